Background: an optimization exercise with open tools, aiming at small area, a short achievable clock period and few clock cycles. Do not read the settings as production practice. Where RTL was checked, it was by simulation tests only, not by an equivalence proof against the original. Runs are listed by start time; runs that overlapped did not see each other's results, and the first one shown may already differ from the original design. Some runs may be left out. An edit can pass the tests and still lose a function that they never use. Only the layout flow was run in run 1; the RTL was not checked for function there.

===== design.v =====
`timescale 1ns / 1ps
module RegisterFile(
	input 					clk,
	input 					rst,
	input 		[4:0] 	read_index_1,
	input 		[4:0] 	read_index_2,
	input 		[4:0] 	write_index,
	input 		[23:0] 	write_data,
	input 					write_enable,
	input						data_ready,
	input						left_click,
	input						right_click,
	input			[15:0]	mouse_x,
	input			[15:0]	mouse_y,
	input						x_overflow,
	input						y_overflow,
	output reg 	[23:0] 	read_data_1,
	output reg 	[23:0] 	read_data_2
   );
	reg [15:0] r0;
	reg [15:0] r1;
	reg [15:0] r2;
	reg [15:0] r3;
	reg [15:0] r4;
	reg [15:0] r5;
	reg [15:0] r6;
	reg [15:0] r7;
	reg [15:0] r8;
	reg [15:0] r9;
	reg [15:0] r10;
	reg [15:0] r11;
	reg [15:0] r12;
	reg [15:0] r13;
	reg [15:0] r14;
	reg [15:0] r15;
	reg [15:0] r16;
	reg [15:0] r17;
	reg [15:0] r18;
	reg r_x_overflow;
	reg r_y_overflow;
	reg [15:0] r_read_data;
	reg [15:0] r_mouse_x;
	reg [15:0] r_mouse_y;
	reg r_data_ready;
	reg r_left_click;
	reg r_right_click;
	reg [23:0] lr0;
	reg [23:0] lr1;
	reg [23:0] lr2;
	reg [23:0] lr3;
	reg [23:0] lr4;
	always@*
	begin
	  case(read_index_1)
		 0 :	 read_data_1 = {{8{r0[15]}}, r0};
		 1 :	 read_data_1 = {{8{r1[15]}}, r1};
		 2 :	 read_data_1 = {{8{r2[15]}}, r2};
		 3 :	 read_data_1 = {{8{r3[15]}}, r3};
		 4 :	 read_data_1 = {{8{r4[15]}}, r4};
		 5 :	 read_data_1 = {{8{r5[15]}}, r5};
		 6 :	 read_data_1 = {{8{r6[15]}}, r6};
		 7 :	 read_data_1 = {{8{r7[15]}}, r7};
		 8 :	 read_data_1 = {{8{r8[15]}}, r8};
		 9 :	 read_data_1 = {{8{r9[15]}}, r9};
		 10 :  read_data_1 = {{8{r10[15]}}, r10};
		 11 :  read_data_1 = {{8{r11[15]}}, r11};
		 12 :  read_data_1 = {{8{r12[15]}}, r12};
		 13 :  read_data_1 = {{8{r13[15]}}, r13};
		 14 :  read_data_1 = {{8{r14[15]}}, r14};
		 15 :  read_data_1 = {{8{r15[15]}}, r15};
		 16 :  read_data_1 = {{8{r16[15]}}, r16};
		 17 :  read_data_1 = {{8{r17[15]}}, r17};
		 18 :  read_data_1 = {{8{r18[15]}}, r18};
		 19 :  read_data_1 = {15'b0, r_x_overflow};
		 20 :  read_data_1 = {15'b0, r_y_overflow};
		 21 :  read_data_1 = {8'b0, r_read_data};
		 22 :  read_data_1 = r_mouse_x;
		 23 :  read_data_1 = r_mouse_y;
		 24 :  read_data_1 = {15'b0, r_data_ready};
		 25 :  read_data_1 = {15'b0, r_left_click};
		 26 :  read_data_1 = {15'b0, r_right_click};
		 27 :  read_data_1 = lr0;
		 28 :  read_data_1 = lr1;
		 29 :  read_data_1 = lr2;
		 30 :  read_data_1 = lr3;
		 31 :  read_data_1 = lr4;
	  endcase
	  case(read_index_2)
		 0 :	 read_data_2 = {{8{r0[15]}}, r0};
		 1 :	 read_data_2 = {{8{r1[15]}}, r1};
		 2 :	 read_data_2 = {{8{r2[15]}}, r2};
		 3 :	 read_data_2 = {{8{r3[15]}}, r3};
		 4 :	 read_data_2 = {{8{r4[15]}}, r4};
		 5 :	 read_data_2 = {{8{r5[15]}}, r5};
		 6 :	 read_data_2 = {{8{r6[15]}}, r6};
		 7 :	 read_data_2 = {{8{r7[15]}}, r7};
		 8 :	 read_data_2 = {{8{r8[15]}}, r8};
		 9 :	 read_data_2 = {{8{r9[15]}}, r9};
		 10 :  read_data_2 = {{8{r10[15]}}, r10};
		 11 :  read_data_2 = {{8{r11[15]}}, r11};
		 12 :  read_data_2 = {{8{r12[15]}}, r12};
		 13 :  read_data_2 = {{8{r13[15]}}, r13};
		 14 :  read_data_2 = {{8{r14[15]}}, r14};
		 15 :  read_data_2 = {{8{r15[15]}}, r15};
		 16 :  read_data_2 = {{8{r16[15]}}, r16};
		 17 :  read_data_2 = {{8{r17[15]}}, r17};
		 18 :  read_data_2 = {{8{r18[15]}}, r18};
		 19 :  read_data_2 = {15'b0, r_x_overflow};
		 20 :  read_data_2 = {15'b0, r_y_overflow};
		 21 :  read_data_2 = {8'b0, r_read_data};
		 22 :  read_data_2 = r_mouse_x;
		 23 :  read_data_2 = r_mouse_y;
		 24 :  read_data_2 = {15'b0, r_data_ready};
		 25 :  read_data_2 = {15'b0, r_left_click};
		 26 :  read_data_2 = {15'b0, r_right_click};
		 27 :  read_data_2 = lr0;
		 28 :  read_data_2 = lr1;
		 29 :  read_data_2 = lr2;
		 30 :  read_data_2 = lr3;
		 31 :  read_data_2 = lr4;
	  endcase
	end
	always@(posedge clk)
	begin
		r_data_ready <= data_ready;
		if (data_ready) begin
			r_read_data <= 16'd1;
			r_mouse_x 	<= mouse_x;
			r_mouse_y	<= mouse_y;
			r_left_click	<= left_click;
			r_right_click  <= right_click;
			r_x_overflow	<= x_overflow;
			r_y_overflow	<= y_overflow;
		end
	  if(rst)
	  begin
		 r0 <= 16'h0000; r1 <= 16'h0000; r2 <= 16'h0000; r3 <= 16'h0000;
		 r4 <= 16'h0000; r5 <= 16'h0000; r6 <= 16'h0000; r7 <= 16'h0000;
		 r8 <= 16'h0000; r9 <= 16'h0000; r10 <= 16'h0000; r11 <= 16'h0000;
		 r12 <= 16'h0000; r13 <= 16'h0000; r14 <= 16'h0000; r15 <= 16'h0000;
		 r16 <= 16'h0000; r17 <= 16'h0000; r18 <= 16'h0000;
		 r_read_data <= 16'h0000;
		 lr0 <= 24'h000000; lr1 <= 24'h000000; lr2 <= 24'h000000; lr3 <= 24'h000000; lr4 <= 24'h000000;
	  end
	  else if(write_enable)
	  begin
		 case(write_index)
			0 : 	r0 <= write_data[15:0];
			1 : 	r1 <= write_data[15:0];
			2 : 	r2 <= write_data[15:0];
			3 : 	r3 <= write_data[15:0];
			4 : 	r4 <= write_data[15:0];
			5 : 	r5 <= write_data[15:0];
			6 : 	r6 <= write_data[15:0];
			7 : 	r7 <= write_data[15:0];
			8 : 	r8 <= write_data[15:0];
			9 : 	r9 <= write_data[15:0];
			10 :  r10 <= write_data[15:0];
			11 :  r11 <= write_data[15:0];
			12 :  r12 <= write_data[15:0];
			13 :  r13 <= write_data[15:0];
			14 :  r14 <= write_data[15:0];
			15 :  r15 <= write_data[15:0];
			16 :  r16 <= write_data[15:0];
			17 :  r17 <= write_data[15:0];
			18 :  r18 <= write_data[15:0];
			21	:	r_read_data <= write_data[15:0];
			27 :  lr0 <= write_data;
			28 :  lr1 <= write_data;
			29 :  lr2 <= write_data;
			30 :  lr3 <= write_data;
			31	:	lr4 <= write_data;
			default: begin
			end
		 endcase
	  end
	end
endmodule
`timescale 1ns / 1ps
module Core(
	input						clk,
	input						rst,
	input						debug_core,
	input						debug_next_inst,
	input			[15:0]	data_from_ram,
	input			[15:0]	mouse_x,
	input			[15:0]	mouse_y,
	input						x_overflow,
	input						y_overflow,
	input						data_ready,
	input						left_click,
	input						right_click,
	output reg	[14:0]	ram_address,
	output reg	[15:0]	data_to_ram,
	output reg				web
	);
	parameter ADD 		= 5'b00000;
	parameter SUB 		= 5'b00001;
	parameter ADDI 	= 5'b00010;
	parameter SHLLI 	= 5'b00011;
	parameter SHRLI 	= 5'b00100;
	parameter JUMP 	= 5'b00101;
	parameter ADDR 	= 5'b00110;
	parameter JUMPL 	= 5'b00111;
	parameter JUMPG 	= 5'b01000;
	parameter JUMPE 	= 5'b01001;
	parameter JUMPNE 	= 5'b01010;
	parameter CMP 		= 5'b01011;
	parameter RET 		= 5'b01100;
	parameter LOAD 	= 5'b01101;
	parameter LOADI 	= 5'b01110;
	parameter STORE 	= 5'b01111;
	parameter MOV 		= 5'b10000;
	parameter INCRSR 	= 5'b10001;
	parameter INDRAW	= 5'b10010;
	parameter INERSR	= 5'b10011;
	parameter SETCOLR	= 5'b10100;
	parameter FETCH 	= 3'b000;
	parameter DECODE  = 3'b001;
	parameter EXECUTE = 3'b010;
	parameter LOAD1 	= 3'b011;
	parameter LOAD2 	= 3'b100;
	parameter STORE1  = 3'b101;
	wire [23:0] read_data_1;
	wire [23:0] read_data_2;
	reg [4:0] 	read_index_1; 	 
	reg [4:0] 	read_index_2; 	 
	reg [4:0] 	write_index; 	 
	reg 			write_enable; 	 
	reg [23:0] 	write_data; 	 
	RegisterFile _RegisterFile(.clk				(clk), 
										.rst				(rst), 
										.read_data_1	(read_data_1), 
										.read_data_2	(read_data_2), 
										.read_index_1	(read_index_1), 
										.read_index_2	(read_index_2), 
										.write_index	(write_index), 
										.write_enable	(write_enable), 
										.write_data		(write_data),
										.mouse_x			(mouse_x),
										.mouse_y			(mouse_y),
										.x_overflow		(x_overflow),
										.y_overflow		(y_overflow),
										.left_click		(left_click),
										.right_click	(right_click),
										.data_ready		(data_ready));
	reg [14:0] program_counter;
	reg [14:0] next_program_counter;
	reg [23:0] program_return_link;
	reg status_ZF;
	reg status_GF;
	reg status_LF;
	reg [3:0] core_state;
	reg [4:0] 	dest_reg_index;
	reg [10:0] 	immediateL;
	reg [5:0] 	immediateS;
	reg [23:0] 	data_from_reg_1;
	reg [23:0] 	data_from_reg_2;
	reg [3:0]	selected_color;
	reg [4:0] opcode;	 
	reg next_status_ZF;
	reg next_status_GF;
	reg next_status_LF;
	reg [3:0] next_selected_color;
	reg [3:0]	next_state;		 
	always@(*) begin
		web = 1'b0;
		ram_address = 16'b0;
		next_state = 4'b0;
		write_data = 24'b0;
		write_enable = 0;		
		next_program_counter = program_counter + 1'b1;		
		read_index_1 = 5'b0;
		read_index_2 = 5'b0;
		write_index = dest_reg_index;
		data_to_ram = 16'b0;
		next_status_ZF = 0;
		next_status_LF = 0;
		next_status_GF = 0;
		next_selected_color = 4'b0111;
		case(core_state)
			FETCH:	begin
							ram_address = program_counter;
						end
			DECODE:	begin
							read_index_1 = data_from_ram[4:0];
							read_index_2 = data_from_ram[9:5];
							if (data_from_ram[15:11] == LOAD)
								next_state = LOAD1;
							else if (data_from_ram[15:11] == STORE)
								next_state = STORE1;
							else
								next_state = EXECUTE;
						end
			EXECUTE:	begin
							case(opcode)
								ADD:		begin
												write_data = data_from_reg_1 + data_from_reg_2;
												write_enable = 1;
											end
								SUB:		begin
												write_data = data_from_reg_1 - data_from_reg_2;
												write_enable = 1;
											end
								ADDI:		begin
												write_data = data_from_reg_1 + {{10{immediateS[5]}},immediateS};
												write_enable = 1;
											end
								SHLLI:	begin
												write_data = data_from_reg_1 << immediateS;
												write_enable = 1;
											end
								SHRLI:	begin
												write_data = data_from_reg_1 >>> immediateS;
												write_enable = 1;
											end
								JUMP:		begin
												next_program_counter = (program_counter + 1'b1) + {{4{immediateL[10]}},immediateL};
											end
								ADDR:	begin
												write_data = (data_from_reg_1<<6)+(data_from_reg_1<<4) + (data_from_reg_2>>2);
												write_index = 5'd31;
												write_enable = 1;
											end
								JUMPL:	begin
												if(status_LF) begin													
													next_program_counter = (program_counter + 1'b1) + {{4{immediateL[10]}}, immediateL};
												end
											end
								JUMPG:	begin
												if(status_GF) begin
													next_program_counter = (program_counter + 1'b1) + {{4{immediateL[10]}}, immediateL};
												end
											end
								JUMPE:	begin
												if(status_ZF == 1) begin
													next_program_counter = (program_counter + 1'b1) + {{4{immediateL[10]}},immediateL};
												end
											end
								JUMPNE:	begin
												if(status_ZF == 0) begin
													next_program_counter = (program_counter + 1'b1) + {{4{immediateL[10]}},immediateL};
												end
											end
								CMP:		begin
												next_status_ZF = !(|(data_from_reg_1 - data_from_reg_2));	 
												if ($signed(data_from_reg_1) < $signed(data_from_reg_2)) begin
													next_status_LF = 1'b1;
												end
												if ($signed(data_from_reg_1) > $signed(data_from_reg_2)) begin
													next_status_GF = 1'b1;
												end
											end
								RET:		begin
											end
								MOV:		begin
												write_data = data_from_reg_2;
												write_index = dest_reg_index;
												write_enable = 1;
											end
								LOADI:	begin
												write_index = dest_reg_index;
												write_data = immediateS;
												write_enable = 1;
											end
								INCRSR: begin
												write_index = 5'd16;
												write_enable = 1'b1;
												case(data_from_reg_1[1:0])
													0 : write_data = {(4'b1111),(data_from_reg_2[11:0])};
													1 : write_data = {(data_from_reg_2[15:12]),(4'b1111),(data_from_reg_2[7:0])};
													2 : write_data = {(data_from_reg_2[15:8]),(4'b1111),(data_from_reg_2[3:0])};
													3 : write_data = {(data_from_reg_2[15:4]),(4'b1111)};
												endcase
											end
								INDRAW: begin
												write_index = 5'd16;
												write_enable =1'b1;
												case(data_from_reg_1[1:0])
													0 : write_data = {selected_color,(data_from_reg_2[11:0])};
													1 : write_data = {(data_from_reg_2[15:12]),selected_color,(data_from_reg_2[7:0])};
													2 : write_data = {(data_from_reg_2[15:8]),selected_color,(data_from_reg_2[3:0])};
													3 : write_data = {(data_from_reg_2[15:4]),selected_color};
												endcase
											end
								INERSR: begin
												write_index = 5'd16;
												write_enable = 1'b1;
												case(data_from_reg_1[1:0])
													0 : write_data = {(4'b0000),(data_from_reg_2[11:0])};
													1 : write_data = {(data_from_reg_2[15:12]),(4'b0000),(data_from_reg_2[7:0])};
													2 : write_data = {(data_from_reg_2[15:8]),(4'b0000),(data_from_reg_2[3:0])};
													3 : write_data = {(data_from_reg_2[15:4]),(4'b0000)};
												endcase
											end
								SETCOLR:	begin
												case(data_from_reg_1[1:0])
													0: next_selected_color = data_from_reg_2[15:12];
													1:	next_selected_color = data_from_reg_2[11:8];
													2:	next_selected_color = data_from_reg_2[7:4];
													3:	next_selected_color = data_from_reg_2[3:0];
												endcase
											end
							endcase
						end
			LOAD1:	begin
							ram_address = data_from_reg_2[14:0];  
						end
			LOAD2:	begin
							write_data = data_from_ram;
							write_index = dest_reg_index;
							write_enable = 1;
						end
			STORE1:	begin
							ram_address = data_from_reg_1[14:0];
							data_to_ram = data_from_reg_2[15:0];
							web = 1'b1;
						end
			default:	begin
						end
		endcase
	end
	always@(posedge clk)	begin
		if (rst) begin
			program_counter <= 15'd19216;	 
			core_state <= FETCH;
			status_ZF <= 1'b0;
			status_GF <= 1'b0;
			status_LF <= 1'b0;
			selected_color <= 4'b0100;
			opcode <= 5'b0;
		end
		else
		case(core_state)
			FETCH:	begin
							if (!debug_core) begin
								core_state <= DECODE;
							end
							else begin
								core_state <= FETCH;
								if (debug_next_inst) begin
									core_state <= DECODE;
								end
							end
						end
			DECODE:	begin
							opcode <= data_from_ram[15:11];
							core_state <= next_state;
							dest_reg_index <= data_from_ram[4:0];
							immediateL <= data_from_ram[10:0];
							immediateS <= data_from_ram[10:5];
							data_from_reg_1 <= read_data_1;
							data_from_reg_2 <= read_data_2;
						end
			EXECUTE:	begin
							core_state <= FETCH;
							program_counter <= next_program_counter;
							status_ZF <= next_status_ZF;
							status_LF <= next_status_LF;
							status_GF <= next_status_GF;
							if(opcode == SETCOLR) begin
								selected_color <= next_selected_color;
							end
						end
			LOAD1:	begin
							core_state <= LOAD2;
						end
			LOAD2:	begin							
							core_state <= FETCH;
							program_counter <= next_program_counter;
						end
			STORE1:	begin
							core_state <= FETCH;
							program_counter <= next_program_counter;
						end
			endcase
	end
endmodule

===== constraint.sdc =====
create_clock -name core_clock -period 7.0 [get_ports {clk}]
set_input_delay 1.4000 -clock core_clock [delete_from_list [all_inputs] [get_ports {clk}]]
set_output_delay 1.4000 -clock core_clock [all_outputs]
set_load 0.01 [all_outputs]

===== run.sh =====
#!/bin/bash
# synth_recipe.tcl (not shown) runs the flow's synth.tcl, then flattens the netlist and writes it again
# the make line also repeats each setting of config.mk as NAME=value (left out here)
make -C /OpenROAD-flow-scripts/flow DESIGN_CONFIG=/design/flow/config.mk WORK_HOME=/design/flow/orfs CLKGATE_MAP_FILE= SYNTH_SCRIPT=/design/flow/synth_recipe.tcl finish

===== config.mk =====
export PLATFORM = sky130hd
export DESIGN_NAME = Core
export DESIGN_NICKNAME = Core
export VERILOG_FILES = /design/flow/design.v
export SDC_FILE = /design/flow/constraint.sdc
export NUM_CORES = 4
export LEC_CHECK = 0
export CAP_MARGIN = 20
export CORE_MARGIN = 2
export CORE_UTILIZATION = 30
export PLACE_DENSITY = 0.5
export SLEW_MARGIN = 20

==> impl_metrics.json, run 1 <==
{
  "status": "timing/DRC/antenna clean",
  "drt-pass1-iter-count": 7,
  "synth_top_area_share_pct": 27.29,
  "clk_pin_slew_ns": 0.06,
  "cts_tree": "yes",
  "drive_gt1_share_pct": 9.601,
  "syn-mean-instance-area_um2": 8.668,
  "cts.sinks": 566,
  "synth_top_area_cell": "dfxtp_1",
  "ys_ff_latch": 566,
  "setup_tns_ns": 0,
  "fin_crit_sh_pct": 75.43,
  "layout_commonest_cell": "dfxtp_1",
  "start_util_pct": 30.22,
  "r2r_end": "_RegisterFile.r14[15]$_SDFFE_PP0P_",
  "io_pins": 89,
  "synth_ff_type": "dfxtp_1",
  "drtIter0Drc": 5354,
  "syn_inst": 3986,
  "slew_headroom_pct": 15.75,
  "wire_per_inst_um": 29.57,
  "final_nets": 4114,
  "hold_path_depth": 2,
  "vias_per_cell": 6.287,
  "met2_usage_pct": 40.15,
  "ctsHtreeMaxLevel": 3,
  "crit_required_ns": 5.60,
  "place_hpwl_um": 113100,
  "synth-edff-count": 95,
  "synth_area_leaders": "dfxtp_1 (27%), edfxtp_1 (8.3%), a22oi_1 (5.1%)",
  "busiest_layer": "met2",
  "cap_violations": 0,
  "worstPathMaxFanout": 27,
  "place_congestion": 1.001,
  "die_w_um": 343.4,
  "grt_max_degree": 173,
  "finalWirelength_um": 163300,
  "timing.fmax_mhz": 189.4,
  "finalCriticalPeriod_ns": 5.280,
  "grt_usage_pct": 26.77,
  "antenna_found_initial": 6,
  "n_fill_cell": 11820,
  "syn_nets": 4147,
  "critPathArrivalTime_ns": 3.88,
  "die_height_um": 343.4,
  "grt_pass1_vias": 31910,
  "drc": 0,
  "critical_path.startpoint_type": "register",
  "grt_pass1_wl_um": 233300,
  "drv_slew": 0,
  "crit_type": "reg -> out",
  "dieArea_mm2": 0.1179,
  "synth.distinct_cells": 96,
  "mappedNetlistArea_mm2": 0.03455,
  "holdCritPathClass": "reg -> reg",
  "reg2reg_from": "opcode[0]$_SDFFE_PP0P_",
  "use_met3_pct": 6.057,
  "critPathCaptureType": "output pin",
  "yosysWarnings": 2,
  "critical_path.startpoint": "core_state[1]$_SDFFE_PP0P_",
  "numPortBuffers": 88,
  "tightest_slew_ns": 1.263,
  "clk_latency_ns": 0.65,
  "rows": 124,
  "hold_buffers": 0,
  "ys_seq_area_share_pct": 35.55,
  "cts_resized": 0,
  "clock_path_buffers": 3,
  "r2r_slack_ns": 1.83,
  "diodes": 0,
  "rsz0062_at_grt": "false",
  "async_reset_ff_share_pct": 0,
  "endpoint": "ram_address[1]",
  "ctsRootBufferMaster": "clkbuf_16",
  "vias": 34720,
  "reg2reg_depth": 14,
  "cts_buffers": 69,
  "postCtsSetupRepairBufs": 0,
  "use_met1_pct": 36.93,
  "coreArea_mm2": 0.1143,
  "setup_violations": 0,
  "final_cell_mix": "dfxtp_1 (471), nor2_1 (405), nand2_1 (324)",
  "overflow": 0,
  "synthToLayoutAreaGrowth_pct": 13.68,
  "skew_ns": 0.03113,
  "hold_viol": 0,
  "ant_nets": 0
}
==> worst min path at each step <==
stage / startpoint / end / slack (ns)
3_5_place_dp: _RegisterFile.r16[1]$_SDFFE_PP0P_ / _RegisterFile.r16[1]$_SDFFE_PP0P_ / 0.46
4_1_cts: _RegisterFile.r16[1]$_SDFFE_PP0P_ / _RegisterFile.r16[1]$_SDFFE_PP0P_ / 0.47
3_3_place_gp: status_LF$_SDFFE_PP0N_ / status_LF$_SDFFE_PP0N_ / 0.46
2_1_floorplan: status_LF$_SDFFE_PP0N_ / status_LF$_SDFFE_PP0N_ / 0.42
5_1_grt: _RegisterFile.r7[6]$_SDFFE_PP0P_ / _RegisterFile.r7[6]$_SDFFE_PP0P_ / 0.49
6_report: _RegisterFile.r6[5]$_SDFFE_PP0P_ / _RegisterFile.r6[5]$_SDFFE_PP0P_ / 0.47
==> metal layers <==
metal,wire (µm),up-vias
li1,-,15170
met1,68560,16900
met2,69470,2222
met3,17630,432
met4,7649,0
met5,0,-
==> cells in the mapped netlist, types with 15 or more instances <==
cell type	count
buf_4	18
inv_1	82
a31oi_1	22
and2_1	21
buf_2	56
mux2_2	19
a21o_1	36
and3_1	18
dfxtp_1	471
nand4b_1	18
clkbuf_1	227
a211oi_2	22
ha_1	84
xnor2_1	37
edfxtp_1	95
o21ai_1	21
o21a_1	16
mux4_1	20
fa_1	20
nand3b_1	202
xor2_1	30
nand2_1	325
a21oi_1	204
nor2_1	423
o211ai_1	20
a22o_1	95
mux2i_1	44
nor2b_1	22
nor3_1	58
a22oi_1	236
nand4_1	69
a211oi_1	156
o31ai_1	35
nand3_1	80
or3_1	15
a222oi_1	48
mux4_2	30
a221oi_1	112
o22ai_1	15
o21ai_0	276
==> state kept, by name (all words and copies together) (netlist names), 24 cells and up <==
signal / flops
_RegisterFile.lr3: 24
_RegisterFile.lr1: 24
_RegisterFile.lr2: 24
data_from_reg_1: 24
_RegisterFile.lr4: 24
_RegisterFile.lr0: 24
data_from_reg_2: 24
==> through the flow <==
step / setup WS, ns / utilization (%) / cells / instance area, µm² / hold WS [ns]
2_1_floorplan: 2.092 / - / 3986 / 34550 / 0.4199
3_3_place_gp: 1.949 / 32.34 / 5394 / 36980 / 0.4554
3_5_place_dp: 1.907 / 32.36 / 5394 / 37000 / 0.4634
4_1_cts: 1.642 / 34.34 / 5522 / 39270 / 0.4719
5_1_grt: 1.467 / 34.35 / 5522 / 39280 / 0.4940
6_report: 1.720 / 34.35 / 5522 / 39280 / 0.4739
==> logic make-up (layout without fill, tap and decap cells) <==
kind of cell,after synthesis,count (layout),share of synthesized area (%)
flip-flops,566,566,35.55
AO/OA/AOI/OAI,1405,1405,28.82
buffers and inverters,418,442,5.425
XOR/XNOR,67,67,1.698
multiplexers,113,113,5.370
adder cells (fa/ha/maj),104,104,4.201
AND/OR/NAND/NOR,1313,1313,18.94
==> layout make-up <==
cell class                      instances  area [µm²]  share of cell area [%]
Clock buffer                           92        1947                   4.957
Clock inverter                         36       324.1                  0.8251
Inverter                               85       319.1                  0.8123
Multi-Input combinational cell       3002       20550                   52.32
Sequential cell                       566       12280                   31.27
Tap cell                             1512        1892                   4.816
Timing Repair Buffer                  229        1964                   5.001
==> worst max-delay path, stage by stage, from the launching register on <==
cell and delay, ns:
dfxtp_1 1.00, and2_1 0.86, a22oi_1 0.35, o21ai_0 0.39, clkdlybuf4s50_1 0.62
Power of run 1 is not shown: the default activity estimate is doubtful for this run.
==> run 2, diff against run 1 <==
==> design.v (replaced) <==
`timescale 1ns / 1ps
module RegisterFile(
	input 					clk,
	input 					rst,
	input 		[4:0] 	read_index_1,
	input 		[4:0] 	read_index_2,
	input 		[4:0] 	write_index,
	input 		[23:0] 	write_data,
	input 					write_enable,
	input						data_ready,
	input						left_click,
	input						right_click,
	input			[15:0]	mouse_x,
	input			[15:0]	mouse_y,
	input						x_overflow,
	input						y_overflow,
	output 		[23:0] 	read_data_1,
	output 		[23:0] 	read_data_2
   );
	reg [18:0] r_valid;
	reg [4:0]  lr_valid;
	reg r_x_overflow;
	reg r_y_overflow;
	reg [15:0] r_read_data;
	reg [15:0] r_mouse_x;
	reg [15:0] r_mouse_y;
	reg r_data_ready;
	reg r_left_click;
	reg r_right_click;
	wire [23:0] rv [0:31];
	wire [31:0] valid;
	genvar gi;
	generate
		for (gi = 0; gi < 19; gi = gi + 1) begin : g_r
			reg [15:0] r;
			always @(posedge clk)
				if (write_enable && write_index == gi)
					r <= write_data[15:0];
			assign rv[gi] = {{8{r[15]}}, r};
			assign valid[gi] = r_valid[gi];
		end
		for (gi = 0; gi < 5; gi = gi + 1) begin : g_lr
			reg [23:0] lr;
			always @(posedge clk)
				if (write_enable && write_index == 27 + gi)
					lr <= write_data;
			assign rv[27 + gi] = lr;
			assign valid[27 + gi] = lr_valid[gi];
		end
	endgenerate
	assign rv[19] = {23'b0, r_x_overflow};
	assign rv[20] = {23'b0, r_y_overflow};
	assign rv[21] = {8'b0, r_read_data};
	assign rv[22] = {8'b0, r_mouse_x};
	assign rv[23] = {8'b0, r_mouse_y};
	assign rv[24] = {23'b0, r_data_ready};
	assign rv[25] = {23'b0, r_left_click};
	assign rv[26] = {23'b0, r_right_click};
	assign valid[26:19] = 8'hFF;
	assign read_data_1 = valid[read_index_1] ? rv[read_index_1] : 24'b0;
	assign read_data_2 = valid[read_index_2] ? rv[read_index_2] : 24'b0;
	integer i;
	always @(posedge clk) begin
		r_data_ready <= data_ready;
		if (data_ready) begin
			r_mouse_x     <= mouse_x;
			r_mouse_y     <= mouse_y;
			r_left_click  <= left_click;
			r_right_click <= right_click;
			r_x_overflow  <= x_overflow;
			r_y_overflow  <= y_overflow;
		end
		if (rst)
			r_read_data <= 16'h0000;
		else if (write_enable && write_index == 5'd21)
			r_read_data <= write_data[15:0];
		else if (data_ready)
			r_read_data <= 16'd1;
	end
	always @(posedge clk) begin
		if (rst) begin
			r_valid  <= 19'b0;
			lr_valid <= 5'b0;
		end else begin
			for (i = 0; i < 19; i = i + 1)
				if (write_enable && write_index == i)
					r_valid[i] <= 1'b1;
			for (i = 0; i < 5; i = i + 1)
				if (write_enable && write_index == 27 + i)
					lr_valid[i] <= 1'b1;
		end
	end
endmodule
`timescale 1ns / 1ps
module Core(
	input						clk,
	input						rst,
	input						debug_core,
	input						debug_next_inst,
	input			[15:0]	data_from_ram,
	input			[15:0]	mouse_x,
	input			[15:0]	mouse_y,
	input						x_overflow,
	input						y_overflow,
	input						data_ready,
	input						left_click,
	input						right_click,
	output reg	[14:0]	ram_address,
	output		[15:0]	data_to_ram,
	output					web
	);
	localparam ADD 		= 5'b00000;
	localparam SUB 		= 5'b00001;
	localparam ADDI 		= 5'b00010;
	localparam SHLLI 		= 5'b00011;
	localparam SHRLI 		= 5'b00100;
	localparam JUMP 		= 5'b00101;
	localparam ADDR 		= 5'b00110;
	localparam JUMPL 		= 5'b00111;
	localparam JUMPG 		= 5'b01000;
	localparam JUMPE 		= 5'b01001;
	localparam JUMPNE 	= 5'b01010;
	localparam CMP 		= 5'b01011;
	localparam RET 		= 5'b01100;
	localparam LOAD 		= 5'b01101;
	localparam LOADI 		= 5'b01110;
	localparam STORE 		= 5'b01111;
	localparam MOV 		= 5'b10000;
	localparam INCRSR 	= 5'b10001;
	localparam INDRAW		= 5'b10010;
	localparam INERSR		= 5'b10011;
	localparam SETCOLR	= 5'b10100;
	reg [14:0] fpc;			 
	reg        fv;				 
	reg [15:0] q0, q1;
	reg        q0v, q1v;
	reg [14:0] pc;				 
	reg        e_lda;			 
	reg        e_ldb;			 
	reg        e_st;			 
	reg        e_ex;			 
	reg        e_we;			 
	reg        e_ldwe;		 
	reg [4:0]  e_rd;
	reg        e_wsx;			 
	reg        e_wzx;			 
	reg [23:0] ea, eb;
	reg [5:0]  e_sh;
	reg        e_add, e_sub, e_shl, e_shr, e_addr, e_passb, e_nib, e_cmp, e_setc;
	reg [1:0]  e_nibk;		 
	reg status_ZF, status_GF, status_LF;
	reg [3:0] selected_color;
	wire [23:0] rd_a, rd_b;
	wire [23:0] w_data;
	wire        w_en;
	RegisterFile _RegisterFile(.clk				(clk),
										.rst				(rst),
										.read_data_1	(rd_a),
										.read_data_2	(rd_b),
										.read_index_1	(q0[4:0]),
										.read_index_2	(q0[9:5]),
										.write_index	(e_rd),
										.write_enable	(w_en),
										.write_data		(w_data),
										.mouse_x			(mouse_x),
										.mouse_y			(mouse_y),
										.x_overflow		(x_overflow),
										.y_overflow		(y_overflow),
										.left_click		(left_click),
										.right_click	(right_click),
										.data_ready		(data_ready));
	wire [23:0] sum  = ea + eb;
	wire [23:0] diff = ea - eb;
	wire [23:0] shl  = ea << e_sh;
	wire [23:0] shr  = ea >> e_sh;
	wire [23:0] addr = (ea << 6) + (ea << 4) + (eb >> 2);
	wire [3:0]  nib  = (e_nibk == 2'd0) ? 4'b1111 : (e_nibk == 2'd1) ? selected_color : 4'b0000;
	reg  [15:0] nibw;
	always @* begin
		case (ea[1:0])
			2'd0: nibw = {nib, eb[11:0]};
			2'd1: nibw = {eb[15:12], nib, eb[7:0]};
			2'd2: nibw = {eb[15:8], nib, eb[3:0]};
			default: nibw = {eb[15:4], nib};
		endcase
	end
	reg [3:0] colw;
	always @* begin
		case (ea[1:0])
			2'd0: colw = eb[15:12];
			2'd1: colw = eb[11:8];
			2'd2: colw = eb[7:4];
			default: colw = eb[3:0];
		endcase
	end
	wire [23:0] alu = ({24{e_add}}   & sum)
	                | ({24{e_sub}}   & diff)
	                | ({24{e_shl}}   & shl)
	                | ({24{e_shr}}   & shr)
	                | ({24{e_addr}}  & addr)
	                | ({24{e_passb}} & eb)
	                | ({24{e_nib}}   & {8'b0, nibw});
	assign w_data = e_ldb ? {8'b0, data_from_ram} : alu;
	assign w_en   = (e_ldb & e_ldwe) | e_we;
	wire [23:0] w_fwd = e_wsx ? {{8{w_data[15]}}, w_data[15:0]}
	                  : e_wzx ? {8'b0, w_data[15:0]}
	                  : w_data;
	wire c_zf = (ea == eb);
	wire c_lf = $signed(ea) < $signed(eb);
	wire c_gf = $signed(ea) > $signed(eb);
	wire f_zf = e_ex ? (e_cmp & c_zf) : status_ZF;
	wire f_lf = e_ex ? (e_cmp & c_lf) : status_LF;
	wire f_gf = e_ex ? (e_cmp & c_gf) : status_GF;
	wire port_busy = e_lda | e_st;
	always @* begin
		if (e_lda)     ram_address = eb[14:0];
		else if (e_st) ram_address = ea[14:0];
		else           ram_address = fpc;
	end
	assign web = e_st;
	assign data_to_ram = eb[15:0];
	wire [4:0] d_op = q0[15:11];
	wire [4:0] d_ra = q0[4:0];
	wire [4:0] d_rb = q0[9:5];
	wire [5:0] d_imm = q0[10:5];
	wire fwd_a = w_en & (e_rd == d_ra);
	wire fwd_b = w_en & (e_rd == d_rb);
	wire [23:0] va = fwd_a ? w_fwd : rd_a;
	wire [23:0] vb = fwd_b ? w_fwd : rd_b;
	wire d_is_ld  = (d_op == LOAD);
	wire d_is_st  = (d_op == STORE);
	wire d_jmp    = (d_op == JUMP);
	wire d_jl     = (d_op == JUMPL);
	wire d_jg     = (d_op == JUMPG);
	wire d_je     = (d_op == JUMPE);
	wire d_jne    = (d_op == JUMPNE);
	wire d_addi   = (d_op == ADDI);
	wire d_loadi  = (d_op == LOADI);
	wire d_nib    = (d_op == INCRSR) | (d_op == INDRAW) | (d_op == INERSR);
	wire d_writes = (d_op == ADD) | (d_op == SUB) | d_addi | (d_op == SHLLI) | (d_op == SHRLI)
	              | (d_op == ADDR) | (d_op == MOV) | d_loadi | d_nib;
	wire [4:0] d_wr = (d_op == ADDR) ? 5'd31 : d_nib ? 5'd16 : d_ra;
	wire d_wr_sx = (d_wr <= 5'd18);
	wire d_wr_zx = (d_wr == 5'd21);
	wire d_wr_ok = d_wr_sx | d_wr_zx | (d_wr >= 5'd27);
	wire d_taken = d_jmp | (d_jl & f_lf) | (d_jg & f_gf) | (d_je & f_zf) | (d_jne & ~f_zf);
	wire [14:0] pc1 = pc + 15'd1;
	wire [14:0] target = pc1 + {{4{q0[10]}}, q0[10:0]};
	wire dbg_ok = ~debug_core | debug_next_inst;
	wire issue = q0v & ~e_lda & dbg_ok;
	wire redirect = issue & d_taken;
	wire [1:0] q_after = q0v + q1v + fv - issue;
	wire fetch = ~port_busy & (q_after <= 2'd1);
	always @(posedge clk) begin
		if (rst) begin
			fpc <= 15'd19216;
			pc  <= 15'd19216;
			fv  <= 1'b0;
			q0v <= 1'b0;
			q1v <= 1'b0;
		end else begin
			if (redirect) fpc <= target;
			else if (fetch) fpc <= fpc + 15'd1;
			fv <= fetch & ~redirect;
			if (issue) pc <= redirect ? target : pc1;
			if (redirect) begin
				q0v <= 1'b0;
				q1v <= 1'b0;
			end else if (issue) begin
				q0  <= q1v ? q1 : data_from_ram;
				q0v <= q1v | fv;
				q1  <= data_from_ram;
				q1v <= q1v & fv;
			end else if (q0v) begin
				if (!q1v) q1 <= data_from_ram;
				q1v <= q1v | fv;
			end else begin
				q0  <= data_from_ram;
				q0v <= fv;
			end
		end
	end
	always @(posedge clk) begin
		if (rst) begin
			e_lda <= 1'b0;
			e_ldb <= 1'b0;
			e_st  <= 1'b0;
			e_ex  <= 1'b0;
			e_we  <= 1'b0;
		end else if (issue) begin
			e_lda <= d_is_ld;
			e_ldb <= 1'b0;
			e_st  <= d_is_st;
			e_ex  <= ~d_is_ld & ~d_is_st;
			e_we  <= d_writes & d_wr_ok;
		end else begin
			e_lda <= 1'b0;
			e_ldb <= e_lda;
			e_st  <= 1'b0;
			e_ex  <= 1'b0;
			e_we  <= 1'b0;
		end
	end
	always @(posedge clk) begin
		if (issue) begin
			e_rd   <= d_is_ld ? d_ra : d_wr;
			e_wsx  <= d_is_ld ? (d_ra <= 5'd18) : d_wr_sx;
			e_wzx  <= d_is_ld ? (d_ra == 5'd21) : d_wr_zx;
			e_ldwe <= (d_ra <= 5'd18) | (d_ra == 5'd21) | (d_ra >= 5'd27);
			ea     <= va;
			eb     <= d_addi  ? {8'b0, {10{d_imm[5]}}, d_imm}
			        : d_loadi ? {18'b0, d_imm}
			        : vb;
			e_sh   <= d_imm;
			e_add  <= (d_op == ADD) | d_addi;
			e_sub  <= (d_op == SUB);
			e_shl  <= (d_op == SHLLI);
			e_shr  <= (d_op == SHRLI);
			e_addr <= (d_op == ADDR);
			e_passb <= (d_op == MOV) | d_loadi;
			e_nib  <= d_nib;
			e_nibk <= (d_op == INCRSR) ? 2'd0 : (d_op == INDRAW) ? 2'd1 : 2'd2;
			e_cmp  <= (d_op == CMP);
			e_setc <= (d_op == SETCOLR);
		end
	end
	always @(posedge clk) begin
		if (rst) begin
			status_ZF <= 1'b0;
			status_GF <= 1'b0;
			status_LF <= 1'b0;
			selected_color <= 4'b0100;
		end else begin
			if (e_ex) begin
				status_ZF <= e_cmp & c_zf;
				status_GF <= e_cmp & c_gf;
				status_LF <= e_cmp & c_lf;
				if (e_setc) selected_color <= colw;
			end
		end
	end
endmodule
==> impl_metrics.json, run 2 <==
{
  "critPathCaptureType": "register",
  "hold_buffers": 0,
  "timing.fmax_mhz": 193.6,
  "hold_viol": 0,
  "die_w_um": 356.3,
  "status": "timing/DRC/antenna clean",
  "grt_usage_pct": 25.68,
  "synth_top_area_share_pct": 45.56,
  "ys_ff_latch": 651,
  "io_pins": 89,
  "coreArea_mm2": 0.1235,
  "cp_slowest_stage_delay_ns": 0.87,
  "crit_required_ns": 7.35,
  "rows": 129,
  "drive_gt1_share_pct": 13.51,
  "syn_inst": 3347,
  "critPathArrivalTime_ns": 5.52,
  "synth_common_cells": "edfxtp_1 (565), nor2_1 (287), a22oi_1 (280)",
  "overflow": 0,
  "slew_headroom_pct": 9.706,
  "finalCriticalPeriod_ns": 5.166,
  "ys_seq_area_share_pct": 50.18,
  "clk_pin_slew_ns": 0.06,
  "setup_violations": 0,
  "drt-pass1-iter-count": 9,
  "syn_nets": 3512,
  "holdCritPathClass": "reg -> reg",
  "cap_violations": 0,
  "synth_top_area_cell": "edfxtp_1",
  "grt_pass1_wl_um": 233600,
  "synth_area_leaders": "edfxtp_1 (46%), a22oi_1 (5.6%), dfxtp_1 (4.6%)",
  "crit_type": "reg -> reg",
  "rsz0062_at_grt": "false",
  "numPortBuffers": 88,
  "synth_ff_type": "edfxtp_1",
  "synthToLayoutAreaGrowth_pct": 15.43,
  "crit_buf_inv": 1,
  "cts.sinks": 651,
  "regArea_mm2": 0.01869,
  "multi_input_area_mm2": 0.01744,
  "ctsRootBufferMaster": "clkbuf_16",
  "critical_path.top_delay_family": "compound AO/OA/AOI/OAI gates",
  "largest-register": "_RegisterFile.g_r.r",
  "drtIter0Drc": 4861,
  "drc": 0,
  "finalWirelength_um": 168300,
  "layout_commonest_cell": "edfxtp_1",
  "cp_slowest_cell": "o211ai_1",
  "drv_slew": 0,
  "place_congestion": 0.9495,
  "crit_chain": "inv_1 -> ha_1 -> fa_1 -> nand2b_1 -> a211oi_1 -> or3_1 -> a21oi_1 -> o21ai_1 -> a21oi_1 -> xnor2_1 -> o211ai_1 -> and2_1",
  "synth.distinct_cells": 88,
  "ant_nets": 0,
  "crit_path_frequent_cell": "a21oi_1",
  "cts_buffers": 74,
  "die_height_um": 356.3,
  "ctsHtreeMaxLevel": 3,
  "fin_crit_sh_pct": 73.80,
  "vias_per_cell": 6.300,
  "final_nets": 3577,
  "yosysWarnings": 2,
  "diodes": 0,
  "worstPathMaxFanout": 24,
  "cts_resized": 0,
  "antenna_found_initial": 8,
  "start_util_pct": 30.16,
  "skew_ns": 0.06599,
  "place_hpwl_um": 107700,
  "async_reset_ff_share_pct": 0,
  "grt_pass1_vias": 30760,
  "reg2reg_from": "ea[0]$_DFFE_PP_",
  "critical_path.startpoint": "ea[0]$_DFFE_PP_",
  "vias": 32180,
  "wire_per_inst_um": 32.95,
  "setup_tns_ns": 0,
  "clock_path_buffers": 3,
  "dieArea_mm2": 0.1270,
  "cts_tree": "yes",
  "synth-edff-count": 565,
  "synth_most_common_cell": "edfxtp_1",
  "largest_register_ffs": 304,
  "final_cell_mix": "edfxtp_1 (565), a22oi_1 (280), nor2_1 (250)",
  "critical_path.startpoint_type": "register",
  "postCtsSetupRepairBufs": 0,
  "n_fill_cell": 12270,
  "syn-mean-instance-area_um2": 11.13,
  "mappedNetlistArea_mm2": 0.03724,
  "grt_max_degree": 81,
  "top_regs": "_RegisterFile.g_r.r x304, _RegisterFile.g_lr.lr x120",
  "tightest_slew_ns": 1.353,
  "hold_path_startpoint": "selected_color[3]$_SDFFE_PP0P_",
  "clk_latency_ns": 0.67
}
-- run 2: changes by cell type in the layout (fill, tap and decap cells not counted), moves of 44 or more --
cell / change
nand2_1: -115
o21ai_0: -142
mux2_2: +52
a21oi_1: -64
a211oi_1: -134
nand3b_1: -183
dfxtp_1: -385
edfxtp_1: +470
a22oi_1: +44
nor2_1: -155
-- run 2: final cells by class --
cell class	instances	share of cell area (%)
Clock inverter	43	1.289
Multi-Input combinational cell	2360	40.58
Sequential cell	651	43.47
Timing Repair Buffer	218	4.336
Clock buffer	92	4.627
Inverter	107	0.9371
Tap cell	1637	4.764
-- run 2: cells by family after synthesis --
kind of cell,count (synthesis),synth area share [%]
adder cells (fa/ha/maj),108,4.031
AO/OA/AOI/OAI,1042,20.36
XOR/XNOR,80,1.881
flip-flops,651,50.18
AND/OR/NAND/NOR,926,12.26
buffers and inverters,336,3.786
multiplexers,204,7.502
-- run 2: final timing paths --
| path | cells after the start | endpoint | slack [ns] |
|---|---|---|---|
| max | 12 | _RegisterFile.g_r[11].r[14]$_DFFE_PP_ | 1.83 |
| min | 2 | selected_color[3]$_SDFFE_PP0P_ | 0.46 |
| max reg2reg | 12 | _RegisterFile.g_r[11].r[14]$_DFFE_PP_ | 1.83 |
| min reg2reg | 2 | selected_color[3]$_SDFFE_PP0P_ | 0.46 |
-- run 2: worst reg2reg max path, cell delays in order, from the launching register on --
cell	delay (ns)
edfxtp_1	0.81
inv_1	0.30
ha_1	0.29
fa_1	0.38
nand2b_1	0.18
a211oi_1	0.32
or3_1	0.17
a21oi_1	0.11
o21ai_1	0.38
a21oi_1	0.16
xnor2_1	0.16
o211ai_1	0.87
and2_1	0.76
-- run 2: routing by layer --
layer	GRT usage, %	up-vias	share of wire [%]	wire length (µm)
li1	-	13370	-	-
met3	7.064	597	12	20970
met4	11.46	4	5.5	9226
met5	0	-	0.014	23
met1	33.73	15770	39	65270
met2	39.40	2444	43	72800
-- run 2: stage by stage --
stage | cell area, µm² | util [%] | instances | setup slack (ns) | hold slack, ns
2_1_floorplan | 37240 | - | 3347 | 1.346 | 0.4354
3_3_place_gp | 40430 | 32.74 | 4972 | 2.026 | 0.4447
3_5_place_dp | 40430 | 32.74 | 4972 | 1.988 | 0.4511
4_1_cts | 42980 | 34.80 | 5107 | 1.974 | 0.4625
5_1_grt | 42990 | 34.82 | 5108 | 1.662 | 0.4860
6_report | 42990 | 34.82 | 5108 | 1.834 | 0.4570
Testbench counts for the RTL of run 2, summed over its fixed seeds: cycles 58,330.
Power of run 2 is not shown: the default activity estimate is doubtful for this run.
==> run 3, diff against run 2 <==
--- a/design.v
+++ b/design.v
@@ -243,7 +243,7 @@
 	wire d_wr_sx = (d_wr <= 5'd18);
 	wire d_wr_zx = (d_wr == 5'd21);
 	wire d_wr_ok = d_wr_sx | d_wr_zx | (d_wr >= 5'd27);
-	wire d_taken = d_jmp | (d_jl & f_lf) | (d_jg & f_gf) | (d_je & f_zf) | (d_jne & ~f_zf);
+	wire d_taken = (q0[10:0] != 11'd0) & (d_jmp | (d_jl & f_lf) | (d_jg & f_gf) | (d_je & f_zf) | (d_jne & ~f_zf));
 	wire [14:0] pc1 = pc + 15'd1;
 	wire [14:0] target = pc1 + {{4{q0[10]}}, q0[10:0]};
 	wire dbg_ok = ~debug_core | debug_next_inst;
--- a/config.mk
+++ b/config.mk
@@ -7,6 +7,7 @@
 export LEC_CHECK = 0
 export CAP_MARGIN = 20
 export CORE_MARGIN = 2
-export CORE_UTILIZATION = 30
-export PLACE_DENSITY = 0.5
+export CORE_UTILIZATION = 40
+export PLACE_DENSITY = 0.6
+export SETUP_SLACK_MARGIN = 4.2
 export SLEW_MARGIN = 20
==> impl_metrics.json, run 3 <==
{
  "status": "timing/DRC/antenna clean",
  "place_hpwl_um": 98990,
  "critPathCaptureType": "register",
  "cp_slowest_cell": "fa_1",
  "hold_end": "selected_color[3]$_SDFFE_PP0P_",
  "synth-simple-area-share_pct": 12.27,
  "synth_compound_area_share_pct": 20.74,
  "drv_slew": 0,
  "cts_buffers": 71,
  "cts_tree": "yes",
  "critical_path.top_delay_family": "compound AO/OA/AOI/OAI gates",
  "synth_area_leaders": "edfxtp_1 (46%), dfxtp_1 (4.6%), a22oi_1 (4.2%)",
  "crit_chain": "inv_2 -> fa_1 -> inv_2 -> buf_6 -> ha_4 -> a21o_1 -> and4_4 -> o211ai_1 -> buf_4 -> a31oi_4 -> a31oi_4 -> nor3b_2 -> o21ai_2 -> o2111ai_4 -> a221o_1",
  "worstPathMaxFanout": 3,
  "mappedNetlistArea_mm2": 0.03712,
  "cp_slowest_stage_delay_ns": 0.56,
  "reg2reg_from": "eb[8]$_DFFE_PP_",
  "hold_path_depth": 2,
  "start_util_pct": 40.43,
  "crit_buf_inv": 4,
  "setup_tns_ns": 0,
  "io_pins": 89,
  "die_height_um": 308.6,
  "antenna_found_initial": 3,
  "hold_viol": 0,
  "crit_required_ns": 7.40,
  "cap_violations": 0,
  "ys_seq_area_share_pct": 50.35,
  "hold_buffers": 0,
  "r2r_slack_ns": 3.03,
  "busiest_layer": "met2",
  "die_w_um": 308.6,
  "layout_commonest_cell": "edfxtp_1",
  "wire_per_inst_um": 35.01,
  "largest_register_ffs": 304,
  "crit_type": "reg -> reg",
  "synth_common_cells": "edfxtp_1 (565), nor2_1 (269), a22oi_1 (208), nand2_1 (208), clkbuf_1 (182)",
  "synth_top_area_share_pct": 45.71,
  "rows": 111,
  "finalCriticalPeriod_ns": 3.969,
  "syn_inst": 3330,
  "fin_crit_sh_pct": 56.70,
  "critical_path.startpoint_type": "register",
  "grt_pass1_wl_um": 244800,
  "synthToLayoutAreaGrowth_pct": 34.07,
  "synthAdderAreaFrac_pct": 4.045,
  "critPathArrivalTime_ns": 4.37,
  "holdCritPathClass": "reg -> reg",
  "async_reset_ff_share_pct": 0,
  "final_cell_mix": "edfxtp_1 (565), buf_4 (265), nor2_1 (210)",
  "vias": 35800,
  "syn_nets": 3495,
  "dieArea_mm2": 0.09524,
  "hold_path_startpoint": "selected_color[3]$_SDFFE_PP0P_",
  "finalWirelength_um": 178000,
  "clk_pin_slew_ns": 0.07,
  "synth_most_common_cell": "edfxtp_1",
  "ant_nets": 0,
  "ctsHtreeMaxLevel": 3,
  "r2r_end": "ea[20]$_DFFE_PP_",
  "tightest_slew_ns": 1.168,
  "use_met3_pct": 14.16,
  "vias_per_cell": 7.041,
  "place_inst": 4535,
  "synth-edff-count": 565,
  "grt_pass1_vias": 33350,
  "synth.distinct_cells": 94,
  "coreArea_mm2": 0.09180,
  "skew_ns": 0.03650,
  "synth_xor_area_share_pct": 1.911,
  "met2_usage_pct": 52.18,
  "drive_gt1_share_pct": 32.36,
  "ys_ff_latch": 651,
  "grt_max_degree": 54,
  "cts.sinks": 651,
  "top_regs": "_RegisterFile.g_r.r x304, _RegisterFile.g_lr.lr x120",
  "final_nets": 3947,
  "clock_path_buffers": 3,
  "timing.fmax_mhz": 252.0,
  "synth_top_area_cell": "edfxtp_1",
  "synth_top_family_by_area": "compound AO/OA/AOI/OAI gates",
  "setup_violations": 0,
  "place_congestion": 0.9782,
  "synth_mux_area_share_pct": 6.843,
  "clk_latency_ns": 0.66,
  "use_met1_pct": 45.64,
  "syn-mean-instance-area_um2": 11.15,
  "reg2reg_depth": 15,
  "rsz0062_at_grt": "true",
  "drc": 0,
  "largest-register": "_RegisterFile.g_r.r",
  "drt-pass1-iter-count": 12,
  "final_cells": 5085,
  "slew_headroom_pct": 22.16,
  "drtIter0Drc": 6648,
  "final_util_pct": 54.20,
  "grt_usage_pct": 35.93,
  "synth_ff_type": "edfxtp_1",
  "overflow": 0,
  "ctsRootBufferMaster": "clkbuf_16",
  "numPortBuffers": 88,
  "yosysWarnings": 2
}
## run 3: cell count changes in the layout (fill, tap and decap cells not counted), sizes merged, moves of 20 or more
| cell | change |
|---|---|
| a21o | -20 |
| a21oi | +22 |
| a221oi | +26 |
| a22o | +31 |
| a22oi | -72 |
| buf | +398 |
| clkdlybuf4s50 | -32 |
| mux2 | -21 |
## run 3: worst reg2reg max path, cell delays in order (launching register included)
cell,delay [ns]
edfxtp_1,0.49
inv_2,0.09
fa_1,0.56
inv_2,0.05
buf_6,0.11
ha_4,0.24
a21o_1,0.15
and4_4,0.24
o211ai_1,0.18
buf_4,0.21
a31oi_4,0.29
a31oi_4,0.14
nor3b_2,0.18
o21ai_2,0.21
o2111ai_4,0.19
a221o_1,0.40
## run 3: logic make-up after synthesis
logic type,count (synthesis)
multiplexers,175
flip-flops,651
XOR/XNOR,81
AO/OA/AOI/OAI,1047
adder cells (fa/ha/maj),108
buffers and inverters,344
AND/OR/NAND/NOR,924
## run 3: layout make-up
type / instances / area (µm²)
well taps: 1243 / 1555
diodes: 4 / 10.01
clock buffers: 91 / 1962
multi-input cells: 2351 / 20140
repair buffers: 596 / 6442
clock inverters: 38 / 437.9
repair inverters: 10 / 70.07
fillers: 7561 / 42040
flip-flops and latches: 651 / 18690
inverters: 101 / 451.7
## run 3: how the worst max path moves through the flow
stage                     from                   end  depth (start not counted)
2_1_floorplan  debug_next_inst   fpc[1]$_SDFFE_PP0P_                         12
3_3_place_gp   debug_next_inst  fpc[14]$_SDFFE_PP1P_                         11
3_5_place_dp   debug_next_inst  fpc[13]$_SDFFE_PP0P_                         11
4_1_cts        ea[0]$_DFFE_PP_  eb[21]$_SDFFCE_PP0P_                         13
5_1_grt        eb[8]$_DFFE_PP_  eb[21]$_SDFFCE_PP0P_                         12
6_report       eb[8]$_DFFE_PP_      ea[20]$_DFFE_PP_                         15
## run 3: what timing repair did
item / CTS / global route
endpoints found under the setup margin: 763 / 614
pin swaps: 116 / 141
buffers inserted: 270 / 95
cloned: 43 / 9
endpoints found under the hold margin: 0 / 0
resized for setup: 655 / 289
## run 3: through the flow
stage	setup slack [ns]	hold slack, ns	instance area (µm²)
3_5_place_dp	1.792	0.4520	39950
6_report	3.031	0.4583	49760
2_1_floorplan	3.250	0.4363	37570
3_3_place_gp	1.849	0.4462	39940
4_1_cts	3.127	0.4603	47430
5_1_grt	2.937	0.4796	49750
## run 3: routing by layer
layer	wire (µm)	part of all wire, %
met1	62030	35
met2	73340	41
met3	28170	16
met4	14050	7.9
met5	462	0.26
Testbench counts for the RTL of run 3, summed over its fixed seeds: cycles 56,511.
Power of run 3 is not shown: the default activity estimate is doubtful for this run.
==> run 4, diff against run 3 <==
--- a/design.v
+++ b/design.v
@@ -107,7 +107,7 @@
 	input						right_click,
 	output reg	[14:0]	ram_address,
 	output		[15:0]	data_to_ram,
-	output					web
+	output reg				web
 	);
 	localparam ADD 		= 5'b00000;
 	localparam SUB 		= 5'b00001;
@@ -148,20 +148,23 @@
 	reg [5:0]  e_sh;
 	reg        e_add, e_sub, e_shl, e_shr, e_addr, e_passb, e_nib, e_cmp, e_setc;
 	reg [1:0]  e_nibk;		 
+	reg [23:0] wres;			 
+	reg [4:0]  w_rd;
+	reg        w_we;
+	reg        w_sx;			 
+	reg        w_zx;			 
 	reg status_ZF, status_GF, status_LF;
 	reg [3:0] selected_color;
 	wire [23:0] rd_a, rd_b;
-	wire [23:0] w_data;
-	wire        w_en;
 	RegisterFile _RegisterFile(.clk				(clk),
 										.rst				(rst),
 										.read_data_1	(rd_a),
 										.read_data_2	(rd_b),
 										.read_index_1	(q0[4:0]),
 										.read_index_2	(q0[9:5]),
-										.write_index	(e_rd),
-										.write_enable	(w_en),
-										.write_data		(w_data),
+										.write_index	(w_rd),
+										.write_enable	(w_we),
+										.write_data		(wres),
 										.mouse_x			(mouse_x),
 										.mouse_y			(mouse_y),
 										.x_overflow		(x_overflow),
@@ -169,71 +172,61 @@
 										.left_click		(left_click),
 										.right_click	(right_click),
 										.data_ready		(data_ready));
-	wire [23:0] sum  = ea + eb;
-	wire [23:0] diff = ea - eb;
-	wire [23:0] shl  = ea << e_sh;
-	wire [23:0] shr  = ea >> e_sh;
-	wire [23:0] addr = (ea << 6) + (ea << 4) + (eb >> 2);
+	wire [23:0] wt = w_sx ? {{8{wres[15]}}, wres[15:0]} : w_zx ? {8'b0, wres[15:0]} : wres;
+	wire [23:0] A = ea;
+	wire [23:0] B = eb;
+	wire [23:0] sum;
+	Add24 _add(.a(A), .b(B ^ {24{e_sub}}), .cin(e_sub), .s(sum));
+	wire [23:0] shl  = A << e_sh;
+	wire [23:0] shr  = A >> e_sh;
+	wire [23:0] ax = {A[17:0], 6'b0};
+	wire [23:0] ay = {A[19:0], 4'b0};
+	wire [23:0] az = {2'b0, B[23:2]};
+	wire [23:0] acs = ax ^ ay ^ az;
+	wire [23:0] acc = (ax & ay) | (ax & az) | (ay & az);
+	wire [23:0] addr;
+	Add24 _addr(.a(acs), .b({acc[22:0], 1'b0}), .cin(1'b0), .s(addr));
 	wire [3:0]  nib  = (e_nibk == 2'd0) ? 4'b1111 : (e_nibk == 2'd1) ? selected_color : 4'b0000;
 	reg  [15:0] nibw;
 	always @* begin
-		case (ea[1:0])
-			2'd0: nibw = {nib, eb[11:0]};
-			2'd1: nibw = {eb[15:12], nib, eb[7:0]};
-			2'd2: nibw = {eb[15:8], nib, eb[3:0]};
-			default: nibw = {eb[15:4], nib};
+		case (A[1:0])
+			2'd0: nibw = {nib, B[11:0]};
+			2'd1: nibw = {B[15:12], nib, B[7:0]};
+			2'd2: nibw = {B[15:8], nib, B[3:0]};
+			default: nibw = {B[15:4], nib};
 		endcase
 	end
 	reg [3:0] colw;
 	always @* begin
-		case (ea[1:0])
-			2'd0: colw = eb[15:12];
-			2'd1: colw = eb[11:8];
-			2'd2: colw = eb[7:4];
-			default: colw = eb[3:0];
+		case (A[1:0])
+			2'd0: colw = B[15:12];
+			2'd1: colw = B[11:8];
+			2'd2: colw = B[7:4];
+			default: colw = B[3:0];
 		endcase
 	end
-	wire [23:0] alu = ({24{e_add}}   & sum)
-	                | ({24{e_sub}}   & diff)
+	wire [23:0] alu = ({24{e_add | e_sub}} & sum)
 	                | ({24{e_shl}}   & shl)
 	                | ({24{e_shr}}   & shr)
 	                | ({24{e_addr}}  & addr)
-	                | ({24{e_passb}} & eb)
+	                | ({24{e_passb}} & B)
 	                | ({24{e_nib}}   & {8'b0, nibw});
-	assign w_data = e_ldb ? {8'b0, data_from_ram} : alu;
-	assign w_en   = (e_ldb & e_ldwe) | e_we;
-	wire [23:0] w_fwd = e_wsx ? {{8{w_data[15]}}, w_data[15:0]}
-	                  : e_wzx ? {8'b0, w_data[15:0]}
-	                  : w_data;
-	wire c_zf = (ea == eb);
-	wire c_lf = $signed(ea) < $signed(eb);
-	wire c_gf = $signed(ea) > $signed(eb);
-	wire f_zf = e_ex ? (e_cmp & c_zf) : status_ZF;
-	wire f_lf = e_ex ? (e_cmp & c_lf) : status_LF;
-	wire f_gf = e_ex ? (e_cmp & c_gf) : status_GF;
-	wire port_busy = e_lda | e_st;
-	always @* begin
-		if (e_lda)     ram_address = eb[14:0];
-		else if (e_st) ram_address = ea[14:0];
-		else           ram_address = fpc;
-	end
-	assign web = e_st;
-	assign data_to_ram = eb[15:0];
+	wire [23:0] e_res = alu | {8'b0, {16{e_ldb}} & data_from_ram};
+	wire e_wr = e_we | (e_ldb & e_ldwe);
+	wire [23:0] e_rt = e_wsx ? {{8{e_res[15]}}, e_res[15:0]} : e_wzx ? {8'b0, e_res[15:0]} : e_res;
+	wire c_zf = (A == B);
+	wire c_lf = $signed(A) < $signed(B);
+	wire c_gf = $signed(B) < $signed(A);
+	wire f_zf = e_cmp ? c_zf : (~e_ex & status_ZF);
+	wire f_lf = e_cmp ? c_lf : (~e_ex & status_LF);
+	wire f_gf = e_cmp ? c_gf : (~e_ex & status_GF);
 	wire [4:0] d_op = q0[15:11];
 	wire [4:0] d_ra = q0[4:0];
 	wire [4:0] d_rb = q0[9:5];
 	wire [5:0] d_imm = q0[10:5];
-	wire fwd_a = w_en & (e_rd == d_ra);
-	wire fwd_b = w_en & (e_rd == d_rb);
-	wire [23:0] va = fwd_a ? w_fwd : rd_a;
-	wire [23:0] vb = fwd_b ? w_fwd : rd_b;
 	wire d_is_ld  = (d_op == LOAD);
 	wire d_is_st  = (d_op == STORE);
-	wire d_jmp    = (d_op == JUMP);
-	wire d_jl     = (d_op == JUMPL);
-	wire d_jg     = (d_op == JUMPG);
-	wire d_je     = (d_op == JUMPE);
-	wire d_jne    = (d_op == JUMPNE);
+	wire d_sub    = (d_op == SUB);
 	wire d_addi   = (d_op == ADDI);
 	wire d_loadi  = (d_op == LOADI);
 	wire d_nib    = (d_op == INCRSR) | (d_op == INDRAW) | (d_op == INERSR);
@@ -243,14 +236,32 @@
 	wire d_wr_sx = (d_wr <= 5'd18);
 	wire d_wr_zx = (d_wr == 5'd21);
 	wire d_wr_ok = d_wr_sx | d_wr_zx | (d_wr >= 5'd27);
-	wire d_taken = (q0[10:0] != 11'd0) & (d_jmp | (d_jl & f_lf) | (d_jg & f_gf) | (d_je & f_zf) | (d_jne & ~f_zf));
+	wire d_ra_ok = (d_ra <= 5'd18) | (d_ra == 5'd21) | (d_ra >= 5'd27);
+	wire w_a = w_we & (w_rd == d_ra);
+	wire w_b = w_we & (w_rd == d_rb);
+	wire [23:0] va = w_a ? wt : rd_a;
+	wire d_bimm = d_addi | d_loadi;
+	wire [23:0] b_imm = d_addi ? {8'b0, {10{d_imm[5]}}, d_imm} : {18'b0, d_imm};
+	wire [23:0] vb = d_bimm ? b_imm : w_b ? wt : rd_b;
+	wire e_a = e_wr & (e_rd == d_ra);
+	wire e_b = e_wr & (e_rd == d_rb) & ~d_bimm;
+	wire [23:0] xa = e_a ? e_rt : va;
+	wire [23:0] xb = e_b ? e_rt : vb;
+	wire d_jmp = (d_op == JUMP);
+	wire d_jl  = (d_op == JUMPL);
+	wire d_jg  = (d_op == JUMPG);
+	wire d_je  = (d_op == JUMPE);
+	wire d_jne = (d_op == JUMPNE);
+	wire d_taken = (q0[10:0] != 11'd0) &
+	               (d_jmp | (d_jl & f_lf) | (d_jg & f_gf) | (d_je & f_zf) | (d_jne & ~f_zf));
 	wire [14:0] pc1 = pc + 15'd1;
 	wire [14:0] target = pc1 + {{4{q0[10]}}, q0[10:0]};
 	wire dbg_ok = ~debug_core | debug_next_inst;
 	wire issue = q0v & ~e_lda & dbg_ok;
 	wire redirect = issue & d_taken;
-	wire [1:0] q_after = q0v + q1v + fv - issue;
-	wire fetch = ~port_busy & (q_after <= 2'd1);
+	wire port_busy = e_lda | e_st;
+	wire fetch = ~port_busy & (issue | ~((q0v & q1v) | (q0v & fv) | (q1v & fv)));
+	wire [14:0] fpc_next = redirect ? target : fetch ? fpc + 15'd1 : fpc;
 	always @(posedge clk) begin
 		if (rst) begin
 			fpc <= 15'd19216;
@@ -259,46 +270,59 @@
 			q0v <= 1'b0;
 			q1v <= 1'b0;
 		end else begin
-			if (redirect) fpc <= target;
-			else if (fetch) fpc <= fpc + 15'd1;
-			fv <= fetch & ~redirect;
+			fpc <= fpc_next;
+			fv  <= fetch & ~redirect;
 			if (issue) pc <= redirect ? target : pc1;
 			if (redirect) begin
 				q0v <= 1'b0;
 				q1v <= 1'b0;
 			end else if (issue) begin
-				q0  <= q1v ? q1 : data_from_ram;
 				q0v <= q1v | fv;
-				q1  <= data_from_ram;
 				q1v <= q1v & fv;
 			end else if (q0v) begin
-				if (!q1v) q1 <= data_from_ram;
 				q1v <= q1v | fv;
 			end else begin
-				q0  <= data_from_ram;
 				q0v <= fv;
 			end
 		end
 	end
 	always @(posedge clk) begin
+		if (issue) begin
+			q0 <= q1v ? q1 : data_from_ram;
+			q1 <= data_from_ram;
+		end else if (q0v) begin
+			if (!q1v) q1 <= data_from_ram;
+		end else begin
+			q0 <= data_from_ram;
+		end
+	end
+	always @(posedge clk) begin
+		if (rst) begin
+			ram_address <= 15'd19216;
+			web <= 1'b0;
+		end else begin
+			if (issue & d_is_ld)      ram_address <= xb[14:0];
+			else if (issue & d_is_st) ram_address <= xa[14:0];
+			else                      ram_address <= fpc_next;
+			web <= issue & d_is_st;
+		end
+	end
+	assign data_to_ram = eb[15:0];
+	always @(posedge clk) begin
 		if (rst) begin
 			e_lda <= 1'b0;
 			e_ldb <= 1'b0;
 			e_st  <= 1'b0;
 			e_ex  <= 1'b0;
 			e_we  <= 1'b0;
-		end else if (issue) begin
-			e_lda <= d_is_ld;
-			e_ldb <= 1'b0;
-			e_st  <= d_is_st;
-			e_ex  <= ~d_is_ld & ~d_is_st;
-			e_we  <= d_writes & d_wr_ok;
+			e_cmp <= 1'b0;
 		end else begin
-			e_lda <= 1'b0;
+			e_lda <= issue & d_is_ld;
 			e_ldb <= e_lda;
-			e_st  <= 1'b0;
-			e_ex  <= 1'b0;
-			e_we  <= 1'b0;
+			e_st  <= issue & d_is_st;
+			e_ex  <= issue & ~d_is_ld & ~d_is_st;
+			e_we  <= issue & d_writes & d_wr_ok;
+			e_cmp <= issue & (d_op == CMP);
 		end
 	end
 	always @(posedge clk) begin
@@ -306,37 +330,72 @@
 			e_rd   <= d_is_ld ? d_ra : d_wr;
 			e_wsx  <= d_is_ld ? (d_ra <= 5'd18) : d_wr_sx;
 			e_wzx  <= d_is_ld ? (d_ra == 5'd21) : d_wr_zx;
-			e_ldwe <= (d_ra <= 5'd18) | (d_ra == 5'd21) | (d_ra >= 5'd27);
-			ea     <= va;
-			eb     <= d_addi  ? {8'b0, {10{d_imm[5]}}, d_imm}
-			        : d_loadi ? {18'b0, d_imm}
-			        : vb;
-			e_sh   <= d_imm;
-			e_add  <= (d_op == ADD) | d_addi;
-			e_sub  <= (d_op == SUB);
-			e_shl  <= (d_op == SHLLI);
-			e_shr  <= (d_op == SHRLI);
-			e_addr <= (d_op == ADDR);
-			e_passb <= (d_op == MOV) | d_loadi;
-			e_nib  <= d_nib;
-			e_nibk <= (d_op == INCRSR) ? 2'd0 : (d_op == INDRAW) ? 2'd1 : 2'd2;
-			e_cmp  <= (d_op == CMP);
-			e_setc <= (d_op == SETCOLR);
+			e_ldwe <= d_ra_ok;
 		end
 	end
 	always @(posedge clk) begin
+		ea      <= xa;
+		eb      <= xb;
+		e_sh    <= d_imm;
+		e_add   <= issue & ((d_op == ADD) | d_addi);
+		e_sub   <= issue & d_sub;
+		e_shl   <= issue & (d_op == SHLLI);
+		e_shr   <= issue & (d_op == SHRLI);
+		e_addr  <= issue & (d_op == ADDR);
+		e_passb <= issue & ((d_op == MOV) | d_loadi);
+		e_nib   <= issue & d_nib;
+		e_nibk  <= (d_op == INCRSR) ? 2'd0 : (d_op == INDRAW) ? 2'd1 : 2'd2;
+		e_setc  <= (d_op == SETCOLR);
+	end
+	always @(posedge clk) begin
+		if (rst)
+			w_we <= 1'b0;
+		else
+			w_we <= e_wr;
+		w_rd <= e_rd;
+		w_sx <= e_wsx;
+		w_zx <= e_wzx;
+		wres <= e_res;
+	end
+	always @(posedge clk) begin
 		if (rst) begin
 			status_ZF <= 1'b0;
 			status_GF <= 1'b0;
 			status_LF <= 1'b0;
 			selected_color <= 4'b0100;
 		end else begin
-			if (e_ex) begin
-				status_ZF <= e_cmp & c_zf;
-				status_GF <= e_cmp & c_gf;
-				status_LF <= e_cmp & c_lf;
-				if (e_setc) selected_color <= colw;
-			end
+			status_ZF <= f_zf;
+			status_GF <= f_gf;
+			status_LF <= f_lf;
+			if (e_ex & e_setc) selected_color <= colw;
 		end
 	end
 endmodule
+module Add24(
+	input  [23:0] a,
+	input  [23:0] b,
+	input         cin,
+	output [23:0] s
+	);
+	wire [23:0] p = a ^ b;
+	wire [23:0] g0 = a & b;
+	wire [23:0] G [0:5];
+	wire [23:0] P [0:5];
+	assign G[0] = {g0[23:1], g0[0] | (p[0] & cin)};
+	assign P[0] = p;
+	genvar l, i;
+	generate
+		for (l = 0; l < 5; l = l + 1) begin : lv
+			for (i = 0; i < 24; i = i + 1) begin : bt
+				if (i >= (1 << l)) begin : m
+					assign G[l+1][i] = G[l][i] | (P[l][i] & G[l][i - (1 << l)]);
+					assign P[l+1][i] = P[l][i] & P[l][i - (1 << l)];
+				end else begin : k
+					assign G[l+1][i] = G[l][i];
+					assign P[l+1][i] = P[l][i];
+				end
+			end
+		end
+	endgenerate
+	assign s = p ^ {G[5][22:0], cin};
+endmodule
--- a/config.mk
+++ b/config.mk
@@ -5,9 +5,10 @@
 export SDC_FILE = /design/flow/constraint.sdc
 export NUM_CORES = 4
 export LEC_CHECK = 0
+export ABC_AREA = 1
 export CAP_MARGIN = 20
 export CORE_MARGIN = 2
 export CORE_UTILIZATION = 40
 export PLACE_DENSITY = 0.6
-export SETUP_SLACK_MARGIN = 4.2
+export SETUP_SLACK_MARGIN = 3
 export SLEW_MARGIN = 20
==> impl_metrics.json, run 4 <==
{
  "cts_tree": "yes",
  "start_util_pct": 40.39,
  "fin_crit_sh_pct": 58.28,
  "ys_ff_latch": 698,
  "finalWirelength_um": 176100,
  "skew_ns": 0.04604,
  "cp_slowest_stage_delay_ns": 0.61,
  "antenna_found_initial": 8,
  "synth_most_common_cell": "nand2_1",
  "hold_viol": 0,
  "grt_pass1_vias": 33910,
  "holdCritPathClass": "reg -> reg",
  "die_height_um": 316.5,
  "mappedNetlistArea_mm2": 0.03906,
  "worstPathMaxFanout": 11,
  "synth.distinct_cells": 63,
  "wl_met2_um": 70320,
  "syn_inst": 4706,
  "cap_violations": 0,
  "syn_nets": 4865,
  "async_reset_ff_share_pct": 0,
  "io_pins": 89,
  "vias": 37540,
  "grt_pass1_wl_um": 245400,
  "critical_path.startpoint_type": "register",
  "cp_slowest_cell": "edfxtp_1",
  "clock_path_buffers": 3,
  "dieArea_mm2": 0.1002,
  "coreArea_mm2": 0.09671,
  "vias_per_cell": 6.156,
  "drive_gt1_share_pct": 6.914,
  "synth_common_cells": "nand2_1 (1006), inv_1 (628), edfxtp_1 (500)",
  "final_nets": 4911,
  "cts_buffers": 79,
  "setup_tns_ns": 0,
  "wl_met3_um": 25290,
  "finalCriticalPeriod_ns": 4.080,
  "overflow": 0,
  "rsz0062_at_grt": "false",
  "numPortBuffers": 88,
  "yosysWarnings": 3,
  "place_hpwl_um": 118400,
  "die_w_um": 316.5,
  "synthToLayoutAreaGrowth_pct": 12.12,
  "ant_nets": 0,
  "crit_type": "reg -> reg",
  "drv_slew": 0,
  "dr.max_layer_used": "met5",
  "synth_ff_type": "edfxtp_1",
  "final_cells": 6098,
  "critPathCaptureType": "register",
  "grt_max_degree": 67,
  "crit_required_ns": 7.59,
  "synth_top_area_cell": "edfxtp_1",
  "crit_path_frequent_cell": "nand2_1",
  "slew_headroom_pct": 14.93,
  "largest-register": "_RegisterFile.g_r.r",
  "ctsHtreeMaxLevel": 3,
  "ys_seq_area_share_pct": 48.59,
  "post-place-ws_ns": 2.512,
  "worst_slack_ns": 2.920,
  "drt-pass1-iter-count": 9,
  "status": "timing/DRC/antenna clean",
  "rows": 114,
  "critPathArrivalTime_ns": 4.67,
  "setup_violations": 0,
  "synth-edff-count": 500,
  "syn-mean-instance-area_um2": 8.300,
  "layout_commonest_cell": "nand2_1",
  "synth_top_area_share_pct": 38.44,
  "ctsRootBufferMaster": "clkbuf_16",
  "timing.fmax_mhz": 245.1,
  "final_cell_mix": "nand2_1 (1004), inv_1 (627), edfxtp_1 (500)",
  "top_regs": "_RegisterFile.g_r.r x304, _RegisterFile.g_lr.lr x120",
  "clk_latency_ns": 0.69,
  "cts.sinks": 698,
  "crit_chain": "nand2_1 -> nor2_2 -> nand2_2 -> inv_1 -> nand2_1 -> o21ai_0 -> a21oi_1 -> nand3b_1 -> nand3_1 -> nand2_1 -> nand2_1 -> a21oi_1 -> nand2_1 -> nand2_1",
  "wire_per_inst_um": 28.88,
  "met1_length_um": 69760,
  "drc": 0,
  "synth_area_leaders": "edfxtp_1 (38%), dfxtp_1 (10%), nand2_1 (9.7%)",
  "place_congestion": 1.004,
  "r2r_slack_ns": 2.92,
  "fin_area_mm2": 0.04379,
  "place_inst": 5943,
  "tightest_slew_ns": 1.275,
  "clk_pin_slew_ns": 0.07,
  "largest_register_ffs": 304,
  "grt_usage_pct": 34.40,
  "place_area_mm2": 0.04122,
  "drtIter0Drc": 6450
}
==> run 4: cell types whose count changed in the layout (fill, tap and decap cells not counted), sizes merged, moves of 65 or more <==
| cell | previous run | this run |
|---|---|---|
| inv | 97 | 669 |
| dfxtp | 86 | 198 |
| nand3 | 69 | 261 |
| edfxtp | 565 | 500 |
| buf | 529 | 69 |
| nand2 | 208 | 1034 |
| a22o | 93 | 8 |
| a21oi | 162 | 254 |
| o21ai | 138 | 351 |
| a221oi | 114 | 29 |
| o22ai | 19 | 280 |
| nor2 | 274 | 418 |
| a22oi | 208 | 11 |
==> run 4: cell type report <==
| class | instances | area (µm²) |
|---|---|---|
| antenna | 6 | 15.01 |
| fill | 9575 | 52910 |
| clock buffer | 102 | 2145 |
| sequential | 698 | 18990 |
| timing repair buffer | 155 | 1374 |
| inverter | 670 | 2521 |
| clock inverter | 43 | 357.8 |
| multi-input combinational | 3148 | 16800 |
| tap | 1276 | 1597 |
==> run 4: what timing repair did <==
| action | 4_1_cts | 5_1_grt |
|---|---|---|
| resized for setup | 1 | 7 |
| endpoints found under the setup margin | 43 | 40 |
| hold buffers | 0 | 0 |
| buffers inserted | 0 | 4 |
==> run 4: metrics by stage <==
stage	hold slack, ns	util [%]
global route	0.4569	45.27
finish	0.4438	45.28
detailed placement	0.4256	42.62
floorplan	0.3487	-
CTS	0.4438	45.21
global placement	0.4250	42.62
==> run 4: cell families after synthesis <==
logic type      after synthesis  share of synthesized area [%]
simple gates               1861                          20.38
compound gates             1105                          16.71
buf+inv                     860                          8.873
flops                       698                          48.59
fa+ha+maj                   102                          3.633
xor+xnor                     73                          1.637
mux                           7                         0.1794
==> run 4: per-layer routing <==
layer,GRT usage [%],vias to the layer above
li1,-,16250
met1,47.27,17640
met4,16.85,12
met5,0.4735,-
met3,12.28,704
met2,47.67,2935
==> run 4: worst paths after layout <==
path / start / to / cells past startpoint
max: q0[1]$_DFFE_PP_ / ram_address[11]$_SDFF_PP1_ / 14
min: e_rd[0]$_DFFE_PP_ / w_rd[0]$_DFF_P_ / 0
max reg2reg: q0[1]$_DFFE_PP_ / ram_address[11]$_SDFF_PP1_ / 14
min reg2reg: e_rd[0]$_DFFE_PP_ / w_rd[0]$_DFF_P_ / 0
==> run 4: worst max-delay path, delay by kind of cell, from the launching register on <==
kind | cells | cell delay, ns
simple gates | 10 | 2.44
buf+inv | 1 | 0.61
flops | 1 | 0.61
compound gates | 3 | 0.32
Testbench counts for the RTL of run 4, summed over its fixed seeds: cycles 56,511.
Power of run 4 is not shown: the default activity estimate is doubtful for this run.
==> run 5, diff against run 4 <==
--- a/design.v
+++ b/design.v
@@ -133,6 +133,7 @@
 	reg [14:0] fpc;			 
 	reg        fv;				 
 	reg [15:0] q0, q1;
+	reg        p_jmp, p_jl, p_jg, p_je, p_jne, p_ld, p_st;
 	reg        q0v, q1v;
 	reg [14:0] pc;				 
 	reg        e_lda;			 
@@ -148,11 +149,6 @@
 	reg [5:0]  e_sh;
 	reg        e_add, e_sub, e_shl, e_shr, e_addr, e_passb, e_nib, e_cmp, e_setc;
 	reg [1:0]  e_nibk;		 
-	reg [23:0] wres;			 
-	reg [4:0]  w_rd;
-	reg        w_we;
-	reg        w_sx;			 
-	reg        w_zx;			 
 	reg status_ZF, status_GF, status_LF;
 	reg [3:0] selected_color;
 	wire [23:0] rd_a, rd_b;
@@ -162,9 +158,9 @@
 										.read_data_2	(rd_b),
 										.read_index_1	(q0[4:0]),
 										.read_index_2	(q0[9:5]),
-										.write_index	(w_rd),
-										.write_enable	(w_we),
-										.write_data		(wres),
+										.write_index	(e_rd),
+										.write_enable	(e_wr),
+										.write_data		(e_res),
 										.mouse_x			(mouse_x),
 										.mouse_y			(mouse_y),
 										.x_overflow		(x_overflow),
@@ -172,7 +168,6 @@
 										.left_click		(left_click),
 										.right_click	(right_click),
 										.data_ready		(data_ready));
-	wire [23:0] wt = w_sx ? {{8{wres[15]}}, wres[15:0]} : w_zx ? {8'b0, wres[15:0]} : wres;
 	wire [23:0] A = ea;
 	wire [23:0] B = eb;
 	wire [23:0] sum;
@@ -224,8 +219,8 @@
 	wire [4:0] d_ra = q0[4:0];
 	wire [4:0] d_rb = q0[9:5];
 	wire [5:0] d_imm = q0[10:5];
-	wire d_is_ld  = (d_op == LOAD);
-	wire d_is_st  = (d_op == STORE);
+	wire d_is_ld  = p_ld;
+	wire d_is_st  = p_st;
 	wire d_sub    = (d_op == SUB);
 	wire d_addi   = (d_op == ADDI);
 	wire d_loadi  = (d_op == LOADI);
@@ -237,23 +232,15 @@
 	wire d_wr_zx = (d_wr == 5'd21);
 	wire d_wr_ok = d_wr_sx | d_wr_zx | (d_wr >= 5'd27);
 	wire d_ra_ok = (d_ra <= 5'd18) | (d_ra == 5'd21) | (d_ra >= 5'd27);
-	wire w_a = w_we & (w_rd == d_ra);
-	wire w_b = w_we & (w_rd == d_rb);
-	wire [23:0] va = w_a ? wt : rd_a;
+	wire [23:0] va = rd_a;
 	wire d_bimm = d_addi | d_loadi;
 	wire [23:0] b_imm = d_addi ? {8'b0, {10{d_imm[5]}}, d_imm} : {18'b0, d_imm};
-	wire [23:0] vb = d_bimm ? b_imm : w_b ? wt : rd_b;
+	wire [23:0] vb = d_bimm ? b_imm : rd_b;
 	wire e_a = e_wr & (e_rd == d_ra);
 	wire e_b = e_wr & (e_rd == d_rb) & ~d_bimm;
 	wire [23:0] xa = e_a ? e_rt : va;
 	wire [23:0] xb = e_b ? e_rt : vb;
-	wire d_jmp = (d_op == JUMP);
-	wire d_jl  = (d_op == JUMPL);
-	wire d_jg  = (d_op == JUMPG);
-	wire d_je  = (d_op == JUMPE);
-	wire d_jne = (d_op == JUMPNE);
-	wire d_taken = (q0[10:0] != 11'd0) &
-	               (d_jmp | (d_jl & f_lf) | (d_jg & f_gf) | (d_je & f_zf) | (d_jne & ~f_zf));
+	wire d_taken = p_jmp | (p_jl & f_lf) | (p_jg & f_gf) | (p_je & f_zf) | (p_jne & ~f_zf);
 	wire [14:0] pc1 = pc + 15'd1;
 	wire [14:0] target = pc1 + {{4{q0[10]}}, q0[10:0]};
 	wire dbg_ok = ~debug_core | debug_next_inst;
@@ -286,15 +273,21 @@
 			end
 		end
 	end
+	wire [15:0] q0_in = q1v ? q1 : data_from_ram;
+	wire        q0_nz = (q0_in[10:0] != 11'd0);
 	always @(posedge clk) begin
-		if (issue) begin
-			q0 <= q1v ? q1 : data_from_ram;
-			q1 <= data_from_ram;
-		end else if (q0v) begin
-			if (!q1v) q1 <= data_from_ram;
-		end else begin
-			q0 <= data_from_ram;
+		if (issue | ~q0v) begin
+			q0    <= q0_in;
+			p_jmp <= q0_nz & (q0_in[15:11] == JUMP);
+			p_jl  <= q0_nz & (q0_in[15:11] == JUMPL);
+			p_jg  <= q0_nz & (q0_in[15:11] == JUMPG);
+			p_je  <= q0_nz & (q0_in[15:11] == JUMPE);
+			p_jne <= q0_nz & (q0_in[15:11] == JUMPNE);
+			p_ld  <= (q0_in[15:11] == LOAD);
+			p_st  <= (q0_in[15:11] == STORE);
 		end
+		if (issue | ~q0v | ~q1v)
+			q1 <= data_from_ram;
 	end
 	always @(posedge clk) begin
 		if (rst) begin
@@ -348,16 +341,6 @@
 		e_setc  <= (d_op == SETCOLR);
 	end
 	always @(posedge clk) begin
-		if (rst)
-			w_we <= 1'b0;
-		else
-			w_we <= e_wr;
-		w_rd <= e_rd;
-		w_sx <= e_wsx;
-		w_zx <= e_wzx;
-		wres <= e_res;
-	end
-	always @(posedge clk) begin
 		if (rst) begin
 			status_ZF <= 1'b0;
 			status_GF <= 1'b0;
--- a/config.mk
+++ b/config.mk
@@ -10,5 +10,5 @@
 export CORE_MARGIN = 2
 export CORE_UTILIZATION = 40
 export PLACE_DENSITY = 0.6
-export SETUP_SLACK_MARGIN = 3
+export SETUP_SLACK_MARGIN = 4.2
 export SLEW_MARGIN = 20
==> impl_metrics.json, run 5 <==
{
  "setup_violations": 0,
  "critPathArrivalTime_ns": 3.78,
  "dieArea_mm2": 0.09548,
  "critical_path.startpoint": "q0[1]$_DFFE_PP_",
  "coreArea_mm2": 0.09194,
  "hold_buffers": 0,
  "antenna_found_initial": 8,
  "worstPathMaxFanout": 6,
  "path_depth": 17,
  "clk_pin_slew_ns": 0.06,
  "synth-edff-count": 507,
  "endpoint": "ram_address[10]$_SDFF_PP0_",
  "vias_per_cell": 6.379,
  "synthToLayoutAreaGrowth_pct": 36.61,
  "syn_nets": 4514,
  "crit_chain": "buf_6 -> inv_8 -> nor2_4 -> nand2_2 -> clkinvlp_4 -> nand2_2 -> nand2_2 -> a21oi_2 -> nand2_2 -> nor2_4 -> nand4_1 -> nand3_2 -> nand3_2 -> nand2_1 -> inv_1 -> nand2_1 -> nand2_1",
  "drc": 0,
  "drt-pass1-iter-count": 13,
  "cap_violations": 0,
  "synth_top_area_share_pct": 40.92,
  "die_w_um": 309.0,
  "layout_commonest_cell": "nand2_1",
  "fin_crit_sh_pct": 46.50,
  "grt_max_degree": 52,
  "mappedNetlistArea_mm2": 0.03721,
  "r2r_slack_ns": 3.74,
  "grt_pass1_vias": 35330,
  "wire_per_inst_um": 31.38,
  "synth_common_cells": "nand2_1 (1025), inv_1 (547), edfxtp_1 (507)",
  "r2r_end": "ram_address[10]$_SDFF_PP0_",
  "hold_path_startpoint": "_RegisterFile.r_valid[1]$_SDFFE_PP0P_",
  "cp_slowest_stage_delay_ns": 0.61,
  "ctsRootBufferMaster": "clkbuf_16",
  "clock_path_buffers": 3,
  "place_hpwl_um": 119700,
  "slew_headroom_pct": 28.45,
  "cts_tree": "yes",
  "grt_pass1_wl_um": 255900,
  "syn_inst": 4355,
  "ant_nets": 0,
  "numPortBuffers": 88,
  "critPathCaptureType": "register",
  "crit_buf_inv": 4,
  "final_cell_mix": "nand2_1 (871), edfxtp_1 (507), inv_1 (492)",
  "start_util_pct": 40.47,
  "crit_type": "reg -> reg",
  "die_height_um": 309.0,
  "setup_tns_ns": 0,
  "critical_path.startpoint_type": "register",
  "synth_ff_type": "edfxtp_1",
  "final_util_pct": 55.29,
  "synth_most_common_cell": "nand2_1",
  "status": "timing/DRC/antenna clean",
  "reg2reg_from": "q0[1]$_DFFE_PP_",
  "async_reset_ff_share_pct": 0,
  "io_pins": 89,
  "ctsHtreeMaxLevel": 3,
  "cts.sinks": 673,
  "drive_gt1_share_pct": 27.37,
  "place_congestion": 1.069,
  "reg2reg_depth": 17,
  "drtIter0Drc": 7144,
  "clk_latency_ns": 0.66,
  "rows": 111,
  "crit_required_ns": 7.53,
  "synth_top_area_cell": "edfxtp_1",
  "hold_viol": 0,
  "finalCriticalPeriod_ns": 3.255,
  "largest-register": "_RegisterFile.g_r.r",
  "grt_usage_pct": 38.01,
  "vias": 39470,
  "drv_slew": 0,
  "crit_path_frequent_cell": "nand2_2",
  "yosysWarnings": 3,
  "holdCritPathClass": "reg -> reg",
  "cts_buffers": 74,
  "timing.fmax_mhz": 307.2,
  "rsz0062_at_grt": "true",
  "overflow": 0,
  "ys_seq_area_share_pct": 49.85,
  "syn-mean-instance-area_um2": 8.544,
  "cp_slowest_cell": "nand4_1",
  "largest_register_ffs": 304,
  "final_nets": 5041,
  "finalWirelength_um": 194200,
  "critical_path.top_delay_family": "simple AND/OR/NAND/NOR gates",
  "synth.distinct_cells": 64,
  "top_regs": "_RegisterFile.g_r.r x304, _RegisterFile.g_lr.lr x120",
  "tightest_slew_ns": 1.071,
  "skew_ns": 0.04212,
  "ys_ff_latch": 673,
  "synth_area_leaders": "edfxtp_1 (41%), nand2_1 (10%), dfxtp_1 (8.9%)"
}
-- run 5: cell types whose count changed after synthesis, moves of 26 or more --
cell,change
o22ai_1,-111
inv_1,-81
nor2_1,-60
nand3_1,-33
dfxtp_1,-32
a21oi_1,-30
o21ai_1,-29
a221oi_1,+26
o21ai_0,-26
-- run 5: worst min path at each step --
| stage | endpoint | slack (ns) | cells after the start |
|---|---|---|---|
| detailed placement | e_ex$_SDFF_PP0_ | 0.44 | 1 |
| global route | _RegisterFile.r_valid[10]$_SDFFE_PP0P_ | 0.49 | 2 |
| CTS | _RegisterFile.r_read_data[9]$_SDFFE_PP0P_ | 0.47 | 2 |
| global placement | selected_color[2]$_SDFFE_PP1P_ | 0.45 | 2 |
| finish | _RegisterFile.r_valid[1]$_SDFFE_PP0P_ | 0.46 | 2 |
| floorplan | e_sh[3]$_DFF_P_ | 0.37 | 0 |
-- run 5: logic make-up after synthesis --
group	count (synthesis)	synth area share [%]
buffers and inverters	733	8.026
AND/OR/NAND/NOR	1816	20.81
multiplexers	16	0.4304
AO/OA/AOI/OAI	940	15.31
adder cells (fa/ha/maj)	102	3.813
flip-flops	673	49.85
XOR/XNOR	75	1.765
-- run 5: repair_timing --
item | in CTS | in global routing
resized for setup | 680 | 527
setup endpoints to repair | 639 | 496
pin swaps | 137 | 211
cloned | 18 | 18
buffers inserted | 224 | 177
-- run 5: worst register-to-register path, delay by kind of cell, from the launching register on --
| family | cells | cell delay, ns |
|---|---|---|
| simple gates | 12 | 1.92 |
| buf+inv | 4 | 0.60 |
| flops | 1 | 0.52 |
| compound gates | 1 | 0.12 |
-- run 5: layout make-up --
| class | count | area, µm² |
|---|---|---|
| Fill cell | 8047 | 41110 |
| Tap cell | 1243 | 1555 |
| Antenna cell | 5 | 12.51 |
| Sequential cell | 673 | 18710 |
| Timing Repair inverter | 4 | 42.54 |
| Clock inverter | 35 | 476.7 |
| Clock buffer | 99 | 2081 |
| Inverter | 584 | 2457 |
| Multi-Input combinational cell | 2965 | 19570 |
| Timing Repair Buffer | 580 | 5926 |
-- run 5: metal layers --
layer  vias up  global-route usage [%]  share of wire, %
met3      1118                   17.96                17
li1      16180                       -                 -
met5         -                       0             0.098
met1     18530                   45.27                34
met4        12                   25.94               9.3
met2      3630                   54.18                40
-- run 5: per-stage QoR --
stage	instance area (µm²)	instances	setup WS (ns)	hold WS, ns
after floorplan	37370	4355	4.085	0.3711
after global placement	39670	5612	2.683	0.4489
after detailed placement	39670	5612	2.741	0.4379
after CTS	46870	5988	3.944	0.4676
after global routing	50820	6183	3.754	0.4902
final	50830	6188	3.745	0.4649
Testbench counts for the RTL of run 5, summed over its fixed seeds: cycles 56,511.
Power of run 5 is not shown: the default activity estimate is doubtful for this run.
==> run 6, diff against run 5 <==
--- a/config.mk
+++ b/config.mk
@@ -8,7 +8,8 @@
 export ABC_AREA = 1
 export CAP_MARGIN = 20
 export CORE_MARGIN = 2
-export CORE_UTILIZATION = 40
-export PLACE_DENSITY = 0.6
+export CORE_UTILIZATION = 55
+export PLACE_DENSITY = 0.7
 export SETUP_SLACK_MARGIN = 4.2
 export SLEW_MARGIN = 20
+export TNS_END_PERCENT = 0
==> impl_metrics.json, run 6 <==
{
  "status": "timing/DRC/antenna clean",
  "final_cell_mix": "nand2_1 (978), inv_1 (522), edfxtp_1 (507)",
  "drt-pass1-iter-count": 13,
  "rsz0062_at_grt": "true",
  "grt_usage_pct": 50.16,
  "start_util_pct": 55.50,
  "clk_latency_ns": 0.66,
  "synth-edff-count": 507,
  "critPathArrivalTime_ns": 3.96,
  "top_regs": "_RegisterFile.g_r.r x304, _RegisterFile.g_lr.lr x120",
  "yosysWarnings": 3,
  "mappedNetlistArea_mm2": 0.03721,
  "place_area_mm2": 0.03923,
  "async_reset_ff_share_pct": 0,
  "reg2reg_from": "q0[3]$_DFFE_PP_",
  "ant_nets": 0,
  "place_hpwl_um": 120000,
  "crit_type": "reg -> reg",
  "slew_headroom_pct": 17.28,
  "setup_tns_ns": 0,
  "critical_path.startpoint": "q0[3]$_DFFE_PP_",
  "endpoint": "ram_address[3]$_SDFF_PP0_",
  "critPathCaptureType": "register",
  "synth_top_area_share_pct": 40.92,
  "setup_violations": 0,
  "holdCritPathClass": "reg -> reg",
  "grt_max_degree": 64,
  "regArea_mm2": 0.01868,
  "synth_area_leaders": "edfxtp_1 (41%), nand2_1 (10%), dfxtp_1 (8.9%)",
  "final_nets": 4759,
  "timing.fmax_mhz": 292.5,
  "largest_register_ffs": 304,
  "numPortBuffers": 88,
  "antenna_found_initial": 10,
  "place_congestion": 1.123,
  "synth_most_common_cell": "nand2_1",
  "wire_per_inst_um": 32.92,
  "drc": 0,
  "ctsRootBufferMaster": "clkbuf_16",
  "grt_pass1_wl_um": 247400,
  "grt_pass1_vias": 34320,
  "vias_per_cell": 6.874,
  "coreArea_mm2": 0.06704,
  "crit_chain": "nand2_1 -> inv_1 -> buf_4 -> nand2_2 -> inv_1 -> nand2_1 -> o21ai_0 -> nor4_1 -> nand4_1 -> nand3_1 -> nand3_1 -> nand3_1 -> nand2_1",
  "drive_gt1_share_pct": 15.75,
  "tightest_slew_ns": 1.238,
  "clk_pin_slew_ns": 0.06,
  "clock_path_buffers": 3,
  "ctsHtreeMaxLevel": 3,
  "die_height_um": 264.1,
  "r2r_end": "ram_address[3]$_SDFF_PP0_",
  "r2r_slack_ns": 3.58,
  "reg2reg_depth": 13,
  "ys_seq_area_share_pct": 49.85,
  "worstPathMaxFanout": 12,
  "drv_slew": 0,
  "critical_path.startpoint_type": "register",
  "cts_buffers": 75,
  "synth_top_area_cell": "edfxtp_1",
  "n_fill_cell": 5532,
  "multi_input_area_mm2": 0.01721,
  "cts.sinks": 673,
  "layout_commonest_cell": "nand2_1",
  "cp_slowest_stage_delay_ns": 0.71,
  "syn_inst": 4355,
  "synthToLayoutAreaGrowth_pct": 20.33,
  "die_w_um": 264.1,
  "dieArea_mm2": 0.06975,
  "vias": 38090,
  "synth.distinct_cells": 64,
  "synth_ff_type": "edfxtp_1",
  "overflow": 0,
  "fin_crit_sh_pct": 48.84,
  "cts_tree": "yes",
  "syn_nets": 4514,
  "skew_ns": 0.04274,
  "rows": 95,
  "hold_viol": 0,
  "synth_common_cells": "nand2_1 (1025), inv_1 (547), edfxtp_1 (507)",
  "finalWirelength_um": 182400,
  "crit_required_ns": 7.54,
  "syn-mean-instance-area_um2": 8.544,
  "ys_ff_latch": 673,
  "cap_violations": 0,
  "fin_area_mm2": 0.04478,
  "finalCriticalPeriod_ns": 3.419,
  "io_pins": 89,
  "drtIter0Drc": 7148,
  "largest-register": "_RegisterFile.g_r.r",
  "cp_slowest_cell": "nor4_1",
  "worst_hold_slack_ns": 0.4750
}
-- run 6: worst min path at each step --
stage / start / end / slack, ns / cells after the start
3_3_place_gp: p_st$_DFFE_PP_ / e_ex$_SDFF_PP0_ / 0.43 / 1
3_5_place_dp: p_st$_DFFE_PP_ / e_ex$_SDFF_PP0_ / 0.46 / 1
5_1_grt: _RegisterFile.r_read_data[4]$_SDFFE_PP0P_ / _RegisterFile.r_read_data[4]$_SDFFE_PP0P_ / 0.49 / 2
4_1_cts: _RegisterFile.r_read_data[9]$_SDFFE_PP0P_ / _RegisterFile.r_read_data[9]$_SDFFE_PP0P_ / 0.47 / 2
2_1_floorplan: q0[8]$_DFFE_PP_ / e_sh[3]$_DFF_P_ / 0.37 / 0
6_report: _RegisterFile.lr_valid[0]$_SDFFE_PP0P_ / _RegisterFile.lr_valid[0]$_SDFFE_PP0P_ / 0.47 / 2
-- run 6: through the flow --
| step | cells | util, % | worst slack [ns] |
|---|---|---|---|
| floorplan | 4355 | - | 4.067 |
| global placement | 5253 | 58.52 | 2.755 |
| detailed placement | 5253 | 58.52 | 2.672 |
| CTS | 5470 | 64.69 | 3.939 |
| global route | 5534 | 66.76 | 3.717 |
| finish | 5541 | 66.79 | 3.581 |
-- run 6: cell families (layout without fill, tap and decap cells) --
kind of cell             Yosys count  after routing  share of synthesized area (%)
XOR/XNOR                          75             75                          1.765
AO/OA/AOI/OAI                    940            940                          15.31
multiplexers                      16             16                         0.4304
adder cells (fa/ha/maj)          102            102                          3.813
flip-flops                       673            673                          49.85
AND/OR/NAND/NOR                 1816           1823                          20.81
other                              0              7                              0
buffers and inverters            733           1032                          8.026
-- run 6: timing repair --
| item | 4_1_cts | 5_1_grt |
|---|---|---|
| pin swaps | 48 | 67 |
| endpoints found under the setup margin | 613 | 612 |
| hold endpoints to repair | 0 | 0 |
| gates resized for setup | 272 | 199 |
| setup buffers | 72 | 58 |
| hold buffers | 0 | 0 |
| gates cloned | 7 | 6 |
-- run 6: per-layer routing --
metal	vias up	GRT usage (%)	share of wire, %
met4	24	30.70	8.7
met1	17790	63.11	35
met2	3663	68.04	38
met5	-	1.040	0.33
li1	15610	-	-
met3	1006	25.54	18
-- run 6: area by class of cell --
class                      instances  area share (%)
tap                              873           2.440
timing repair inverter             3         0.05309
clock buffer                     102           4.692
clock inverter                    36          0.8299
sequential                       673           41.72
inverter                         584           5.156
antenna                            7         0.03912
multi-input combinational       2956           38.44
timing repair buffer             307           6.634
-- run 6: worst max-delay path: cells and delay by family (launching register included) --
family,cells,cell delay [ns]
simple gates,9,2.19
compound gates,1,0.08
buf+inv,3,0.51
flops,1,0.52
Power of run 6 is not shown: the default activity estimate is doubtful for this run.
==> run 7, diff against run 6 <==
--- a/config.mk
+++ b/config.mk
@@ -9,6 +9,8 @@
 export CAP_MARGIN = 20
 export CORE_MARGIN = 2
 export CORE_UTILIZATION = 55
+export CTS_CLUSTER_DIAMETER = 100
+export CTS_CLUSTER_SIZE = 25
 export PLACE_DENSITY = 0.7
 export SETUP_SLACK_MARGIN = 4.2
 export SLEW_MARGIN = 20
==> impl_metrics.json, run 7 <==
{
  "ys_ff_latch": 673,
  "synthToLayoutAreaGrowth_pct": 15.20,
  "yosysWarnings": 3,
  "ctsHtreeMaxLevel": 2,
  "drc": 0,
  "cts_buffers": 34,
  "numPortBuffers": 88,
  "die_w_um": 264.1,
  "coreArea_mm2": 0.06704,
  "synth_top_area_cell": "edfxtp_1",
  "top_regs": "_RegisterFile.g_r.r x304, _RegisterFile.g_lr.lr x120",
  "largest_register_ffs": 304,
  "worst_slack_ns": 3.630,
  "place_congestion": 1.123,
  "critical_path.top_delay_family": "simple AND/OR/NAND/NOR gates",
  "ys_seq_area_share_pct": 49.85,
  "ant_nets": 0,
  "cp_slowest_cell": "a211oi_2",
  "rows": 95,
  "cts_tree": "yes",
  "critPathCaptureType": "register",
  "tightest_slew_ns": 1.211,
  "synth_ff_type": "edfxtp_1",
  "final_nets": 4690,
  "crit_buf_inv": 4,
  "rsz0062_at_grt": "true",
  "clk_pin_slew_ns": 0.10,
  "timing.fmax_mhz": 296.7,
  "status": "timing/DRC/antenna clean",
  "path_depth": 14,
  "mappedNetlistArea_mm2": 0.03721,
  "hold_viol": 0,
  "finalWirelength_um": 178200,
  "vias": 37340,
  "syn_nets": 4514,
  "final_cell_mix": "nand2_1 (988), inv_1 (528), edfxtp_1 (507)",
  "synth_area_leaders": "edfxtp_1 (41%), nand2_1 (10%), dfxtp_1 (8.9%)",
  "place_hpwl_um": 120000,
  "cts.sinks": 673,
  "critPathArrivalTime_ns": 3.90,
  "wl_met3_um": 31770,
  "ctsRootBufferMaster": "clkbuf_16",
  "syn_inst": 4355,
  "post-place-ws_ns": 2.672,
  "layout_commonest_cell": "nand2_1",
  "synth-edff-count": 507,
  "critical_path.startpoint_type": "register",
  "dr.max_layer_used": "met5",
  "skew_ns": 0.05818,
  "drive_gt1_share_pct": 13.44,
  "grt_max_degree": 64,
  "synth_common_cells": "nand2_1 (1025), inv_1 (547), edfxtp_1 (507)",
  "setup_violations": 0,
  "drt-pass1-iter-count": 13,
  "grt_pass1_wl_um": 242900,
  "wl_met2_um": 68690,
  "async_reset_ff_share_pct": 0,
  "finalCriticalPeriod_ns": 3.370,
  "grt_pass1_vias": 33580,
  "hold_buffers": 0,
  "hold_path_depth": 2,
  "met1_length_um": 62720,
  "io_pins": 89,
  "crit_type": "reg -> reg",
  "synth_most_common_cell": "nand2_1",
  "cp_slowest_stage_delay_ns": 0.56,
  "drv_slew": 0,
  "cap_violations": 0,
  "start_util_pct": 55.50,
  "largest-register": "_RegisterFile.g_r.r",
  "vias_per_cell": 6.870,
  "worstPathMaxFanout": 12,
  "synth_top_area_share_pct": 40.92,
  "reg2reg_depth": 14,
  "crit_required_ns": 7.53,
  "antenna_found_initial": 18,
  "clk_latency_ns": 0.65,
  "wire_per_inst_um": 32.78,
  "slew_headroom_pct": 19.06,
  "crit_chain": "buf_4 -> nor2_4 -> nand2_1 -> buf_4 -> clkinvlp_4 -> buf_4 -> nand2_1 -> o211ai_1 -> a211oi_2 -> nand4_1 -> nand3_1 -> nand3_1 -> nand3_1 -> nand2_1",
  "holdCritPathClass": "reg -> reg",
  "syn-mean-instance-area_um2": 8.544,
  "die_height_um": 264.1,
  "clock_path_buffers": 3,
  "dieArea_mm2": 0.06975,
  "setup_tns_ns": 0,
  "synth.distinct_cells": 64,
  "grt_usage_pct": 49.22,
  "fin_crit_sh_pct": 48.14,
  "overflow": 0,
  "drtIter0Drc": 7278
}
run 7: worst paths after layout:
| path | startpoint | end | slack, ns |
|---|---|---|---|
| setup reg to reg | q0[1]$_DFFE_PP_ | ram_address[3]$_SDFF_PP0_ | 3.63 |
| hold reg to reg | _RegisterFile.r_read_data[9]$_SDFFE_PP0P_ | _RegisterFile.r_read_data[9]$_SDFFE_PP0P_ | 0.48 |
| hold / removal | _RegisterFile.r_read_data[9]$_SDFFE_PP0P_ | _RegisterFile.r_read_data[9]$_SDFFE_PP0P_ | 0.48 |
| setup / recovery | q0[1]$_DFFE_PP_ | ram_address[3]$_SDFF_PP0_ | 3.63 |
run 7: kinds of logic (layout without fill, tap and decap cells):
group                      after synthesis  count (layout)  synth area share [%]
AOI/OAI and AO/OA                      940             940                 15.31
xor gates and xnor gates                75              75                 1.765
adders and majority gates              102             102                 3.813
buffers and inverters                  733             928                 8.026
DFF                                    673             673                 49.85
muxes                                   16              16                0.4304
other                                    0               8                     0
and+or+nand+nor                       1816            1820                 20.81
run 7: cell type report:
cell class | instances | area, µm²
clock buffers | 49 | 928.4
clock inverters | 10 | 140.1
repair buffers | 282 | 2616
fillers | 5797 | 24180
inverters | 584 | 2283
repair inverters | 3 | 23.77
flip-flops and latches | 673 | 18670
multi-input cells | 2953 | 17090
diodes | 8 | 20.02
well taps | 873 | 1092
run 7: routing by layer:
metal  vias to the layer above  track usage, %
met2                      3660           66.88
met1                     17360           62.63
li1                      15410               -
met4                        18           29.02
met5                         -           2.841
met3                       887           24.32
run 7: worst reg2reg max path: stages (launching register included):
cell and delay, ns:
edfxtp_1 0.51, buf_4 0.19, nor2_4 0.07, nand2_1 0.07, buf_4 0.31, clkinvlp_4 0.25
buf_4 0.25, nand2_1 0.11, o211ai_1 0.12, a211oi_2 0.56, nand4_1 0.41, nand3_1 0.21
nand3_1 0.09, nand3_1 0.09, nand2_1 0.05
run 7: through the flow:
step           instances  utilization [%]  hold WS, ns  area, µm²
6_report            5435            63.94       0.4770      42860
3_5_place_dp        5253            58.52       0.4562      39230
4_1_cts             5393            62.40       0.4744      41830
3_3_place_gp        5253            58.52       0.4338      39230
5_1_grt             5429            63.92       0.4938      42850
2_1_floorplan       4355                -       0.3711      37320
run 7: repair_timing:
action                     in CTS  in global routing
gates cloned                    7                  3
setup endpoints to repair     610                613
gates resized for setup       247                158
pin swaps                      45                 51
setup buffers                  74                 31
Power of run 7 is not shown: the default activity estimate is doubtful for this run.
==> run 8, diff against run 7 <==
--- a/design.v
+++ b/design.v
@@ -136,6 +136,7 @@
 	reg        p_jmp, p_jl, p_jg, p_je, p_jne, p_ld, p_st;
 	reg        q0v, q1v;
 	reg [14:0] pc;				 
+	reg        pred;			 
 	reg        e_lda;			 
 	reg        e_ldb;			 
 	reg        e_st;			 
@@ -245,22 +246,36 @@
 	wire [14:0] target = pc1 + {{4{q0[10]}}, q0[10:0]};
 	wire dbg_ok = ~debug_core | debug_next_inst;
 	wire issue = q0v & ~e_lda & dbg_ok;
-	wire redirect = issue & d_taken;
+	wire redirect = issue & d_taken & ~pred;
+	wire ptaken   = issue & d_taken & pred;
+	wire pmiss    = pred & ~(issue & d_taken);
 	wire port_busy = e_lda | e_st;
 	wire fetch = ~port_busy & (issue | ~((q0v & q1v) | (q0v & fv) | (q1v & fv)));
-	wire [14:0] fpc_next = redirect ? target : fetch ? fpc + 15'd1 : fpc;
+	wire [4:0]  f_op = data_from_ram[15:11];
+	wire        f_likely = (data_from_ram[10:0] != 11'd0) &
+	                       ((f_op == JUMP) | (f_op == JUMPNE) |
+	                        (data_from_ram[10] & ((f_op == JUMPL) | (f_op == JUMPG) | (f_op == JUMPE))));
+	wire predict = fv & f_likely & fetch & ~pred & ~redirect & ~q1v & (~q0v | issue)
+	             & ~(issue & (d_is_ld | d_is_st));
+	wire [14:0] f_target = fpc + {{4{data_from_ram[10]}}, data_from_ram[10:0]};
+	wire [14:0] fpc_next = redirect ? target
+	                     : pmiss    ? pc1 + 15'd1
+	                     : predict  ? f_target
+	                     : fetch    ? fpc + 15'd1 : fpc;
 	always @(posedge clk) begin
 		if (rst) begin
 			fpc <= 15'd19216;
 			pc  <= 15'd19216;
 			fv  <= 1'b0;
+			pred <= 1'b0;
 			q0v <= 1'b0;
 			q1v <= 1'b0;
 		end else begin
 			fpc <= fpc_next;
-			fv  <= fetch & ~redirect;
-			if (issue) pc <= redirect ? target : pc1;
-			if (redirect) begin
+			fv  <= fetch & ~redirect & ~pmiss;
+			pred <= predict;
+			if (issue) pc <= (redirect | ptaken) ? target : pc1;
+			if (redirect | ptaken) begin
 				q0v <= 1'b0;
 				q1v <= 1'b0;
 			end else if (issue) begin
==> impl_metrics.json, run 8 <==
{
  "critPathArrivalTime_ns": 3.99,
  "final_nets": 4791,
  "vias_per_cell": 6.651,
  "timing.fmax_mhz": 288.2,
  "place_congestion": 1.158,
  "synth_top_area_cell": "edfxtp_1",
  "hold_path_depth": 2,
  "n_fill_cell": 5535,
  "post-place-ws_ns": 2.376,
  "r2r_slack_ns": 3.53,
  "cts_buffers": 35,
  "grt_usage_pct": 43.01,
  "clk_pin_slew_ns": 0.10,
  "rows": 96,
  "setup_tns_ns": 0,
  "reg2reg_depth": 13,
  "fin_crit_sh_pct": 49.57,
  "overflow": 0,
  "critical_path.top_delay_family": "compound AO/OA/AOI/OAI gates",
  "clock_path_buffers": 3,
  "final_cell_mix": "nand2_1 (871), inv_1 (515), edfxtp_1 (507)",
  "ctsRootBufferMaster": "clkbuf_16",
  "vias": 36790,
  "largest-register": "_RegisterFile.g_r.r",
  "crit_type": "reg -> reg",
  "worst_slack_ns": 3.530,
  "worst_hold_slack_ns": 0.4805,
  "synth_xor_area_share_pct": 2.307,
  "synthToLayoutAreaGrowth_pct": 19.81,
  "syn_inst": 4327,
  "r2r_end": "ram_address[6]$_SDFF_PP0_",
  "cts_tree": "yes",
  "worstPathMaxFanout": 16,
  "layout_commonest_cell": "nand2_1",
  "critPathCaptureType": "register",
  "finalCriticalPeriod_ns": 3.470,
  "start_util_pct": 55.32,
  "synth_ff_type": "edfxtp_1",
  "dieArea_mm2": 0.07086,
  "synth_common_cells": "nand2_1 (944), inv_1 (550), edfxtp_1 (507)",
  "drv_slew": 0,
  "grt_pass1_vias": 32850,
  "crit_chain": "nand2_1 -> nor2_1 -> nand2_1 -> buf_4 -> inv_2 -> nand2_1 -> o21ai_0 -> a221oi_1 -> o2111ai_2 -> o311ai_1 -> a21oi_1 -> nand2_1 -> nand2_1",
  "synth-simple-area-share_pct": 18.34,
  "reg2reg_from": "q0[5]$_DFFE_PN_",
  "hold_end": "_RegisterFile.r_valid[15]$_SDFFE_PP0P_",
  "cp_slowest_cell": "edfxtp_1",
  "rsz0062_at_grt": "true",
  "drt-pass1-iter-count": 8,
  "finalWirelength_um": 159500,
  "synth_most_common_cell": "nand2_1",
  "die_height_um": 266.2,
  "grt_max_degree": 71,
  "async_reset_ff_share_pct": 0,
  "ctsHtreeMaxLevel": 2,
  "cts.sinks": 674,
  "numPortBuffers": 88,
  "ys_seq_area_share_pct": 49.11,
  "status": "timing/DRC/antenna clean",
  "synth-edff-count": 507,
  "synth_top_area_share_pct": 40.27,
  "drc": 0,
  "cap_violations": 0,
  "drtIter0Drc": 7128,
  "die_w_um": 266.2,
  "io_pins": 89,
  "drive_gt1_share_pct": 18.42,
  "ys_ff_latch": 674,
  "crit_required_ns": 7.52,
  "fin_area_mm2": 0.04530,
  "syn_nets": 4503,
  "hold_path_startpoint": "_RegisterFile.r_valid[15]$_SDFFE_PP0P_",
  "synth_mux_area_share_pct": 0.1588,
  "mappedNetlistArea_mm2": 0.03781,
  "largest_register_ffs": 304,
  "coreArea_mm2": 0.06835,
  "holdCritPathClass": "reg -> reg",
  "tightest_slew_ns": 1.113,
  "place_hpwl_um": 109800,
  "wire_per_inst_um": 28.84,
  "grt_pass1_wl_um": 222100,
  "slew_headroom_pct": 25.68,
  "critical_path.startpoint_type": "register",
  "skew_ns": 0.04886,
  "hold_viol": 0,
  "crit_path_frequent_cell": "nand2_1",
  "clk_latency_ns": 0.65,
  "top_regs": "_RegisterFile.g_r.r x304, _RegisterFile.g_lr.lr x120",
  "synth_top_family_by_area": "simple AND/OR/NAND/NOR gates",
  "synth.distinct_cells": 73,
  "crit_buf_inv": 2,
  "synth_compound_area_share_pct": 17.62,
  "antenna_found_initial": 13,
  "yosysWarnings": 3,
  "place_area_mm2": 0.03965,
  "synthAdderAreaFrac_pct": 4.335,
  "cp_slowest_stage_delay_ns": 0.56,
  "synth_area_leaders": "edfxtp_1 (40%), nand2_1 (9.4%), dfxtp_1 (8.8%)",
  "setup_violations": 0,
  "syn-mean-instance-area_um2": 8.738,
  "ant_nets": 0
}
## run 8: per-stage QoR
step           utilization [%]  std cells
2_1_floorplan                -       4327
3_3_place_gp             58.01       5213
3_5_place_dp             58.01       5213
4_1_cts                  62.84       5387
5_1_grt                  66.26       5526
6_report                 66.28       5531
## run 8: cell type report
class / count / area [µm²] / share of cell area, %
flip-flops and latches: 674 / 18700 / 41.28
diodes: 8 / 20.02 / 0.04419
well taps: 882 / 1104 / 2.436
repair inverters: 2 / 12.51 / 0.02762
clock inverters: 12 / 161.4 / 0.3563
multi-input cells: 2898 / 18230 / 40.25
repair buffers: 406 / 3731 / 8.237
clock buffers: 51 / 935.9 / 2.066
inverters: 598 / 2401 / 5.301
## run 8: worst max-delay path by stage
stage	cells past startpoint	endpoint	slack, ns	startpoint
global placement	16	ram_address[14]$_SDFF_PP1_	2.38	debug_core
global route	13	ram_address[6]$_SDFF_PP0_	3.58	q0[5]$_DFFE_PN_
CTS	18	ea[16]$_DFF_P_	3.71	eb[8]$_DFF_P_
finish	13	ram_address[6]$_SDFF_PP0_	3.53	q0[5]$_DFFE_PN_
detailed placement	16	ram_address[14]$_SDFF_PP1_	2.38	debug_core
floorplan	19	ram_address[12]$_SDFF_PP0_	3.63	data_from_ram[0]
## run 8: layer usage
layer	up-vias	part of all wire, %	track usage (%)
met5	-	0.067	0.7623
met4	12	6.6	22.08
li1	15750	-	-
met1	17270	36	57.25
met3	665	16	15.20
met2	3083	41	61.73
## run 8: tightest hold or removal path, cell delays in order, from the launching register on
cell	delay [ns]
dfxtp_1	0.34
nor2_1	0.05
nor2_1	0.07
## run 8: repair_timing
action / CTS / global route
cloned: 9 / 4
resized for setup: 299 / 319
endpoints found under the setup margin: 614 / 616
pin swaps: 37 / 101
hold buffers: 0 / 0
buffers inserted: 102 / 132
## run 8: cells by family (layout without fill, tap and decap cells)
family	after synthesis	after routing
multiplexers	6	6
adder cells (fa/ha/maj)	119	119
flip-flops	674	674
XOR/XNOR	97	97
AO/OA/AOI/OAI	1055	1055
other	0	8
AND/OR/NAND/NOR	1618	1621
buffers and inverters	758	1069
Testbench counts for the RTL of run 8, summed over its fixed seeds: cycles 55,308.
Power of run 8 is not shown: the default activity estimate is doubtful for this run.
==> run 9, diff against run 8 <==
--- a/config.mk
+++ b/config.mk
@@ -9,7 +9,7 @@
 export CAP_MARGIN = 20
 export CORE_MARGIN = 2
 export CORE_UTILIZATION = 55
-export CTS_CLUSTER_DIAMETER = 100
+export CTS_CLUSTER_DIAMETER = 60
 export CTS_CLUSTER_SIZE = 25
 export PLACE_DENSITY = 0.7
 export SETUP_SLACK_MARGIN = 4.2
==> impl_metrics.json, run 9 <==
{
  "clock_path_buffers": 3,
  "synth_area_leaders": "edfxtp_1 (40%), nand2_1 (9.4%), dfxtp_1 (8.8%)",
  "overflow": 0,
  "setup_violations": 0,
  "crit_type": "reg -> reg",
  "hold_buffers": 0,
  "yosysWarnings": 3,
  "synth_compound_area_share_pct": 17.62,
  "setup_tns_ns": 0,
  "hold_viol": 0,
  "r2r_slack_ns": 3.61,
  "ctsRootBufferMaster": "clkbuf_16",
  "die_w_um": 266.2,
  "ctsHtreeMaxLevel": 2,
  "largest-register": "_RegisterFile.g_r.r",
  "critical_path.startpoint_type": "register",
  "dieArea_mm2": 0.07086,
  "rows": 96,
  "syn_nets": 4503,
  "crit_chain": "nand2_1 -> inv_1 -> nand3_4 -> clkinv_2 -> a221oi_1 -> nand4_1 -> o221ai_1 -> nand2_1 -> a21oi_1 -> a21oi_1",
  "synth_xor_area_share_pct": 2.307,
  "syn-mean-instance-area_um2": 8.738,
  "synth.distinct_cells": 73,
  "ys_seq_area_share_pct": 49.11,
  "ant_nets": 0,
  "timing.fmax_mhz": 295.0,
  "clk_latency_ns": 0.67,
  "status": "timing/DRC/antenna clean",
  "die_height_um": 266.2,
  "largest_register_ffs": 304,
  "synth_mux_area_share_pct": 0.1588,
  "slew_headroom_pct": 24.83,
  "cp_slowest_stage_delay_ns": 0.52,
  "grt_usage_pct": 43.23,
  "drt-pass1-iter-count": 10,
  "critPathArrivalTime_ns": 3.94,
  "n_fill_cell": 5351,
  "cts_buffers": 51,
  "reg2reg_depth": 10,
  "finalCriticalPeriod_ns": 3.390,
  "drv_slew": 0,
  "antenna_found_initial": 9,
  "cp_slowest_cell": "a221oi_1",
  "holdCritPathClass": "reg -> reg",
  "vias": 37260,
  "start_util_pct": 55.32,
  "async_reset_ff_share_pct": 0,
  "io_pins": 89,
  "crit_required_ns": 7.55,
  "critPathCaptureType": "register",
  "reg2reg_from": "q0[2]$_DFFE_PN_",
  "top_regs": "_RegisterFile.g_r.r x304, _RegisterFile.g_lr.lr x120",
  "coreArea_mm2": 0.06835,
  "syn_inst": 4327,
  "place_congestion": 1.158,
  "cts_tree": "yes",
  "drc": 0,
  "path_depth": 10,
  "synth_ff_type": "edfxtp_1",
  "layout_commonest_cell": "nand2_1",
  "critical_path.startpoint": "q0[2]$_DFFE_PN_",
  "cts.sinks": 674,
  "final_cell_mix": "nand2_1 (859), inv_1 (514), edfxtp_1 (507)",
  "finalWirelength_um": 160800,
  "rsz0062_at_grt": "true",
  "final_nets": 4814,
  "hold_path_depth": 2,
  "skew_ns": 0.05460,
  "synth-edff-count": 507,
  "clk_pin_slew_ns": 0.09,
  "ys_ff_latch": 674,
  "tightest_slew_ns": 1.126,
  "grt_pass1_vias": 33120,
  "grt_pass1_wl_um": 223500,
  "worstPathMaxFanout": 15,
  "endpoint": "ram_address[2]$_SDFF_PP0_",
  "synth_top_area_share_pct": 40.27,
  "critical_path.top_delay_family": "compound AO/OA/AOI/OAI gates",
  "crit_buf_inv": 2,
  "grt_max_degree": 71,
  "fin_crit_sh_pct": 48.43,
  "r2r_end": "ram_address[2]$_SDFF_PP0_",
  "synth-simple-area-share_pct": 18.34,
  "mappedNetlistArea_mm2": 0.03781,
  "vias_per_cell": 6.692,
  "synth_top_area_cell": "edfxtp_1",
  "synth_common_cells": "nand2_1 (944), inv_1 (550), edfxtp_1 (507)",
  "synth_top_family_by_area": "simple AND/OR/NAND/NOR gates",
  "drtIter0Drc": 6742,
  "numPortBuffers": 88,
  "synthAdderAreaFrac_pct": 4.335,
  "place_hpwl_um": 109800,
  "wire_per_inst_um": 28.87,
  "synth_most_common_cell": "nand2_1",
  "cap_violations": 0,
  "drive_gt1_share_pct": 19.70,
  "synthToLayoutAreaGrowth_pct": 22.30
}
## run 9: cell counts after synthesis
No cell type changed its count.
## run 9: final cells by class
| class | instances | area (µm²) | share of cell area (%) |
|---|---|---|---|
| diodes | 5 | 12.51 | 0.02706 |
| clock buffers | 57 | 1361 | 2.944 |
| clock inverters | 39 | 548.0 | 1.185 |
| inverters | 598 | 2400 | 5.190 |
| multi-input cells | 2898 | 18360 | 39.70 |
| flip-flops and latches | 674 | 18690 | 40.42 |
| well taps | 882 | 1104 | 2.387 |
| repair buffers | 414 | 3757 | 8.126 |
| repair inverters | 1 | 7.507 | 0.01624 |
## run 9: worst register-to-register path, cell delays in order (launching register included)
cell and delay [ns]:
edfxtp_1 0.50, nand2_1 0.22, inv_1 0.25, nand3_4 0.29, clkinv_2 0.32, a221oi_1 0.52, nand4_1 0.30, o221ai_1 0.42
nand2_1 0.20, a21oi_1 0.18, a21oi_1 0.08
## run 9: worst min path at each step
stage / from / to / slack [ns]
floorplan: q0[5]$_DFFE_PN_ / e_sh[0]$_DFF_P_ / 0.37
global placement: _RegisterFile.r_valid[2]$_SDFFE_PP0P_ / _RegisterFile.r_valid[2]$_SDFFE_PP0P_ / 0.45
detailed placement: _RegisterFile.r_valid[3]$_SDFFE_PP0P_ / _RegisterFile.r_valid[3]$_SDFFE_PP0P_ / 0.46
CTS: _RegisterFile.r_valid[3]$_SDFFE_PP0P_ / _RegisterFile.r_valid[3]$_SDFFE_PP0P_ / 0.48
global route: _RegisterFile.r_read_data[9]$_SDFFE_PP0P_ / _RegisterFile.r_read_data[9]$_SDFFE_PP0P_ / 0.50
finish: pc[12]$_SDFFE_PP0P_ / pc[12]$_SDFFE_PP0P_ / 0.48
## run 9: kinds of logic (layout without fill, tap and decap cells)
family | after synthesis | after routing
buffers and inverters | 758 | 1109
flip-flops | 674 | 674
XOR/XNOR | 97 | 97
AND/OR/NAND/NOR | 1618 | 1621
adder cells (fa/ha/maj) | 119 | 119
multiplexers | 6 | 6
AO/OA/AOI/OAI | 1055 | 1055
other | 0 | 5
## run 9: metrics by stage
step           area (µm²)  instances  util [%]  setup WS (ns)  hold slack (ns)
2_1_floorplan       37830       4327         -          3.626           0.3711
3_3_place_gp        39640       5213     58.01          2.382           0.4508
3_5_place_dp        39650       5213     58.01          2.376           0.4559
4_1_cts             43590       5413     63.78          3.691           0.4781
5_1_grt             46230       5564     67.64          3.602           0.5031
6_report            46240       5568     67.66          3.610           0.4775
## run 9: metal layers
metal | global-route usage [%] | share of wire, % | vias up
met1 | 57.53 | 36 | 17380
li1 | - | - | 15840
met2 | 61.62 | 41 | 3245
met5 | 0.6237 | 0.15 | -
met3 | 15.26 | 16 | 781
met4 | 23.20 | 7.2 | 14
## run 9: timing repair
| action | in CTS | in global routing |
|---|---|---|
| setup buffers | 95 | 147 |
| gates cloned | 9 | 3 |
| endpoints found under the setup margin | 614 | 598 |
| resized for setup | 283 | 369 |
| pin swaps | 34 | 115 |
Power of run 9 is not shown: the default activity estimate is doubtful for this run.
==> run 10, diff against run 9 <==
--- a/design.v
+++ b/design.v
@@ -136,7 +136,6 @@
 	reg        p_jmp, p_jl, p_jg, p_je, p_jne, p_ld, p_st;
 	reg        q0v, q1v;
 	reg [14:0] pc;				 
-	reg        pred;			 
 	reg        e_lda;			 
 	reg        e_ldb;			 
 	reg        e_st;			 
@@ -246,36 +245,22 @@
 	wire [14:0] target = pc1 + {{4{q0[10]}}, q0[10:0]};
 	wire dbg_ok = ~debug_core | debug_next_inst;
 	wire issue = q0v & ~e_lda & dbg_ok;
-	wire redirect = issue & d_taken & ~pred;
-	wire ptaken   = issue & d_taken & pred;
-	wire pmiss    = pred & ~(issue & d_taken);
+	wire redirect = issue & d_taken;
 	wire port_busy = e_lda | e_st;
 	wire fetch = ~port_busy & (issue | ~((q0v & q1v) | (q0v & fv) | (q1v & fv)));
-	wire [4:0]  f_op = data_from_ram[15:11];
-	wire        f_likely = (data_from_ram[10:0] != 11'd0) &
-	                       ((f_op == JUMP) | (f_op == JUMPNE) |
-	                        (data_from_ram[10] & ((f_op == JUMPL) | (f_op == JUMPG) | (f_op == JUMPE))));
-	wire predict = fv & f_likely & fetch & ~pred & ~redirect & ~q1v & (~q0v | issue)
-	             & ~(issue & (d_is_ld | d_is_st));
-	wire [14:0] f_target = fpc + {{4{data_from_ram[10]}}, data_from_ram[10:0]};
-	wire [14:0] fpc_next = redirect ? target
-	                     : pmiss    ? pc1 + 15'd1
-	                     : predict  ? f_target
-	                     : fetch    ? fpc + 15'd1 : fpc;
+	wire [14:0] fpc_next = redirect ? target : fetch ? fpc + 15'd1 : fpc;
 	always @(posedge clk) begin
 		if (rst) begin
 			fpc <= 15'd19216;
 			pc  <= 15'd19216;
 			fv  <= 1'b0;
-			pred <= 1'b0;
 			q0v <= 1'b0;
 			q1v <= 1'b0;
 		end else begin
 			fpc <= fpc_next;
-			fv  <= fetch & ~redirect & ~pmiss;
-			pred <= predict;
-			if (issue) pc <= (redirect | ptaken) ? target : pc1;
-			if (redirect | ptaken) begin
+			fv  <= fetch & ~redirect;
+			if (issue) pc <= redirect ? target : pc1;
+			if (redirect) begin
 				q0v <= 1'b0;
 				q1v <= 1'b0;
 			end else if (issue) begin
--- a/config.mk
+++ b/config.mk
@@ -9,9 +9,9 @@
 export CAP_MARGIN = 20
 export CORE_MARGIN = 2
 export CORE_UTILIZATION = 55
-export CTS_CLUSTER_DIAMETER = 60
+export CTS_CLUSTER_DIAMETER = 100
 export CTS_CLUSTER_SIZE = 25
 export PLACE_DENSITY = 0.7
-export SETUP_SLACK_MARGIN = 4.2
+export SETUP_SLACK_MARGIN = 4.5
 export SLEW_MARGIN = 20
 export TNS_END_PERCENT = 0
==> impl_metrics.json, run 10 <==
{
  "vias": 37550,
  "r2r_slack_ns": 3.71,
  "rsz0062_at_grt": "true",
  "drtIter0Drc": 7556,
  "reg2reg_from": "q0[4]$_DFFE_PP_",
  "setup_tns_ns": 0,
  "fin_crit_sh_pct": 47.02,
  "die_height_um": 264.1,
  "ctsRootBufferMaster": "clkbuf_16",
  "wire_per_inst_um": 32.76,
  "finalCriticalPeriod_ns": 3.291,
  "antenna_found_initial": 14,
  "synth_most_common_cell": "nand2_1",
  "coreArea_mm2": 0.06704,
  "cts_tree": "yes",
  "synthToLayoutAreaGrowth_pct": 16.48,
  "async_reset_ff_share_pct": 0,
  "yosysWarnings": 3,
  "hold_path_depth": 1,
  "largest-register": "_RegisterFile.g_r.r",
  "synth_ff_type": "edfxtp_1",
  "cts_buffers": 34,
  "synth_top_area_cell": "edfxtp_1",
  "clk_pin_slew_ns": 0.10,
  "fin_area_mm2": 0.04334,
  "synth-edff-count": 507,
  "tightest_slew_ns": 1.167,
  "place_hpwl_um": 120000,
  "skew_ns": 0.04872,
  "final_nets": 4721,
  "die_w_um": 264.1,
  "synth.distinct_cells": 64,
  "vias_per_cell": 6.870,
  "hold_viol": 0,
  "hold_path_startpoint": "p_st$_DFFE_PP_",
  "clock_path_buffers": 3,
  "crit_type": "reg -> reg",
  "largest_register_ffs": 304,
  "drv_slew": 0,
  "place_area_mm2": 0.03923,
  "setup_violations": 0,
  "reg2reg_depth": 15,
  "grt_pass1_vias": 34000,
  "ys_ff_latch": 673,
  "critPathArrivalTime_ns": 3.82,
  "dieArea_mm2": 0.06975,
  "worstPathMaxFanout": 12,
  "place_congestion": 1.123,
  "syn_nets": 4514,
  "critPathCaptureType": "register",
  "mappedNetlistArea_mm2": 0.03721,
  "critical_path.startpoint_type": "register",
  "final_util_pct": 64.65,
  "layout_commonest_cell": "nand2_1",
  "grt_usage_pct": 49.88,
  "cap_violations": 0,
  "drt-pass1-iter-count": 14,
  "syn-mean-instance-area_um2": 8.544,
  "drc": 0,
  "rows": 95,
  "holdCritPathClass": "reg -> reg",
  "r2r_end": "ram_address[3]$_SDFF_PP0_",
  "top_regs": "_RegisterFile.g_r.r x304, _RegisterFile.g_lr.lr x120",
  "cts.sinks": 673,
  "synth_common_cells": "nand2_1 (1025), inv_1 (547), edfxtp_1 (507)",
  "ant_nets": 0,
  "synth_top_area_share_pct": 40.92,
  "overflow": 0,
  "grt_max_degree": 64,
  "hold_end": "e_ex$_SDFF_PP0_",
  "io_pins": 89,
  "drive_gt1_share_pct": 14.96,
  "status": "timing/DRC/antenna clean",
  "clk_latency_ns": 0.64,
  "ctsHtreeMaxLevel": 2,
  "ys_seq_area_share_pct": 49.85,
  "syn_inst": 4355,
  "start_util_pct": 55.50,
  "synth_area_leaders": "edfxtp_1 (41%), nand2_1 (10%), dfxtp_1 (8.9%)",
  "timing.fmax_mhz": 303.8,
  "hold_buffers": 0,
  "grt_pass1_wl_um": 246300,
  "crit_required_ns": 7.53,
  "finalWirelength_um": 179000,
  "slew_headroom_pct": 22.01,
  "final_cell_mix": "nand2_1 (980), inv_1 (526), edfxtp_1 (507)",
  "numPortBuffers": 88
}
run 10: cell count changes in the layout (fill, tap and decap cells not counted), sizes merged, moves of 34 or more:
cell,before,now
nand4,53,87
nand3,185,228
nor2,299,357
nand2,971,1046
buf,323,223
a221oi,97,55
o21ai,335,297
o22ai,116,169
run 10: routing by layer:
| layer | up-vias | GRT usage [%] | share of wire [%] |
|---|---|---|---|
| met5 | - | 3.257 | 0.28 |
| met4 | 16 | 29.36 | 8.0 |
| met3 | 902 | 23.49 | 17 |
| met2 | 3618 | 68.12 | 39 |
| met1 | 17540 | 63.93 | 35 |
| li1 | 15480 | - | - |
run 10: logic make-up (layout without fill, tap and decap cells):
family          Yosys count  in the layout  synth area share (%)
buf+inv                 733            959                 8.026
xor+xnor                 75             75                 1.765
compound gates          940            940                 15.31
other cells               0              8                     0
flops                   673            673                 49.85
mux                      16             16                0.4304
simple gates           1816           1820                 20.81
fa+ha+maj               102            102                 3.813
run 10: metrics by stage:
stage | setup slack [ns] | std cells | hold slack [ns]
after floorplan | 4.067 | 4355 | 0.3711
after global placement | 2.755 | 5253 | 0.4338
after detailed placement | 2.672 | 5253 | 0.4562
after CTS | 4.013 | 5443 | 0.4744
after global routing | 3.782 | 5461 | 0.4938
final | 3.709 | 5466 | 0.4817
run 10: layout make-up:
cell class,count,area [µm²]
antenna,8,20.02
timing repair buffer,313,2844
sequential,673,18700
clock buffer,49,928.4
tap,873,1092
timing repair inverter,3,23.77
multi-input combinational,2953,17300
inverter,584,2295
clock inverter,10,140.1
fill,5738,23700
run 10: worst max path at each step:
stage / startpoint / end / depth (start not counted)
2_1_floorplan: debug_next_inst / ram_address[14]$_SDFF_PP1_ / 17
3_3_place_gp: eb[11]$_DFF_P_ / eb[15]$_DFF_P_ / 14
3_5_place_dp: eb[11]$_DFF_P_ / eb[15]$_DFF_P_ / 14
4_1_cts: eb[12]$_DFF_P_ / _RegisterFile.r_read_data[15]$_SDFFE_PP0P_ / 15
5_1_grt: pc[0]$_SDFFE_PP0P_ / ram_address[13]$_SDFF_PP0_ / 17
6_report: q0[4]$_DFFE_PP_ / ram_address[3]$_SDFF_PP0_ / 15
run 10: worst max-delay path, cell delays in order (launching register included):
cell        delay (ns)
edfxtp_1          0.37
buf_4             0.19
nand2_1           0.10
nor2_2            0.09
nand2_1           0.08
buf_6             0.25
clkinvlp_4        0.20
buf_4             0.24
nand2_1           0.09
o211ai_1          0.12
a211oi_2          0.58
nand4_1           0.41
nand3_1           0.21
nand3_1           0.09
nand3_1           0.09
nand2_1           0.05
run 10: repair_timing:
item / in CTS / in global routing
setup endpoints to repair: 993 / 839
gates resized for setup: 365 / 117
cloned: 9 / 1
pin swaps: 84 / 52
buffers inserted: 122 / 14
Testbench counts for the RTL of run 10, summed over its fixed seeds: cycles 56,511.
Power of run 10 is not shown: the default activity estimate is doubtful for this run.
==> run 11, diff against run 10 <==
--- a/design.v
+++ b/design.v
@@ -136,6 +136,7 @@
 	reg        p_jmp, p_jl, p_jg, p_je, p_jne, p_ld, p_st;
 	reg        q0v, q1v;
 	reg [14:0] pc;				 
+	reg        pred;			 
 	reg        e_lda;			 
 	reg        e_ldb;			 
 	reg        e_st;			 
@@ -245,22 +246,36 @@
 	wire [14:0] target = pc1 + {{4{q0[10]}}, q0[10:0]};
 	wire dbg_ok = ~debug_core | debug_next_inst;
 	wire issue = q0v & ~e_lda & dbg_ok;
-	wire redirect = issue & d_taken;
+	wire redirect = issue & d_taken & ~pred;
+	wire ptaken   = issue & d_taken & pred;
+	wire pmiss    = pred & ~(issue & d_taken);
 	wire port_busy = e_lda | e_st;
 	wire fetch = ~port_busy & (issue | ~((q0v & q1v) | (q0v & fv) | (q1v & fv)));
-	wire [14:0] fpc_next = redirect ? target : fetch ? fpc + 15'd1 : fpc;
+	wire [4:0]  f_op = data_from_ram[15:11];
+	wire        f_likely = (data_from_ram[10:0] != 11'd0) &
+	                       ((f_op == JUMP) | (f_op == JUMPNE) |
+	                        (data_from_ram[10] & ((f_op == JUMPL) | (f_op == JUMPG) | (f_op == JUMPE))));
+	wire predict = fv & f_likely & fetch & ~pred & ~redirect & ~q1v & (~q0v | issue)
+	             & ~(issue & (d_is_ld | d_is_st));
+	wire [14:0] f_target = fpc + {{4{data_from_ram[10]}}, data_from_ram[10:0]};
+	wire [14:0] fpc_next = redirect ? target
+	                     : pmiss    ? pc1 + 15'd1
+	                     : predict  ? f_target
+	                     : fetch    ? fpc + 15'd1 : fpc;
 	always @(posedge clk) begin
 		if (rst) begin
 			fpc <= 15'd19216;
 			pc  <= 15'd19216;
 			fv  <= 1'b0;
+			pred <= 1'b0;
 			q0v <= 1'b0;
 			q1v <= 1'b0;
 		end else begin
 			fpc <= fpc_next;
-			fv  <= fetch & ~redirect;
-			if (issue) pc <= redirect ? target : pc1;
-			if (redirect) begin
+			fv  <= fetch & ~redirect & ~pmiss;
+			pred <= predict;
+			if (issue) pc <= (redirect | ptaken) ? target : pc1;
+			if (redirect | ptaken) begin
 				q0v <= 1'b0;
 				q1v <= 1'b0;
 			end else if (issue) begin
==> impl_metrics.json, run 11 <==
{
  "status": "timing/DRC/antenna clean",
  "hold_viol": 0,
  "timing.fmax_mhz": 288.2,
  "critPathArrivalTime_ns": 3.99,
  "largest_register_ffs": 304,
  "rows": 96,
  "mappedNetlistArea_mm2": 0.03781,
  "synth_common_cells": "nand2_1 (944), inv_1 (550), edfxtp_1 (507)",
  "crit_required_ns": 7.52,
  "layout_commonest_cell": "nand2_1",
  "syn_inst": 4327,
  "setup_violations": 0,
  "drtIter0Drc": 7128,
  "wire_per_inst_um": 28.84,
  "ctsRootBufferMaster": "clkbuf_16",
  "grt_max_degree": 71,
  "final_util_pct": 66.28,
  "die_height_um": 266.2,
  "drc": 0,
  "die_w_um": 266.2,
  "cts_buffers": 35,
  "tightest_slew_ns": 1.113,
  "critical_path.startpoint": "q0[5]$_DFFE_PN_",
  "synth_ff_type": "edfxtp_1",
  "skew_ns": 0.04886,
  "hold_path_startpoint": "_RegisterFile.r_valid[15]$_SDFFE_PP0P_",
  "place_area_mm2": 0.03965,
  "cts.sinks": 674,
  "hold_buffers": 0,
  "grt_pass1_vias": 32850,
  "final_cell_mix": "nand2_1 (871), inv_1 (515), edfxtp_1 (507)",
  "ys_ff_latch": 674,
  "synth_most_common_cell": "nand2_1",
  "crit_type": "reg -> reg",
  "worstPathMaxFanout": 16,
  "fin_crit_sh_pct": 49.57,
  "drv_slew": 0,
  "syn-mean-instance-area_um2": 8.738,
  "drt-pass1-iter-count": 8,
  "clk_latency_ns": 0.65,
  "n_fill_cell": 5535,
  "syn_nets": 4503,
  "slew_headroom_pct": 25.68,
  "synth_area_leaders": "edfxtp_1 (40%), nand2_1 (9.4%), dfxtp_1 (8.8%)",
  "clk_pin_slew_ns": 0.10,
  "io_pins": 89,
  "dieArea_mm2": 0.07086,
  "ctsHtreeMaxLevel": 2,
  "drive_gt1_share_pct": 18.42,
  "place_congestion": 1.158,
  "yosysWarnings": 3,
  "top_regs": "_RegisterFile.g_r.r x304, _RegisterFile.g_lr.lr x120",
  "start_util_pct": 55.32,
  "coreArea_mm2": 0.06835,
  "rsz0062_at_grt": "true",
  "grt_pass1_wl_um": 222100,
  "antenna_found_initial": 13,
  "largest-register": "_RegisterFile.g_r.r",
  "ant_nets": 0,
  "async_reset_ff_share_pct": 0,
  "synth-edff-count": 507,
  "clock_path_buffers": 3,
  "fin_area_mm2": 0.04530,
  "grt_usage_pct": 43.01,
  "finalWirelength_um": 159500,
  "synth_top_area_share_pct": 40.27,
  "holdCritPathClass": "reg -> reg",
  "synth.distinct_cells": 73,
  "ys_seq_area_share_pct": 49.11,
  "critical_path.startpoint_type": "register",
  "final_nets": 4791,
  "setup_tns_ns": 0,
  "cts_tree": "yes",
  "cap_violations": 0,
  "synthToLayoutAreaGrowth_pct": 19.81,
  "reg2reg_from": "q0[5]$_DFFE_PN_",
  "synth_top_area_cell": "edfxtp_1",
  "overflow": 0,
  "critPathCaptureType": "register",
  "vias": 36790,
  "finalCriticalPeriod_ns": 3.470,
  "place_hpwl_um": 109800,
  "vias_per_cell": 6.651,
  "numPortBuffers": 88
}
## run 11: changes by cell type after synthesis, sizes merged, moves of 21 or more
cell    before  now
nand4       87   53
a21oi      223  247
nand2     1044  969
a221oi      55   97
o22ai      169  116
nor2       357  299
o221ai      17   48
o21ai      297  335
a211oi      39   18
nand3      227  184
## run 11: what timing repair did
action                                 4_1_cts  5_1_grt
setup endpoints to repair                  748      755
resized for setup                          299      319
pin swaps                                   37      101
endpoints found under the hold margin        0        0
buffers inserted                           102      132
gates cloned                                 9        4
## run 11: routing by layer
metal	vias to the layer above	routed length, µm	global-route usage, %	part of all wire, %
met4	12	10450	22.08	6.6
met2	3083	66090	61.73	41
met1	17270	58030	57.25	36
li1	15750	-	-	-
met5	-	107	0.7623	0.067
met3	665	24820	15.20	16
## run 11: worst paths after layout
check | to | slack, ns | depth (start not counted)
setup / recovery | ram_address[6]$_SDFF_PP0_ | 3.53 | 13
hold / removal | _RegisterFile.r_valid[15]$_SDFFE_PP0P_ | 0.48 | 2
hold reg to reg | _RegisterFile.r_valid[15]$_SDFFE_PP0P_ | 0.48 | 2
setup reg to reg | ram_address[6]$_SDFF_PP0_ | 3.53 | 13
## run 11: worst max-delay path, cell delays in order (launching register included)
cell       delay [ns]
edfxtp_1         0.56
nand2_1          0.24
nor2_1           0.14
nand2_1          0.13
buf_4            0.30
inv_2            0.20
nand2_1          0.09
o21ai_0          0.11
a221oi_1         0.39
o2111ai_2        0.38
o311ai_1         0.52
a21oi_1          0.15
nand2_1          0.09
nand2_1          0.06
## run 11: final cells by class
class | instances | area, µm² | area share [%]
Tap cell | 882 | 1104 | 2.436
Inverter | 598 | 2401 | 5.301
Timing Repair Buffer | 406 | 3731 | 8.237
Clock buffer | 51 | 935.9 | 2.066
Multi-Input combinational cell | 2898 | 18230 | 40.25
Timing Repair inverter | 2 | 12.51 | 0.02762
Antenna cell | 8 | 20.02 | 0.04419
Clock inverter | 12 | 161.4 | 0.3563
Sequential cell | 674 | 18700 | 41.28
## run 11: metrics by stage
step	setup slack, ns	cells	hold WS, ns
6_report	3.530	5531	0.4805
5_1_grt	3.580	5526	0.5070
4_1_cts	3.706	5387	0.4795
3_5_place_dp	2.376	5213	0.4559
3_3_place_gp	2.382	5213	0.4508
2_1_floorplan	3.626	4327	0.3711
## run 11: logic make-up after synthesis
family          Yosys count  synth area share, %
fa+ha+maj               119                4.335
xor+xnor                 97                2.307
buf+inv                 758                8.128
simple gates           1618                18.34
mux                       6               0.1589
compound gates         1055                17.62
flops                   674                49.11
Testbench counts for the RTL of run 11, summed over its fixed seeds: cycles 55,308.
Power of run 11 is not shown: the default activity estimate is doubtful for this run.
==> run 12, diff against run 11 <==
--- a/design.v
+++ b/design.v
@@ -136,7 +136,6 @@
 	reg        p_jmp, p_jl, p_jg, p_je, p_jne, p_ld, p_st;
 	reg        q0v, q1v;
 	reg [14:0] pc;				 
-	reg        pred;			 
 	reg        e_lda;			 
 	reg        e_ldb;			 
 	reg        e_st;			 
@@ -246,36 +245,22 @@
 	wire [14:0] target = pc1 + {{4{q0[10]}}, q0[10:0]};
 	wire dbg_ok = ~debug_core | debug_next_inst;
 	wire issue = q0v & ~e_lda & dbg_ok;
-	wire redirect = issue & d_taken & ~pred;
-	wire ptaken   = issue & d_taken & pred;
-	wire pmiss    = pred & ~(issue & d_taken);
+	wire redirect = issue & d_taken;
 	wire port_busy = e_lda | e_st;
 	wire fetch = ~port_busy & (issue | ~((q0v & q1v) | (q0v & fv) | (q1v & fv)));
-	wire [4:0]  f_op = data_from_ram[15:11];
-	wire        f_likely = (data_from_ram[10:0] != 11'd0) &
-	                       ((f_op == JUMP) | (f_op == JUMPNE) |
-	                        (data_from_ram[10] & ((f_op == JUMPL) | (f_op == JUMPG) | (f_op == JUMPE))));
-	wire predict = fv & f_likely & fetch & ~pred & ~redirect & ~q1v & (~q0v | issue)
-	             & ~(issue & (d_is_ld | d_is_st));
-	wire [14:0] f_target = fpc + {{4{data_from_ram[10]}}, data_from_ram[10:0]};
-	wire [14:0] fpc_next = redirect ? target
-	                     : pmiss    ? pc1 + 15'd1
-	                     : predict  ? f_target
-	                     : fetch    ? fpc + 15'd1 : fpc;
+	wire [14:0] fpc_next = redirect ? target : fetch ? fpc + 15'd1 : fpc;
 	always @(posedge clk) begin
 		if (rst) begin
 			fpc <= 15'd19216;
 			pc  <= 15'd19216;
 			fv  <= 1'b0;
-			pred <= 1'b0;
 			q0v <= 1'b0;
 			q1v <= 1'b0;
 		end else begin
 			fpc <= fpc_next;
-			fv  <= fetch & ~redirect & ~pmiss;
-			pred <= predict;
-			if (issue) pc <= (redirect | ptaken) ? target : pc1;
-			if (redirect | ptaken) begin
+			fv  <= fetch & ~redirect;
+			if (issue) pc <= redirect ? target : pc1;
+			if (redirect) begin
 				q0v <= 1'b0;
 				q1v <= 1'b0;
 			end else if (issue) begin
--- a/config.mk
+++ b/config.mk
@@ -12,6 +12,6 @@
 export CTS_CLUSTER_DIAMETER = 100
 export CTS_CLUSTER_SIZE = 25
 export PLACE_DENSITY = 0.7
-export SETUP_SLACK_MARGIN = 4.5
+export SETUP_SLACK_MARGIN = 4.8
 export SLEW_MARGIN = 20
 export TNS_END_PERCENT = 0
==> impl_metrics.json, run 12 <==
{
  "crit_required_ns": 7.53,
  "grt_pass1_vias": 34000,
  "reg2reg_from": "q0[4]$_DFFE_PP_",
  "antenna_found_initial": 14,
  "synth_most_common_cell": "nand2_1",
  "setup_tns_ns": 0,
  "worst_hold_slack_ns": 0.4817,
  "vias": 37550,
  "endpoint": "ram_address[3]$_SDFF_PP0_",
  "critPathArrivalTime_ns": 3.82,
  "timing.fmax_mhz": 303.8,
  "final_nets": 4721,
  "final_cell_mix": "nand2_1 (980), inv_1 (526), edfxtp_1 (507)",
  "cts_tree": "yes",
  "critical_path.startpoint": "q0[4]$_DFFE_PP_",
  "finalCriticalPeriod_ns": 3.291,
  "hold_buffers": 0,
  "crit_type": "reg -> reg",
  "slew_headroom_pct": 22.01,
  "clk_latency_ns": 0.64,
  "largest_register_ffs": 304,
  "synthAdderAreaFrac_pct": 3.813,
  "hold_viol": 0,
  "clk_pin_slew_ns": 0.10,
  "cts_buffers": 34,
  "setup_violations": 0,
  "largest-register": "_RegisterFile.g_r.r",
  "grt_usage_pct": 49.88,
  "synth_compound_area_share_pct": 15.31,
  "multi_input_area_mm2": 0.01730,
  "start_util_pct": 55.50,
  "ys_ff_latch": 673,
  "drc": 0,
  "wire_per_inst_um": 32.76,
  "r2r_end": "ram_address[3]$_SDFF_PP0_",
  "cts.sinks": 673,
  "finalWirelength_um": 179000,
  "status": "timing/DRC/antenna clean",
  "synth_area_leaders": "edfxtp_1 (41%), nand2_1 (10%), dfxtp_1 (8.9%)",
  "critical_path.startpoint_type": "register",
  "synthToLayoutAreaGrowth_pct": 16.48,
  "ant_nets": 0,
  "reg2reg_depth": 15,
  "drv_slew": 0,
  "synth_top_area_cell": "edfxtp_1",
  "n_fill_cell": 5738,
  "ys_seq_area_share_pct": 49.85,
  "synth.distinct_cells": 64,
  "coreArea_mm2": 0.06704,
  "holdCritPathClass": "reg -> reg",
  "top_regs": "_RegisterFile.g_r.r x304, _RegisterFile.g_lr.lr x120",
  "die_w_um": 264.1,
  "dieArea_mm2": 0.06975,
  "die_height_um": 264.1,
  "grt_pass1_wl_um": 246300,
  "rows": 95,
  "ctsRootBufferMaster": "clkbuf_16",
  "place_hpwl_um": 120000,
  "ctsHtreeMaxLevel": 2,
  "synth-edff-count": 507,
  "synth_xor_area_share_pct": 1.765,
  "drive_gt1_share_pct": 14.96,
  "worstPathMaxFanout": 12,
  "place_congestion": 1.123,
  "yosysWarnings": 3,
  "tightest_slew_ns": 1.167,
  "drt-pass1-iter-count": 14,
  "syn_nets": 4514,
  "async_reset_ff_share_pct": 0,
  "syn_inst": 4355,
  "clock_path_buffers": 3,
  "mappedNetlistArea_mm2": 0.03721,
  "grt_max_degree": 64,
  "regArea_mm2": 0.01870,
  "syn-mean-instance-area_um2": 8.544,
  "r2r_slack_ns": 3.71,
  "critPathCaptureType": "register",
  "synth_top_area_share_pct": 40.92,
  "synth_top_family_by_area": "simple AND/OR/NAND/NOR gates",
  "drtIter0Drc": 7556,
  "skew_ns": 0.04872,
  "vias_per_cell": 6.870,
  "synth-simple-area-share_pct": 20.81,
  "overflow": 0,
  "fin_crit_sh_pct": 47.02,
  "synth_mux_area_share_pct": 0.4304,
  "synth_ff_type": "edfxtp_1",
  "numPortBuffers": 88,
  "layout_commonest_cell": "nand2_1",
  "cap_violations": 0,
  "io_pins": 89,
  "synth_common_cells": "nand2_1 (1025), inv_1 (547), edfxtp_1 (507)",
  "rsz0062_at_grt": "true"
}
-- run 12: cell count changes after synthesis, sizes merged, moves of 16 or more --
cell     previous run  this run
a221oi             97        55
a21oi             247       223
nand4              53        87
o21ai             335       297
a211oi             18        39
o221ai             48        17
xor2               79        62
o22ai             116       169
nor2              299       357
nand2             969      1044
nand3             184       227
a2111oi            20         3
o2111ai            37        21
ha                 99        83
-- run 12: worst min path at each step --
stage | start | to | slack (ns) | cells past startpoint
after floorplan | q0[8]$_DFFE_PP_ | e_sh[3]$_DFF_P_ | 0.37 | 0
after global placement | p_st$_DFFE_PP_ | e_ex$_SDFF_PP0_ | 0.43 | 1
after detailed placement | p_st$_DFFE_PP_ | e_ex$_SDFF_PP0_ | 0.46 | 1
after CTS | _RegisterFile.r_read_data[9]$_SDFFE_PP0P_ | _RegisterFile.r_read_data[9]$_SDFFE_PP0P_ | 0.47 | 2
after global routing | _RegisterFile.r_read_data[4]$_SDFFE_PP0P_ | _RegisterFile.r_read_data[4]$_SDFFE_PP0P_ | 0.49 | 2
final | p_st$_DFFE_PP_ | e_ex$_SDFF_PP0_ | 0.48 | 1
-- run 12: kinds of logic after synthesis --
logic type / count (synthesis)
AO/OA/AOI/OAI: 940
buffers and inverters: 733
adder cells (fa/ha/maj): 102
multiplexers: 16
AND/OR/NAND/NOR: 1816
XOR/XNOR: 75
flip-flops: 673
-- run 12: critical path, cell delays in order (launching register included) --
cell and delay, ns:
edfxtp_1 0.37, buf_4 0.19, nand2_1 0.10, nor2_2 0.09, nand2_1 0.08, buf_6 0.25
clkinvlp_4 0.20, buf_4 0.24, nand2_1 0.09, o211ai_1 0.12, a211oi_2 0.58, nand4_1 0.41
nand3_1 0.21, nand3_1 0.09, nand3_1 0.09, nand2_1 0.05
-- run 12: area by class of cell --
type / instances / share of cell area, %
inverters: 584 / 5.295
diodes: 8 / 0.04619
multi-input cells: 2953 / 39.91
flip-flops and latches: 673 / 43.14
repair inverters: 3 / 0.05485
clock buffers: 49 / 2.142
clock inverters: 10 / 0.3233
well taps: 873 / 2.520
repair buffers: 313 / 6.562
-- run 12: timing repair --
item / in CTS / in global routing
buffers inserted: 122 / 14
cloned: 9 / 1
resized for setup: 365 / 117
hold endpoints to repair: 0 / 0
endpoints found under the setup margin: 1084 / 1069
pin swaps: 84 / 52
-- run 12: stage by stage --
| stage | utilization [%] | std cells | setup WS (ns) | area [µm²] |
|---|---|---|---|---|
| 2_1_floorplan | - | 4355 | 4.067 | 37320 |
| 3_3_place_gp | 58.52 | 5253 | 2.755 | 39230 |
| 3_5_place_dp | 58.52 | 5253 | 2.672 | 39230 |
| 4_1_cts | 63.75 | 5443 | 4.013 | 42740 |
| 5_1_grt | 64.63 | 5461 | 3.782 | 43330 |
| 6_report | 64.65 | 5466 | 3.709 | 43340 |
-- run 12: metal layers --
layer,part of all wire (%),global-route usage (%),up-vias
met5,0.28,3.257,-
met4,8.0,29.36,16
met3,17,23.49,902
met2,39,68.12,3618
met1,35,63.93,17540
li1,-,-,15480
Testbench counts for the RTL of run 12, summed over its fixed seeds: cycles 56,511.
Power of run 12 is not shown: the default activity estimate is doubtful for this run.
==> run 13, diff against run 12 <==
--- a/config.mk
+++ b/config.mk
@@ -8,10 +8,10 @@
 export ABC_AREA = 1
 export CAP_MARGIN = 20
 export CORE_MARGIN = 2
-export CORE_UTILIZATION = 55
+export CORE_UTILIZATION = 65
 export CTS_CLUSTER_DIAMETER = 100
 export CTS_CLUSTER_SIZE = 25
-export PLACE_DENSITY = 0.7
-export SETUP_SLACK_MARGIN = 4.8
+export PLACE_DENSITY = 0.8
+export SETUP_SLACK_MARGIN = 4.5
 export SLEW_MARGIN = 20
 export TNS_END_PERCENT = 0
==> impl_metrics.json, run 13 <==
{
  "clock_path_buffers": 3,
  "synth_ff_type": "edfxtp_1",
  "die_height_um": 243.3,
  "overflow": 3,
  "syn_inst": 4355,
  "synth_area_leaders": "edfxtp_1 (41%), nand2_1 (10%), dfxtp_1 (8.9%)",
  "synthAdderAreaFrac_pct": 3.813,
  "ys_ff_latch": 673,
  "start_util_pct": 65.86,
  "ys_seq_area_share_pct": 49.85,
  "worstEpCategory": "register input",
  "syn-mean-instance-area_um2": 8.544,
  "cts.sinks": 673,
  "rows": 87,
  "synth.distinct_cells": 64,
  "mappedNetlistArea_mm2": 0.03721,
  "place_congestion": 1.098,
  "status": "did not finish",
  "synth_top_area_cell": "edfxtp_1",
  "synth_mux_area_share_pct": 0.4304,
  "synth_xor_area_share_pct": 1.765,
  "synth_top_family_by_area": "simple AND/OR/NAND/NOR gates",
  "async_reset_ff_share_pct": 0,
  "grt_max_degree": 64,
  "grt_usage_pct": 72.70,
  "die_w_um": 243.3,
  "place_area_mm2": 0.03897,
  "place_inst": 5127,
  "grt-worst-endpoint": "ram_address[14]$_SDFF_PP1_/D",
  "synth-edff-count": 507,
  "synth_top_area_share_pct": 40.92,
  "io_pins": 89,
  "lastStage": "global routing",
  "synth_compound_area_share_pct": 15.31,
  "place_hpwl_um": 116600,
  "syn_nets": 4514,
  "hold_buffers": 0,
  "cts_buffers": 34,
  "ctsHtreeMaxLevel": 2,
  "synth_common_cells": "nand2_1 (1025), inv_1 (547), edfxtp_1 (507)",
  "synth_most_common_cell": "nand2_1",
  "synth-simple-area-share_pct": 20.81,
  "yosysWarnings": 3,
  "ctsRootBufferMaster": "clkbuf_16",
  "firstError": "[ERROR GRT-0232] Routing congestion too high. Check the congestion heatmap in the GUI.",
  "numPortBuffers": 88
}
-- run 13: cell counts after synthesis --
No cell type changed its count.
-- run 13: what timing repair did --
item | CTS
gates cloned | 10
pin swaps | 77
setup buffers | 141
gates resized for setup | 367
setup endpoints to repair | 892
-- run 13: worst min-delay path by stage --
stage	startpoint	endpoint
after floorplan	q0[8]$_DFFE_PP_	e_sh[3]$_DFF_P_
after global placement	p_st$_DFFE_PP_	e_ex$_SDFF_PP0_
after detailed placement	p_st$_DFFE_PP_	e_ex$_SDFF_PP0_
after CTS	_RegisterFile.r_read_data[6]$_SDFFE_PP0P_	_RegisterFile.r_read_data[6]$_SDFFE_PP0P_
-- run 13: kinds of logic after synthesis --
kind of cell | count (synthesis)
XOR/XNOR | 75
flip-flops | 673
AO/OA/AOI/OAI | 940
multiplexers | 16
adder cells (fa/ha/maj) | 102
buffers and inverters | 733
AND/OR/NAND/NOR | 1816
-- run 13: routing by layer --
layer	GRT overflow	GRT usage, %
met1	0	79.00
met2	3	85.10
met3	0	59.28
met4	0	60.10
met5	0	38.89
-- run 13: per-stage QoR --
step / hold WS, ns / util, % / setup slack, ns
2_1_floorplan: 0.3711 / - / 4.067
3_3_place_gp: 0.4507 / 68.99 / 2.798
3_5_place_dp: 0.4541 / 68.99 / 2.719
4_1_cts: 0.4730 / 75.65 / 4.011
==> run 14, diff against run 13 <==
--- a/config.mk
+++ b/config.mk
@@ -8,10 +8,10 @@
 export ABC_AREA = 1
 export CAP_MARGIN = 20
 export CORE_MARGIN = 2
-export CORE_UTILIZATION = 65
+export CORE_UTILIZATION = 50
 export CTS_CLUSTER_DIAMETER = 100
 export CTS_CLUSTER_SIZE = 25
-export PLACE_DENSITY = 0.8
+export PLACE_DENSITY = 0.65
 export SETUP_SLACK_MARGIN = 4.5
 export SLEW_MARGIN = 20
 export TNS_END_PERCENT = 0
==> impl_metrics.json, run 14 <==
{
  "largest-register": "_RegisterFile.g_r.r",
  "r2r_end": "ram_address[2]$_SDFF_PP0_",
  "cts_buffers": 34,
  "drv_slew": 0,
  "cts.sinks": 673,
  "clk_pin_slew_ns": 0.10,
  "layout_commonest_cell": "nand2_1",
  "crit_buf_inv": 4,
  "regArea_mm2": 0.01869,
  "synthToLayoutAreaGrowth_pct": 15.70,
  "critPathArrivalTime_ns": 3.85,
  "clock_path_buffers": 3,
  "async_reset_ff_share_pct": 0,
  "r2r_slack_ns": 3.68,
  "setup_tns_ns": 0,
  "io_pins": 89,
  "cp_slowest_stage_delay_ns": 0.46,
  "ctsHtreeMaxLevel": 2,
  "cts_tree": "yes",
  "rows": 100,
  "hold_buffers": 0,
  "reg2reg_depth": 16,
  "final_nets": 4710,
  "finalWirelength_um": 175700,
  "grt_pass1_vias": 33680,
  "ant_nets": 0,
  "synth_top_area_share_pct": 40.92,
  "n_fill_cell": 6696,
  "hold_path_startpoint": "_RegisterFile.r_read_data[4]$_SDFFE_PP0P_",
  "critPathCaptureType": "register",
  "syn_inst": 4355,
  "crit_chain": "buf_4 -> buf_12 -> nor2_8 -> nand3_4 -> buf_4 -> inv_1 -> a21oi_1 -> o2111ai_1 -> nor2_1 -> nand2_1 -> nand3_1 -> nand2_1 -> nand2_1 -> nand2_1 -> nand2_1 -> a21oi_1",
  "hold_viol": 0,
  "overflow": 0,
  "critical_path.top_delay_family": "simple AND/OR/NAND/NOR gates",
  "drtIter0Drc": 6461,
  "place_hpwl_um": 119600,
  "setup_violations": 0,
  "place_congestion": 1.090,
  "die_w_um": 276.8,
  "critical_path.startpoint_type": "register",
  "drt-pass1-iter-count": 11,
  "drc": 0,
  "antenna_found_initial": 8,
  "yosysWarnings": 3,
  "coreArea_mm2": 0.07407,
  "dieArea_mm2": 0.07662,
  "synth_ff_type": "edfxtp_1",
  "timing.fmax_mhz": 301.6,
  "vias_per_cell": 6.580,
  "final_cell_mix": "nand2_1 (990), inv_1 (520), edfxtp_1 (507)",
  "multi_input_area_mm2": 0.01699,
  "top_regs": "_RegisterFile.g_r.r x304, _RegisterFile.g_lr.lr x120",
  "synth_most_common_cell": "nand2_1",
  "ys_seq_area_share_pct": 49.85,
  "start_util_pct": 50.23,
  "synth-edff-count": 507,
  "reg2reg_from": "q0[5]$_DFFE_PP_",
  "synth.distinct_cells": 64,
  "largest_register_ffs": 304,
  "cap_violations": 0,
  "cp_slowest_cell": "edfxtp_1",
  "drive_gt1_share_pct": 13.44,
  "ys_ff_latch": 673,
  "tightest_slew_ns": 1.167,
  "skew_ns": 0.04537,
  "status": "timing/DRC/antenna clean",
  "syn-mean-instance-area_um2": 8.544,
  "grt_usage_pct": 44.52,
  "holdCritPathClass": "reg -> reg",
  "synth_area_leaders": "edfxtp_1 (41%), nand2_1 (10%), dfxtp_1 (8.9%)",
  "vias": 36530,
  "clk_latency_ns": 0.63,
  "slew_headroom_pct": 22.04,
  "synth_top_area_cell": "edfxtp_1",
  "syn_nets": 4514,
  "worstPathMaxFanout": 9,
  "die_height_um": 276.8,
  "crit_type": "reg -> reg",
  "numPortBuffers": 88,
  "synth_common_cells": "nand2_1 (1025), inv_1 (547), edfxtp_1 (507)",
  "finalCriticalPeriod_ns": 3.315,
  "ctsRootBufferMaster": "clkbuf_16",
  "hold_end": "_RegisterFile.r_read_data[4]$_SDFFE_PP0P_",
  "wire_per_inst_um": 31.66,
  "hold_path_depth": 2,
  "crit_path_frequent_cell": "nand2_1",
  "mappedNetlistArea_mm2": 0.03721,
  "fin_crit_sh_pct": 47.36,
  "grt_pass1_wl_um": 243900,
  "crit_required_ns": 7.53,
  "rsz0062_at_grt": "true",
  "grt_max_degree": 63
}
run 14: cell counts after synthesis:
Identical to the previous run, type by type.
run 14: layout make-up:
class | instances | area share (%)
flip-flops and latches | 673 | 43.42
multi-input cells | 2955 | 39.47
repair buffers | 301 | 6.446
inverters | 584 | 5.354
well taps | 969 | 2.816
clock buffers | 55 | 2.209
clock inverters | 6 | 0.2180
diodes | 6 | 0.03488
repair inverters | 2 | 0.03197
run 14: through the flow:
step,area (µm²),hold slack (ns),utilization [%],setup WS (ns),cells
finish,43050,0.4744,58.12,3.685,5551
global route,43040,0.4884,58.10,3.760,5546
CTS,42730,0.4716,57.68,4.012,5530
detailed placement,39270,0.4547,53.01,2.804,5335
global placement,39230,0.4506,52.96,2.804,5334
floorplan,37320,0.3711,-,4.067,4355
run 14: logic make-up after synthesis:
| family | Yosys count | share of synthesized area [%] |
|---|---|---|
| multiplexers | 16 | 0.4304 |
| buffers and inverters | 733 | 8.026 |
| flip-flops | 673 | 49.85 |
| adder cells (fa/ha/maj) | 102 | 3.813 |
| XOR/XNOR | 75 | 1.765 |
| AO/OA/AOI/OAI | 940 | 15.31 |
| AND/OR/NAND/NOR | 1816 | 20.81 |
run 14: worst max path at each step:
stage / start / endpoint / slack (ns) / cells past startpoint
after floorplan: debug_next_inst / ram_address[14]$_SDFF_PP1_ / 4.07 / 17
after global placement: data_from_ram[4] / ram_address[4]$_SDFF_PP1_ / 2.80 / 9
after detailed placement: data_from_ram[1] / ram_address[1]$_SDFF_PP0_ / 2.80 / 9
after CTS: pc[0]$_SDFFE_PP0P_ / pc[14]$_SDFFE_PP1P_ / 4.01 / 20
after global routing: ea[1]$_DFF_P_ / _RegisterFile.g_r[0].r[13]$_DFFE_PP_ / 3.76 / 14
final: q0[5]$_DFFE_PP_ / ram_address[2]$_SDFF_PP0_ / 3.68 / 16
run 14: worst min-delay path, stage by stage, from the launching register on:
cell	delay (ns)
dfxtp_1	0.32
nand2_1	0.06
a21oi_1	0.05
run 14: routing by layer:
layer | vias up | track usage, % | part of all wire (%)
li1 | 15470 | - | -
met1 | 17080 | 58.76 | 37
met2 | 3242 | 62.59 | 40
met3 | 718 | 17.27 | 16
met4 | 16 | 24.25 | 7.1
met5 | - | 1.689 | 0.17
run 14: repair_timing:
action | 4_1_cts | 5_1_grt
cloned | 8 | 1
setup endpoints to repair | 976 | 979
pin swaps | 60 | 37
setup buffers | 126 | 14
gates resized for setup | 351 | 44
Power of run 14 is not shown: the default activity estimate is doubtful for this run.

port drivers added, routing unchanged:
How much do the figures lean on ideal ports? The routed layouts below were timed once more, with nothing changed but the port constraints.
Step 1: set_driving_cell puts a clkbuf_16 on clk and a buf_2 on each other input, an assumption about the parent block.
Step 2 times the ports against the registers' clock, not the clock port: input delays grow and output delays shrink by t, the midpoint of the rising clock arrivals with the driver on.
Slacks: no drivers / after step 1 / after step 2; pairs: no drivers / after step 1.
| run | t (ns) | setup WS [ns] | worst setup path at the end |
|---|---|---|---|
| run 1 | 0.701 | 1.720 / 1.651 / 1.832 | register to register |
| run 2 | 0.708 | 1.834 / 1.834 / 1.834 | register to register |
| run 3 | 0.710 | 3.031 / 3.031 / 3.009 | input to register |
| run 4 | 0.735 | 2.920 / 2.920 / 2.882 | input to register |
| run 5 | 0.710 | 3.745 / 3.745 / 3.334 | input to register |
| run 6 | 0.711 | 3.581 / 3.581 / 3.323 | input to register |
| run 7 | 0.693 | 3.630 / 3.630 / 3.260 | input to register |
| run 8 | 0.679 | 3.530 / 3.530 / 3.052 | input to register |
| run 9 | 0.711 | 3.610 / 3.610 / 3.077 | input to register |
| run 10 | 0.679 | 3.709 / 3.709 / 3.272 | input to register |
| run 11 | 0.679 | 3.530 / 3.530 / 3.052 | input to register |
| run 12 | 0.679 | 3.709 / 3.709 / 3.272 | input to register |
| run 14 | 0.677 | 3.685 / 3.685 / 3.253 | input to register |
After both steps every run listed still meets setup and hold. The setup slack of run 9, which loses most, moves by 0.000 ns with the drivers and by -0.533 ns with both steps.
